From an optimization exercise on the open Yosys and OpenROAD flow, aimed at small area; shortcuts taken in it are not production practice. Where RTL was checked, it was by simulation tests only, not by an equivalence proof against the original. The runs stand in the order in which they began. Some may have run side by side, so a run need not build on the results above it, and the first need not be the original design. Not every run is shown, and edits may drop behaviour that the tests do not exercise. No functional check of the RTL was part of runs 2, 3 and 20. In runs 7 to 21 the design's own scripts or RTL, not TritonCTS, make the clock network. The clock port is modelled as an ideal driver, which makes a skipped or thinned clock tree look cheaper than it is; a real chip needs a root buffer or a tree.

[design.v]
`timescale 1ns / 1ps
module full_adder( input logic a ,  b ,  cin ,  output logic  sum ,  cout );
    assign sum = a ^ b ^ cin;
    assign cout = (a & cin)|(b & cin)|(a & b) ;
endmodule
`timescale 1ns / 1ps
module mux_2_to_1(  input logic select, input logic [3:0] input1, input0,  output logic  [3:0]  result );
    assign  result  =  select  ?  input1  :  input0;
endmodule
`timescale 1ns / 1ps
module ALU( input logic [3:0] in1,  in2,  input logic [1:0]  select,  output logic [3:0]  Rel );
    logic [3:0] sum;
    logic [3:0]  sum2;
    logic [3:0]  cout;
    logic [3:0]  cout2;
    full_adder addbit0( in1[0],  in2[0],  1'b0, sum[0],  cout[0] );
    full_adder addbit1( in1[1],  in2[1],  cout[0],  sum[1],  cout[1] );
    full_adder addbit2( in1[2],  in2[2],  cout[1],  sum[2],  cout[2] );
    full_adder addbit3( in1[3],  in2[3],  cout[2],  sum[3],  cout[3] );
    full_adder subtractbit0( in1[0],  ~in2[0],  1'b1,  sum2[0],  cout2[0] );
    full_adder subtractbit1( in1[1],  ~in2[1],  cout2[0],  sum2[1],  cout2[1] );
    full_adder subtractbit2( in1[2],  ~in2[2],  cout2[1],  sum2[2],  cout2[2] );
    full_adder subtractbit3( in1[3],  ~in2[3],  cout2[2],  sum2[3],  cout2[3] );
    always_comb
        begin
            case( select )
            0: Rel = 0;
            1: Rel = sum;
            2: Rel = sum2;
            3: Rel = 0;
            endcase
        end
endmodule
`timescale 1ns / 1ps
module PC(input logic clk , ld , reset , output logic [2:0] result);
    always_ff @( posedge clk , posedge reset )
    if ( reset )
    begin
        result  <= 0;
    end      
    else if ( ld )
    begin
        result  <=  result + 1;
    end
endmodule
`timescale 1ns / 1ps
module IR(input logic clk, ld, reset, switch_en, input logic [11:0] in1, in0,  output logic [11:0] result);
    always_ff @(posedge clk or posedge reset)
      if (reset)
        begin
        result <= 0;
        end
      else
         begin
         if (ld)
         begin
         case (switch_en)
         0: result <= in0;
         1: result <=  in1;
         endcase
         end
      end
endmodule
`timescale 1ns / 1ps
module Instruction_Memory( input logic [2:0] rda, output logic [11:0] rdd);
        always_comb
        case ( rda )
        0: rdd = 12'b000_00_001_0011;  
        1: rdd = 12'b000_00_000_0111;  
        2: rdd = 12'b101_011_000_001;  
        3: rdd = 12'b101_111_001_011;  
        4: rdd = 12'b110_100_000_011;  
        5: rdd = 12'b001_00_100_0101;  
        6: rdd = 12'b000_00_000_0101;  
        7: rdd = 12'b101_111_001_000;  
        endcase
endmodule 
`timescale 1ns / 1ps
module Controller_sp(input logic switch_Enable , clk , reset , debouncer_left_btn , debouncer_right_btn , input logic [11:0] instructions, 
output logic D_rd , D_wr , isExternal,
output logic [1:0] ALUSel , 
output logic wr_en , 
output logic [3:0] D_addr , 
output logic [2:0] RF_addr1 , RF_addr2 , RF_waddr );
    logic cntr_load;
    always_ff @( posedge clk, posedge reset )
    if ( reset )
    begin
        ALUSel <= 0;
        D_rd <= 0;
        D_wr <= 0;
        isExternal <= 0; 
        wr_en <= 0; 
        D_addr <= 0;
        RF_addr1 <= 0;
        RF_addr2 <= 0;
        RF_waddr <= 0;
        cntr_load <= 0;   
    end
    else 
    begin
        if((debouncer_right_btn & switch_Enable) | (debouncer_left_btn & ~switch_Enable))
        begin           
            case( instructions[11:9] )
            3'b000:
            begin    
                isExternal <= 1;
                D_rd <=  1;
                D_wr <=  0;
                wr_en <=  1;
                ALUSel <= 0;
                RF_waddr <= instructions[6:4];
                D_addr <=  instructions[3:0];
                case ( cntr_load )
                0:
                begin
                cntr_load <= 1;
                RF_addr1  <= instructions[6:4];
                end
                1:
                begin
                cntr_load <= 0;
                RF_addr2  <= instructions[6:4];
                end
                endcase                 
            end
            3'b001:
            begin       
                cntr_load <= 1;      
                isExternal <= 0;   
                D_rd <= 0;
                D_wr <= 1;
                ALUSel <= 0;
                wr_en <= 0; 
                D_addr <= instructions[3:0];
                RF_addr1 <= instructions[6:4];
                case ( cntr_load )
                0:
                begin
                cntr_load <= 1;
                RF_addr1 <= instructions[6:4];
                end
                1:
                begin
                cntr_load <= 0;
                RF_addr2 <= instructions[6:4];
                end
                endcase 
            end
            3'b101:
            begin
                isExternal <= 0;
                D_rd <= 0;
                D_wr <= 0;
                ALUSel <= 2'b01;
                wr_en <= 1;
                RF_waddr <= instructions[8:6];
                RF_addr1 <= instructions[2:0];
                RF_addr2 <= instructions[5:3];
            end    
            3'b110:
            begin
                isExternal <= 0; 
                D_rd <= 0;
                D_wr <= 0;
                ALUSel <= 2'b10;
                wr_en <= 1;
                RF_waddr <= instructions[8:6];
                RF_addr1 <= instructions[2:0];
                RF_addr2 <= instructions[5:3];     
            end
            endcase 
         end   
    end
endmodule 
`timescale 1ns / 1ps
module Control_Unit( input logic clk, reset, leftBtnDebounce, rightBtnDebounce, switch_Enable, input logic[11:0] switch,
output logic [3:0] D_addr, 
output logic D_rd , D_wr, 
output logic [2:0] RF_addr1 , RF_addr2 , RF_waddr, 
output logic [1:0] ALUSel,
 output logic isExternal , wr_en);
    logic cntr_load, IR_ld;
    logic [2:0] PC_out;
    logic [2:0] PC_index;
    logic [11:0] instructions;
    logic [11:0] IM_ins;
    logic [11:0] IR_ins;
    assign IR_ld = 1;
    PC pc_counter( clk, leftBtnDebounce, reset, PC_index );        
    Instruction_Memory rom( PC_index , IM_ins );
    IR insforim( clk, IR_ld , reset, switch_Enable , switch, IM_ins, instructions );
    Controller_sp  controller( switch_Enable , clk , reset , leftBtnDebounce , rightBtnDebounce , instructions ,
    D_rd , D_wr , isExternal , ALUSel , wr_en , D_addr , RF_addr1 , RF_addr2 , RF_waddr );
endmodule
`timescale 1ns / 1ps
module Data_Memory(input logic  D_rd , D_wr , clk , reset , input logic [3:0] D_addr , W_data , output logic [3:0] R_data); 
    logic [3:0] data_mem [15:0];
    always_ff @(posedge clk or posedge reset)
    begin
        if (reset)
        begin
          R_data <= 0;
          data_mem[0]  <=  4'h0;
          data_mem[1]  <=  4'h1;
          data_mem[2]  <=  4'h2;
          data_mem[3]  <=  4'h3;
          data_mem[4]  <=  4'h4;
          data_mem[5]  <=  4'h5;
          data_mem[6]  <=  4'h6;
          data_mem[7]  <=  4'h7;
          data_mem[8]  <=  4'h8;
          data_mem[9]  <=  4'h9;
          data_mem[10] <=  4'hA;
          data_mem[11] <=  4'hB;
          data_mem[12] <=  4'hC;
          data_mem[13] <=  4'hD;
          data_mem[14] <=  4'hE;
          data_mem[15] <=  4'hF;
        end
        else
        begin
           if (D_rd)
                R_data  <=  data_mem[D_addr];
           else if (D_wr)
                data_mem [D_addr]  <=  W_data;
        end
    end
endmodule
`timescale 1ns / 1ps
module Register_File(input logic  clk ,  wr_en , reset , input logic [2:0] rda1 , rda2 , wra , input logic  [3:0] wrd , output logic [3:0] rdd1 , rdd2);
    logic cntr_load;
    logic [3:0] data [7:0];
    always_ff @( posedge clk or posedge reset )
    begin
        if ( reset )
        begin
          data[0]  <= 0;
          data[1]  <= 0;
          data[2]  <= 0;
          data[3]  <= 0;
          data[4]  <= 0;
          data[5]  <= 0;
          data[6]  <= 0;
          data[7]  <= 0;
          cntr_load <= 0;
          rdd1 <= 0;
          rdd2 <= 0;
        end
        else
        begin
            if (wr_en)
                data[wra]  <=  wrd;
            rdd1  <=  data[rda1];
            rdd2  <=  data[rda2]; 
        end
    end
endmodule
`timescale 1ns / 1ps
module SevenSegmentDisplay(
    input logic clk, reset,
    input logic [3:0] in3, in2, in1, in0,
    output logic [6:0]seg, output logic dp,
    output logic [3:0] an
    );
    localparam N = 18;
    logic [N-1:0] count;
    always@ (posedge clk or posedge reset)
        if (reset)
            count <= {N{1'b0}};
        else
            count <= count + 1;
    logic [4:0]digit_val;
    logic [3:0]digit_en;
    always@ (*)
     begin
     digit_en = 4'b1111;
     digit_val = in0;
      case(count[N-1:N-2])
       2'b00 :   
        begin
         digit_val = {1'b0, in0};
         digit_en = 4'b1110;
        end
       2'b01:   
        begin
         digit_val = {1'b0, in1};
         digit_en = 4'b1101;
        end
       2'b10:   
        begin
         digit_val = {1'b0, in2};
         digit_en = 4'b1011;
        end
       2'b11:   
        begin
         digit_val = {1'b0, in3};
         digit_en = 4'b0111;
        end
      endcase
     end
    logic [6:0] sseg_LEDs; 
    always @(*)
     begin 
      sseg_LEDs = 7'b1111111;  
      case( digit_val)
       5'd0 : sseg_LEDs = 7'b1000000;  
       5'd1 : sseg_LEDs = 7'b1111001;  
       5'd2 : sseg_LEDs = 7'b0100100;  
       5'd3 : sseg_LEDs = 7'b0110000;  
       5'd4 : sseg_LEDs = 7'b0011001;  
       5'd5 : sseg_LEDs = 7'b0010010;  
       5'd6 : sseg_LEDs = 7'b0000010;  
       5'd7 : sseg_LEDs = 7'b1111000;  
       5'd8 : sseg_LEDs = 7'b0000000;  
       5'd9 : sseg_LEDs = 7'b0010000;  
       5'd10: sseg_LEDs = 7'b0001000;  
       5'd11: sseg_LEDs = 7'b0000011;  
       5'd12: sseg_LEDs = 7'b1000110;  
       5'd13: sseg_LEDs = 7'b0100001;  
       5'd14: sseg_LEDs = 7'b0000110;  
       5'd15: sseg_LEDs = 7'b0001110;  
       5'd16: sseg_LEDs = 7'b0110111;  
       default : sseg_LEDs = 7'b0111111;  
      endcase
    end
    assign an = digit_en;
    assign seg = sseg_LEDs; 
    assign dp = 1'b1;  
endmodule
`timescale 1ns / 1ps
module debouncer(input logic clk, input logic reset, input logic btnL,output logic pulse);
    localparam logic [7:0] DEBOUNCE_CYCLES = 8'd200;
    logic [7:0] timer;
    typedef enum logic [1:0]{S0,S1,S2,S3} states;
    states state, nextState;
    logic gotInput;
    always_ff@(posedge clk or posedge reset)
        if (reset)
        begin
            state <= S0;
            timer <= 0;
        end
        else
        begin    
            state <= nextState;
            if(gotInput)
                timer <= DEBOUNCE_CYCLES;
            else
                timer <= timer - 1;
        end
    always_comb
        case(state)
            S0: if(btnL) 
                begin  
                    nextState = S1;    
                    gotInput = 1;
                end
                else begin nextState = S0; gotInput = 0; end
            S1: begin nextState = S2; gotInput = 0; end
            S2: begin nextState = S3; gotInput = 0; end
            S3: begin if(timer == 0) nextState = S0; else nextState = S3; gotInput = 0; end
            default: begin nextState = S0; gotInput = 0; end
            endcase
    assign pulse = ( state == S1 );
endmodule
module Datapath ( input logic [3:0] Ext_Data, input logic [2:0]  Addr_Src1,  Addr_Src2,  Addr_Dest, input logic  isExternal,  clk,  push_Button,  reset , input logic [1:0] ALUSel, output logic [6:0]seg, 
  output logic dp ,  output logic [3:0] an ,   output logic  [3:0] rdd1);
    logic pulse_for_btn;
    logic [3:0] data;
    logic [3:0] Rel;
    logic [3:0] rdd2;
    mux_2_to_1 select_for_data( isExternal, Ext_Data, Rel, data );
    debouncer debounce( clk, reset, push_Button, pulse_for_btn );
    Register_File register_file ( clk,  pulse_for_btn,  reset ,  Addr_Src1 ,  Addr_Src2 , Addr_Dest , data , rdd1 , rdd2 );
    ALU alu_operation ( rdd1 , rdd2 , ALUSel , Rel ); 
    SevenSegmentDisplay sevenSegment( clk , reset , rdd1 , rdd2 , 4'b0000 , Rel , seg , dp , an );    
endmodule
`timescale 1ns / 1ps
module Simple_Processor(input logic clk, reset,  leftBtn , rightBtn , switchEn, input logic [11:0] switch,
                          output logic [6:0] seg, output logic dp , output logic [3:0] an);
    logic D_wr;
    logic D_rd;
    logic isExternal;
    logic wr_en;
    logic debouncer_left_btn;
    logic debouncer_right_btn;
    logic [1:0] ALUSel;
    logic [3:0] D_addr;
    logic [3:0] Data_mem_read;
    logic [3:0] rdd1;
    logic [2:0] RF_waddr;
    logic [2:0] RF_addr1;
    logic [2:0] RF_addr2;
    debouncer debbouncer_rom( clk , reset , leftBtn , debouncer_left_btn );
    debouncer debouncer_switch( clk , reset , rightBtn , debouncer_right_btn );
    Control_Unit control_unit_sp( clk , reset , debouncer_left_btn , debouncer_right_btn , switchEn , switch , D_addr , D_rd , D_wr , RF_addr1 , RF_addr2 , RF_waddr , ALUSel , isExternal , wr_en );    
    Data_Memory data_memory_sp( D_rd , D_wr , clk , reset , D_addr , rdd1 , Data_mem_read );                                                                                            
    Datapath datapath_sp( Data_mem_read , RF_addr1 , RF_addr2 , RF_waddr , isExternal , clk ,  wr_en , reset , ALUSel , seg , dp , an , rdd1);
endmodule
[run.sh]
#!/bin/bash
# synth_recipe.tcl (not shown) runs the flow's synth.tcl, then flattens the netlist and writes it again
# the make line also repeats each setting of config.mk as NAME=value (left out here)
make -C /OpenROAD-flow-scripts/flow DESIGN_CONFIG=/design/flow/config.mk WORK_HOME=/design/flow/orfs CLKGATE_MAP_FILE= SYNTH_SCRIPT=/design/flow/synth_recipe.tcl finish
[config.mk]
export PLATFORM = sky130hd
export DESIGN_NAME = Simple_Processor
export DESIGN_NICKNAME = Simple_Processor
export VERILOG_FILES = /design/flow/design.v
export SDC_FILE = /design/flow/constraint.sdc
export NUM_CORES = 4
export LEC_CHECK = 0
export CAP_MARGIN = 20
export CORE_MARGIN = 2
export CORE_UTILIZATION = 40
export SLEW_MARGIN = 20
[constraint.sdc]
create_clock -name core_clock -period 10.0 [get_ports {clk}]
set_input_delay 2.0000 -clock core_clock [delete_from_list [all_inputs] [get_ports {clk}]]
set_output_delay 2.0000 -clock core_clock [all_outputs]
set_load 0.01 [all_outputs]
==> summary.txt, run 1 <==
Status
  • Status: no timing/DRC/antenna violations

Place
  • Buffers on Ports: 27
  • Final Wtd Congestion: around 0.81
  • DP Wirelength: 13800 um

STA
  • Min Tclk post-route: about 6400 ps
  • Worst-Margin Slew: 974 ps
  • Slew headroom: between 30% and 40%
  • RSZ-0062 raised after global routing: no
  • Max Slew Vio Count: 0
  • Final Skew: 14.0 ps
  • Final setup violation count: 0
  • Final hold viol count: 0
  • Tcrit/Tclk final: between 60% and 70%
  • Max Fclk: approximately 160 MHz
  • TNS Setup: 0 ps

Clock tree
  • Reg clk slew, reported paths: around 80 ps
  • Root Driver: clkbuf_16
  • Clk buf depth: 2
  • CTS H-Tree Depth: 4
  • Clock insertion delay at the later pin of the skew report: 440 ps
  • CTS buffer count: 17
  • CTS tree: yes
  • Post-CTS Hold Buffers: 0
  • TritonCTS Sinks: 190
  • Post-CTS setup buffer count: 0
  • CTS resizes: 0

Cells and area
  • Antenna fix cells: 0
  • Share of post-route cells with drive strength above 1: between 15 and 20%
  • Nets: 952
  • Area Growth Syn to Fin: 11.9%
  • Commonest cells after routing, fill and taps aside: dfrtp_1 (158), nand2_1 (104), mux2_2 (72)
  • Commonest non-fill, non-tap cell in the layout: dfrtp_1

Logic synthesis
  • Top post-synthesis cells by area: dfrtp_1 (42%), dfstp_2 (8.8%), mux2_2 (8.5%)
  • Primary FF master, synth: dfrtp_1
  • Yosys reg bits: 190
  • Syn avg cell area: 10.5 um^2
  • Top cell type's share of synthesized area: 41.6%
  • Cell area after synthesis: 9500 um^2
  • Seq/Total Area, Yosys: 50.4%
  • Syn Nets: 943
  • Area leader, netlist: dfrtp_1
  • Ys async rst share: 100%
  • Count of cell types in the netlist: 65
  • Post-synth EDFFs: 0
  • Post-Syn Instances: around 900
  • Synth warn: 11

Route
  • Via/cell ratio: 5.21
  • DRT Pass-1 Iters: 5
  • Routed via count: around 6500
  • Drt drc: 0
  • Routed wire length per instance: between 15 and 20 um
  • Detail Route Antenna Nets: 0
  • Post-Route WL: between 15000 and 20000 um
  • Drt initial violations: about 360

Hold path
  • WHS Path Cells: 1
  • Worst Hold Path EP: debbouncer_rom.timer[0]
  • Min-Delay Startpoint: debbouncer_rom.timer[0]
  • Tightest Hold Check Type: reg2reg

Worst setup path
  • Reg-to-reg startpoint: datapath_sp.register_file.rdd1[0]
  • Critical Path RT: about 8000 ps
  • Element type at the critical path end: output port
  • Reg-to-Reg End: datapath_sp.register_file.data[5][3]
  • Reg2Reg Setup Slack: around 6700 ps
  • Worst path arrival time: between 4000 and 5000 ps
  • Worst Setup Path Type: reg2out
  • Maximum fanout along the worst path: 14
  • Crit path launch type: flip-flop
  • Path depth of the worst reg2reg path: 10

Global route
  • All-layer global routing usage: 17.1%
  • Total grt overflow: 0
  • Vias in the first global route: between 6000 and 7000
  • First-pass GRT wire length: between 30000 and 40000 um
  • Largest net degree at the start of global routing: 131
  • Initial antenna violation count: 0

Die
  • Row count: 56
  • Placeable Area: between 20000 and 25000 um^2
  • # IOs: 29
  • Die width: 158 um
  • Chip height: 158 um
  • Die ar.: 25000 um^2
  • Starting density of the core: between 40% and 50%

Job
  • Max-cap violations: 0
-- layer usage --
metal	vias to the layer above	part of all wire [%]	track usage [%]	routed length, um
li1	3185	-	-	-
met1	3180	48	23.3	9510
met2	104	48	28.0	9530
met3	13	3.6	3.97	715
met4	0	0.91	3.78	182
met5	-	0	0	0
-- flip-flops by register name, indices dropped and copies added (netlist names), 8 cells and up --
register,count
data_memory_sp.data_mem,64
datapath_sp.register_file.data,32
datapath_sp.sevenSegment.count,18
control_unit_sp.insforim.result,12
datapath_sp.debounce.timer,8
debbouncer_rom.timer,8
debouncer_switch.timer,8
-- Yosys cell counts (all sizes together), types with 12 or more instances --
cell      n
mux2     72
o21ai    70
xor2     12
xnor2    22
nand3    16
clkbuf   30
nand2   104
nor3b    12
o22ai    16
dfrtp   158
ha       20
dfstp    32
mux2i    24
nor2     65
a21oi    49
inv      38
nand2b   17
-- critical path, cell delays in order (launching register included) --
cell,delay (ps)
dfrtp_1,460
inv_1,380
ha_1,270
fa_1,180
inv_1,60
fa_1,410
xor3_1,370
o22ai_1,100
a21oi_2,590
nor3b_1,120
or4_1,550
clkdlybuf4s50_1,490
-- worst max-delay path by stage --
stage	startpoint	end	slack [ps]	cells after the start
final	datapath_sp.register_file.rdd1[0]	seg[0]	3580	11
after detailed placement	datapath_sp.register_file.rdd1[0]	seg[0]	3710	11
after global placement	datapath_sp.register_file.rdd1[0]	seg[0]	3850	11
after floorplan	reset	control_unit_sp.controller.ALUSel[0]	2880	1
after CTS	datapath_sp.register_file.rdd1[0]	seg[0]	3210	11
after global routing	datapath_sp.register_file.rdd1[0]	seg[0]	3350	11
-- stage by stage --
| step | setup slack [ps] | std cells | utilization, % | cell area (um^2) | hold WS, ps |
|---|---|---|---|---|---|
| 5_1_grt | 3350 | 1243 | 45.4 | 10600 | 476 |
| 6_report | 3580 | 1243 | 45.4 | 10600 | 447 |
| 3_5_place_dp | 3710 | 1211 | 42.9 | 10000 | 437 |
| 2_1_floorplan | 2880 | 902 | - | 9500 | 419 |
| 3_3_place_gp | 3850 | 1211 | 42.9 | 10000 | 442 |
| 4_1_cts | 3210 | 1243 | 45.4 | 10600 | 449 |
-- cells by family (layout without fill, tap and decap cells) --
family | after synthesis | count (layout) | synth area share (%)
XOR/XNOR | 36 | 36 | 3.63
flip-flops | 190 | 190 | 50.4
AND/OR/NAND/NOR | 286 | 286 | 14.5
other | 1 | 1 | 0.0395
AO/OA/AOI/OAI | 180 | 180 | 11.3
buffers and inverters | 80 | 102 | 3.34
adder cells (fa/ha/maj) | 24 | 24 | 3.48
multiplexers | 105 | 105 | 13.2
-- area by class of cell --
class                   count  area, um^2
well taps                 319         399
multi-input cells         632        4400
flip-flops and latches    190        4790
repair buffers             31         300
clock inverters            14         163
fillers                  2250       12800
clock buffers              18         429
inverters                  39         154
Power of run 1 is not shown: the default activity estimate is doubtful for this run.
==> run 2: changes to the inputs <==
==> design.v (replaced) <==
`timescale 1ns / 1ps
module debouncer(input logic clk, reset, btn, output logic pulse);
    logic [7:0] c;
    logic idle;
    assign idle  = ~(c[7] | c[6] | c[5]);
    assign pulse = ~c[7] & ~c[6] & c[5] & ~c[3];
    always_ff @(posedge clk or posedge reset)
        if (reset)     c <= 8'd0;
        else if (idle) c <= btn ? 8'd55 : 8'd0;
        else           c <= c + 8'd1;
endmodule
module Simple_Processor(input logic clk, reset, leftBtn, rightBtn, switchEn, input logic [11:0] switch,
                        output logic [6:0] seg, output logic dp, output logic [3:0] an);
    logic lp, rp, wp;
    logic l, e, s;           
    debouncer deb_left (clk, reset, leftBtn,  lp);
    debouncer deb_right(clk, reset, rightBtn, rp);
    debouncer deb_wr   (clk, reset, l | e,    wp);    
    logic [2:0] pc;
    always_ff @(posedge clk or posedge reset)
        if (reset)   pc <= 3'd0;
        else if (lp) pc <= pc + 3'd1;
    logic [11:0] rom;
    always_comb
        case (pc)
            3'd0: rom = 12'b000_00_001_0011;
            3'd1: rom = 12'b000_00_000_0111;
            3'd2: rom = 12'b101_011_000_001;
            3'd3: rom = 12'b101_111_001_011;
            3'd4: rom = 12'b110_100_000_011;
            3'd5: rom = 12'b001_00_100_0101;
            3'd6: rom = 12'b000_00_000_0101;
            default: rom = 12'b101_111_001_000;
        endcase
    logic [11:0] ir;
    always_ff @(posedge clk)
        ir <= switchEn ? switch : rom;
    logic exec;
    assign exec = switchEn ? rp : lp;
    logic [2:0] op;
    assign op = ir[11:9];
    logic op_ld, op_st, op_mem, op_alu;
    assign op_ld  = (op == 3'b000);
    assign op_st  = (op == 3'b001);
    assign op_mem = op_ld | op_st;
    assign op_alu = (op == 3'b101) | (op == 3'b110);
    logic cnt;
    logic [2:0] a1, a2, wa;
    logic [3:0] daddr;
    always_ff @(posedge clk or posedge reset)
        if (reset) begin
            l <= 1'b0; e <= 1'b0; s <= 1'b0; cnt <= 1'b0; a1 <= 3'd0; a2 <= 3'd0;
        end else if (exec & (op_mem | op_alu)) begin
            l <= op_ld;
            e <= op[2];
            s <= op[2] ^ op[0];
            if (op_mem) begin
                cnt <= ~cnt;
                if (op_st | ~cnt) a1 <= ir[6:4];
                if (cnt)          a2 <= ir[6:4];
            end else begin
                a1 <= ir[2:0];
                a2 <= ir[5:3];
            end
        end
    always_ff @(posedge clk)
        if (exec) begin
            if (op_mem)         daddr <= ir[3:0];
            if (op_ld | op_alu) wa <= op_ld ? ir[6:4] : ir[8:6];
        end
    logic pend;
    always_ff @(posedge clk or posedge reset)
        if (reset) pend <= 1'b1;
        else       pend <= 1'b0;
    logic [3:0] rdd1, rdd2, alu;
    always_comb
        if (!e)     alu = 4'd0;
        else if (s) alu = rdd1 - rdd2;
        else        alu = rdd1 + rdd2;
    logic [3:0] dm [16];
    logic [3:0] rdata;
    always_ff @(posedge clk)
        for (int i = 0; i < 16; i++)
            if (pend)                            dm[i] <= 4'(i);
            else if (s & ~e & (daddr == 4'(i)))  dm[i] <= rdd1;
    always_ff @(posedge clk or posedge reset)
        if (reset)  rdata <= 4'd0;
        else if (l) rdata <= dm[daddr];
    logic [3:0] wd;
    assign wd = l ? rdata : alu;
    logic [3:0] rf0;
    logic [3:0] rfh [1:7];
    logic [3:0] rf [8];
    always_ff @(posedge clk or posedge reset)
        if (reset)                   rf0 <= 4'd0;
        else if (wp & (wa == 3'd0))  rf0 <= wd;
    always_ff @(posedge clk)
        for (int i = 1; i < 8; i++)
            if (pend)                      rfh[i] <= 4'd0;
            else if (wp & (wa == 3'(i)))   rfh[i] <= wd;
    always_comb begin
        rf[0] = rf0;
        for (int i = 1; i < 8; i++) rf[i] = rfh[i];
    end
    always_ff @(posedge clk or posedge reset)
        if (reset) begin
            rdd1 <= 4'd0; rdd2 <= 4'd0;
        end else begin
            rdd1 <= rf[a1];
            rdd2 <= rf[a2];
        end
    logic [15:0] lf;
    logic [1:0] ph;
    logic z;
    assign z = ~|lf[14:0];
    always_ff @(posedge clk or posedge reset)
        if (reset) begin
            lf <= 16'd0; ph <= 2'd0;
        end else begin
            lf <= {lf[14:0], lf[15] ^ lf[13] ^ lf[12] ^ lf[10] ^ z};
            if (lf[15] & z) ph <= ph + 2'd1;
        end
    logic [3:0] dv;
    always_comb
        case (ph)
            2'd0: dv = alu;
            2'd1: dv = 4'd0;
            2'd2: dv = rdd2;
            default: dv = rdd1;
        endcase
    always_comb
        case (dv)
            4'h0: seg = 7'b1000000;
            4'h1: seg = 7'b1111001;
            4'h2: seg = 7'b0100100;
            4'h3: seg = 7'b0110000;
            4'h4: seg = 7'b0011001;
            4'h5: seg = 7'b0010010;
            4'h6: seg = 7'b0000010;
            4'h7: seg = 7'b1111000;
            4'h8: seg = 7'b0000000;
            4'h9: seg = 7'b0010000;
            4'hA: seg = 7'b0001000;
            4'hB: seg = 7'b0000011;
            4'hC: seg = 7'b1000110;
            4'hD: seg = 7'b0100001;
            4'hE: seg = 7'b0000110;
            default: seg = 7'b0001110;
        endcase
    assign an = ~(4'b0001 << ph);
    assign dp = 1'b1;
endmodule
--- a/config.mk
+++ b/config.mk
@@ -6,4 +6,5 @@
 export NUM_CORES = 4
 export LEC_CHECK = 0
+export ABC_AREA = 1
 export CAP_MARGIN = 20
 export CORE_MARGIN = 2
==> run 2 against run 1 <==
Non-clock buffer count shrank 2. Global-route usage is 1.7 points higher. Via count is 11% higher. Fmax is 13% higher. Critical path type unchanged. Critical endpoint is now seg[6].
==> summary.txt, run 2 <==
Route
  • Drt drc: 0 (unchanged)
  • Via/cell ratio: 5.03 (-3.5%)
  • Drt initial violations: 513 (+43%)
  • DRT Pass-1 Iters: 5 (unchanged)
  • Post-Route WL: 20300 um (+2.1%)
  • Routed via count: 7164 (+11%)
  • Routed wire length per instance: 14.3 um (-11%)
  • Detail Route Antenna Nets: 0 (unchanged)

STA
  • Tcrit/Tclk final: 56.7% (-7.5 points)
  • Slew headroom: 38.8% (+3.7 points)
  • Final Skew: 16.1 ps (+2.02 ps)
  • Min Tclk post-route: 5670 ps (-749 ps)
  • Worst-Margin Slew: 919 ps (-55.5 ps)
  • Max Fclk: 176 MHz (+13%)
  • Max Slew Vio Count: 0 (unchanged)
  • RSZ-0062 raised after global routing: no
  • TNS Setup: 0 ps (unchanged)
  • Final hold viol count: 0 (unchanged)
  • Final setup violation count: 0 (unchanged)

Place
  • DP Wirelength: 14600 um (+6.2%)
  • Final Wtd Congestion: 0.881 (+8.8%)
  • Buffers on Ports: 27 (unchanged)

Logic synthesis
  • Syn avg cell area: 7.82 um^2 (-26%)
  • Ys async rst share: 39.3% (-61 points)
  • Synth warn: 5 (-6)
  • Top cell type's share of synthesized area: 24.0% (-18 points)
  • Count leader, synth: nand2_1
  • Syn Nets: 1150 (+22%)
  • Seq/Total Area, Yosys: 47.2% (-3.2 points)
  • Area leader, netlist: dfxtp_1
  • Synth cell count leaders: nand2_1 (241), inv_1 (165), o21ai_0 (113), dfxtp_1 (104), nor2_1 (81)
  • Count of cell types in the netlist: 45 (-31%)
  • Yosys reg bits: 183 (-3.7%)
  • Cell area after synthesis: 8670 um^2 (-8.8%)
  • Post-Syn Instances: 1109 (+23%)
  • Post-synth EDFFs: 7 (+7)
  • Top post-synthesis cells by area: dfxtp_1 (24%), dfrtp_1 (20%), nand2_1 (10%)
  • Primary FF master, synth: dfxtp_1

Die
  • # IOs: 29 (unchanged)
  • Die width: 151 um (-4.4%)
  • Row count: 53 (-5.4%)
  • Chip height: 151 um (-4.4%)
  • Placeable Area: 21200 um^2 (-9.6%)
  • Starting density of the core: 41.0% (+0.38 points)
  • Die ar.: 22900 um^2 (-8.6%)

Cells and area
  • Commonest non-fill, non-tap cell in the layout: nand2_1
  • Top reg by flops: dm
  • Area of the multi-input gates: 3820 um^2 (-13%)
  • Share of post-route cells with drive strength above 1: 5.74% (-11 points)
  • Nets: 1177 (+24%)
  • Antenna fix cells: 0 (unchanged)
  • Max reg flops: 64 (unchanged)
  • FF+latch area: 4100 um^2 (-15%)
  • Fillers: 2127 (-5.5%)
  • Regs by FF count: dm: 64 flops, rfh: 28 flops, lf: 16 flops
  • Area Growth Syn to Fin: 13.1%
  • Commonest cells after routing, fill and taps aside: nand2_1 (241), inv_1 (163), o21ai_0 (113)

Clock tree
  • CTS tree: yes
  • CTS buffer count: 17 (unchanged)
  • Clk buf depth: 2 (unchanged)
  • CTS H-Tree Depth: 4 (unchanged)
  • Clock insertion delay at the later pin of the skew report: 440 ps (about the same)
  • Post-CTS setup buffer count: 0 (unchanged)
  • TritonCTS Sinks: 183 (-3.7%)
  • Post-CTS Hold Buffers: 0 (unchanged)
  • Reg clk slew, reported paths: 70 ps (about the same)
  • Root Driver: clkbuf_16
  • CTS resizes: 0 (unchanged)

Job
  • Max-cap violations: 0 (unchanged)

Worst setup path
  • Worst Setup Path Type: reg2out
  • Maximum fanout along the worst path: 14 (unchanged)
  • CP max-delay cell: clkdlybuf4s50_1
  • Sum of buffers and inverters on the critical path: 3 (unchanged)
  • Element type at the critical path end: output port
  • CP cell instances: inv_1 > ha_1 > fa_1 > nor2_1 > nand2_1 > o211ai_1 > o21ai_1 > inv_1 > ha_1 > nand2_1 > o21ai_0 > nand2_1 > nand2_1 > clkdlybuf4s50_1
  • CP delay by family, top: buffers and inverters
  • Critical Path Stages: 14 (+3)
  • Most used cell, CP: nand2_1
  • Worst path arrival time: 3670 ps (-750 ps)
  • Critical path's largest stage delay: 530 ps (-60 ps)
  • Crit path launch type: flip-flop
  • Path depth of the worst reg2reg path: 8 (-2)
  • Critical Path RT: 8000 ps (about the same)

Global route
  • Vias in the first global route: 6744 (+6.4%)
  • Largest net degree at the start of global routing: 73 (-44%)
  • Total grt overflow: 0 (unchanged)
  • Initial antenna violation count: 0 (unchanged)
  • All-layer global routing usage: 18.8% (+1.7 points)
  • First-pass GRT wire length: 33600 um (+0.81%)

Hold path
  • Tightest Hold Check Type: reg2reg
  • WHS Path Cells: 0 (-1)

Status
  • Status: no timing/DRC/antenna violations
run 2: cell types whose count changed after synthesis, sizes merged, moves of 33 or more:
cell,before,now
dfrtp,158,71
dfxtp,0,104
nand2,104,244
mux2,72,0
inv,38,172
nand3,16,49
o21ai,70,123
run 2: final timing paths:
path / start / slack, ps / end
setup / recovery: rdd1[0] / 4330 / seg[6]
hold / removal: lf[6] / 380 / lf[7]
setup reg to reg: rdd1[0] / 7340 / rfh[1][2]
hold reg to reg: lf[6] / 380 / lf[7]
max in group asynchronous: reset / 7230 / rdd1[1]
min in group asynchronous: reset / 2150 / deb_right.c[5]
run 2: through the flow:
step	instance area, um^2	cells	hold WS (ps)	setup slack [ps]	utilization [%]
floorplan	8670	1109	354	5580	-
global placement	9200	1392	359	4840	43.5
detailed placement	9200	1392	364	4790	43.5
CTS	9810	1424	382	4310	46.4
global route	9810	1424	392	4030	46.4
finish	9810	1424	379	4330	46.4
run 2: worst reg2reg max path, stage by stage (launching register included):
cell and delay (ps):
dfrtp_1 430, inv_1 310, ha_1 350, fa_1 410
nand2_1 90, nand3_1 90, o21ai_1 600, o21ai_0 150
a21oi_1 150
run 2: layer usage:
layer / vias up / wire length (um) / global-route usage [%] / share of wire (%)
li1: 3697 / - / - / -
met1: 3302 / 10000 / 25.9 / 49
met2: 146 / 9150 / 30.5 / 45
met3: 19 / 972 / 4.07 / 4.8
met4: 0 / 192 / 3.74 / 0.94
met5: - / 0 / 0 / 0
run 2: cells by family after synthesis:
kind of cell	count (synthesis)	synth area share, %
AND/OR/NAND/NOR	431	22.2
flip-flops	183	47.2
other	2	0.0866
AO/OA/AOI/OAI	259	16.7
buffers and inverters	194	8.67
adder cells (fa/ha/maj)	24	3.55
XOR/XNOR	16	1.62
run 2: layout make-up:
type,instances,area share [%]
sequential,183,41.8
multi-input combinational,732,39.0
inverter,173,6.62
clock buffer,18,4.38
tap,275,3.51
timing repair buffer,29,2.91
clock inverter,14,1.82
Power of run 2 is not shown: the default activity estimate is doubtful for this run.
==> run 3: changes to the inputs <==
--- a/design.v
+++ b/design.v
@@ -1,2 +1,3 @@
+`default_nettype none
 `timescale 1ns / 1ps
 module debouncer(input logic clk, reset, btn, output logic pulse);
@@ -78,10 +79,19 @@
         else if (s) alu = rdd1 - rdd2;
         else        alu = rdd1 + rdd2;
+    logic st;
+    assign st = s & ~e;
+    logic [3:0] w1, w0;            
+    assign w1 = rdd1 | {4{pend}};
+    assign w0 = rdd1 & ~{4{pend}};
     logic [3:0] dm [16];
     logic [3:0] rdata;
-    always_ff @(posedge clk)
-        for (int i = 0; i < 16; i++)
-            if (pend)                            dm[i] <= 4'(i);
-            else if (s & ~e & (daddr == 4'(i)))  dm[i] <= rdd1;
+    for (genvar i = 0; i < 16; i++) begin : g_dm
+        logic [3:0] wi;
+        for (genvar b = 0; b < 4; b++) begin : g_b
+            assign wi[b] = ((i >> b) & 1) ? w1[b] : w0[b];
+        end
+        always_ff @(posedge clk)
+            if (pend | (st & (daddr == 4'(i)))) dm[i] <= wi;
+    end
     always_ff @(posedge clk or posedge reset)
         if (reset)  rdata <= 4'd0;
@@ -97,6 +107,5 @@
     always_ff @(posedge clk)
         for (int i = 1; i < 8; i++)
-            if (pend)                      rfh[i] <= 4'd0;
-            else if (wp & (wa == 3'(i)))   rfh[i] <= wd;
+            if (pend | (wp & (wa == 3'(i)))) rfh[i] <= wd & ~{4{pend}};
     always_comb begin
         rf[0] = rf0;
@@ -151,2 +160,3 @@
     assign dp = 1'b1;
 endmodule
+`default_nettype wire
==> flow/run.sh (new file) <==
#!/bin/bash
# Layout flow: the standard synthesis, then the combinational logic is
# re-mapped with a stronger ABC area script (registers untouched), then the
# rest of the standard flow (floorplan .. finish) on that netlist.
set -euo pipefail
HERE=$(pwd)
RES=$HERE/orfs/results/$FLOW_PLATFORM/Simple_Processor/base

bash standard.sh synth > std_synth.log 2>&1

cp $RES/1_2_yosys.v $RES/1_2_yosys_std.v
export REMAP_LIB=$FLOW_HOME/platforms/$FLOW_PLATFORM/lib/sky130_fd_sc_hd__tt_025C_1v80.lib
export REMAP_RESULTS=$RES
export REMAP_SCRIPT=$HERE/flow/abc.script
export REMAP_DONT_USE="$(sed -n '/DONT_USE_CELLS/,/^$/p' $FLOW_HOME/platforms/$FLOW_PLATFORM/config.mk | grep -o 'sky130_fd_sc_hd__[A-Za-z0-9_]*' | tr '\n' ' ')"
yosys -c flow/remap.tcl > remap.log 2>&1
touch $RES/1_2_yosys.v

bash standard.sh finish > std_finish.log 2>&1
==> flow/abc.script (new file) <==
strash
&get -n
&fraig -x
&put
scorr
dc2
strash
&get -n
&dch -f
&nf -R 1000 -p
&put
==> flow/remap.tcl (new file) <==
# Re-map the combinational logic of the standard synthesis netlist with a
# stronger ABC area script; registers (and tie cells) are kept as they are.
set lib $::env(REMAP_LIB)
set res $::env(REMAP_RESULTS)
yosys read_liberty -ignore_miss_func $lib
yosys read_verilog $res/1_2_yosys_std.v
yosys hierarchy -top $::env(FLOW_TOP)
yosys blackbox sky130_fd_sc_hd__df* sky130_fd_sc_hd__edf* sky130_fd_sc_hd__conb_1
yosys flatten
yosys delete t:\$scopeinfo
yosys opt_clean -purge
yosys opt
set du {}
foreach c $::env(REMAP_DONT_USE) { lappend du -dont_use $c }
yosys abc -script $::env(REMAP_SCRIPT) -liberty $lib {*}$du
yosys opt_clean -purge
yosys splitnets
yosys opt_clean -purge
yosys hilomap -singleton -hicell sky130_fd_sc_hd__conb_1 HI -locell sky130_fd_sc_hd__conb_1 LO
yosys insbuf -buf sky130_fd_sc_hd__buf_4 A X
# left out here: clean up, hide names made inside functions
yosys tee -o $res/remap_stat.txt stat -liberty $lib
yosys write_verilog -noattr -nohex -nodec $res/1_2_yosys.v
==> standard.sh (new file) <==
#!/bin/bash
# synth_recipe.tcl (not shown) runs the flow's synth.tcl, then flattens the netlist and writes it again
# the make line also repeats each setting of config.mk as NAME=value (left out here)
make -C /OpenROAD-flow-scripts/flow DESIGN_CONFIG=/design/flow/config.mk WORK_HOME=/design/flow/orfs CLKGATE_MAP_FILE= SYNTH_SCRIPT=/design/flow/synth_recipe.tcl "${@:-finish}"
removed: run.sh
==> run 3 against run 2 <==
Largest cell class unchanged. Utilization rose by 0.57 points. Register-to-register slack lost 100 ps. Hold slack is essentially flat. Sequential share of layout area grew 16 points. Still clean on timing, DRC and antenna. Critical endpoint is now seg[3]. Synthesized cell count decreased by 46%.
==> summary.txt, run 3 <==
Worst setup path
  • Critical Path RT: 8000 ps (about the same)
  • Worst Setup Path Type: reg2out
  • Maximum fanout along the worst path: 8 (-6)
  • Worst path arrival time: 3590 ps (-80 ps)
  • Element type at the critical path end: output port
  • Crit path launch type: flip-flop

Clock tree
  • CTS buffer count: 17 (unchanged)
  • CTS resizes: 0 (unchanged)
  • Clk buf depth: 2 (unchanged)
  • Reg clk slew, reported paths: 70 ps (about the same)
  • Post-CTS Hold Buffers: 0 (unchanged)
  • Post-CTS setup buffer count: 0 (unchanged)
  • TritonCTS Sinks: 183 (unchanged)
  • CTS tree: yes
  • CTS H-Tree Depth: 4 (unchanged)
  • Root Driver: clkbuf_16
  • Clock insertion delay at the later pin of the skew report: 430 ps (about the same)

Route
  • Drt initial violations: 680 (+33%)
  • Via/cell ratio: 5.79 (+15%)
  • DRT Pass-1 Iters: 6 (+1)
  • Detail Route Antenna Nets: 0 (unchanged)
  • Routed wire length per instance: 19.4 um (+35%)
  • Routed via count: 5191 (-28%)
  • Post-Route WL: 17300 um (-15%)
  • Drt drc: 0 (unchanged)

Cells and area
  • Commonest non-fill, non-tap cell in the layout: edfxtp_1
  • Regs by FF count: dm: 64 flops, rfh: 28 flops, lf: 16 flops
  • Top reg by flops: dm
  • Area Growth Syn to Fin: 16.0%
  • Fillers: 1614 (-24%)
  • Commonest cells after routing, fill and taps aside: edfxtp_1 (99), dfrtp_1 (71), nor2_1 (51)
  • Nets: 666 (-43%)
  • Share of post-route cells with drive strength above 1: 5.14% (-0.61 points)
  • Max reg flops: 64 (unchanged)
  • Antenna fix cells: 0 (unchanged)
  • Fin cells: 896 (-37%)

STA
  • Max Fclk: 179 MHz (+1.6%)
  • TNS Setup: 0 ps (unchanged)
  • Max Slew Vio Count: 0 (unchanged)
  • Worst-Margin Slew: 923 ps (+4.61 ps)
  • RSZ-0062 raised after global routing: no
  • Final Skew: 7.30 ps (-8.77 ps)
  • Tcrit/Tclk final: 55.9% (-0.88 points)
  • Min Tclk post-route: 5590 ps (-87.6 ps)
  • Final setup violation count: 0 (unchanged)
  • Post-route worst setup slack: 4410 ps (+87.6 ps)
  • Slew headroom: 38.5% (-0.31 points)
  • Final hold viol count: 0 (unchanged)

Logic synthesis
  • Cell area after synthesis: 7510 um^2 (-13%)
  • Syn avg cell area: 12.5 um^2 (+60%)
  • Synth warn: 5 (unchanged)
  • Syn Nets: 618 (-46%)
  • Post-Syn Instances: 601 (-46%)

Hold path
  • Tightest Hold Check Type: reg2reg

Die
  • Starting density of the core: 40.4% (-0.55 points)
  • Die width: 141 um (-6.7%)
  • Row count: 50 (-5.7%)
  • # IOs: 29 (unchanged)
  • Chip height: 141 um (-6.7%)
  • Die ar.: 19900 um^2 (-13%)
  • Placeable Area: 18600 um^2 (-12%)

Place
  • DP Wirelength: 12100 um (-17%)
  • Place WS: 4910 ps (+121 ps)
  • Buffers on Ports: 27 (unchanged)
  • Placed insts: 864 (-38%)
  • Final Wtd Congestion: 0.962 (+9.1%)

Global route
  • Total grt overflow: 0 (unchanged)
  • Largest net degree at the start of global routing: 73 (unchanged)
  • First-pass GRT wire length: 27800 um (-17%)
  • Vias in the first global route: 5149 (-24%)
  • All-layer global routing usage: 18.2% (-0.58 points)
  • Initial antenna violation count: 0 (unchanged)

Job
  • Max-cap violations: 0 (unchanged)

Status
  • Status: no timing/DRC/antenna violations
-- run 3: cell count changes in the layout (fill, tap and decap cells not counted), moves of 27 or more --
cell / change
nand2_1: -197
inv_1: -163
dfxtp_1: -92
edfxtp_1: +92
o21ai_0: -80
nand3_1: -32
nor2_1: -30
a22oi_1: +29
a21oi_1: -27
-- run 3: metal layers --
layer | up-vias | routed length, um | GRT usage [%]
met2 | 199 | 8060 | 28.3
met1 | 2546 | 7860 | 25.3
li1 | 2416 | - | -
met4 | 0 | 342 | 5.68
met5 | - | 0 | 0
met3 | 30 | 1070 | 4.59
-- run 3: critical path, stage by stage (launching register included) --
cell and delay, ps:
dfrtp_1 430, nor2_1 80, nor2_1 170, nand2_1 90
nand3_1 100, nor2b_1 160, xnor2_1 120, nand2_1 80
o21ai_0 600, nor2_1 160, nor2_1 220, o21ai_0 160
nand2_1 150, a21o_1 120, clkdlybuf4s50_1 530
-- run 3: per-stage QoR --
step	util (%)	hold WS [ps]	area, um^2
2_1_floorplan	-	354	7510
3_3_place_gp	43.5	356	8090
3_5_place_dp	43.5	361	8090
4_1_cts	46.9	382	8720
5_1_grt	46.9	389	8720
6_report	46.9	379	8720
-- run 3: worst paths after layout --
path	from	to	slack [ps]	cells past startpoint
worst min-delay path	lf[14]	lf[15]	380	0
worst max register to register	deb_left.c[3]	a1[0]	7240	8
worst min register to register	lf[14]	lf[15]	380	0
min in group asynchronous	reset	deb_wr.c[0]	2150	3
worst max-delay path	rdd2[0]	seg[3]	4410	14
max in group asynchronous	reset	lf[3]	7230	3
-- run 3: area by class of cell --
type | count | area, um^2 | area share [%]
Clock inverter | 13 | 194 | 2.22
Inverter | 7 | 26.3 | 0.301
Multi-Input combinational cell | 411 | 2470 | 28.3
Timing Repair Buffer | 29 | 285 | 3.27
Tap cell | 234 | 293 | 3.36
Clock buffer | 19 | 433 | 4.97
Sequential cell | 183 | 5020 | 57.5
Power of run 3 is not shown: the default activity estimate is doubtful for this run.
==> run 4: changes to the inputs <==
--- a/design.v
+++ b/design.v
@@ -2,12 +2,13 @@
 `timescale 1ns / 1ps
 module debouncer(input logic clk, reset, btn, output logic pulse);
-    logic [7:0] c;
-    logic idle;
-    assign idle  = ~(c[7] | c[6] | c[5]);
-    assign pulse = ~c[7] & ~c[6] & c[5] & ~c[3];
+    logic [7:0] s;
+    logic idle, last, start;
+    assign idle  = ~(s[0] | s[1] | s[2] | s[3] | s[5] | s[6]);
+    assign last  = s[0] & ~s[1] & ~s[2] & ~s[4] & ~s[6] & ~s[7];
+    assign pulse = ~s[0] & s[1] & ~s[2] & ~s[3] & ~s[5] & ~s[7];
+    assign start = idle & btn;
     always_ff @(posedge clk or posedge reset)
-        if (reset)     c <= 8'd0;
-        else if (idle) c <= btn ? 8'd55 : 8'd0;
-        else           c <= c + 8'd1;
+        if (reset) s <= 8'd0;
+        else       s <= ({s[6:0], s[7] ^ s[2]} & {8{~last}}) | ({8{start}} & 8'd18);
 endmodule
 module Simple_Processor(input logic clk, reset, leftBtn, rightBtn, switchEn, input logic [11:0] switch,
--- a/flow/run.sh
+++ b/flow/run.sh
@@ -17,3 +17,6 @@
 touch $RES/1_2_yosys.v
 
+# smallest buffer on the ports; no dummy loads and clkbuf_8 buffers in the clock tree
+export BUFFER_PORTS_ARGS="-buffer_cell sky130_fd_sc_hd__buf_1"
+export CTS_ARGS="-sink_clustering_enable -repair_clock_nets -dont_use_dummy_load -buf_list sky130_fd_sc_hd__clkbuf_8 -root_buf sky130_fd_sc_hd__clkbuf_8"
 bash standard.sh finish > std_finish.log 2>&1
==> run 4 against run 3 <==
Via count down 4.6%. Cell area down 7.9%. Count of clock-buffer cells in the layout down 2. Hold slack better by 6.1 ps. Sequential share of layout area up 4.9 points. Routed wire length down 4.1%. Largest cell class unchanged. Clock skew up 29 ps. Highest routed layer unchanged. Sequential cell count unchanged.
==> summary.txt, run 4 <==
Status
  • Status: no timing/DRC/antenna violations

Place
  • Final Wtd Congestion: 0.943 (-2.0%)
  • Buffers on Ports: 27 (unchanged)
  • DP Wirelength: 12100 um (-0.10%)

Cells and area
  • Area Growth Syn to Fin: 8.62%
  • Commonest cells after routing, fill and taps aside: edfxtp_1 (99), dfrtp_1 (71), nor2_1 (54)
  • Nets: 644 (-3.3%)
  • Top reg by flops: dm
  • Share of post-route cells with drive strength above 1: 3.36% (-1.8 points)
  • Commonest non-fill, non-tap cell in the layout: edfxtp_1
  • Antenna fix cells: 0 (unchanged)
  • Max reg flops: 64 (unchanged)
  • Fillers: 1655 (+2.5%)
  • Regs by FF count: dm: 64 flops, rfh: 28 flops, lf: 16 flops

STA
  • TNS Setup: 0 ps (unchanged)
  • Tcrit/Tclk final: 52.9% (-3.0 points)
  • Final hold viol count: 0 (unchanged)
  • Slew headroom: 37.2% (-1.3 points)
  • Worst hold margin: 385 ps (+6.10 ps)
  • Min Tclk post-route: 5290 ps (-300 ps)
  • Worst-Margin Slew: 933 ps (+9.66 ps)
  • Max Slew Vio Count: 0 (unchanged)
  • RSZ-0062 raised after global routing: no
  • Max Fclk: 189 MHz (+5.7%)
  • Final setup violation count: 0 (unchanged)
  • Final Skew: 36.1 ps (+28.8 ps)

Route
  • DRT Pass-1 Iters: 6 (unchanged)
  • Detail Route Antenna Nets: 0 (unchanged)
  • Via/cell ratio: 5.80 (about the same)
  • Routed via count: 4951 (-4.6%)
  • Drt drc: 0 (unchanged)
  • Routed wire length per instance: 19.5 um (+0.66%)
  • Drt initial violations: 609 (-10%)
  • Post-Route WL: 16600 um (-4.1%)

Worst setup path
  • Reg-to-reg startpoint: rdd2[1]
  • Worst Setup Path Type: reg2out
  • Maximum fanout along the worst path: 6 (-2)
  • Path depth of the worst reg2reg path: 11 (+3)
  • Worst path arrival time: 3290 ps (-300 ps)
  • Element type at the critical path end: output port
  • CP delay by family, top: compound AO/OA/AOI/OAI gates
  • Critical Path RT: 8000 ps (about the same)
  • CP max-delay cell: o31ai_1
  • Crit path to: seg[3]
  • Launch point of the worst path: rdd2[1]
  • Sum of buffers and inverters on the critical path: 1 (unchanged)
  • Crit path launch type: flip-flop
  • Critical path's largest stage delay: 470 ps (-130 ps)
  • Reg2Reg Setup Slack: 7480 ps (+240 ps)
  • CP cell instances: nor2_1 > nor2_1 > nand2_1 > a21o_1 > a21boi_0 > o21a_1 > nand2_1 > o21ai_0 > o21ai_0 > o31ai_1 > o22ai_1 > buf_1
  • Critical Path Stages: 12 (-2)
  • Reg-to-Reg End: rfh[5][3]

Clock tree
  • CTS resizes: 0 (unchanged)
  • CTS buffer count: 17 (unchanged)
  • Reg clk slew, reported paths: 90 ps (+20 ps)
  • CTS tree: yes
  • Clock insertion delay at the later pin of the skew report: 460 ps (+30 ps)
  • Post-CTS Hold Buffers: 0 (unchanged)
  • Post-CTS setup buffer count: 0 (unchanged)
  • TritonCTS Sinks: 183 (unchanged)
  • Root Driver: clkbuf_8
  • Clk buf depth: 2 (unchanged)
  • CTS H-Tree Depth: 4 (unchanged)

Die
  • # IOs: 29 (unchanged)
  • Die ar.: 19600 um^2 (-1.6%)
  • Starting density of the core: 41.0% (+0.57 points)
  • Row count: 49 (-2.0%)
  • Chip height: 140 um (-0.79%)
  • Die width: 140 um (-0.79%)
  • Placeable Area: 18000 um^2 (-3.0%)

Logic synthesis
  • Syn Nets: 596 (-3.6%)
  • Post-Syn Instances: 579 (-3.7%)
  • Cell area after synthesis: 7390 um^2 (-1.6%)
  • Syn avg cell area: 12.8 um^2 (+2.1%)
  • Synth warn: 5 (unchanged)

Global route
  • Largest net degree at the start of global routing: 73 (unchanged)
  • Total grt overflow: 0 (unchanged)
  • Initial antenna violation count: 0 (unchanged)
  • Vias in the first global route: 4998 (-2.9%)
  • First-pass GRT wire length: 27300 um (-2.1%)
  • All-layer global routing usage: 17.8% (-0.37 points)

Job
  • Max-cap violations: 0 (unchanged)

Hold path
  • Tightest Hold Check Type: reg2reg
[run 4: metal layers]
metal / GRT usage, % / wire, um
met1: 23.3 / 7180
met2: 30.0 / 8270
met3: 3.76 / 782
met4: 5.68 / 406
met5: 0 / 0
[run 4: stage by stage]
stage                     instance area, um^2  setup slack, ps  utilization, %  instances
after floorplan                          7390             5780               -        579
after global placement                   7790             5640            43.2        837
after detailed placement                 7790             5310            43.2        837
after CTS                                8030             4820            44.5        854
after global routing                     8030             4350            44.5        854
final                                    8030             4710            44.5        854
[run 4: final cells by class]
type,count,area (um^2),share of cell area (%)
clock buffers,17,234,2.91
inverters,12,45.0,0.561
multi-input cells,384,2330,29.0
flip-flops and latches,183,5020,62.5
well taps,229,287,3.57
repair buffers,29,116,1.45
[run 4: worst min-delay path by stage]
stage / slack [ps] / cells past startpoint / to / from
floorplan: 350 / 0 / deb_left.s[5] / deb_left.s[4]
global placement: 360 / 0 / deb_left.s[7] / deb_left.s[6]
global route: 390 / 0 / deb_left.s[5] / deb_left.s[4]
detailed placement: 360 / 0 / lf[3] / lf[2]
finish: 390 / 0 / lf[4] / lf[3]
CTS: 390 / 0 / lf[4] / lf[3]
Power of run 4 is not shown: the default activity estimate is doubtful for this run.
==> run 5: changes to the inputs <==
--- a/design.v
+++ b/design.v
@@ -1,22 +1,26 @@
 `default_nettype none
 `timescale 1ns / 1ps
-module debouncer(input logic clk, reset, btn, output logic pulse);
+module debouncer(input logic clk, reset, pend, btn, output logic pulse);
     logic [7:0] s;
-    logic idle, last, start;
+    logic idle, last, start, kill;
     assign idle  = ~(s[0] | s[1] | s[2] | s[3] | s[5] | s[6]);
     assign last  = s[0] & ~s[1] & ~s[2] & ~s[4] & ~s[6] & ~s[7];
-    assign pulse = ~s[0] & s[1] & ~s[2] & ~s[3] & ~s[5] & ~s[7];
-    assign start = idle & btn;
-    always_ff @(posedge clk or posedge reset)
-        if (reset) s <= 8'd0;
-        else       s <= ({s[6:0], s[7] ^ s[2]} & {8{~last}}) | ({8{start}} & 8'd18);
+    assign pulse = ~s[0] & s[1] & ~s[2] & ~s[3] & ~s[5] & ~s[7] & ~pend;
+    assign start = (idle | pend) & btn & ~reset;
+    assign kill  = last | pend;
+    always_ff @(posedge clk)
+        s <= ({s[6:0], s[7] ^ s[2]} & {8{~kill}}) | ({8{start}} & 8'd18);
 endmodule
 module Simple_Processor(input logic clk, reset, leftBtn, rightBtn, switchEn, input logic [11:0] switch,
                         output logic [6:0] seg, output logic dp, output logic [3:0] an);
+    logic pend;
+    always_ff @(posedge clk or posedge reset)
+        if (reset) pend <= 1'b1;
+        else       pend <= 1'b0;
     logic lp, rp, wp;
     logic l, e, s;           
-    debouncer deb_left (clk, reset, leftBtn,  lp);
-    debouncer deb_right(clk, reset, rightBtn, rp);
-    debouncer deb_wr   (clk, reset, l | e,    wp);    
+    debouncer deb_left (clk, reset, pend, leftBtn,  lp);
+    debouncer deb_right(clk, reset, pend, rightBtn, rp);
+    debouncer deb_wr   (clk, reset, pend, l | e,    wp);    
     logic [2:0] pc;
     always_ff @(posedge clk or posedge reset)
@@ -71,8 +75,4 @@
             if (op_ld | op_alu) wa <= op_ld ? ir[6:4] : ir[8:6];
         end
-    logic pend;
-    always_ff @(posedge clk or posedge reset)
-        if (reset) pend <= 1'b1;
-        else       pend <= 1'b0;
     logic [3:0] rdd1, rdd2, alu;
     always_comb
@@ -113,11 +113,8 @@
         for (int i = 1; i < 8; i++) rf[i] = rfh[i];
     end
-    always_ff @(posedge clk or posedge reset)
-        if (reset) begin
-            rdd1 <= 4'd0; rdd2 <= 4'd0;
-        end else begin
-            rdd1 <= rf[a1];
-            rdd2 <= rf[a2];
-        end
+    always_ff @(posedge clk) begin
+        rdd1 <= rf[a1];
+        rdd2 <= rf[a2];
+    end
     logic [15:0] lf;
     logic [1:0] ph;
==> run 5 against run 4 <==
Via count up 0.57%. Routed wire length down 4.4%. Die area down 1.1%. Critical path depth unchanged. Non-clock buffer count up 1. Synthesized cell count up 1.7%.
==> summary.txt, run 5 <==
Worst setup path
  • Reg-to-reg startpoint: deb_left.s[2]
  • Crit path launch type: flip-flop
  • Reg-to-Reg End: wa[1]
  • Reg2Reg Setup Slack: 6920 ps (-560 ps)
  • Worst Setup Path Type: reg2out
  • Path depth of the worst reg2reg path: 6 (-5)
  • Element type at the critical path end: output port
  • Worst path arrival time: 3210 ps (-80 ps)
  • Critical Path RT: 8000 ps (about the same)
  • Maximum fanout along the worst path: 9 (+3)

Logic synthesis
  • Post-Syn Instances: 589 (+1.7%)
  • Cell area after synthesis: 7310 um^2 (-1.1%)
  • Synth warn: 5 (unchanged)
  • Syn Nets: 606 (+1.7%)
  • Syn avg cell area: 12.4 um^2 (-2.8%)

Cells and area
  • Antenna fix cells: 0 (unchanged)
  • Nets: 655 (+1.7%)
  • Regs by FF count: dm: 64 flops, rfh: 28 flops, lf: 16 flops
  • Commonest non-fill, non-tap cell in the layout: edfxtp_1
  • Max reg flops: 64 (unchanged)
  • Top reg by flops: dm
  • Share of post-route cells with drive strength above 1: 3.30% (-0.058 points)
  • Area Growth Syn to Fin: 8.82%
  • Commonest cells after routing, fill and taps aside: edfxtp_1 (99), nor2_1 (62), dfxtp_1 (44)

Die
  • Starting density of the core: 40.7% (-0.32 points)
  • Placeable Area: 18000 um^2 (-0.34%)
  • Chip height: 139 um (-0.54%)
  • Die width: 139 um (-0.54%)
  • Die ar.: 19400 um^2 (-1.1%)
  • Row count: 49 (unchanged)
  • # IOs: 29 (unchanged)

Route
  • Routed wire length per instance: 18.4 um (-5.6%)
  • Detail Route Antenna Nets: 0 (unchanged)
  • Drt initial violations: 512 (-16%)
  • Post-Route WL: 15900 um (-4.4%)
  • Drt drc: 0 (unchanged)
  • DRT Pass-1 Iters: 5 (-1)
  • Routed via count: 4979 (+0.57%)
  • Via/cell ratio: 5.76 (-0.71%)

Global route
  • Initial antenna violation count: 0 (unchanged)
  • Total grt overflow: 0 (unchanged)
  • First-pass GRT wire length: 25200 um (-7.5%)
  • All-layer global routing usage: 16.7% (-1.1 points)
  • Vias in the first global route: 4818 (-3.6%)
  • Largest net degree at the start of global routing: 56 (-23%)

Clock tree
  • Clk buf depth: 2 (unchanged)
  • TritonCTS Sinks: 183 (unchanged)
  • Reg clk slew, reported paths: 80 ps (about the same)
  • Root Driver: clkbuf_8
  • CTS resizes: 0 (unchanged)
  • CTS buffer count: 17 (unchanged)
  • Post-CTS Hold Buffers: 0 (unchanged)
  • Post-CTS setup buffer count: 0 (unchanged)
  • Clock insertion delay at the later pin of the skew report: 470 ps (about the same)
  • CTS H-Tree Depth: 4 (unchanged)
  • CTS tree: yes

STA
  • Tcrit/Tclk final: 52.1% (-0.76 points)
  • Final hold viol count: 0 (unchanged)
  • Slew headroom: 28.5% (-8.6 points)
  • Worst-Margin Slew: 1060 ps (+128 ps)
  • RSZ-0062 raised after global routing: no
  • Max Slew Vio Count: 0 (unchanged)
  • TNS Setup: 0 ps (unchanged)
  • Final setup violation count: 0 (unchanged)
  • Final Skew: 25.6 ps (-10.5 ps)
  • Min Tclk post-route: 5210 ps (-76.3 ps)
  • Max Fclk: 192 MHz (+1.5%)

Hold path
  • Tightest Hold Check Type: reg2reg
  • WHS Path Cells: 0 (unchanged)
  • Min-Delay Startpoint: lf[5]
  • Worst Hold Path EP: lf[6]

Place
  • DP Wirelength: 11200 um (-6.7%)
  • Buffers on Ports: 27 (unchanged)
  • Final Wtd Congestion: 0.879 (-6.7%)

Status
  • Status: no timing/DRC/antenna violations

Job
  • Max-cap violations: 0 (unchanged)
## run 5: layer usage
metal,track usage (%),up-vias,wire length (um)
met5,0,-,0
met4,6.91,0,393
met3,4.11,40,894
met2,26.9,200,7660
met1,21.7,2405,6960
li1,-,2334,-
## run 5: critical path: stages (launching register included)
cell and delay, ps:
dfrtp_1 430, nor2_1 180, nand2_1 110, a21o_1 180, a21boi_0 140, nand2_1 140, nand2_1 80, o21ai_0 170
o21ai_0 350, or3_1 500, a21boi_0 140, a21oi_1 180, buf_1 160
## run 5: metrics by stage
step / worst slack [ps] / util (%) / hold slack [ps] / cells / area, um^2
floorplan: 5680 / - / 354 / 589 / 7310
global placement: 5460 / 43.0 / 362 / 848 / 7720
detailed placement: 5340 / 43.0 / 360 / 848 / 7720
CTS: 4840 / 44.3 / 378 / 865 / 7950
global route: 4520 / 44.3 / 382 / 865 / 7950
finish: 4790 / 44.3 / 368 / 865 / 7950
## run 5: how the worst max path moves through the flow
stage | cells past startpoint | endpoint | from
after global placement | 13 | seg[0] | rdd2[0]
after floorplan | 11 | seg[0] | rdd2[0]
after global routing | 12 | seg[0] | s
final | 12 | seg[0] | s
after detailed placement | 13 | seg[0] | rdd2[0]
after CTS | 12 | seg[0] | s
## run 5: cell type report
cell class              instances  area [um^2]
flip-flops and latches        183         4860
fillers                      1631        10000
well taps                     229          287
inverters                       8         30.0
repair buffers                 30          124
clock buffers                  17          234
multi-input cells             398         2420
Power of run 5 is not shown: the default activity estimate is doubtful for this run.
==> run 6: changes to the inputs <==
--- a/design.v
+++ b/design.v
@@ -1,26 +1,22 @@
 `default_nettype none
 `timescale 1ns / 1ps
-module debouncer(input logic clk, reset, pend, btn, output logic pulse);
+module debouncer(input logic clk, reset, btn, output logic pulse);
     logic [7:0] s;
-    logic idle, last, start, kill;
+    logic idle, last, start;
     assign idle  = ~(s[0] | s[1] | s[2] | s[3] | s[5] | s[6]);
     assign last  = s[0] & ~s[1] & ~s[2] & ~s[4] & ~s[6] & ~s[7];
-    assign pulse = ~s[0] & s[1] & ~s[2] & ~s[3] & ~s[5] & ~s[7] & ~pend;
-    assign start = (idle | pend) & btn & ~reset;
-    assign kill  = last | pend;
-    always_ff @(posedge clk)
-        s <= ({s[6:0], s[7] ^ s[2]} & {8{~kill}}) | ({8{start}} & 8'd18);
+    assign pulse = ~s[0] & s[1] & ~s[2] & ~s[3] & ~s[5] & ~s[7];
+    assign start = idle & btn;
+    always_ff @(posedge clk or posedge reset)
+        if (reset) s <= 8'd0;
+        else       s <= ({s[6:0], s[7] ^ s[2]} & {8{~last}}) | ({8{start}} & 8'd18);
 endmodule
 module Simple_Processor(input logic clk, reset, leftBtn, rightBtn, switchEn, input logic [11:0] switch,
                         output logic [6:0] seg, output logic dp, output logic [3:0] an);
-    logic pend;
-    always_ff @(posedge clk or posedge reset)
-        if (reset) pend <= 1'b1;
-        else       pend <= 1'b0;
     logic lp, rp, wp;
     logic l, e, s;           
-    debouncer deb_left (clk, reset, pend, leftBtn,  lp);
-    debouncer deb_right(clk, reset, pend, rightBtn, rp);
-    debouncer deb_wr   (clk, reset, pend, l | e,    wp);    
+    debouncer deb_left (clk, reset, leftBtn,  lp);
+    debouncer deb_right(clk, reset, rightBtn, rp);
+    debouncer deb_wr   (clk, reset, l | e,    wp);    
     logic [2:0] pc;
     always_ff @(posedge clk or posedge reset)
@@ -75,4 +71,8 @@
             if (op_ld | op_alu) wa <= op_ld ? ir[6:4] : ir[8:6];
         end
+    logic pend;
+    always_ff @(posedge clk or posedge reset)
+        if (reset) pend <= 1'b1;
+        else       pend <= 1'b0;
     logic [3:0] rdd1, rdd2, alu;
     always_comb
@@ -113,8 +113,11 @@
         for (int i = 1; i < 8; i++) rf[i] = rfh[i];
     end
-    always_ff @(posedge clk) begin
-        rdd1 <= rf[a1];
-        rdd2 <= rf[a2];
-    end
+    always_ff @(posedge clk or posedge reset)
+        if (reset) begin
+            rdd1 <= 4'd0; rdd2 <= 4'd0;
+        end else begin
+            rdd1 <= rf[a1];
+            rdd2 <= rf[a2];
+        end
     logic [15:0] lf;
     logic [1:0] ph;
--- a/config.mk
+++ b/config.mk
@@ -9,4 +9,4 @@
 export CAP_MARGIN = 20
 export CORE_MARGIN = 2
-export CORE_UTILIZATION = 40
+export CORE_UTILIZATION = 65
 export SLEW_MARGIN = 20
==> run 6 against run 5 <==
Still clean. Clock skew shrank 1.5 ps. Utilization grew 28 points. Register-to-register slack gained 670 ps. Setup slack gained 120 ps. Hold slack gained 16 ps. Synthesized area grew 1.1%. Cell area shrank 0.46%. Fmax grew 2.4%. Die area shrank 37%. Critical path type unchanged.
==> summary.txt, run 6 <==
STA
  • Final Skew: 24.1 ps (-1.53 ps)
  • RSZ-0062 raised after global routing: no
  • Max Fclk: 197 MHz (+2.4%)
  • Worst-Margin Slew: 902 ps (-159 ps)
  • Tcrit/Tclk final: 50.9% (-1.2 points)
  • Final setup violation count: 0 (unchanged)
  • Post-route worst setup slack: 4910 ps (+123 ps)
  • Slew headroom: 39.2% (+11 points)
  • Max Slew Vio Count: 0 (unchanged)
  • Min Tclk post-route: 5090 ps (-123 ps)
  • TNS Setup: 0 ps (unchanged)
  • Final hold viol count: 0 (unchanged)

Die
  • Chip height: 111 um (-21%)
  • Placeable Area: 11000 um^2 (-39%)
  • Starting density of the core: 67.3% (+27 points)
  • # IOs: 29 (unchanged)
  • Die ar.: 12200 um^2 (-37%)
  • Die width: 111 um (-21%)
  • Row count: 38 (-22%)

Cells and area
  • Max reg flops: 64 (unchanged)
  • Share of post-route cells with drive strength above 1: 3.36% (+0.058 points)
  • Antenna fix cells: 0 (unchanged)
  • Commonest non-fill, non-tap cell in the layout: edfxtp_1
  • Fillers: 750 (-54%)
  • Cell area after layout: 7920 um^2 (-0.46%)
  • Area Growth Syn to Fin: 7.11%
  • Top reg by flops: dm
  • Regs by FF count: dm: 64 flops, rfh: 28 flops, lf: 16 flops
  • Commonest cells after routing, fill and taps aside: edfxtp_1 (99), dfrtp_1 (71), nor2_1 (54)
  • Nets: 644 (-1.7%)
  • Post-layout util: 72.1% (+28 points)

Global route
  • Vias in the first global route: 4892 (+1.5%)
  • Initial antenna violation count: 0 (unchanged)
  • Total grt overflow: 0 (unchanged)
  • First-pass GRT wire length: 25300 um (+0.33%)
  • All-layer global routing usage: 26.9% (+10 points)
  • Largest net degree at the start of global routing: 73 (+30%)

Place
  • Buffers on Ports: 27 (unchanged)
  • Cell Area, Placed: 7680 um^2 (-0.47%)
  • DP Wirelength: 11500 um (+2.1%)
  • Place WS: 5450 ps (+106 ps)
  • Final Wtd Congestion: 0.974 (+11%)

Logic synthesis
  • Syn avg cell area: 12.8 um^2 (+2.9%)
  • Cell area after synthesis: 7390 um^2 (+1.1%)
  • Syn Nets: 596 (-1.7%)
  • Post-Syn Instances: 579 (-1.7%)
  • Synth warn: 5 (unchanged)

Clock tree
  • Clk buf depth: 2 (unchanged)
  • CTS buffer count: 17 (unchanged)
  • Reg clk slew, reported paths: 80 ps (about the same)
  • CTS tree: yes
  • Root Driver: clkbuf_8
  • Post-CTS Hold Buffers: 0 (unchanged)
  • CTS H-Tree Depth: 4 (unchanged)
  • CTS resizes: 0 (unchanged)
  • TritonCTS Sinks: 183 (unchanged)
  • Clock insertion delay at the later pin of the skew report: 460 ps (about the same)
  • Post-CTS setup buffer count: 0 (unchanged)

Worst setup path
  • Maximum fanout along the worst path: 7 (-2)
  • Crit path launch type: flip-flop
  • Reg-to-reg startpoint: rdd2[0]
  • Element type at the critical path end: output port
  • Worst path arrival time: 3090 ps (-120 ps)
  • Critical Path RT: 8000 ps (about the same)
  • Worst Setup Path Type: reg2out
  • Launch point of the worst path: rdd2[0]

Hold path
  • Min-Delay Startpoint: deb_wr.s[4]
  • Tightest Hold Check Type: reg2reg

Route
  • Via/cell ratio: 6.48 (+13%)
  • Drt initial violations: 535 (+4.5%)
  • Drt drc: 0 (unchanged)
  • Post-Route WL: 15800 um (-0.55%)
  • DRT Pass-1 Iters: 8 (+3)
  • Routed wire length per instance: 20.7 um (+12%)
  • Detail Route Antenna Nets: 0 (unchanged)
  • Routed via count: 4954 (-0.50%)

Job
  • Max-cap violations: 0 (unchanged)

Status
  • Status: no timing/DRC/antenna violations
==> run 6: worst max-delay path, cell delays in order (launching register included) <==
cell and delay (ps):
dfrtp_1 420, nor2_1 60, nor2_1 160, nand2_1 110, a21o_1 180, nand2_1 80, xor2_1 140, nand2_1 80
o21ai_0 140, o21ai_0 260, nor2b_1 380, and2_0 210, a21oi_1 60, a21oi_1 180, buf_1 160
==> run 6: final cells by class <==
class	instances	area, um^2	share of cell area [%]
clock buffers	17	234	2.96
inverters	12	45.0	0.569
multi-input cells	384	2330	29.4
flip-flops and latches	183	5020	63.4
well taps	140	175	2.21
repair buffers	29	116	1.47
==> run 6: path summary, 6_finish.rpt <==
path | cells after the start | end | slack, ps
max | 14 | seg[6] | 4910
min in group asynchronous | 3 | lf[13] | 1760
min reg2reg | 0 | deb_wr.s[5] | 380
min | 0 | deb_wr.s[5] | 380
max in group asynchronous | 3 | deb_wr.s[0] | 7630
max reg2reg | 11 | rfh[1][3] | 7590
==> run 6: per-layer routing <==
metal | GRT usage (%) | share of wire, % | vias up
met5 | 0 | 0 | -
met3 | 6.31 | 6.3 | 43
met2 | 44.1 | 49 | 209
met4 | 11.5 | 3.0 | 0
met1 | 34.8 | 41 | 2415
li1 | - | - | 2287
==> run 6: stage by stage <==
stage,hold slack [ps],cells
after floorplan,345,579
after global placement,359,748
after detailed placement,365,748
after CTS,378,765
after global routing,394,765
final,384,765
Power of run 6 is not shown: the default activity estimate is doubtful for this run.
==> run 7: changes to the inputs <==
--- a/design.v
+++ b/design.v
@@ -1,22 +1,26 @@
 `default_nettype none
 `timescale 1ns / 1ps
-module debouncer(input logic clk, reset, btn, output logic pulse);
+module debouncer(input logic clk, reset, pend, btn, output logic pulse);
     logic [7:0] s;
-    logic idle, last, start;
+    logic idle, last, start, kill;
     assign idle  = ~(s[0] | s[1] | s[2] | s[3] | s[5] | s[6]);
     assign last  = s[0] & ~s[1] & ~s[2] & ~s[4] & ~s[6] & ~s[7];
-    assign pulse = ~s[0] & s[1] & ~s[2] & ~s[3] & ~s[5] & ~s[7];
-    assign start = idle & btn;
-    always_ff @(posedge clk or posedge reset)
-        if (reset) s <= 8'd0;
-        else       s <= ({s[6:0], s[7] ^ s[2]} & {8{~last}}) | ({8{start}} & 8'd18);
+    assign pulse = ~s[0] & s[1] & ~s[2] & ~s[3] & ~s[5] & ~s[7] & ~pend;
+    assign start = (idle | pend) & btn & ~reset;
+    assign kill  = last | pend;
+    always_ff @(posedge clk)
+        s <= ({s[6:0], s[7] ^ s[2]} & {8{~kill}}) | ({8{start}} & 8'd18);
 endmodule
 module Simple_Processor(input logic clk, reset, leftBtn, rightBtn, switchEn, input logic [11:0] switch,
                         output logic [6:0] seg, output logic dp, output logic [3:0] an);
+    logic pend;
+    always_ff @(posedge clk or posedge reset)
+        if (reset) pend <= 1'b1;
+        else       pend <= 1'b0;
     logic lp, rp, wp;
     logic l, e, s;           
-    debouncer deb_left (clk, reset, leftBtn,  lp);
-    debouncer deb_right(clk, reset, rightBtn, rp);
-    debouncer deb_wr   (clk, reset, l | e,    wp);    
+    debouncer deb_left (clk, reset, pend, leftBtn,  lp);
+    debouncer deb_right(clk, reset, pend, rightBtn, rp);
+    debouncer deb_wr   (clk, reset, pend, l | e,    wp);    
     logic [2:0] pc;
     always_ff @(posedge clk or posedge reset)
@@ -71,8 +75,4 @@
             if (op_ld | op_alu) wa <= op_ld ? ir[6:4] : ir[8:6];
         end
-    logic pend;
-    always_ff @(posedge clk or posedge reset)
-        if (reset) pend <= 1'b1;
-        else       pend <= 1'b0;
     logic [3:0] rdd1, rdd2, alu;
     always_comb
@@ -113,11 +113,8 @@
         for (int i = 1; i < 8; i++) rf[i] = rfh[i];
     end
-    always_ff @(posedge clk or posedge reset)
-        if (reset) begin
-            rdd1 <= 4'd0; rdd2 <= 4'd0;
-        end else begin
-            rdd1 <= rf[a1];
-            rdd2 <= rf[a2];
-        end
+    always_ff @(posedge clk) begin
+        rdd1 <= rf[a1];
+        rdd2 <= rf[a2];
+    end
     logic [15:0] lf;
     logic [1:0] ph;
--- a/flow/run.sh
+++ b/flow/run.sh
@@ -17,6 +17,7 @@
 touch $RES/1_2_yosys.v
 
-# smallest buffer on the ports; no dummy loads and clkbuf_8 buffers in the clock tree
+# smallest buffer on the ports; clock tree built by flow/pre_cts.tcl
 export BUFFER_PORTS_ARGS="-buffer_cell sky130_fd_sc_hd__buf_1"
-export CTS_ARGS="-sink_clustering_enable -repair_clock_nets -dont_use_dummy_load -buf_list sky130_fd_sc_hd__clkbuf_8 -root_buf sky130_fd_sc_hd__clkbuf_8"
+export PRE_CTS_TCL=$HERE/flow/pre_cts.tcl
+export MY_CTS_LEAVES=10
 bash standard.sh finish > std_finish.log 2>&1
==> flow/mktree.tcl (new file) <==
# Manual clock tree: the clock port drives one root buffer, which drives
# NLEAF leaf buffers; each leaf drives one cluster of registers (k-means on
# register positions). Buffers are placed at their cluster's centre of mass;
# detailed placement legalizes them afterwards.
proc mk_clock_tree { nleaf rootm leafm } {
  set block [ord::get_db_block]
  set db [ord::get_db]
  set clk [$block findNet clk]
  set sinks {}
  foreach it [$clk getITerms] {
    set inst [$it getInst]
    set loc [$inst getLocation]
    lappend sinks [list $it [lindex $loc 0] [lindex $loc 1]]
  }
  set n [llength $sinks]
  puts "mk_clock_tree: $n sinks, $nleaf leaves"
  # k-means: init centres spread along sorted x then y
  set srt [lsort -real -index 1 $sinks]
  set cx {}; set cy {}
  for {set k 0} {$k < $nleaf} {incr k} {
    set s [lindex $srt [expr {int(($k + 0.5) * $n / $nleaf)}]]
    lappend cx [lindex $s 1]; lappend cy [lindex $s 2]
  }
  set cap [expr {int(ceil(double($n) / $nleaf)) + 2}]
  for {set iter 0} {$iter < 30} {incr iter} {
    # balanced assignment: greedy by distance with a capacity per cluster
    set pairs {}
    set i 0
    foreach s $sinks {
      for {set k 0} {$k < $nleaf} {incr k} {
        set d [expr {abs([lindex $s 1] - [lindex $cx $k]) + abs([lindex $s 2] - [lindex $cy $k])}]
        lappend pairs [list $d $i $k]
      }
      incr i
    }
    set pairs [lsort -real -index 0 $pairs]
    set asg [lrepeat $n -1]
    set cnt [lrepeat $nleaf 0]
    foreach p $pairs {
      lassign $p d i k
      if {[lindex $asg $i] >= 0} continue
      if {[lindex $cnt $k] >= $cap} continue
      lset asg $i $k
      lset cnt $k [expr {[lindex $cnt $k] + 1}]
    }
    set sx [lrepeat $nleaf 0.0]; set sy [lrepeat $nleaf 0.0]
    set i 0
    foreach s $sinks {
      set k [lindex $asg $i]
      lset sx $k [expr {[lindex $sx $k] + [lindex $s 1]}]
      lset sy $k [expr {[lindex $sy $k] + [lindex $s 2]}]
      incr i
    }
    for {set k 0} {$k < $nleaf} {incr k} {
      set c [lindex $cnt $k]
      if {$c > 0} {
        lset cx $k [expr {[lindex $sx $k] / $c}]
        lset cy $k [expr {[lindex $sy $k] / $c}]
      }
    }
  }
  puts "mk_clock_tree: cluster sizes $cnt"
  set lib_root [$db findMaster $rootm]
  set lib_leaf [$db findMaster $leafm]
  # root buffer at the centre of the leaves
  set rx 0.0; set ry 0.0
  for {set k 0} {$k < $nleaf} {incr k} { set rx [expr {$rx + [lindex $cx $k]}]; set ry [expr {$ry + [lindex $cy $k]}] }
  set rx [expr {int($rx / $nleaf)}]; set ry [expr {int($ry / $nleaf)}]
  set root [odb::dbInst_create $block $lib_root clkbuf_root]
  $root setLocation $rx $ry
  $root setPlacementStatus PLACED
  set rootnet [odb::dbNet_create $block clknet_root]
  $rootnet setSigType CLOCK
  [$root findITerm A] connect $clk
  [$root findITerm X] connect $rootnet
  for {set k 0} {$k < $nleaf} {incr k} {
    set b [odb::dbInst_create $block $lib_leaf clkbuf_leaf_$k]
    $b setLocation [expr {int([lindex $cx $k])}] [expr {int([lindex $cy $k])}]
    $b setPlacementStatus PLACED
    set net [odb::dbNet_create $block clknet_leaf_$k]
    $net setSigType CLOCK
    [$b findITerm A] connect $rootnet
    [$b findITerm X] connect $net
    set nets($k) $net
  }
  set i 0
  foreach s $sinks {
    set it [lindex $s 0]
    $it disconnect
    $it connect $nets([lindex $asg $i])
    incr i
  }
}
==> flow/pre_cts.tcl (new file) <==
# Runs before ORFS's CTS step: builds the clock tree by hand (one root
# buffer, leaf buffers on k-means clusters of the registers) and then stands
# in for TritonCTS, so the rest of ORFS's cts.tcl (timing repair, detailed
# placement, checks) runs on this tree.
source [file join [file dirname [info script]] mktree.tcl]
mk_clock_tree $::env(MY_CTS_LEAVES) sky130_fd_sc_hd__clkbuf_8 sky130_fd_sc_hd__clkbuf_8
set_propagated_clock [all_clocks]
rename clock_tree_synthesis __tritoncts
proc clock_tree_synthesis {args} { puts "clock tree built by flow/pre_cts.tcl; TritonCTS not run" }
==> run 7 against run 6 <==
Routed wire length grew 0.27%. Utilization shrank 0.82 points. Global-route usage shrank 0.73 points. Sequential share of layout area shrank 0.78 points. Clock skew grew 8.9 ps. Hold slack lost 21 ps. Cell area shrank 2.0%. Largest cell class unchanged.
==> summary.txt, run 7 <==
Clock tree
  • Reg clk slew, reported paths: 120 ps (+40 ps)
  • Post-CTS Hold Buffers: 0 (unchanged)
  • CTS resizes: 0 (unchanged)
  • Clock insertion delay at the later pin of the skew report: 440 ps (-20 ps)
  • Post-CTS setup buffer count: 0 (unchanged)

Route
  • Drt initial violations: 541 (+1.1%)
  • Routed via count: 5013 (+1.2%)
  • DRT Pass-1 Iters: 5 (-3)
  • Via/cell ratio: 6.51 (+0.53%)
  • Detail Route Antenna Nets: 0 (unchanged)
  • Post-Route WL: 15900 um (+0.27%)
  • Routed wire length per instance: 20.6 um (-0.39%)
  • Drt drc: 0 (unchanged)

Global route
  • All-layer global routing usage: 26.2% (-0.73 points)
  • Busiest grt layer: met2
  • Largest net degree at the start of global routing: 57 (-22%)
  • First-pass GRT wire length: 24400 um (-3.5%)
  • Initial antenna violation count: 0 (unchanged)
  • Total grt overflow: 0 (unchanged)
  • Met3 Usage GRT: 2.76% (-3.5 points)
  • GRT met1 Usage: 36.0% (+1.2 points)
  • Met2 global-route usage: 43.6% (-0.48 points)
  • Vias in the first global route: 4755 (-2.8%)

Logic synthesis
  • Syn Nets: 606 (+1.7%)
  • Syn avg cell area: 12.4 um^2 (-2.8%)
  • Cell area after synthesis: 7310 um^2 (-1.1%)
  • Synth warn: 5 (unchanged)
  • Post-Syn Instances: 589 (+1.7%)

Worst setup path
  • CP max-delay cell: o21ai_0
  • Crit path launch type: flip-flop
  • Maximum fanout along the worst path: 11 (+4)
  • Worst path arrival time: 3230 ps (+140 ps)
  • Critical Path RT: 8000 ps (about the same)
  • Critical path's largest stage delay: 420 ps (about the same)
  • Worst Setup Path Type: reg2out
  • Most used cell, CP: o21ai_0
  • CP cell instances: nor2_1 > nor2_1 > nand2_1 > a21o_1 > a21boi_0 > nand2_1 > a21o_1 > nand3_1 > o21ai_0 > o21ai_0 > o21ai_0 > o32ai_1 > buf_1
  • Element type at the critical path end: output port

STA
  • Tcrit/Tclk final: 52.3% (+1.4 points)
  • Min Tclk post-route: 5230 ps (+144 ps)
  • Max Slew Vio Count: 0 (unchanged)
  • Worst-Margin Slew: 1100 ps (+199 ps)
  • Final Skew: 33.0 ps (+8.89 ps)
  • Max Fclk: 191 MHz (-2.8%)
  • Final hold viol count: 0 (unchanged)
  • TNS Setup: 0 ps (unchanged)
  • RSZ-0062 raised after global routing: no
  • Slew headroom: 25.8% (-13 points)
  • Final setup violation count: 0 (unchanged)

Die
  • Die ar.: 12100 um^2 (-1.1%)
  • Starting density of the core: 67.1% (-0.17 points)
  • Placeable Area: 10900 um^2 (-0.87%)
  • Row count: 38 (unchanged)
  • Die width: 110 um (-0.54%)
  • # IOs: 29 (unchanged)
  • Chip height: 110 um (-0.54%)

Cells and area
  • Nets: 649 (+0.78%)
  • Commonest cells after routing, fill and taps aside: edfxtp_1 (99), nor2_1 (62), dfxtp_1 (44)
  • Antenna fix cells: 0 (unchanged)
  • Top reg by flops: dm
  • Regs by FF count: dm: 64 flops, rfh: 28 flops, lf: 16 flops
  • Share of post-route cells with drive strength above 1: 2.38% (-0.98 points)
  • Area Growth Syn to Fin: 6.16%
  • Commonest non-fill, non-tap cell in the layout: edfxtp_1
  • Max reg flops: 64 (unchanged)

Place
  • Buffers on Ports: 27 (unchanged)
  • DP Wirelength: 11300 um (-2.0%)
  • Final Wtd Congestion: 0.923 (-5.2%)

Hold path
  • Tightest Hold Check Type: reg2reg

Job
  • Max-cap violations: 0 (unchanged)

Status
  • Status: no timing/DRC/antenna violations
## run 7: final timing paths
check	slack (ps)	to	cells past startpoint	start
hold reg to reg	360	lf[1]	0	lf[0]
min in group asynchronous	1690	rf0[3]	3	reset
setup / recovery	4770	seg[1]	13	rdd2[0]
hold / removal	360	lf[1]	0	lf[0]
max in group asynchronous	7890	lf[0]	3	reset
setup reg to reg	6920	wa[2]	7	pend
## run 7: routing by layer
metal  up-vias  part of all wire, %  wire [um]
met4         0                  3.1        490
met2       215                   49       7750
met3        33                  6.2        983
li1       2330                    -          -
met1      2435                   42       6640
met5         -                    0          0
## run 7: layout make-up
type	instances	area, um^2
multi-input combinational	398	2420
fill	762	3130
timing repair buffer	30	124
tap	140	175
buffer	11	151
sequential	183	4860
inverter	8	30.0
## run 7: per-stage QoR
step	hold slack (ps)	std cells	worst slack (ps)	cell area, um^2	utilization [%]
after floorplan	354	589	5680	7310	-
after global placement	357	759	5480	7610	69.9
after detailed placement	360	759	5330	7610	69.9
after CTS	376	770	4830	7760	71.3
after global routing	372	770	4540	7760	71.3
final	363	770	4770	7760	71.3
## run 7: worst max-delay path, delay by kind of cell (launching register included)
kind            cells  cell delay, ps
compound gates      7            1730
simple gates        5             510
flops               1             370
buf+inv             1             180
Power of run 7 is not shown: the default activity estimate is doubtful for this run.
==> run 8: changes to the inputs <==
--- a/flow/run.sh
+++ b/flow/run.sh
@@ -20,4 +20,4 @@
 export BUFFER_PORTS_ARGS="-buffer_cell sky130_fd_sc_hd__buf_1"
 export PRE_CTS_TCL=$HERE/flow/pre_cts.tcl
-export MY_CTS_LEAVES=10
+export MY_CTS_LEAVES=13
 bash standard.sh finish > std_finish.log 2>&1
--- a/config.mk
+++ b/config.mk
@@ -9,4 +9,4 @@
 export CAP_MARGIN = 20
 export CORE_MARGIN = 2
-export CORE_UTILIZATION = 65
+export CORE_UTILIZATION = 80
 export SLEW_MARGIN = 20
==> run 8 against run 7 <==
Die area decreased by 18%. Sequential share of layout area hardly changed. Cell area barely moved. Synthesized cell count stayed put. Hold slack better by 15 ps. First-iteration DRC count rose by 26%. Fmax fell by 0.12%. Utilization is 17 points higher. Synthesized area unchanged. Critical path type unchanged.
==> summary.txt, run 8 <==
Worst setup path
  • Critical Path RT: 8000 ps (about the same)
  • Element type at the critical path end: output port
  • Crit path launch type: flip-flop
  • Maximum fanout along the worst path: 9 (-2)
  • Worst path arrival time: 3240 ps (about the same)
  • Worst Setup Path Type: reg2out

Cells and area
  • Area Growth Syn to Fin: 6.18% (about the same)
  • Antenna fix cells: 0 (unchanged)
  • Commonest cells after routing, fill and taps aside: edfxtp_1 (99), nor2_1 (62), dfxtp_1 (44)
  • Share of post-route cells with drive strength above 1: 2.84% (+0.46 points)
  • Top reg by flops: dm
  • Post-layout util: 88.1% (+17 points)
  • Nets: 652 (+0.46%)
  • Regs by FF count: dm: 64 flops, rfh: 28 flops, lf: 16 flops
  • Max reg flops: 64 (unchanged)
  • Commonest non-fill, non-tap cell in the layout: edfxtp_1

Die
  • Die ar.: 9920 um^2 (-18%)
  • Placeable Area: 8810 um^2 (-19%)
  • # IOs: 29 (unchanged)
  • Chip height: 99.6 um (-9.5%)
  • Die width: 99.6 um (-9.5%)
  • Row count: 34 (-11%)
  • Starting density of the core: 83.0% (+16 points)

Clock tree
  • Reg clk slew, reported paths: 80 ps (-40 ps)
  • Post-CTS Hold Buffers: 0 (unchanged)
  • Post-CTS setup buffer count: 0 (unchanged)
  • Clock insertion delay at the later pin of the skew report: 440 ps (about the same)
  • CTS resizes: 0 (unchanged)

STA
  • Min Tclk post-route: 5240 ps (+6.37 ps)
  • Final setup violation count: 0 (unchanged)
  • Max Slew Vio Count: 0 (unchanged)
  • TNS Setup: 0 ps (unchanged)
  • Worst-Margin Slew: 968 ps (-133 ps)
  • Max Fclk: 191 MHz (-0.12%)
  • RSZ-0062 raised after global routing: no
  • Final hold viol count: 0 (unchanged)
  • Slew headroom: 34.8% (+9.0 points)
  • Final Skew: 31.4 ps (-1.61 ps)
  • Tcrit/Tclk final: 52.4% (+0.064 points)

Job
  • Max-cap violations: 0 (unchanged)

Route
  • DRT Pass-1 Iters: 6 (+1)
  • Routed via count: 5261 (+4.9%)
  • Post-Route WL: 16900 um (+6.7%)
  • Detail Route Antenna Nets: 0 (unchanged)
  • Routed wire length per instance: 22.8 um (+11%)
  • Drt initial violations: 681 (+26%)
  • Via/cell ratio: 7.10 (+9.1%)
  • Drt drc: 0 (unchanged)

Logic synthesis
  • Syn Nets: 606 (unchanged)
  • Cell area after synthesis: 7310 um^2 (unchanged)
  • Post-Syn Instances: 589 (unchanged)
  • Syn avg cell area: 12.4 um^2 (unchanged)
  • Synth warn: 5 (unchanged)

Hold path
  • Tightest Hold Check Type: reg2reg

Global route
  • Total grt overflow: 0 (unchanged)
  • Initial antenna violation count: 0 (unchanged)
  • Largest net degree at the start of global routing: 56 (-1.8%)
  • All-layer global routing usage: 34.6% (+8.5 points)
  • Vias in the first global route: 5039 (+6.0%)
  • First-pass GRT wire length: 26700 um (+9.3%)

Place
  • Final Wtd Congestion: 1.01 (+9.9%)
  • Buffers on Ports: 27 (unchanged)
  • DP Wirelength: 12300 um (+9.6%)

Status
  • Status: no timing/DRC/antenna violations
run 8: final timing paths:
check | start | end | slack, ps | cells past startpoint
worst max register to register | deb_left.s[2] | wa[2] | 6760 | 6
worst min-delay path | lf[11] | lf[12] | 380 | 0
min in group asynchronous | reset | rf0[3] | 1690 | 3
max in group asynchronous | reset | lf[0] | 7900 | 3
worst min register to register | lf[11] | lf[12] | 380 | 0
worst max-delay path | rdd2[0] | seg[0] | 4760 | 12
run 8: cell type report:
cell class / instances / area, um^2
sequential: 183 / 4860
multi-input combinational: 398 / 2420
timing repair buffer: 30 / 124
buffer: 14 / 193
tap: 108 / 135
fill: 409 / 1040
inverter: 8 / 30.0
run 8: per-stage QoR:
| step | setup slack (ps) | hold slack, ps | cell area [um^2] | cells |
|---|---|---|---|---|
| after floorplan | 5680 | 354 | 7310 | 589 |
| after global placement | 5490 | 356 | 7570 | 727 |
| after detailed placement | 5280 | 370 | 7570 | 727 |
| after CTS | 4810 | 374 | 7760 | 741 |
| after global routing | 4490 | 391 | 7760 | 741 |
| final | 4760 | 378 | 7760 | 741 |
run 8: layer usage:
metal	global-route usage [%]	up-vias	part of all wire (%)
met1	46.4	2515	37
met4	9.80	0	3.3
met3	3.44	62	9.3
met5	0	-	0
li1	-	2330	-
met2	61.3	354	51
run 8: critical path: stages, from the launching register on:
cell,delay (ps)
dfxtp_1,410
nor2_1,70
nor2_1,190
xnor2_1,200
xor2_1,240
o21a_1,160
nand2_1,70
o21ai_0,140
o21ai_0,340
or3_1,510
a21boi_0,140
a21oi_1,180
buf_1,160
Power of run 8 is not shown: the default activity estimate is doubtful for this run.
==> run 9: changes to the inputs <==
--- a/config.mk
+++ b/config.mk
@@ -9,4 +9,4 @@
 export CAP_MARGIN = 20
 export CORE_MARGIN = 2
-export CORE_UTILIZATION = 80
+export CORE_UTILIZATION = 70
 export SLEW_MARGIN = 20
==> run 9 against run 8 <==
Still clean. Synthesized cell count stayed put. Critical path depth up 1. Fmax up 0.50%. Synthesized area stayed put. First-iteration DRC count decreased by 11%. Sequential share of layout area shrank 0.28 points. Highest routed layer unchanged. Die area is 14% higher. Routed wire length is 8.4% lower. Critical endpoint unchanged. Via count fell by 4.6%. Utilization down 12 points.
==> summary.txt, run 9 <==
Status
  • Status: no timing/DRC/antenna violations

Logic synthesis
  • Cell area after synthesis: 7310 um^2 (unchanged)
  • Synth warn: 5 (unchanged)
  • Post-Syn Instances: 589 (unchanged)
  • Syn Nets: 606 (unchanged)
  • Syn avg cell area: 12.4 um^2 (unchanged)

Global route
  • All-layer global routing usage: 27.8% (-6.8 points)
  • Total grt overflow: 0 (unchanged)
  • Vias in the first global route: 4803 (-4.7%)
  • Initial antenna violation count: 0 (unchanged)
  • Largest net degree at the start of global routing: 57 (+1.8%)
  • First-pass GRT wire length: 24700 um (-7.5%)

Die
  • # IOs: 29 (unchanged)
  • Chip height: 106 um (+6.6%)
  • Starting density of the core: 71.4% (-12 points)
  • Die ar.: 11300 um^2 (+14%)
  • Die width: 106 um (+6.6%)
  • Row count: 37 (+8.8%)
  • Placeable Area: 10200 um^2 (+16%)

Worst setup path
  • Most used cell, CP: nand2_1
  • CP cell instances: nor2_1 > nor2_1 > nand2_1 > a21o_1 > a21boi_0 > nand2_1 > nand2_1 > o21ai_0 > o21ai_0 > or3_1 > a21boi_0 > a21oi_1 > buf_1
  • CP delay by family, top: compound AO/OA/AOI/OAI gates
  • Worst path arrival time: 3210 ps (-30 ps)
  • Critical path's largest stage delay: 490 ps (-20 ps)
  • Worst Setup Path Type: reg2out
  • Launch point of the worst path: rdd2[0]
  • Critical Path RT: 8000 ps (about the same)
  • Path depth of the worst reg2reg path: 6 (unchanged)
  • Crit path to: seg[0]
  • Maximum fanout along the worst path: 9 (unchanged)
  • Reg-to-Reg End: wa[0]
  • Sum of buffers and inverters on the critical path: 1 (unchanged)
  • CP max-delay cell: or3_1
  • Critical Path Stages: 13 (+1)
  • Reg2Reg Setup Slack: 6740 ps (-20 ps)
  • Element type at the critical path end: output port
  • Reg-to-reg startpoint: deb_left.s[2]
  • Crit path launch type: flip-flop

Hold path
  • Tightest Hold Check Type: reg2reg

STA
  • TNS Setup: 0 ps (unchanged)
  • Max Fclk: 192 MHz (+0.50%)
  • Worst-Margin Slew: 962 ps (-6.76 ps)
  • Max Slew Vio Count: 0 (unchanged)
  • Min Tclk post-route: 5210 ps (-26.0 ps)
  • Worst hold margin: 388 ps (+10.0 ps)
  • Slew headroom: 35.2% (+0.46 points)
  • Final hold viol count: 0 (unchanged)
  • Final setup violation count: 0 (unchanged)
  • Final Skew: 21.5 ps (-9.83 ps)
  • Tcrit/Tclk final: 52.1% (-0.26 points)
  • RSZ-0062 raised after global routing: no

Clock tree
  • CTS resizes: 0 (unchanged)
  • Reg clk slew, reported paths: 90 ps (about the same)
  • Clock insertion delay at the later pin of the skew report: 450 ps (about the same)
  • Post-CTS Hold Buffers: 0 (unchanged)
  • Post-CTS setup buffer count: 0 (unchanged)

Place
  • Buffers on Ports: 27 (unchanged)
  • Final Wtd Congestion: 0.987 (-2.7%)
  • DP Wirelength: 11200 um (-9.4%)

Job
  • Max-cap violations: 0 (unchanged)

Cells and area
  • Max reg flops: 64 (unchanged)
  • Commonest non-fill, non-tap cell in the layout: edfxtp_1
  • Top reg by flops: dm
  • Antenna fix cells: 0 (unchanged)
  • Nets: 652 (unchanged)
  • Share of post-route cells with drive strength above 1: 2.84% (unchanged)
  • Regs by FF count: dm: 64 flops, rfh: 28 flops, lf: 16 flops
  • Area Growth Syn to Fin: 6.66%
  • Commonest cells after routing, fill and taps aside: edfxtp_1 (99), nor2_1 (62), dfxtp_1 (44)
  • Fillers: 698 (+71%)

Route
  • Routed via count: 5017 (-4.6%)
  • DRT Pass-1 Iters: 5 (-1)
  • Drt drc: 0 (unchanged)
  • Routed wire length per instance: 20.2 um (-12%)
  • Post-Route WL: 15500 um (-8.4%)
  • Drt initial violations: 603 (-11%)
  • Detail Route Antenna Nets: 0 (unchanged)
  • Via/cell ratio: 6.52 (-8.1%)
==> run 9: worst min-delay path by stage <==
stage | start | endpoint | slack (ps) | cells after the start
2_1_floorplan | lf[1] | lf[2] | 350 | 0
3_3_place_gp | lf[1] | lf[2] | 360 | 0
3_5_place_dp | lf[8] | lf[9] | 360 | 0
4_1_cts | lf[1] | lf[2] | 390 | 0
5_1_grt | lf[0] | lf[1] | 400 | 0
6_report | lf[1] | lf[2] | 390 | 0
==> run 9: final cells by class <==
class / count / area [um^2] / area share (%)
Sequential cell: 183 / 4860 / 62.3
Multi-Input combinational cell: 398 / 2420 / 31.1
Buffer: 14 / 193 / 2.47
Tap cell: 136 / 170 / 2.18
Timing Repair Buffer: 30 / 124 / 1.59
Inverter: 8 / 30.0 / 0.385
==> run 9: layer usage <==
| metal | track usage, % | routed length, um | vias up |
|---|---|---|---|
| met4 | 7.42 | 503 | 0 |
| li1 | - | - | 2325 |
| met2 | 47.5 | 7620 | 236 |
| met3 | 1.78 | 1080 | 38 |
| met5 | 0 | 0 | - |
| met1 | 39.5 | 6300 | 2418 |
==> run 9: worst register-to-register path: stages, from the launching register on <==
cell and delay [ps]:
dfxtp_1 350, or4_1 570, nor3b_1 760, nor2_1 120, a21oi_1 210, and3_1 280, a21boi_0 600
==> run 9: metrics by stage <==
step | util (%) | std cells | area, um^2 | setup WS (ps)
after detailed placement | 74.3 | 755 | 7600 | 5280
after CTS | 76.2 | 769 | 7800 | 4800
after global placement | 74.3 | 755 | 7600 | 5460
final | 76.2 | 769 | 7800 | 4790
after global routing | 76.2 | 769 | 7800 | 4430
after floorplan | - | 589 | 7310 | 5680
Power of run 9 is not shown: the default activity estimate is doubtful for this run.
==> run 10: changes to the inputs <==
--- a/config.mk
+++ b/config.mk
@@ -7,6 +7,6 @@
 export LEC_CHECK = 0
 export ABC_AREA = 1
-export CAP_MARGIN = 20
+export CAP_MARGIN = 0
 export CORE_MARGIN = 2
 export CORE_UTILIZATION = 70
-export SLEW_MARGIN = 20
+export SLEW_MARGIN = 0
==> run 10 against run 9 <==
Via count stayed put. Register-to-register slack about the same. Synthesized cell count stayed put. Final cell count stayed put. Largest cell class unchanged. Die area unchanged. Utilization unchanged. Critical path depth stayed put. First-iteration DRC count unchanged. Cell area unchanged.
==> summary.txt, run 10 <==
Cells and area
  • Nets: 652 (unchanged)
  • Share of post-route cells with drive strength above 1: 2.84% (unchanged)
  • Max reg flops: 64 (unchanged)
  • Antenna fix cells: 0 (unchanged)
  • Fillers: 698 (unchanged)
  • Fin cells: 769 (unchanged)
  • Top reg by flops: dm
  • Commonest cells after routing, fill and taps aside: edfxtp_1 (99), nor2_1 (62), dfxtp_1 (44)
  • Commonest non-fill, non-tap cell in the layout: edfxtp_1
  • Area Growth Syn to Fin: 6.66% (unchanged)
  • Regs by FF count: dm: 64 flops, rfh: 28 flops, lf: 16 flops

Die
  • Row count: 37 (unchanged)
  • Chip height: 106 um (unchanged)
  • Die ar.: 11300 um^2 (unchanged)
  • Starting density of the core: 71.4% (unchanged)
  • Placeable Area: 10200 um^2 (unchanged)
  • # IOs: 29 (unchanged)
  • Die width: 106 um (unchanged)

Global route
  • Vias in the first global route: 4803 (unchanged)
  • GRT met1 Usage: 39.5% (unchanged)
  • Met3 Usage GRT: 1.78% (unchanged)
  • Met2 global-route usage: 47.5% (unchanged)
  • Largest net degree at the start of global routing: 57 (unchanged)
  • Total grt overflow: 0 (unchanged)
  • Busiest grt layer: met2
  • All-layer global routing usage: 27.8% (unchanged)
  • First-pass GRT wire length: 24700 um (unchanged)
  • Initial antenna violation count: 0 (unchanged)

STA
  • Min Tclk post-route: 5210 ps (unchanged)
  • Final hold viol count: 0 (unchanged)
  • RSZ-0062 raised after global routing: no
  • Max Fclk: 192 MHz (unchanged)
  • Worst hold margin: 388 ps (unchanged)
  • Slew headroom: 35.2% (unchanged)
  • TNS Setup: 0 ps (unchanged)
  • Tcrit/Tclk final: 52.1% (unchanged)
  • Final setup violation count: 0 (unchanged)
  • Max Slew Vio Count: 0 (unchanged)
  • Post-route worst setup slack: 4790 ps (unchanged)
  • Final Skew: 21.5 ps (unchanged)
  • Worst-Margin Slew: 962 ps (unchanged)

Place
  • Final Wtd Congestion: 0.987 (unchanged)
  • Buffers on Ports: 27 (unchanged)
  • DP Wirelength: 11200 um (unchanged)
  • Placed insts: 755 (unchanged)
  • Place WS: 5280 ps (unchanged)

Clock tree
  • Clock insertion delay at the later pin of the skew report: 450 ps (about the same)
  • Reg clk slew, reported paths: 90 ps (about the same)
  • Post-CTS Hold Buffers: 0 (unchanged)
  • CTS resizes: 0 (unchanged)
  • Post-CTS setup buffer count: 0 (unchanged)

Worst setup path
  • Worst Setup Path Type: reg2out
  • Element type at the critical path end: output port
  • Reg2Reg Setup Slack: 6740 ps (about the same)
  • Critical Path RT: 8000 ps (about the same)
  • Reg-to-reg startpoint: deb_left.s[2]
  • Reg-to-Reg End: wa[0]
  • Crit path launch type: flip-flop
  • Path depth of the worst reg2reg path: 6 (unchanged)
  • Worst path arrival time: 3210 ps (about the same)
  • Maximum fanout along the worst path: 9 (unchanged)

Route
  • Post-Route WL: 15500 um (unchanged)
  • Detail Route Antenna Nets: 0 (unchanged)
  • Drt drc: 0 (unchanged)
  • Via/cell ratio: 6.52 (unchanged)
  • DRT Pass-1 Iters: 5 (unchanged)
  • Routed wire length per instance: 20.2 um (unchanged)
  • Drt initial violations: 603 (unchanged)
  • Routed via count: 5017 (unchanged)

Hold path
  • Min-Delay Startpoint: lf[1]
  • Worst Hold Path EP: lf[2]
  • Tightest Hold Check Type: reg2reg
  • WHS Path Cells: 0 (unchanged)

Logic synthesis
  • Syn avg cell area: 12.4 um^2 (unchanged)
  • Cell area after synthesis: 7310 um^2 (unchanged)
  • Post-Syn Instances: 589 (unchanged)
  • Syn Nets: 606 (unchanged)
  • Synth warn: 5 (unchanged)

Status
  • Status: no timing/DRC/antenna violations

Job
  • Max-cap violations: 0 (unchanged)
## run 10: routing by layer
metal  vias to the layer above  share of wire (%)
met3                        38                7.0
li1                       2325                  -
met4                         0                3.2
met1                      2418                 41
met5                         -                  0
met2                       236                 49
## run 10: worst max-delay path, stage by stage, from the launching register on
cell and delay (ps):
dfxtp_1 430, nor2_1 90, nor2_1 170, nand2_1 110, a21o_1 180, a21boi_0 130, nand2_1 130, nand2_1 70
o21ai_0 150, o21ai_0 330, or3_1 490, a21boi_0 140, a21oi_1 200, buf_1 170
## run 10: stage by stage
stage | util [%] | area, um^2
after CTS | 76.2 | 7800
after global routing | 76.2 | 7800
final | 76.2 | 7800
after floorplan | - | 7310
after global placement | 74.3 | 7600
after detailed placement | 74.3 | 7600
## run 10: final cells by class
class | count | area, um^2 | share of cell area (%)
timing repair buffer | 30 | 124 | 1.59
multi-input combinational | 398 | 2420 | 31.1
inverter | 8 | 30.0 | 0.385
tap | 136 | 170 | 2.18
buffer | 14 | 193 | 2.47
sequential | 183 | 4860 | 62.3
## run 10: worst max-delay path by stage
| stage | end | from | slack [ps] | depth (start not counted) |
|---|---|---|---|---|
| floorplan | seg[0] | rdd2[0] | 5680 | 11 |
| global placement | seg[0] | rdd2[0] | 5460 | 13 |
| detailed placement | seg[0] | rdd2[0] | 5280 | 13 |
| CTS | seg[0] | rdd2[0] | 4800 | 13 |
| global route | seg[0] | rdd2[0] | 4430 | 13 |
| finish | seg[0] | rdd2[0] | 4790 | 13 |
Power of run 10 is not shown: the default activity estimate is doubtful for this run.
==> run 11: changes to the inputs <==
==> flow/run.sh (replaced) <==
#!/bin/bash
# Layout flow: the standard synthesis; then the combinational logic is
# re-mapped with stronger ABC area scripts (registers untouched, the smaller
# of two recipes is kept); then the rest of the standard flow (floorplan
# .. finish) on that netlist, with buf_1 port buffers and a hand-built clock
# tree (flow/pre_cts.tcl).
set -euo pipefail
HERE=$(pwd)
RES=$HERE/orfs/results/$FLOW_PLATFORM/Simple_Processor/base

bash standard.sh synth > std_synth.log 2>&1

cp $RES/1_2_yosys.v $RES/1_2_yosys_std.v
export REMAP_LIB=$FLOW_HOME/platforms/$FLOW_PLATFORM/lib/sky130_fd_sc_hd__tt_025C_1v80.lib
export REMAP_DONT_USE="$(sed -n '/DONT_USE_CELLS/,/^$/p' $FLOW_HOME/platforms/$FLOW_PLATFORM/config.mk | grep -o 'sky130_fd_sc_hd__[A-Za-z0-9_]*' | tr '\n' ' ')"
remap() {  # in out script log
  REMAP_IN=$1 REMAP_OUT=$2 REMAP_STAT=$2.stat REMAP_SCRIPT=$HERE/flow/$3 yosys -c flow/remap.tcl > $4 2>&1
  grep "Chip area" $2.stat | awk '{print $NF}'
}
A=$(remap $RES/1_2_yosys_std.v $RES/remap_a.v abc_d4.script remap_a.log)
remap $RES/1_2_yosys_std.v $RES/remap_b1.v abc_c1.script remap_b1.log > /dev/null
B=$(remap $RES/remap_b1.v $RES/remap_b.v abc_d4.script remap_b.log)
echo "remap areas: a=$A b=$B" > remap_choice.log
if awk "BEGIN{exit !($A <= $B)}"; then cp $RES/remap_a.v $RES/1_2_yosys.v; else cp $RES/remap_b.v $RES/1_2_yosys.v; fi
touch $RES/1_2_yosys.v

# smallest buffer on the ports; clock tree built by flow/pre_cts.tcl
export BUFFER_PORTS_ARGS="-buffer_cell sky130_fd_sc_hd__buf_1"
export PRE_CTS_TCL=$HERE/flow/pre_cts.tcl
export MY_CTS_LEAVES=13
bash standard.sh finish > std_finish.log 2>&1
==> flow/abc_c1.script (new file) <==
strash
&get -n
&fraig -x
&put
scorr
dc2
strash
&get -n
&dch -f
&nf -R 1000 -p
&put
==> flow/abc_d4.script (new file) <==
strash
&get -n
&fraig -x
&put
scorr
dc2
strash
&get -n
&dch -f
&nf -R 1000 -p -E 2
&put
==> flow/remap.tcl (replaced) <==
# Re-map the combinational logic of a synthesized netlist with an ABC area
# script; registers (and tie cells) are kept as they are, with their names.
# env: REMAP_LIB, REMAP_IN, REMAP_OUT, REMAP_STAT, REMAP_SCRIPT, REMAP_DONT_USE, FLOW_TOP
set lib $::env(REMAP_LIB)
yosys read_liberty -ignore_miss_func $lib
yosys read_verilog $::env(REMAP_IN)
yosys hierarchy -top $::env(FLOW_TOP)
yosys blackbox sky130_fd_sc_hd__df* sky130_fd_sc_hd__edf* sky130_fd_sc_hd__conb_1
yosys flatten
yosys delete t:\$scopeinfo
yosys opt_clean -purge
yosys opt
set du {}
foreach c $::env(REMAP_DONT_USE) { lappend du -dont_use $c }
yosys abc -script $::env(REMAP_SCRIPT) -liberty $lib {*}$du
yosys opt_clean -purge
yosys splitnets
yosys opt_clean -purge
yosys hilomap -singleton -hicell sky130_fd_sc_hd__conb_1 HI -locell sky130_fd_sc_hd__conb_1 LO
yosys insbuf -buf sky130_fd_sc_hd__buf_4 A X
# left out here: clean up, hide names made inside functions
yosys tee -o $::env(REMAP_STAT) stat -liberty $lib
yosys write_verilog -noattr -nohex -nodec $::env(REMAP_OUT)
--- a/config.mk
+++ b/config.mk
@@ -7,6 +7,7 @@
 export LEC_CHECK = 0
 export ABC_AREA = 1
-export CAP_MARGIN = 0
+export CAP_MARGIN = 20
 export CORE_MARGIN = 2
 export CORE_UTILIZATION = 70
-export SLEW_MARGIN = 0
+export GPL_TIMING_DRIVEN = 0
+export SLEW_MARGIN = 20
removed: flow/abc.script
==> run 11 against run 10 <==
Clock skew grew 16 ps. Sequential cell count is the same. Global-route usage grew 1.3 points. Highest routed layer unchanged.
==> summary.txt, run 11 <==
Route
  • Via/cell ratio: 6.67 (+2.3%)
  • Metal-1 WL: 6490 um (+3.1%)
  • Routed via count: 5064 (+0.94%)
  • Top sig layer: met4
  • DRT Pass-1 Iters: 5 (unchanged)
  • Met2 Wirelength: 7600 um (-0.24%)
  • Drt initial violations: 512 (-15%)
  • Drt drc: 0 (unchanged)
  • Routed length on met3: 1540 um (+42%)
  • Routed wire length per instance: 21.2 um (+5.3%)
  • Detail Route Antenna Nets: 0 (unchanged)
  • Post-Route WL: 16100 um (+3.9%)

Clock tree
  • CTS resizes: 0 (unchanged)
  • Post-CTS setup buffer count: 0 (unchanged)
  • Clock insertion delay at the later pin of the skew report: 460 ps (about the same)
  • Post-CTS Hold Buffers: 0 (unchanged)
  • Reg clk slew, reported paths: 100 ps (about the same)

Worst setup path
  • Element type at the critical path end: output port
  • Worst Setup Path Type: reg2out
  • Reg2Reg Setup Slack: 7240 ps (+500 ps)
  • Path depth of the worst reg2reg path: 8 (+2)
  • Critical Path RT: 8000 ps (about the same)
  • Reg-to-Reg End: a2[1]
  • Reg-to-reg startpoint: pend
  • Maximum fanout along the worst path: 8 (-1)
  • Worst path arrival time: 3300 ps (+90 ps)
  • Crit path launch type: flip-flop

Hold path
  • WHS Path Cells: 0 (unchanged)
  • Worst Hold Path EP: lf[7]
  • Tightest Hold Check Type: reg2reg
  • Min-Delay Startpoint: lf[6]

Cells and area
  • Fillers: 611 (-12%)
  • Area of the multi-input gates: 2390 um^2 (-1.4%)
  • Area Growth Syn to Fin: 6.42%
  • Max reg flops: 64 (unchanged)
  • Fin cells: 759 (-1.3%)
  • FF+latch area: 4860 um^2 (unchanged)
  • Regs by FF count: dm: 64 flops, rfh: 28 flops, lf: 16 flops
  • Top reg by flops: dm
  • Commonest cells after routing, fill and taps aside: edfxtp_1 (99), nor2_1 (57), dfxtp_1 (44)
  • Antenna fix cells: 0 (unchanged)
  • Commonest non-fill, non-tap cell in the layout: edfxtp_1
  • Nets: 642 (-1.5%)
  • Share of post-route cells with drive strength above 1: 2.73% (-0.11 points)

STA
  • Tcrit/Tclk final: 53.0% (+0.85 points)
  • RSZ-0062 raised after global routing: no
  • Min Tclk post-route: 5300 ps (+85.4 ps)
  • TNS Setup: 0 ps (unchanged)
  • Worst-Margin Slew: 1070 ps (+108 ps)
  • Max Fclk: 189 MHz (-1.6%)
  • Slew headroom: 27.9% (-7.3 points)
  • Final hold viol count: 0 (unchanged)
  • Final Skew: 38.0 ps (+16.5 ps)
  • Max Slew Vio Count: 0 (unchanged)
  • Final setup violation count: 0 (unchanged)

Logic synthesis
  • Cell area after synthesis: 7290 um^2 (-0.26%)
  • Post-Syn Instances: 582 (-1.2%)
  • Synth warn: 5 (unchanged)
  • Syn Nets: 599 (-1.2%)
  • Syn avg cell area: 12.5 um^2 (+0.94%)

Die
  • # IOs: 29 (unchanged)
  • Die width: 106 um (-0.12%)
  • Row count: 37 (unchanged)
  • Starting density of the core: 71.3% (-0.18 points)
  • Die ar.: 11200 um^2 (-0.24%)
  • Chip height: 106 um (-0.12%)
  • Placeable Area: 10200 um^2 (unchanged)

Global route
  • All-layer global routing usage: 29.1% (+1.3 points)
  • First-pass GRT wire length: 25800 um (+4.3%)
  • Largest net degree at the start of global routing: 57 (unchanged)
  • Initial antenna violation count: 0 (unchanged)
  • Total grt overflow: 0 (unchanged)
  • Vias in the first global route: 4885 (+1.7%)

Place
  • DP Wirelength: 11700 um (+4.7%)
  • Placed insts: 745 (-1.3%)
  • Final Wtd Congestion: 0.915 (-7.3%)
  • Buffers on Ports: 27 (unchanged)

Status
  • Status: no timing/DRC/antenna violations

Job
  • Max-cap violations: 0 (unchanged)
## run 11: critical path, stage by stage, from the launching register on
cell and delay [ps]:
dfrtp_1 470, o21bai_1 200, a21oi_1 70, a21oi_1 230
nand2_1 90, a21oi_1 220, o21ai_0 100, a21oi_1 180
nand2_1 70, nand2_1 100, o21ai_0 380, nand2_1 220
clkinv_1 100, a21oi_1 140, a21oi_1 80, buf_1 170
## run 11: how the worst max path moves through the flow
stage	startpoint	end	slack, ps	cells after the start
after floorplan	rdd2[0]	seg[1]	5740	13
after global placement	s	seg[2]	5290	15
after detailed placement	s	seg[2]	5110	15
after CTS	s	seg[2]	4590	15
after global routing	s	seg[1]	4380	14
final	s	seg[0]	4700	15
## run 11: cell type report
class                      instances  area share, %
buffer                            14           2.48
inverter                          13          0.645
multi-input combinational        386           30.8
sequential                       183           62.6
tap                              136           2.19
timing repair buffer              27           1.31
## run 11: stage by stage
| step | utilization [%] | hold slack (ps) | instance area (um^2) | setup WS [ps] |
|---|---|---|---|---|
| finish | 75.8 | 383 | 7760 | 4700 |
| floorplan | - | 354 | 7290 | 5740 |
| detailed placement | 74.0 | 366 | 7570 | 5110 |
| CTS | 75.8 | 385 | 7760 | 4590 |
| global route | 75.8 | 394 | 7760 | 4380 |
| global placement | 73.9 | 358 | 7560 | 5290 |
## run 11: layer usage
metal  up-vias  global-route usage [%]
li1       2308                       -
met1      2421                    41.9
met2       295                    47.5
met3        40                    3.74
met4         0                    8.46
met5         -                       0
Power of run 11 is not shown: the default activity estimate is doubtful for this run.
==> run 12: changes to the inputs <==
==> flow/run.sh (replaced) <==
#!/bin/bash
# Layout flow: the standard synthesis; then the combinational logic is
# re-mapped with stronger ABC area scripts (registers untouched, the smallest
# of a few recipes is kept); then the rest of the standard flow (floorplan
# .. finish) on that netlist, with buf_1 port buffers and a hand-built clock
# tree (flow/pre_cts.tcl).
set -euo pipefail
HERE=$(pwd)
RES=$HERE/orfs/results/$FLOW_PLATFORM/Simple_Processor/base

bash standard.sh synth > std_synth.log 2>&1

cp $RES/1_2_yosys.v $RES/1_2_yosys_std.v
export REMAP_LIB=$FLOW_HOME/platforms/$FLOW_PLATFORM/lib/sky130_fd_sc_hd__tt_025C_1v80.lib
export REMAP_DONT_USE="$(sed -n '/DONT_USE_CELLS/,/^$/p' $FLOW_HOME/platforms/$FLOW_PLATFORM/config.mk | grep -o 'sky130_fd_sc_hd__[A-Za-z0-9_]*' | tr '\n' ' ')"
remap() {  # in out script log -> prints the area
  REMAP_IN=$1 REMAP_OUT=$2 REMAP_STAT=$2.stat REMAP_SCRIPT=$HERE/flow/$3 yosys -c flow/remap.tcl > $4 2>&1
  grep "Chip area" $2.stat | awk '{print $NF}'
}
# recipes: each a chain of ABC scripts applied in turn; the smallest result is kept
RECIPES=("d4" "c1 d4" "c1" "a2" "b1" "a2 d4" "d4 c1" "b1 d4")
BEST=""; BESTA=1e99; n=0
for r in "${RECIPES[@]}"; do
  n=$((n+1)); IN=$RES/1_2_yosys_std.v; k=0
  for s in $r; do
    k=$((k+1)); OUT=$RES/remap_${n}_$k.v
    A=$(remap $IN $OUT abc_$s.script remap_${n}_$k.log)
    IN=$OUT
  done
  echo "recipe $n ($r): $A" >> remap_choice.log
  if awk "BEGIN{exit !($A < $BESTA)}"; then BESTA=$A; BEST=$IN; fi
done
echo "kept $BEST ($BESTA)" >> remap_choice.log
cp $BEST $RES/1_2_yosys.v
touch $RES/1_2_yosys.v

# smallest buffer on the ports; clock tree built by flow/pre_cts.tcl
export BUFFER_PORTS_ARGS="-buffer_cell sky130_fd_sc_hd__buf_1"
export PRE_CTS_TCL=$HERE/flow/pre_cts.tcl
export MY_CTS_LEAVES=13
export MY_CTS_SLACK=0
bash standard.sh finish > std_finish.log 2>&1
==> flow/abc_a2.script (new file) <==
strash
&get -n
&fraig -x
&put
scorr
dc2
dretime
strash
&get -n
&dch -f
&nf -R 1000
&put
==> flow/abc_b1.script (new file) <==
strash
&get -n
&st
&dch -f
&nf -R 1000
&put
mfs2
strash
&get -n
&st
&dch -f
&nf -R 1000
&put
--- a/flow/mktree.tcl
+++ b/flow/mktree.tcl
@@ -22,5 +22,5 @@
     lappend cx [lindex $s 1]; lappend cy [lindex $s 2]
   }
-  set cap [expr {int(ceil(double($n) / $nleaf)) + 2}]
+  set cap [expr {int(ceil(double($n) / $nleaf)) + $::env(MY_CTS_SLACK)}]
   for {set iter 0} {$iter < 30} {incr iter} {
     # balanced assignment: greedy by distance with a capacity per cluster
==> run 12 against run 11 <==
Sequential cell count unchanged. Critical path depth unchanged. Global-route usage decreased by 0.18 points. First-iteration DRC count increased by 15%. Largest cell class unchanged. Routed wire length decreased by 0.52%. Die area unchanged. Utilization unchanged. Clock skew decreased by 13 ps. Cell area unchanged. Hold slack improved by 2.4 ps.
==> summary.txt, run 12 <==
Cells and area
  • Regs by FF count: dm: 64 flops, rfh: 28 flops, lf: 16 flops
  • Commonest non-fill, non-tap cell in the layout: edfxtp_1
  • Post-layout util: 75.8% (unchanged)
  • Top reg by flops: dm
  • Max reg flops: 64 (unchanged)
  • Area Growth Syn to Fin: 6.42% (unchanged)
  • Fillers: 618 (+1.1%)
  • Cell area after layout: 7760 um^2 (unchanged)
  • Nets: 642 (unchanged)
  • Area of the multi-input gates: 2390 um^2 (unchanged)
  • FF+latch area: 4860 um^2 (unchanged)
  • Commonest cells after routing, fill and taps aside: edfxtp_1 (99), nor2_1 (57), dfxtp_1 (44)
  • Share of post-route cells with drive strength above 1: 2.73% (unchanged)
  • Antenna fix cells: 0 (unchanged)

Worst setup path
  • Element type at the critical path end: output port
  • Worst Setup Path Type: reg2out
  • Crit path launch type: flip-flop
  • Maximum fanout along the worst path: 8 (unchanged)
  • CP max-delay cell: dfrtp_1
  • Most used cell, CP: a21oi_1
  • Reg-to-reg startpoint: pend
  • Critical Path RT: 8000 ps (about the same)
  • Critical path's largest stage delay: 460 ps (about the same)
  • Worst path arrival time: 3270 ps (-30 ps)
  • CP cell instances: o21bai_1 > a21oi_1 > a21oi_1 > nand2_1 > a21oi_1 > o21ai_0 > a21oi_1 > nand2_1 > nand2_1 > o21ai_0 > nand2_1 > clkinv_1 > a21oi_1 > a21oi_1 > buf_1
  • Launch point of the worst path: s

Route
  • Metal-1 WL: 6570 um (+1.2%)
  • Routed via count: 5074 (+0.20%)
  • Post-Route WL: 16000 um (-0.52%)
  • Drt initial violations: 587 (+15%)
  • Drt drc: 0 (unchanged)
  • Via/cell ratio: 6.69 (+0.20%)
  • Routed length on met3: 1370 um (-11%)
  • DRT Pass-1 Iters: 5 (unchanged)
  • Top sig layer: met4
  • Detail Route Antenna Nets: 0 (unchanged)
  • Met2 Wirelength: 7560 um (-0.64%)
  • Routed wire length per instance: 21.1 um (-0.52%)

Place
  • Final Wtd Congestion: 0.915 (unchanged)
  • Cell Area, Placed: 7570 um^2 (unchanged)
  • DP Wirelength: 11700 um (unchanged)
  • Buffers on Ports: 27 (unchanged)

STA
  • Final setup violation count: 0 (unchanged)
  • Tcrit/Tclk final: 52.7% (-0.31 points)
  • Max Fclk: 190 MHz (+0.59%)
  • TNS Setup: 0 ps (unchanged)
  • RSZ-0062 raised after global routing: no
  • Worst hold margin: 386 ps (+2.38 ps)
  • Final Skew: 24.6 ps (-13.4 ps)
  • Worst-Margin Slew: 1060 ps (-12.0 ps)
  • Final hold viol count: 0 (unchanged)
  • Min Tclk post-route: 5270 ps (-30.9 ps)
  • Slew headroom: 28.7% (+0.81 points)
  • Max Slew Vio Count: 0 (unchanged)

Global route
  • Vias in the first global route: 4882 (-0.061%)
  • Largest net degree at the start of global routing: 57 (unchanged)
  • Initial antenna violation count: 0 (unchanged)
  • First-pass GRT wire length: 25600 um (-0.75%)
  • Total grt overflow: 0 (unchanged)
  • All-layer global routing usage: 29.0% (-0.18 points)

Die
  • Die width: 106 um (unchanged)
  • Die ar.: 11200 um^2 (unchanged)
  • # IOs: 29 (unchanged)
  • Starting density of the core: 71.3% (unchanged)
  • Row count: 37 (unchanged)
  • Placeable Area: 10200 um^2 (unchanged)
  • Chip height: 106 um (unchanged)

Status
  • Status: no timing/DRC/antenna violations

Logic synthesis
  • Cell area after synthesis: 7290 um^2 (unchanged)
  • Syn Nets: 599 (unchanged)
  • Synth warn: 5 (unchanged)
  • Post-Syn Instances: 582 (unchanged)
  • Syn avg cell area: 12.5 um^2 (unchanged)

Clock tree
  • CTS resizes: 0 (unchanged)
  • Reg clk slew, reported paths: 90 ps (about the same)
  • Clock insertion delay at the later pin of the skew report: 440 ps (-20 ps)
  • Post-CTS setup buffer count: 0 (unchanged)
  • Post-CTS Hold Buffers: 0 (unchanged)

Hold path
  • Min-Delay Startpoint: lf[6]
  • Tightest Hold Check Type: reg2reg

Job
  • Max-cap violations: 0 (unchanged)
run 12: per-layer routing:
metal	track usage [%]	vias to the layer above
li1	-	2307
met1	41.5	2464
met2	46.9	260
met3	3.74	43
met4	9.40	0
met5	0	-
run 12: final timing paths:
check	end	slack (ps)	depth (start not counted)
setup / recovery	seg[0]	4730	15
hold / removal	lf[7]	390	0
setup reg to reg	a2[0]	7240	8
hold reg to reg	lf[7]	390	0
max in group asynchronous	lf[8]	7890	2
min in group asynchronous	l	1670	2
run 12: cell type report:
type                    instances  share of cell area (%)
plain buffers                  14                    2.48
inverters                      13                   0.645
multi-input cells             386                    30.8
flip-flops and latches        183                    62.6
well taps                     136                    2.19
repair buffers                 27                    1.31
run 12: stage by stage:
step | cells | worst slack, ps
after floorplan | 582 | 5740
after global routing | 759 | 4380
after global placement | 745 | 5290
after detailed placement | 745 | 5110
after CTS | 759 | 4620
final | 759 | 4730
run 12: worst max-delay path, delay by kind of cell, from the launching register on:
kind	cells	cell delay, ps
buffers and inverters	2	270
AND/OR/NAND/NOR	4	480
flip-flops	1	460
AO/OA/AOI/OAI	9	1620
Power of run 12 is not shown: the default activity estimate is doubtful for this run.
==> run 13: changes to the inputs <==
--- a/flow/run.sh
+++ b/flow/run.sh
@@ -38,5 +38,5 @@
 export BUFFER_PORTS_ARGS="-buffer_cell sky130_fd_sc_hd__buf_1"
 export PRE_CTS_TCL=$HERE/flow/pre_cts.tcl
-export MY_CTS_LEAVES=13
+export MY_CTS_LEAVES=12
 export MY_CTS_SLACK=0
 bash standard.sh finish > std_finish.log 2>&1
==> run 13 against run 12 <==
Synthesized area did not move. Synthesized cell count did not move. Still clean. Global-route usage barely moved. Sequential cell count did not move. Sequential share of layout area rose by 0.11 points. Clock skew fell by 5.2 ps. Setup slack got worse by 0.80 ps. First-iteration DRC count fell by 8.9%. Hold slack improved by 4.4 ps. Via count fell by 0.67%. Critical path depth fell by 1. Cell area fell by 0.18%.
==> summary.txt, run 13 <==
Clock tree
  • Post-CTS Hold Buffers: 0 (unchanged)
  • Clock insertion delay at the later pin of the skew report: 440 ps (about the same)
  • Post-CTS setup buffer count: 0 (unchanged)
  • CTS resizes: 0 (unchanged)
  • Reg clk slew, reported paths: 100 ps (about the same)

Job
  • Max-cap violations: 0 (unchanged)

Worst setup path
  • Critical Path RT: 8000 ps (about the same)
  • Worst Setup Path Type: reg2out
  • Maximum fanout along the worst path: 11 (+3)
  • Crit path launch type: flip-flop
  • Worst path arrival time: 3270 ps (about the same)
  • Element type at the critical path end: output port

STA
  • Min Tclk post-route: 5270 ps (+0.800 ps)
  • Final hold viol count: 0 (unchanged)
  • Tcrit/Tclk final: 52.7% (about the same)
  • Worst-Margin Slew: 1040 ps (-16.8 ps)
  • Max Fclk: 190 MHz (about the same)
  • Final setup violation count: 0 (unchanged)
  • Slew headroom: 29.9% (+1.1 points)
  • Max Slew Vio Count: 0 (unchanged)
  • Final Skew: 19.4 ps (-5.18 ps)
  • TNS Setup: 0 ps (unchanged)
  • RSZ-0062 raised after global routing: no

Cells and area
  • Antenna fix cells: 0 (unchanged)
  • Share of post-route cells with drive strength above 1: 2.57% (-0.16 points)
  • Max reg flops: 64 (unchanged)
  • Area of the multi-input gates: 2390 um^2 (unchanged)
  • Regs by FF count: dm: 64 flops, rfh: 28 flops, lf: 16 flops
  • Top reg by flops: dm
  • Nets: 641 (-0.16%)
  • Cell area after layout: 7740 um^2 (-0.18%)
  • Area Growth Syn to Fin: 6.23%
  • FF+latch area: 4860 um^2 (unchanged)
  • Commonest non-fill, non-tap cell in the layout: edfxtp_1
  • Fillers: 616 (-0.32%)
  • Commonest cells after routing, fill and taps aside: edfxtp_1 (99), nor2_1 (57), dfxtp_1 (44)

Global route
  • Vias in the first global route: 4912 (+0.61%)
  • Total grt overflow: 0 (unchanged)
  • Initial antenna violation count: 0 (unchanged)
  • First-pass GRT wire length: 25600 um (about the same)
  • Largest net degree at the start of global routing: 57 (unchanged)
  • All-layer global routing usage: 29.0% (about the same)

Logic synthesis
  • Post-Syn Instances: 582 (unchanged)
  • Syn avg cell area: 12.5 um^2 (unchanged)
  • Synth warn: 5 (unchanged)
  • Syn Nets: 599 (unchanged)
  • Cell area after synthesis: 7290 um^2 (unchanged)

Status
  • Status: no timing/DRC/antenna violations

Place
  • DP Wirelength: 11700 um (unchanged)
  • Buffers on Ports: 27 (unchanged)
  • Cell Area, Placed: 7570 um^2 (unchanged)
  • Final Wtd Congestion: 0.915 (unchanged)

Route
  • Routed via count: 5040 (-0.67%)
  • Metal-1 WL: 6650 um (+1.2%)
  • Top sig layer: met4
  • Routed wire length per instance: 21.3 um (+0.64%)
  • Detail Route Antenna Nets: 0 (unchanged)
  • DRT Pass-1 Iters: 7 (+2)
  • Via/cell ratio: 6.65 (-0.54%)
  • Post-Route WL: 16100 um (+0.51%)
  • Met2 Wirelength: 7520 um (-0.53%)
  • Drt initial violations: 535 (-8.9%)
  • Drt drc: 0 (unchanged)
  • Routed length on met3: 1430 um (+4.0%)

Die
  • Chip height: 106 um (unchanged)
  • # IOs: 29 (unchanged)
  • Placeable Area: 10200 um^2 (unchanged)
  • Die width: 106 um (unchanged)
  • Die ar.: 11200 um^2 (unchanged)
  • Starting density of the core: 71.3% (unchanged)
  • Row count: 37 (unchanged)

Hold path
  • Tightest Hold Check Type: reg2reg
run 13: cell count changes in the layout (fill, tap and decap cells not counted):
cell,previous run,this run
clkbuf_8,14,13
run 13: area by class of cell:
cell class	instances	area share, %
repair buffers	27	1.31
plain buffers	13	2.31
multi-input cells	386	30.8
flip-flops and latches	183	62.7
well taps	136	2.20
inverters	13	0.646
run 13: final timing paths:
check,slack (ps),to,cells after the start,startpoint
worst max register to register,7290,a2[0],8,pend
max in group asynchronous,7880,rdata[2],2,reset
min in group asynchronous,1680,pc[2],2,reset
worst max-delay path,4730,seg[3],14,s
worst min-delay path,390,lf[7],0,lf[6]
worst min register to register,390,lf[7],0,lf[6]
run 13: metrics by stage:
step	instances	worst slack [ps]	hold WS [ps]	utilization, %
final	758	4730	390	75.7
after global routing	758	4410	401	75.7
after CTS	758	4620	392	75.7
after detailed placement	745	5110	366	74.0
after global placement	745	5290	358	73.9
after floorplan	582	5740	354	-
run 13: critical path, cell delays in order (launching register included):
cell and delay [ps]:
dfrtp_1 460, o21bai_1 200, a21oi_1 70, a21oi_1 230, nand2_1 90, a21oi_1 220
nand2_1 110, a21oi_1 160, nor2_1 80, nand2_1 60, nand2_1 60, o21ai_1 450
o21ai_0 260, o22ai_1 190, buf_1 170
run 13: metal layers:
| layer | up-vias | track usage [%] |
|---|---|---|
| met2 | 260 | 46.9 |
| met3 | 44 | 4.66 |
| met4 | 0 | 8.83 |
| li1 | 2307 | - |
| met5 | - | 0 |
| met1 | 2429 | 41.1 |
Power of run 13 is not shown: the default activity estimate is doubtful for this run.
==> run 14: changes to the inputs <==
--- a/flow/run.sh
+++ b/flow/run.sh
@@ -40,3 +40,5 @@
 export MY_CTS_LEAVES=12
 export MY_CTS_SLACK=0
+export MY_CTS_ROOT=sky130_fd_sc_hd__clkbuf_8
+export MY_CTS_LEAF=sky130_fd_sc_hd__buf_6
 bash standard.sh finish > std_finish.log 2>&1
--- a/flow/pre_cts.tcl
+++ b/flow/pre_cts.tcl
@@ -4,5 +4,5 @@
 # placement, checks) runs on this tree.
 source [file join [file dirname [info script]] mktree.tcl]
-mk_clock_tree $::env(MY_CTS_LEAVES) sky130_fd_sc_hd__clkbuf_8 sky130_fd_sc_hd__clkbuf_8
+mk_clock_tree $::env(MY_CTS_LEAVES) $::env(MY_CTS_ROOT) $::env(MY_CTS_LEAF)
 set_propagated_clock [all_clocks]
 rename clock_tree_synthesis __tritoncts
==> run 14 against run 13 <==
Synthesized cell count unchanged. Register-to-register slack got worse by 80 ps. Synthesized area stayed put. Clock skew rose by 4.0 ps. Fmax rose by 0.70%. Hold slack got worse by 2.1 ps. Setup slack gained 37 ps. Routed wire length fell by 0.31%. Utilization is 0.29 points lower. Cell area is 0.39% lower. Global-route usage about the same. First-iteration DRC count is 18% higher.
==> summary.txt, run 14 <==
Die
  • Die width: 106 um (unchanged)
  • Die ar.: 11200 um^2 (unchanged)
  • Placeable Area: 10200 um^2 (unchanged)
  • # IOs: 29 (unchanged)
  • Chip height: 106 um (unchanged)
  • Starting density of the core: 71.3% (unchanged)
  • Row count: 37 (unchanged)

Worst setup path
  • CP max-delay cell: dfrtp_1
  • Launch point of the worst path: s
  • Maximum fanout along the worst path: 11 (unchanged)
  • Crit path launch type: flip-flop
  • Element type at the critical path end: output port
  • Critical path's largest stage delay: 460 ps (about the same)
  • Sum of buffers and inverters on the critical path: 1 (unchanged)
  • Worst Setup Path Type: reg2out
  • Critical Path RT: 8000 ps (about the same)
  • CP delay by family, top: compound AO/OA/AOI/OAI gates
  • Reg-to-reg startpoint: pend
  • Worst path arrival time: 3230 ps (-40 ps)
  • CP cell instances: o21bai_1 > a21oi_1 > a21oi_1 > nand2_1 > a21oi_1 > nand2_1 > a21oi_1 > nor2_1 > nand2_1 > nand2_1 > o21ai_1 > o21ai_0 > o32ai_1 > buf_1

Place
  • DP Wirelength: 11700 um (unchanged)
  • Buffers on Ports: 27 (unchanged)
  • Final Wtd Congestion: 0.915 (unchanged)

Logic synthesis
  • Syn avg cell area: 12.5 um^2 (unchanged)
  • Synth warn: 5 (unchanged)
  • Syn Nets: 599 (unchanged)
  • Post-Syn Instances: 582 (unchanged)
  • Cell area after synthesis: 7290 um^2 (unchanged)

Cells and area
  • Nets: 641 (unchanged)
  • FF+latch area: 4860 um^2 (unchanged)
  • Antenna fix cells: 0 (unchanged)
  • Fillers: 621 (+0.81%)
  • Commonest non-fill, non-tap cell in the layout: edfxtp_1
  • Share of post-route cells with drive strength above 1: 2.57% (unchanged)
  • Max reg flops: 64 (unchanged)
  • Area Growth Syn to Fin: 5.82%
  • Commonest cells after routing, fill and taps aside: edfxtp_1 (99), nor2_1 (57), dfxtp_1 (44)
  • Area of the multi-input gates: 2390 um^2 (unchanged)
  • Top reg by flops: dm
  • Regs by FF count: dm: 64 flops, rfh: 28 flops, lf: 16 flops

STA
  • Max Slew Vio Count: 0 (unchanged)
  • Final hold viol count: 0 (unchanged)
  • Tcrit/Tclk final: 52.3% (-0.37 points)
  • RSZ-0062 raised after global routing: no
  • Worst-Margin Slew: 1040 ps (+0.0469 ps)
  • Final Skew: 23.4 ps (+3.99 ps)
  • TNS Setup: 0 ps (unchanged)
  • Slew headroom: 29.9% (about the same)
  • Min Tclk post-route: 5230 ps (-36.7 ps)
  • Max Fclk: 191 MHz (+0.70%)
  • Final setup violation count: 0 (unchanged)

Global route
  • Vias in the first global route: 4884 (-0.57%)
  • First-pass GRT wire length: 25500 um (-0.27%)
  • Largest net degree at the start of global routing: 57 (unchanged)
  • Total grt overflow: 0 (unchanged)
  • Initial antenna violation count: 0 (unchanged)
  • GRT met1 Usage: 41.2% (+0.16 points)
  • All-layer global routing usage: 28.9% (-0.033 points)
  • Busiest grt layer: met2
  • Met3 Usage GRT: 4.17% (-0.49 points)
  • Met2 global-route usage: 47.0% (+0.092 points)

Job
  • Max-cap violations: 0 (unchanged)

Clock tree
  • Post-CTS setup buffer count: 0 (unchanged)
  • Clock insertion delay at the later pin of the skew report: 420 ps (-20 ps)
  • CTS resizes: 0 (unchanged)
  • Post-CTS Hold Buffers: 0 (unchanged)
  • Reg clk slew, reported paths: 100 ps (about the same)

Route
  • Via/cell ratio: 6.65 (unchanged)
  • Routed via count: 5040 (unchanged)
  • Routed wire length per instance: 21.2 um (-0.31%)
  • Drt drc: 0 (unchanged)
  • Post-Route WL: 16100 um (-0.31%)
  • Detail Route Antenna Nets: 0 (unchanged)
  • DRT Pass-1 Iters: 6 (-1)
  • Drt initial violations: 630 (+18%)

Hold path
  • Tightest Hold Check Type: reg2reg
  • Min-Delay Startpoint: lf[6]

Status
  • Status: no timing/DRC/antenna violations
-- run 14: worst paths after layout --
| check | to | slack (ps) | cells past startpoint |
|---|---|---|---|
| hold / removal | lf[7] | 390 | 0 |
| setup reg to reg | a2[0] | 7210 | 8 |
| hold reg to reg | lf[7] | 390 | 0 |
| max in group asynchronous | rdata[2] | 7860 | 2 |
| setup / recovery | seg[6] | 4770 | 14 |
| min in group asynchronous | e | 1700 | 2 |
-- run 14: through the flow --
step / util [%] / worst slack [ps] / instance area, um^2 / hold WS (ps) / instances
2_1_floorplan: - / 5740 / 7290 / 354 / 582
3_3_place_gp: 73.9 / 5290 / 7560 / 358 / 745
3_5_place_dp: 74.0 / 5110 / 7570 / 366 / 745
4_1_cts: 75.4 / 4640 / 7710 / 389 / 758
5_1_grt: 75.4 / 4430 / 7710 / 400 / 758
6_report: 75.4 / 4770 / 7710 / 388 / 758
-- run 14: cell type report --
class	instances	share of cell area (%)
timing repair buffer	27	1.31
sequential	183	62.9
tap	136	2.21
inverter	13	0.649
buffer	13	1.93
multi-input combinational	386	31.0
-- run 14: worst register-to-register path, stage by stage (launching register included) --
cell     delay (ps)
dfstp_2        1240
nor2b_1         180
nand2_1         140
nor2_1          100
a22oi_1         360
nor2_1          170
o21ai_0         290
nand2_1         120
o31ai_1          90
-- run 14: routing by layer --
metal,part of all wire [%],routed length (um),up-vias
li1,-,-,2310
met1,41,6570,2415
met5,0,0,-
met3,8.7,1400,47
met2,47,7510,268
met4,3.7,588,0
Power of run 14 is not shown: the default activity estimate is doubtful for this run.
==> run 15: changes to the inputs <==
--- a/flow/run.sh
+++ b/flow/run.sh
@@ -38,5 +38,5 @@
 export BUFFER_PORTS_ARGS="-buffer_cell sky130_fd_sc_hd__buf_1"
 export PRE_CTS_TCL=$HERE/flow/pre_cts.tcl
-export MY_CTS_LEAVES=12
+export MY_CTS_LEAVES=13
 export MY_CTS_SLACK=0
 export MY_CTS_ROOT=sky130_fd_sc_hd__clkbuf_8
==> run 15 against run 14 <==
Synthesized area unchanged. Synthesized cell count unchanged. Utilization increased by 0.11 points. Via count increased by 0.30%. Clock skew increased by 3.8 ps. Global-route usage decreased by 0.054 points.
==> summary.txt, run 15 <==
Status
  • Status: no timing/DRC/antenna violations

Die
  • Chip height: 106 um (unchanged)
  • # IOs: 29 (unchanged)
  • Starting density of the core: 71.3% (unchanged)
  • Die width: 106 um (unchanged)
  • Die ar.: 11200 um^2 (unchanged)
  • Row count: 37 (unchanged)
  • Placeable Area: 10200 um^2 (unchanged)

Logic synthesis
  • Cell area after synthesis: 7290 um^2 (unchanged)
  • Syn avg cell area: 12.5 um^2 (unchanged)
  • Post-Syn Instances: 582 (unchanged)
  • Synth warn: 5 (unchanged)
  • Syn Nets: 599 (unchanged)

Job
  • Max-cap violations: 0 (unchanged)

Worst setup path
  • Reg-to-Reg End: a2[0]
  • Reg2Reg Setup Slack: 7230 ps (+20 ps)
  • Maximum fanout along the worst path: 8 (-3)
  • Worst Setup Path Type: reg2out
  • Crit path launch type: flip-flop
  • Critical Path RT: 8000 ps (about the same)
  • Reg-to-reg startpoint: pend
  • Element type at the critical path end: output port
  • Path depth of the worst reg2reg path: 8 (unchanged)
  • Worst path arrival time: 3220 ps (about the same)

Global route
  • Initial antenna violation count: 0 (unchanged)
  • Total grt overflow: 0 (unchanged)
  • Vias in the first global route: 4881 (-0.061%)
  • All-layer global routing usage: 28.9% (-0.054 points)
  • First-pass GRT wire length: 25500 um (-0.19%)
  • Largest net degree at the start of global routing: 57 (unchanged)

STA
  • Tcrit/Tclk final: 52.2% (-0.082 points)
  • Final Skew: 27.1 ps (+3.75 ps)
  • TNS Setup: 0 ps (unchanged)
  • Final hold viol count: 0 (unchanged)
  • Min Tclk post-route: 5220 ps (-8.15 ps)
  • Max Fclk: 191 MHz (+0.16%)
  • Max Slew Vio Count: 0 (unchanged)
  • RSZ-0062 raised after global routing: no
  • Final setup violation count: 0 (unchanged)
  • Worst-Margin Slew: 1050 ps (+4.86 ps)
  • Slew headroom: 30.3% (+0.41 points)

Route
  • Drt drc: 0 (unchanged)
  • Post-Route WL: 16000 um (-0.44%)
  • Routed via count: 5055 (+0.30%)
  • Routed wire length per instance: 21.1 um (-0.57%)
  • Via/cell ratio: 6.66 (+0.17%)
  • Drt initial violations: 603 (-4.3%)
  • DRT Pass-1 Iters: 5 (-1)
  • Detail Route Antenna Nets: 0 (unchanged)

Cells and area
  • Top reg by flops: dm
  • Share of post-route cells with drive strength above 1: 2.73% (+0.16 points)
  • Area of the multi-input gates: 2390 um^2 (unchanged)
  • Area Growth Syn to Fin: 5.97%
  • Nets: 642 (+0.16%)
  • Regs by FF count: dm: 64 flops, rfh: 28 flops, lf: 16 flops
  • Fillers: 622 (+0.16%)
  • FF+latch area: 4860 um^2 (unchanged)
  • Max reg flops: 64 (unchanged)
  • Commonest non-fill, non-tap cell in the layout: edfxtp_1
  • Antenna fix cells: 0 (unchanged)
  • Commonest cells after routing, fill and taps aside: edfxtp_1 (99), nor2_1 (57), dfxtp_1 (44)

Hold path
  • Min-Delay Startpoint: lf[6]
  • Worst Hold Path EP: lf[7]
  • WHS Path Cells: 0 (unchanged)
  • Tightest Hold Check Type: reg2reg

Clock tree
  • CTS resizes: 0 (unchanged)
  • Reg clk slew, reported paths: 90 ps (about the same)
  • Post-CTS setup buffer count: 0 (unchanged)
  • Clock insertion delay at the later pin of the skew report: 430 ps (about the same)
  • Post-CTS Hold Buffers: 0 (unchanged)

Place
  • DP Wirelength: 11700 um (unchanged)
  • Final Wtd Congestion: 0.915 (unchanged)
  • Buffers on Ports: 27 (unchanged)
==> run 15: stage by stage <==
stage               instance area [um^2]  instances  worst slack, ps  util, %  hold WS, ps
CTS                                 7730        759             4620     75.5          387
floorplan                           7290        582             5740        -          354
detailed placement                  7570        745             5110     74.0          366
finish                              7730        759             4780     75.5          387
global placement                    7560        745             5290     73.9          358
global route                        7730        759             4380     75.5          399
==> run 15: worst max-delay path by stage <==
stage	from	end	slack, ps	cells after the start
after CTS	s	seg[2]	4620	15
final	s	seg[0]	4780	15
after global routing	s	seg[1]	4380	14
after global placement	s	seg[2]	5290	15
after floorplan	rdd2[0]	seg[1]	5740	13
after detailed placement	s	seg[2]	5110	15
==> run 15: cell type report <==
class | count | share of cell area [%]
multi-input combinational | 386 | 30.9
inverter | 13 | 0.648
tap | 136 | 2.20
sequential | 183 | 62.9
timing repair buffer | 27 | 1.31
buffer | 14 | 2.07
==> run 15: per-layer routing <==
layer	track usage, %	part of all wire, %	up-vias	wire, um
met1	41.2	40	2395	6470
met3	4.23	9.6	51	1530
met2	46.6	46	297	7430
met4	9.30	3.5	0	563
met5	0	0	-	0
li1	-	-	2312	-
==> run 15: worst max-delay path: stages, from the launching register on <==
cell      delay [ps]
dfrtp_1          460
o21bai_1         200
a21oi_1           70
a21oi_1          230
nand2_1           90
a21oi_1          220
o21ai_0          100
a21oi_1          180
nand2_1           70
nand2_1          100
o21ai_0          370
nand2_1          220
clkinv_1         100
a21oi_1          150
a21oi_1           80
buf_1            170
Power of run 15 is not shown: the default activity estimate is doubtful for this run.
==> run 16: changes to the inputs <==
--- a/design.v
+++ b/design.v
@@ -1,11 +1,17 @@
 `default_nettype none
 `timescale 1ns / 1ps
-module debouncer(input logic clk, reset, pend, btn, output logic pulse);
+module debouncer #(parameter bit QUIET = 0)
+                 (input logic clk, reset, pend, btn, output logic pulse);
     logic [7:0] s;
     logic idle, last, start, kill;
     assign idle  = ~(s[0] | s[1] | s[2] | s[3] | s[5] | s[6]);
     assign last  = s[0] & ~s[1] & ~s[2] & ~s[4] & ~s[6] & ~s[7];
-    assign pulse = ~s[0] & s[1] & ~s[2] & ~s[3] & ~s[5] & ~s[7] & ~pend;
-    assign start = (idle | pend) & btn & ~reset;
+    if (QUIET) begin : g_quiet
+        assign pulse = ~s[0] & s[1] & ~s[2] & ~s[3] & ~s[5] & ~s[7];
+        assign start = idle & btn;
+    end else begin : g_noisy
+        assign pulse = ~s[0] & s[1] & ~s[2] & ~s[3] & ~s[5] & ~s[7] & ~pend;
+        assign start = (idle | pend) & btn & ~reset;
+    end
     assign kill  = last | pend;
     always_ff @(posedge clk)
@@ -22,5 +28,5 @@
     debouncer deb_left (clk, reset, pend, leftBtn,  lp);
     debouncer deb_right(clk, reset, pend, rightBtn, rp);
-    debouncer deb_wr   (clk, reset, pend, l | e,    wp);    
+    debouncer #(.QUIET(1)) deb_wr(clk, reset, pend, l | e, wp);
     logic [2:0] pc;
     always_ff @(posedge clk or posedge reset)
@@ -108,5 +114,5 @@
     always_ff @(posedge clk)
         for (int i = 1; i < 8; i++)
-            if (pend | (wp & (wa == 3'(i)))) rfh[i] <= wd & ~{4{pend}};
+            if (pend | (wp & (wa == 3'(i)))) rfh[i] <= wd;    
     always_comb begin
         rf[0] = rf0;
==> run 16 against run 15 <==
Still clean on timing, DRC and antenna. Via count fell by 1.6%. Utilization rose by 0.22 points. Clock skew fell by 7.0 ps. Die area barely moved. Final cell count rose by 0.79%. Fmax fell by 2.8%. Routed wire length fell by 5.3%. Critical path type unchanged.
==> summary.txt, run 16 <==
STA
  • Final Skew: 20.1 ps (-7.04 ps)
  • Max Slew Vio Count: 0 (unchanged)
  • Tcrit/Tclk final: 53.7% (+1.5 points)
  • Worst-Margin Slew: 1000 ps (-45.6 ps)
  • RSZ-0062 raised after global routing: no
  • Final setup violation count: 0 (unchanged)
  • Max Fclk: 186 MHz (-2.8%)
  • Slew headroom: 32.6% (+2.3 points)
  • TNS Setup: 0 ps (unchanged)
  • Final hold viol count: 0 (unchanged)
  • Min Tclk post-route: 5370 ps (+152 ps)

Place
  • Final Wtd Congestion: 0.921 (+0.59%)
  • Buffers on Ports: 27 (unchanged)
  • DP Wirelength: 10800 um (-7.7%)

Die
  • Die ar.: 11200 um^2 (about the same)
  • Chip height: 106 um (about the same)
  • Starting density of the core: 71.2% (about the same)
  • # IOs: 29 (unchanged)
  • Placeable Area: 10200 um^2 (unchanged)
  • Row count: 37 (unchanged)
  • Die width: 106 um (about the same)

Cells and area
  • Max reg flops: 64 (unchanged)
  • Area of the multi-input gates: 2380 um^2 (-0.37%)
  • Nets: 648 (+0.93%)
  • Commonest non-fill, non-tap cell in the layout: edfxtp_1
  • Regs by FF count: dm: 64 flops, rfh: 28 flops, lf: 16 flops
  • Antenna fix cells: 0 (unchanged)
  • Area Growth Syn to Fin: 6.34%
  • FF+latch area: 4860 um^2 (unchanged)
  • Commonest cells after routing, fill and taps aside: edfxtp_1 (99), nand2_1 (49), nor2_1 (47)
  • Top reg by flops: dm
  • Fillers: 689 (+11%)
  • Share of post-route cells with drive strength above 1: 3.02% (+0.29 points)

Logic synthesis
  • Syn Nets: 604 (+0.83%)
  • Post-Syn Instances: 587 (+0.86%)
  • Cell area after synthesis: 7290 um^2 (about the same)
  • Syn avg cell area: 12.4 um^2 (-0.90%)
  • Synth warn: 6 (+1)

Global route
  • Met3 Usage GRT: 2.94% (-1.3 points)
  • Vias in the first global route: 4708 (-3.5%)
  • Busiest grt layer: met2
  • Total grt overflow: 0 (unchanged)
  • Initial antenna violation count: 0 (unchanged)
  • GRT met1 Usage: 40.0% (-1.2 points)
  • All-layer global routing usage: 26.8% (-2.0 points)
  • Met2 global-route usage: 43.5% (-3.0 points)
  • Largest net degree at the start of global routing: 51 (-11%)
  • First-pass GRT wire length: 23900 um (-6.3%)

Worst setup path
  • Worst path arrival time: 3370 ps (+150 ps)
  • Maximum fanout along the worst path: 10 (+2)
  • Crit path launch type: flip-flop
  • Worst Setup Path Type: reg2out
  • Element type at the critical path end: output port
  • Critical Path RT: 8000 ps (about the same)

Job
  • Max-cap violations: 0 (unchanged)

Route
  • Via/cell ratio: 6.50 (-2.4%)
  • Detail Route Antenna Nets: 0 (unchanged)
  • DRT Pass-1 Iters: 8 (+3)
  • Routed wire length per instance: 19.8 um (-6.1%)
  • Drt initial violations: 694 (+15%)
  • Post-Route WL: 15100 um (-5.3%)
  • Routed via count: 4973 (-1.6%)
  • Drt drc: 0 (unchanged)

Clock tree
  • Reg clk slew, reported paths: 100 ps (about the same)
  • Post-CTS setup buffer count: 0 (unchanged)
  • Post-CTS Hold Buffers: 0 (unchanged)
  • CTS resizes: 0 (unchanged)
  • Clock insertion delay at the later pin of the skew report: 420 ps (about the same)

Hold path
  • Tightest Hold Check Type: reg2reg

Status
  • Status: no timing/DRC/antenna violations
[run 16: cell type report]
class	instances	area share [%]
sequential	183	62.7
inverter	16	0.791
buffer	14	2.07
timing repair buffer	28	1.57
multi-input combinational	388	30.7
tap	136	2.20
[run 16: metal layers]
layer	up-vias	wire, um
met5	-	0
met4	0	343
met3	28	1150
met2	241	7210
met1	2365	6430
li1	2339	-
[run 16: stage by stage]
stage | hold slack (ps) | setup WS, ps | std cells | utilization [%] | cell area, um^2
after detailed placement | 363 | 5130 | 751 | 74.1 | 7590
after CTS | 376 | 4640 | 765 | 75.7 | 7750
after global placement | 363 | 5260 | 750 | 73.9 | 7560
after floorplan | 354 | 5490 | 587 | - | 7290
final | 376 | 4630 | 765 | 75.7 | 7750
after global routing | 392 | 4190 | 765 | 75.7 | 7750
[run 16: critical path, stage by stage (launching register included)]
cell	delay, ps
dfxtp_1	420
clkinv_1	110
nor2_1	120
xnor2_1	160
xor2_1	100
o21ai_0	110
nand2_1	130
maj3_1	380
o21ai_0	160
a21o_1	120
o21ai_0	70
o21ai_0	370
o21ai_0	280
a21boi_0	230
buf_1	170
[run 16: path summary, 6_finish.rpt]
path                       startpoint  endpoint  slack, ps  cells after the start
setup / recovery              rdd2[0]    seg[5]       4630                     14
hold / removal                  lf[6]     lf[7]        380                      0
max in group asynchronous       reset      pend       8120                      3
hold reg to reg                 lf[6]     lf[7]        380                      0
min in group asynchronous       reset     a1[1]       1610                      3
setup reg to reg                 pend     a1[1]       7170                      9
Power of run 16 is not shown: the default activity estimate is doubtful for this run.
==> run 17: changes to the inputs <==
--- a/design.v
+++ b/design.v
@@ -1,17 +1,11 @@
 `default_nettype none
 `timescale 1ns / 1ps
-module debouncer #(parameter bit QUIET = 0)
-                 (input logic clk, reset, pend, btn, output logic pulse);
+module debouncer(input logic clk, reset, pend, btn, output logic pulse);
     logic [7:0] s;
     logic idle, last, start, kill;
     assign idle  = ~(s[0] | s[1] | s[2] | s[3] | s[5] | s[6]);
     assign last  = s[0] & ~s[1] & ~s[2] & ~s[4] & ~s[6] & ~s[7];
-    if (QUIET) begin : g_quiet
-        assign pulse = ~s[0] & s[1] & ~s[2] & ~s[3] & ~s[5] & ~s[7];
-        assign start = idle & btn;
-    end else begin : g_noisy
-        assign pulse = ~s[0] & s[1] & ~s[2] & ~s[3] & ~s[5] & ~s[7] & ~pend;
-        assign start = (idle | pend) & btn & ~reset;
-    end
+    assign pulse = ~s[0] & s[1] & ~s[2] & ~s[3] & ~s[5] & ~s[7] & ~pend;
+    assign start = (idle | pend) & btn & ~reset;
     assign kill  = last | pend;
     always_ff @(posedge clk)
@@ -28,5 +22,5 @@
     debouncer deb_left (clk, reset, pend, leftBtn,  lp);
     debouncer deb_right(clk, reset, pend, rightBtn, rp);
-    debouncer #(.QUIET(1)) deb_wr(clk, reset, pend, l | e, wp);
+    debouncer deb_wr   (clk, reset, pend, l | e,    wp);    
     logic [2:0] pc;
     always_ff @(posedge clk or posedge reset)
@@ -114,5 +108,5 @@
     always_ff @(posedge clk)
         for (int i = 1; i < 8; i++)
-            if (pend | (wp & (wa == 3'(i)))) rfh[i] <= wd;    
+            if (pend | (wp & (wa == 3'(i)))) rfh[i] <= wd & ~{4{pend}};
     always_comb begin
         rf[0] = rf0;
--- a/config.mk
+++ b/config.mk
@@ -7,7 +7,7 @@
 export LEC_CHECK = 0
 export ABC_AREA = 1
-export CAP_MARGIN = 20
+export CAP_MARGIN = 0
 export CORE_MARGIN = 2
 export CORE_UTILIZATION = 70
 export GPL_TIMING_DRIVEN = 0
-export SLEW_MARGIN = 20
+export SLEW_MARGIN = 0
==> run 17 against run 16 <==
Synthesized area about the same. Sequential cell count is the same. Clock skew fell by 1.3 ps. Synthesized cell count down 0.85%. Routed wire length up 6.0%. Critical path type unchanged.
==> summary.txt, run 17 <==
Logic synthesis
  • Synth warn: 5 (-1)
  • Cell area after synthesis: 7290 um^2 (about the same)
  • Post-Syn Instances: 582 (-0.85%)
  • Syn Nets: 599 (-0.83%)
  • Syn avg cell area: 12.5 um^2 (+0.91%)

Worst setup path
  • Crit path launch type: flip-flop
  • Element type at the critical path end: output port
  • Critical Path RT: 8000 ps (about the same)
  • Worst Setup Path Type: reg2out
  • Reg2Reg Setup Slack: 7260 ps (+90 ps)
  • Worst path arrival time: 3400 ps (+30 ps)
  • Reg-to-reg startpoint: pend
  • Path depth of the worst reg2reg path: 8 (-1)
  • Maximum fanout along the worst path: 11 (+1)
  • Reg-to-Reg End: a2[0]

Die
  • Die ar.: 11200 um^2 (about the same)
  • Starting density of the core: 71.3% (about the same)
  • # IOs: 29 (unchanged)
  • Chip height: 106 um (about the same)
  • Placeable Area: 10200 um^2 (unchanged)
  • Die width: 106 um (about the same)
  • Row count: 37 (unchanged)

Cells and area
  • FF+latch area: 4860 um^2 (unchanged)
  • Area Growth Syn to Fin: 6.20%
  • Top reg by flops: dm
  • Share of post-route cells with drive strength above 1: 2.56% (-0.46 points)
  • Regs by FF count: dm: 64 flops, rfh: 28 flops, lf: 16 flops
  • Commonest non-fill, non-tap cell in the layout: edfxtp_1
  • Fillers: 645 (-6.4%)
  • Max reg flops: 64 (unchanged)
  • Antenna fix cells: 0 (unchanged)
  • Area of the multi-input gates: 2390 um^2 (+0.26%)
  • Nets: 643 (-0.77%)
  • Commonest cells after routing, fill and taps aside: edfxtp_1 (99), nor2_1 (57), dfxtp_1 (44)
  • Cell area after layout: 7740 um^2 (about the same)

Route
  • Routed wire length per instance: 21.1 um (+6.7%)
  • Detail Route Antenna Nets: 0 (unchanged)
  • Drt drc: 0 (unchanged)
  • Routed via count: 5127 (+3.1%)
  • Post-Route WL: 16000 um (+6.0%)
  • Via/cell ratio: 6.75 (+3.8%)
  • DRT Pass-1 Iters: 8 (unchanged)
  • Drt initial violations: 579 (-17%)

Place
  • Buffers on Ports: 27 (unchanged)
  • Final Wtd Congestion: 0.915 (-0.59%)
  • Place WS: 5120 ps (-3.79 ps)
  • DP Wirelength: 11600 um (+7.6%)
  • Cell Area, Placed: 7580 um^2 (about the same)

STA
  • Slew headroom: 12.2% (-20 points)
  • Tcrit/Tclk final: 54.0% (+0.23 points)
  • Worst-Margin Slew: 1310 ps (+314 ps)
  • Max Fclk: 185 MHz (-0.42%)
  • Post-route worst setup slack: 4600 ps (-22.7 ps)
  • Max Slew Vio Count: 0 (unchanged)
  • Final setup violation count: 0 (unchanged)
  • TNS Setup: 0 ps (unchanged)
  • Worst hold margin: 384 ps (+8.02 ps)
  • Final Skew: 18.8 ps (-1.28 ps)
  • Min Tclk post-route: 5400 ps (+22.7 ps)
  • RSZ-0062 raised after global routing: no
  • Final hold viol count: 0 (unchanged)

Clock tree
  • Post-CTS setup buffer count: 0 (unchanged)
  • CTS resizes: 0 (unchanged)
  • Reg clk slew, reported paths: 100 ps (about the same)
  • Post-CTS Hold Buffers: 0 (unchanged)
  • Clock insertion delay at the later pin of the skew report: 440 ps (+20 ps)

Hold path
  • Tightest Hold Check Type: reg2reg
  • WHS Path Cells: 0 (unchanged)
  • Worst Hold Path EP: lf[7]
  • Min-Delay Startpoint: lf[6]

Global route
  • First-pass GRT wire length: 25600 um (+7.1%)
  • All-layer global routing usage: 28.9% (+2.0 points)
  • Vias in the first global route: 4903 (+4.1%)
  • Largest net degree at the start of global routing: 57 (+12%)
  • Initial antenna violation count: 0 (unchanged)
  • Total grt overflow: 0 (unchanged)

Status
  • Status: no timing/DRC/antenna violations

Job
  • Max-cap violations: 0 (unchanged)
==> run 17: worst max-delay path by stage <==
stage / from / to / depth (start not counted)
after detailed placement: s / seg[2] / 15
after CTS: s / seg[2] / 15
final: s / seg[2] / 15
after floorplan: rdd2[0] / seg[1] / 13
after global routing: s / seg[2] / 15
after global placement: s / seg[2] / 15
==> run 17: metal layers <==
layer	part of all wire (%)	track usage, %	up-vias
li1	-	-	2308
met1	39	39.8	2465
met2	48	46.8	300
met3	9.4	4.60	54
met4	3.6	11.1	0
met5	0	0	-
==> run 17: final cells by class <==
cell class / instances / share of cell area [%]
plain buffers: 14 / 2.07
inverters: 13 / 0.630
well taps: 136 / 2.20
multi-input cells: 386 / 30.8
repair buffers: 28 / 1.57
flip-flops and latches: 183 / 62.7
==> run 17: stage by stage <==
step           instances  util (%)
5_1_grt              760      75.7
2_1_floorplan        582         -
6_report             760      75.7
3_5_place_dp         746      74.1
3_3_place_gp         745      73.9
4_1_cts              760      75.7
==> run 17: critical path: stages, from the launching register on <==
cell and delay [ps]:
dfrtp_1 460, o21bai_1 200, a21oi_1 70, a21oi_1 230, nand2_1 90, a21oi_1 220, nand2_1 110, nand3_1 90
nand2_1 50, nor2_1 120, nand2_1 70, nand2_1 70, o21ai_0 440, a211oi_1 450, a21o_1 130, buf_1 160
Power of run 17 is not shown: the default activity estimate is doubtful for this run.
==> run 18: changes to the inputs <==
--- a/design.v
+++ b/design.v
@@ -1,11 +1,17 @@
 `default_nettype none
 `timescale 1ns / 1ps
-module debouncer(input logic clk, reset, pend, btn, output logic pulse);
+module debouncer #(parameter bit QUIET = 0)
+                 (input logic clk, reset, pend, btn, output logic pulse);
     logic [7:0] s;
     logic idle, last, start, kill;
     assign idle  = ~(s[0] | s[1] | s[2] | s[3] | s[5] | s[6]);
     assign last  = s[0] & ~s[1] & ~s[2] & ~s[4] & ~s[6] & ~s[7];
-    assign pulse = ~s[0] & s[1] & ~s[2] & ~s[3] & ~s[5] & ~s[7] & ~pend;
-    assign start = (idle | pend) & btn & ~reset;
+    if (QUIET) begin : g_quiet
+        assign pulse = ~s[0] & s[1] & ~s[2] & ~s[3] & ~s[5] & ~s[7];
+        assign start = idle & btn;
+    end else begin : g_noisy
+        assign pulse = ~s[0] & s[1] & ~s[2] & ~s[3] & ~s[5] & ~s[7] & ~pend;
+        assign start = (idle | pend) & btn & ~reset;
+    end
     assign kill  = last | pend;
     always_ff @(posedge clk)
@@ -22,5 +28,5 @@
     debouncer deb_left (clk, reset, pend, leftBtn,  lp);
     debouncer deb_right(clk, reset, pend, rightBtn, rp);
-    debouncer deb_wr   (clk, reset, pend, l | e,    wp);    
+    debouncer #(.QUIET(1)) deb_wr(clk, reset, pend, l | e, wp);
     logic [2:0] pc;
     always_ff @(posedge clk or posedge reset)
@@ -108,5 +114,5 @@
     always_ff @(posedge clk)
         for (int i = 1; i < 8; i++)
-            if (pend | (wp & (wa == 3'(i)))) rfh[i] <= wd & ~{4{pend}};
+            if (pend | (wp & (wa == 3'(i)))) rfh[i] <= wd;    
     always_comb begin
         rf[0] = rf0;
==> run 18 against run 17 <==
Utilization shrank 0.22 points. Via count fell by 2.9%. Setup slack improved by 9.4 ps. Sequential share of layout area rose by 0.18 points. Final cell count rose by 0.53%.
==> summary.txt, run 18 <==
Status
  • Status: no timing/DRC/antenna violations

STA
  • Slew headroom: 10.4% (-1.8 points)
  • Final setup violation count: 0 (unchanged)
  • Max Fclk: 186 MHz (+0.17%)
  • Worst hold margin: 382 ps (-1.42 ps)
  • Min Tclk post-route: 5390 ps (-9.40 ps)
  • Worst-Margin Slew: 1340 ps (+27.4 ps)
  • Tcrit/Tclk final: 53.9% (-0.094 points)
  • Final Skew: 21.4 ps (+2.65 ps)
  • TNS Setup: 0 ps (unchanged)
  • Final hold viol count: 0 (unchanged)
  • Max Slew Vio Count: 0 (unchanged)
  • RSZ-0062 raised after global routing: no

Hold path
  • Tightest Hold Check Type: reg2reg

Place
  • Buffers on Ports: 27 (unchanged)
  • Final Wtd Congestion: 0.921 (+0.59%)
  • DP Wirelength: 10700 um (-7.6%)

Die
  • Chip height: 106 um (about the same)
  • Placeable Area: 10200 um^2 (unchanged)
  • Die ar.: 11200 um^2 (about the same)
  • Die width: 106 um (about the same)
  • # IOs: 29 (unchanged)
  • Starting density of the core: 71.2% (about the same)
  • Row count: 37 (unchanged)

Logic synthesis
  • Cell area after synthesis: 7290 um^2 (about the same)
  • Post-Syn Instances: 587 (+0.86%)
  • Syn avg cell area: 12.4 um^2 (-0.90%)
  • Syn Nets: 604 (+0.83%)
  • Synth warn: 6 (+1)

Cells and area
  • Nets: 647 (+0.62%)
  • Commonest cells after routing, fill and taps aside: edfxtp_1 (99), nand2_1 (49), nor2_1 (47)
  • Antenna fix cells: 0 (unchanged)
  • Share of post-route cells with drive strength above 1: 2.55% (-0.016 points)
  • Area Growth Syn to Fin: 5.94%
  • Regs by FF count: dm: 64 flops, rfh: 28 flops, lf: 16 flops
  • Top reg by flops: dm
  • Fillers: 679 (+5.3%)
  • Commonest non-fill, non-tap cell in the layout: edfxtp_1
  • Max reg flops: 64 (unchanged)

Worst setup path
  • CP delay by family, top: compound AO/OA/AOI/OAI gates
  • Critical path's largest stage delay: 410 ps (-50 ps)
  • Most used cell, CP: o21ai_0
  • Worst path arrival time: 3390 ps (about the same)
  • CP max-delay cell: dfxtp_1
  • Worst Setup Path Type: reg2out
  • Element type at the critical path end: output port
  • Maximum fanout along the worst path: 10 (-1)
  • CP cell instances: clkinv_1 > nor2_1 > xnor2_1 > xor2_1 > o21ai_0 > nand2_1 > maj3_1 > o21ai_0 > a21o_1 > o21ai_0 > o21ai_0 > o21ai_0 > a21boi_0 > buf_1
  • Crit path launch type: flip-flop
  • Sum of buffers and inverters on the critical path: 2 (+1)
  • Critical Path RT: 8000 ps (about the same)

Clock tree
  • Clock insertion delay at the later pin of the skew report: 420 ps (-20 ps)
  • Post-CTS Hold Buffers: 0 (unchanged)
  • CTS resizes: 0 (unchanged)
  • Reg clk slew, reported paths: 100 ps (about the same)
  • Post-CTS setup buffer count: 0 (unchanged)

Global route
  • Largest net degree at the start of global routing: 51 (-11%)
  • Total grt overflow: 0 (unchanged)
  • First-pass GRT wire length: 24000 um (-6.3%)
  • All-layer global routing usage: 26.8% (-2.1 points)
  • Vias in the first global route: 4656 (-5.0%)
  • Initial antenna violation count: 0 (unchanged)

Route
  • Routed wire length per instance: 19.8 um (-6.1%)
  • Via/cell ratio: 6.51 (-3.4%)
  • Post-Route WL: 15200 um (-5.6%)
  • Detail Route Antenna Nets: 0 (unchanged)
  • Drt drc: 0 (unchanged)
  • Drt initial violations: 642 (+11%)
  • DRT Pass-1 Iters: 7 (-1)
  • Routed via count: 4977 (-2.9%)

Job
  • Max-cap violations: 0 (unchanged)
## run 18: final cells by class
type                            count  area [um^2]  area share [%]
Multi-Input combinational cell    388         2370            30.7
Tap cell                          136          170            2.20
Inverter                           16         61.3           0.794
Sequential cell                   183         4860            62.9
Buffer                             14          160            2.07
Timing Repair Buffer               27          101            1.31
## run 18: worst paths after layout
check	from	to	slack, ps	cells past startpoint
setup / recovery	rdd2[0]	seg[5]	4610	14
hold reg to reg	lf[14]	lf[15]	380	0
hold / removal	lf[14]	lf[15]	380	0
max in group asynchronous	reset	rf0[0]	7860	2
min in group asynchronous	reset	pc[1]	1680	2
setup reg to reg	pend	a1[1]	7130	9
## run 18: through the flow
stage	cells	setup WS, ps	utilization, %	area, um^2
final	764	4610	75.5	7720
after global routing	764	4160	75.5	7720
after CTS	764	4630	75.5	7720
after detailed placement	750	5110	73.9	7560
after global placement	750	5260	73.9	7560
after floorplan	587	5490	-	7290
## run 18: per-layer routing
metal	global-route usage, %	wire length, um
met3	2.70	1180
met4	5.64	260
met1	40.5	6610
met5	0	0
met2	43.3	7100
Power of run 18 is not shown: the default activity estimate is doubtful for this run.
==> run 19: changes to the inputs <==
--- a/flow/run.sh
+++ b/flow/run.sh
@@ -14,4 +14,8 @@
 export REMAP_LIB=$FLOW_HOME/platforms/$FLOW_PLATFORM/lib/sky130_fd_sc_hd__tt_025C_1v80.lib
 export REMAP_DONT_USE="$(sed -n '/DONT_USE_CELLS/,/^$/p' $FLOW_HOME/platforms/$FLOW_PLATFORM/config.mk | grep -o 'sky130_fd_sc_hd__[A-Za-z0-9_]*' | tr '\n' ' ')"
+# where a stronger size of a cell has the same area, leave out the weaker one
+for c in inv_1 clkinv_1 a21bo_1 a21boi_0 a31o_1 and2_0 and4bb_1 mux2_1 o211a_1 o21ai_0 o21ba_1 o221a_1 o311ai_0 or2_0 or2_1 or3b_1 or4b_1; do
+  REMAP_DONT_USE="$REMAP_DONT_USE sky130_fd_sc_hd__$c"
+done
 remap() {  # in out script log -> prints the area
   REMAP_IN=$1 REMAP_OUT=$2 REMAP_STAT=$2.stat REMAP_SCRIPT=$HERE/flow/$3 yosys -c flow/remap.tcl > $4 2>&1
==> run 19 against run 18 <==
Still clean on timing, DRC and antenna. Register-to-register slack improved by 250 ps. Fmax increased by 5.3%. Cell area is essentially flat. Synthesized area unchanged. Utilization is essentially flat. Critical path type unchanged.
==> summary.txt, run 19 <==
Status
  • Status: no timing/DRC/antenna violations

STA
  • RSZ-0062 raised after global routing: no
  • Final hold viol count: 0 (unchanged)
  • Final Skew: 25.8 ps (+4.33 ps)
  • Max Slew Vio Count: 0 (unchanged)
  • Slew headroom: 9.16% (-1.2 points)
  • Max Fclk: 195 MHz (+5.3%)
  • Final setup violation count: 0 (unchanged)
  • Min Tclk post-route: 5120 ps (-273 ps)
  • Worst-Margin Slew: 1360 ps (+18.0 ps)
  • TNS Setup: 0 ps (unchanged)
  • Tcrit/Tclk final: 51.2% (-2.7 points)

Hold path
  • WHS Path Cells: 0 (unchanged)
  • Tightest Hold Check Type: reg2reg
  • Min-Delay Startpoint: lf[0]
  • Worst Hold Path EP: lf[1]

Die
  • Chip height: 106 um (unchanged)
  • Die width: 106 um (unchanged)
  • Placeable Area: 10200 um^2 (unchanged)
  • # IOs: 29 (unchanged)
  • Row count: 37 (unchanged)
  • Die ar.: 11200 um^2 (unchanged)
  • Starting density of the core: 71.2% (unchanged)

Worst setup path
  • Critical Path RT: 8000 ps (about the same)
  • Element type at the critical path end: output port
  • Worst path arrival time: 3120 ps (-270 ps)
  • Maximum fanout along the worst path: 10 (unchanged)
  • Worst Setup Path Type: reg2out
  • Reg2Reg Setup Slack: 7380 ps (+250 ps)
  • Crit path launch type: flip-flop
  • Reg-to-reg startpoint: pend
  • Reg-to-Reg End: a1[1]
  • Path depth of the worst reg2reg path: 9 (unchanged)

Cells and area
  • Regs by FF count: dm: 64 flops, rfh: 28 flops, lf: 16 flops
  • Commonest non-fill, non-tap cell in the layout: edfxtp_1
  • Share of post-route cells with drive strength above 1: 7.64% (+5.1 points)
  • Fin cells: 764 (unchanged)
  • Max reg flops: 64 (unchanged)
  • Commonest cells after routing, fill and taps aside: edfxtp_1 (99), nand2_1 (49), nor2_1 (47)
  • Nets: 647 (unchanged)
  • Antenna fix cells: 0 (unchanged)
  • Top reg by flops: dm
  • Area Growth Syn to Fin: 5.92% (about the same)

Clock tree
  • Clock insertion delay at the later pin of the skew report: 420 ps (about the same)
  • CTS resizes: 0 (unchanged)
  • Reg clk slew, reported paths: 90 ps (about the same)
  • Post-CTS Hold Buffers: 0 (unchanged)
  • Post-CTS setup buffer count: 0 (unchanged)

Route
  • Routed wire length per instance: 20.4 um (+2.9%)
  • Detail Route Antenna Nets: 0 (unchanged)
  • Routed via count: 5120 (+2.9%)
  • Post-Route WL: 15600 um (+2.9%)
  • DRT Pass-1 Iters: 7 (unchanged)
  • Via/cell ratio: 6.70 (+2.9%)
  • Drt initial violations: 547 (-15%)
  • Drt drc: 0 (unchanged)

Logic synthesis
  • Cell area after synthesis: 7290 um^2 (unchanged)
  • Syn avg cell area: 12.4 um^2 (unchanged)
  • Post-Syn Instances: 587 (unchanged)
  • Syn Nets: 604 (unchanged)
  • Synth warn: 6 (unchanged)

Global route
  • Largest net degree at the start of global routing: 51 (unchanged)
  • Total grt overflow: 0 (unchanged)
  • First-pass GRT wire length: 24900 um (+4.1%)
  • Vias in the first global route: 4758 (+2.2%)
  • Initial antenna violation count: 0 (unchanged)
  • All-layer global routing usage: 28.2% (+1.4 points)

Place
  • Final Wtd Congestion: 1.01 (+9.4%)
  • Placed insts: 750 (unchanged)
  • Buffers on Ports: 27 (unchanged)
  • DP Wirelength: 11400 um (+6.2%)

Job
  • Max-cap violations: 0 (unchanged)
-- run 19: cell type report --
| class | instances | area, um^2 |
|---|---|---|
| Multi-Input combinational cell | 388 | 2370 |
| Sequential cell | 183 | 4860 |
| Timing Repair Buffer | 27 | 101 |
| Buffer | 14 | 160 |
| Fill cell | 676 | 2510 |
| Tap cell | 136 | 170 |
| Inverter | 16 | 60.1 |
-- run 19: worst max-delay path by stage --
stage              to  cells past startpoint    start  slack, ps
2_1_floorplan  seg[4]                     13  rdd2[0]       5710
3_3_place_gp   seg[3]                     13        s       5440
3_5_place_dp   seg[4]                     13        s       5360
4_1_cts        seg[4]                     13        s       4870
5_1_grt        seg[4]                     13        s       4620
6_report       seg[4]                     13        s       4880
-- run 19: per-layer routing --
| layer | routed length (um) | track usage [%] |
|---|---|---|
| met1 | 6320 | 39.9 |
| met2 | 7630 | 48.2 |
| met3 | 1220 | 2.70 |
| met4 | 420 | 6.30 |
| met5 | 0 | 0 |
-- run 19: metrics by stage --
stage	hold slack (ps)	setup WS (ps)	utilization, %	instance area (um^2)
2_1_floorplan	354	5710	-	7290
3_3_place_gp	364	5440	73.9	7560
3_5_place_dp	360	5360	73.9	7560
4_1_cts	388	4870	75.4	7720
5_1_grt	401	4620	75.4	7720
6_report	386	4880	75.4	7720
-- run 19: critical path, stage by stage, from the launching register on --
cell and delay, ps:
dfrtp_1 450, nor2_1 160, xnor2_1 170, xor2_1 110, o21ai_1 110, nand2_1 120, maj3_1 380, o21ai_1 130
a21o_1 120, o21ai_1 60, o21ai_1 320, a21oi_1 90, nor3b_1 310, buf_1 190
Power of run 19 is not shown: the default activity estimate is doubtful for this run.
==> run 20: changes to the inputs <==
--- a/design.v
+++ b/design.v
@@ -101,25 +101,23 @@
             if (pend | (st & (daddr == 4'(i)))) dm[i] <= wi;
     end
-    always_ff @(posedge clk or posedge reset)
-        if (reset)  rdata <= 4'd0;
-        else if (l) rdata <= dm[daddr];
+    logic [3:0] dmrd;
+    always_comb begin
+        dmrd = 4'd0;
+        for (int i = 0; i < 16; i++)
+            dmrd = dmrd | (dm[i] & {4{(daddr == 4'(i)) & ~pend}});
+    end
+    always_ff @(posedge clk)
+        if (l | pend) rdata <= dmrd;
     logic [3:0] wd;
     assign wd = l ? rdata : alu;
-    logic [3:0] rf0;
-    logic [3:0] rfh [1:7];
     logic [3:0] rf [8];
-    always_ff @(posedge clk or posedge reset)
-        if (reset)                   rf0 <= 4'd0;
-        else if (wp & (wa == 3'd0))  rf0 <= wd;
     always_ff @(posedge clk)
-        for (int i = 1; i < 8; i++)
-            if (pend | (wp & (wa == 3'(i)))) rfh[i] <= wd;    
-    always_comb begin
-        rf[0] = rf0;
-        for (int i = 1; i < 8; i++) rf[i] = rfh[i];
-    end
+        for (int i = 0; i < 8; i++)
+            if (pend | (wp & (wa == 3'(i)))) rf[i] <= wd;    
+    logic [3:0] rf0m;
+    assign rf0m = rf[0] & ~{4{pend}};
     always_ff @(posedge clk) begin
-        rdd1 <= rf[a1];
-        rdd2 <= rf[a2];
+        rdd1 <= (a1 == 3'd0) ? rf0m : rf[a1];
+        rdd2 <= (a2 == 3'd0) ? rf0m : rf[a2];
     end
     logic [15:0] lf;
==> run 20 against run 19 <==
Synthesized area increased by 0.58%. Clock skew increased by 0.78 ps. Hold slack about the same. Synthesized cell count increased by 3.1%. Critical path type unchanged. Critical endpoint is now seg[0].
==> summary.txt, run 20 <==
Logic synthesis
  • Syn avg cell area: 12.1 um^2 (-2.4%)
  • Cell area after synthesis: 7330 um^2 (+0.58%)
  • Synth warn: 5 (-1)
  • Post-Syn Instances: 605 (+3.1%)
  • Syn Nets: 622 (+3.0%)

Die
  • Placeable Area: 10200 um^2 (unchanged)
  • Row count: 37 (unchanged)
  • Die ar.: 11300 um^2 (+0.56%)
  • # IOs: 29 (unchanged)
  • Starting density of the core: 71.6% (+0.42 points)
  • Die width: 106 um (+0.28%)
  • Chip height: 106 um (+0.28%)

Place
  • Final Wtd Congestion: 0.976 (-3.1%)
  • Cell Area, Placed: 7600 um^2 (+0.56%)
  • DP Wirelength: 11800 um (+3.5%)
  • Buffers on Ports: 27 (unchanged)

Hold path
  • Tightest Hold Check Type: reg2reg
  • Min-Delay Startpoint: lf[11]
  • WHS Path Cells: 0 (unchanged)

Cells and area
  • FF+latch area: 4900 um^2 (+0.82%)
  • Commonest non-fill, non-tap cell in the layout: edfxtp_1
  • Top reg by flops: dm
  • Commonest cells after routing, fill and taps aside: edfxtp_1 (107), nand2_1 (62), o21ai_1 (45)
  • Fillers: 677 (+0.15%)
  • Area Growth Syn to Fin: 5.89% (about the same)
  • Area of the multi-input gates: 2370 um^2 (-0.21%)
  • Cell area after layout: 7760 um^2 (+0.55%)
  • Max reg flops: 64 (unchanged)
  • Nets: 665 (+2.8%)
  • Antenna fix cells: 0 (unchanged)
  • Share of post-route cells with drive strength above 1: 6.97% (-0.68 points)
  • Regs by FF count: dm: 64 flops, rf: 32 flops, lf: 16 flops

STA
  • RSZ-0062 raised after global routing: no
  • Tcrit/Tclk final: 54.1% (+3.0 points)
  • Slew headroom: 38.5% (+29 points)
  • Final hold viol count: 0 (unchanged)
  • Worst-Margin Slew: 916 ps (-444 ps)
  • Final Skew: 26.6 ps (+0.779 ps)
  • Max Slew Vio Count: 0 (unchanged)
  • Max Fclk: 185 MHz (-5.5%)
  • TNS Setup: 0 ps (unchanged)
  • Min Tclk post-route: 5410 ps (+297 ps)
  • Final setup violation count: 0 (unchanged)

Route
  • Routed wire length per instance: 20.7 um (+1.2%)
  • Routed via count: 5180 (+1.2%)
  • DRT Pass-1 Iters: 5 (-2)
  • Post-Route WL: 16200 um (+3.6%)
  • Detail Route Antenna Nets: 0 (unchanged)
  • Via/cell ratio: 6.62 (-1.2%)
  • Drt drc: 0 (unchanged)
  • Drt initial violations: 860 (+57%)

Global route
  • Total grt overflow: 0 (unchanged)
  • Vias in the first global route: 4892 (+2.8%)
  • First-pass GRT wire length: 25500 um (+2.3%)
  • Initial antenna violation count: 0 (unchanged)
  • All-layer global routing usage: 29.3% (+1.1 points)
  • Largest net degree at the start of global routing: 39 (-24%)

Worst setup path
  • Crit path to: seg[0]
  • Path depth of the worst reg2reg path: 6 (-3)
  • CP max-delay cell: dfrtp_1
  • CP cell instances: nor2b_1 > xnor2_1 > and2_1 > nor2b_1 > or3_1 > nand2_1 > o21ai_1 > a21o_1 > o21ai_1 > o21ai_1 > or2_2 > nor2b_1 > a32o_1 > buf_1
  • CP delay by family, top: simple AND/OR/NAND/NOR gates
  • Critical Path Stages: 14 (+1)
  • Crit path launch type: flip-flop
  • Launch point of the worst path: s
  • Maximum fanout along the worst path: 9 (-1)
  • Critical Path RT: 8000 ps (about the same)
  • Reg-to-Reg End: rdata[0]
  • Worst Setup Path Type: reg2out
  • Sum of buffers and inverters on the critical path: 1 (unchanged)
  • Critical path's largest stage delay: 440 ps (about the same)
  • Reg2Reg Setup Slack: 6830 ps (-550 ps)
  • Element type at the critical path end: output port
  • Worst path arrival time: 3410 ps (+290 ps)
  • Reg-to-reg startpoint: pend

Job
  • Max-cap violations: 0 (unchanged)

Status
  • Status: no timing/DRC/antenna violations

Clock tree
  • Post-CTS setup buffer count: 0 (unchanged)
  • CTS resizes: 0 (unchanged)
  • Reg clk slew, reported paths: 90 ps (about the same)
  • Clock insertion delay at the later pin of the skew report: 440 ps (+20 ps)
  • Post-CTS Hold Buffers: 0 (unchanged)
-- run 20: cell type report --
| type | instances | share of cell area [%] |
|---|---|---|
| tap | 136 | 2.19 |
| timing repair buffer | 27 | 1.31 |
| inverter | 18 | 0.871 |
| multi-input combinational | 404 | 30.5 |
| buffer | 14 | 2.06 |
| sequential | 183 | 63.1 |
-- run 20: through the flow --
step           cells  utilization [%]  hold WS, ps  setup slack, ps
6_report         782             75.9          387             4590
5_1_grt          782             75.9          396             4350
4_1_cts          782             75.9          391             4600
3_5_place_dp     768             74.3          361             5100
3_3_place_gp     768             74.3          360             5230
2_1_floorplan    605                -          354             5500
-- run 20: worst min path at each step --
stage              to
5_1_grt        lf[12]
3_5_place_dp    lf[9]
2_1_floorplan  lf[10]
6_report       lf[12]
4_1_cts        lf[12]
3_3_place_gp    lf[9]
-- run 20: per-layer routing --
metal	part of all wire [%]	track usage, %
met1	42	44.5
met2	45	45.7
met3	10	4.11
met4	2.7	6.95
met5	0	0
Power of run 20 is not shown: the default activity estimate is doubtful for this run.
==> run 21: changes to the inputs <==
--- a/design.v
+++ b/design.v
@@ -77,8 +77,10 @@
         end
     always_ff @(posedge clk)
-        if (exec) begin
-            if (op_mem)         daddr <= ir[3:0];
-            if (op_ld | op_alu) wa <= op_ld ? ir[6:4] : ir[8:6];
-        end
+        if (exec & op_mem) daddr <= ir[3:0];
+    logic wa_ld, wa_alu;
+    assign wa_ld  = exec & op_ld;
+    assign wa_alu = exec & op_alu;
+    always_ff @(posedge clk)     
+        wa <= ({3{wa_ld}} & ir[6:4]) | ({3{wa_alu}} & ir[8:6]) | ({3{~(wa_ld | wa_alu)}} & wa);
     logic [3:0] rdd1, rdd2, alu;
     always_comb
@@ -101,35 +103,37 @@
             if (pend | (st & (daddr == 4'(i)))) dm[i] <= wi;
     end
-    logic [3:0] dmrd;
-    always_comb begin
-        dmrd = 4'd0;
-        for (int i = 0; i < 16; i++)
-            dmrd = dmrd | (dm[i] & {4{(daddr == 4'(i)) & ~pend}});
-    end
-    always_ff @(posedge clk)
-        if (l | pend) rdata <= dmrd;
+    always_ff @(posedge clk or posedge reset)
+        if (reset)  rdata <= 4'd0;
+        else if (l) rdata <= dm[daddr];
     logic [3:0] wd;
     assign wd = l ? rdata : alu;
+    logic [3:0] rf0;
+    logic [3:0] rfh [1:7];
     logic [3:0] rf [8];
+    always_ff @(posedge clk or posedge reset)
+        if (reset)                   rf0 <= 4'd0;
+        else if (wp & (wa == 3'd0))  rf0 <= wd;
     always_ff @(posedge clk)
-        for (int i = 0; i < 8; i++)
-            if (pend | (wp & (wa == 3'(i)))) rf[i] <= wd;    
-    logic [3:0] rf0m;
-    assign rf0m = rf[0] & ~{4{pend}};
+        for (int i = 1; i < 8; i++)
+            if (pend | (wp & (wa == 3'(i)))) rfh[i] <= wd;    
+    always_comb begin
+        rf[0] = rf0;
+        for (int i = 1; i < 8; i++) rf[i] = rfh[i];
+    end
     always_ff @(posedge clk) begin
-        rdd1 <= (a1 == 3'd0) ? rf0m : rf[a1];
-        rdd2 <= (a2 == 3'd0) ? rf0m : rf[a2];
+        rdd1 <= rf[a1];
+        rdd2 <= rf[a2];
     end
-    logic [15:0] lf;
+    logic [15:0] lfq, lf, lf_next;
     logic [1:0] ph;
     logic z;
+    assign lf = lfq ^ 16'hAAAA;
     assign z = ~|lf[14:0];
+    assign lf_next = {lf[14:0] & ~{15{pend}}, ~reset & (pend | (lf[15] ^ lf[13] ^ lf[12] ^ lf[10] ^ z))};
+    always_ff @(posedge clk)
+        lfq <= lf_next ^ 16'hAAAA;
     always_ff @(posedge clk or posedge reset)
-        if (reset) begin
-            lf <= 16'd0; ph <= 2'd0;
-        end else begin
-            lf <= {lf[14:0], lf[15] ^ lf[13] ^ lf[12] ^ lf[10] ^ z};
-            if (lf[15] & z) ph <= ph + 2'd1;
-        end
+        if (reset)                   ph <= 2'd0;
+        else if (lf[15] & z & ~pend) ph <= ph + 2'd1;
     logic [3:0] dv;
     always_comb
==> run 21 against run 20 <==
Still clean on timing, DRC and antenna. Sequential cell count stayed put. Utilization is 0.39 points lower. Critical path depth is 2 lower. Register-to-register slack better by 250 ps. Via count is 0.50% lower. Final cell count is 1.5% higher. Sequential share of layout area is 1.3 points lower. Die area is 0.99% lower. Critical endpoint is now seg[3].
==> summary.txt, run 21 <==
Status
  • Status: no timing/DRC/antenna violations

Hold path
  • Tightest Hold Check Type: reg2reg
  • Min-Delay Startpoint: lfq[2]

Worst setup path
  • Crit path launch type: flip-flop
  • Worst Setup Path Type: reg2out
  • Element type at the critical path end: output port
  • Maximum fanout along the worst path: 8 (-1)
  • Launch point of the worst path: s
  • Critical Path RT: 8000 ps (about the same)
  • Reg-to-reg startpoint: deb_left.s[5]
  • Worst path arrival time: 3150 ps (-260 ps)

Logic synthesis
  • Post-Syn Instances: 617 (+2.0%)
  • Syn avg cell area: 11.8 um^2 (-2.9%)
  • Cell area after synthesis: 7250 um^2 (-1.0%)
  • Synth warn: 6 (+1)
  • Syn Nets: 634 (+1.9%)

STA
  • Final setup violation count: 0 (unchanged)
  • RSZ-0062 raised after global routing: no
  • Min Tclk post-route: 5150 ps (-265 ps)
  • Final hold viol count: 0 (unchanged)
  • Final Skew: 24.4 ps (-2.18 ps)
  • TNS Setup: 0 ps (unchanged)
  • Slew headroom: 30.5% (-8.0 points)
  • Tcrit/Tclk final: 51.5% (-2.6 points)
  • Max Fclk: 194 MHz (+5.1%)
  • Worst-Margin Slew: 1040 ps (+123 ps)
  • Max Slew Vio Count: 0 (unchanged)

Job
  • Max-cap violations: 0 (unchanged)

Global route
  • Largest net degree at the start of global routing: 37 (-5.1%)
  • Vias in the first global route: 4882 (-0.20%)
  • Total grt overflow: 0 (unchanged)
  • First-pass GRT wire length: 25100 um (-1.5%)
  • Initial antenna violation count: 0 (unchanged)
  • All-layer global routing usage: 28.4% (-0.86 points)

Die
  • Die width: 106 um (-0.49%)
  • Chip height: 106 um (-0.49%)
  • Placeable Area: 10200 um^2 (-0.45%)
  • Die ar.: 11200 um^2 (-0.99%)
  • # IOs: 29 (unchanged)
  • Starting density of the core: 71.2% (-0.41 points)
  • Row count: 37 (unchanged)

Clock tree
  • CTS resizes: 0 (unchanged)
  • Clock insertion delay at the later pin of the skew report: 430 ps (about the same)
  • Reg clk slew, reported paths: 100 ps (about the same)
  • Post-CTS setup buffer count: 0 (unchanged)
  • Post-CTS Hold Buffers: 0 (unchanged)

Route
  • Routed wire length per instance: 20.0 um (-3.1%)
  • Routed via count: 5154 (-0.50%)
  • Drt drc: 0 (unchanged)
  • Drt initial violations: 580 (-33%)
  • Post-Route WL: 15900 um (-1.6%)
  • Via/cell ratio: 6.49 (-2.0%)
  • DRT Pass-1 Iters: 5 (unchanged)
  • Detail Route Antenna Nets: 0 (unchanged)

Cells and area
  • Commonest cells after routing, fill and taps aside: edfxtp_1 (96), nand2_1 (90), dfxtp_1 (63)
  • Fillers: 679 (+0.30%)
  • Regs by FF count: dm: 64 flops, rfh: 28 flops, lfq: 16 flops
  • Share of post-route cells with drive strength above 1: 7.29% (+0.33 points)
  • Commonest non-fill, non-tap cell in the layout: edfxtp_1
  • Top reg by flops: dm
  • Max reg flops: 64 (unchanged)
  • Area Growth Syn to Fin: 5.95% (about the same)
  • Nets: 677 (+1.8%)
  • Antenna fix cells: 0 (unchanged)

Place
  • Final Wtd Congestion: 1.00 (+2.5%)
  • Buffers on Ports: 27 (unchanged)
  • DP Wirelength: 11400 um (-3.3%)
-- run 21: path summary, 6_finish.rpt --
path	endpoint	slack, ps	cells after the start
worst min-delay path	lfq[3]	400	1
max in group asynchronous	pc[2]	7950	2
worst max register to register	wa[1]	7080	8
worst max-delay path	seg[3]	4850	12
worst min register to register	lfq[3]	400	1
min in group asynchronous	pc[0]	1650	2
-- run 21: layout make-up --
cell class	instances	area, um^2	area share (%)
buffer	14	160	2.08
inverter	21	78.8	1.03
multi-input combinational	413	2430	31.6
sequential	183	4750	61.7
tap	136	170	2.21
timing repair buffer	27	101	1.32
-- run 21: per-layer routing --
layer	vias up	track usage, %	wire (um)
met5	-	0	0
met4	0	7.33	459
met3	39	2.10	1100
met2	262	47.8	7670
met1	2451	40.9	6660
li1	2402	-	-
-- run 21: per-stage QoR --
stage | hold slack, ps | cell area (um^2) | std cells | worst slack, ps | utilization (%)
after floorplan | 358 | 7250 | 617 | 5800 | -
after global placement | 367 | 7530 | 780 | 5490 | 73.9
after detailed placement | 380 | 7530 | 780 | 5370 | 73.9
after CTS | 403 | 7690 | 794 | 4890 | 75.5
after global routing | 422 | 7690 | 794 | 4610 | 75.5
final | 398 | 7690 | 794 | 4850 | 75.5
-- run 21: worst max-delay path, cell delays in order (launching register included) --
cell and delay, ps:
dfrtp_1 480, nor2b_1 170, xnor2_1 110, maj3_1 350
nor2_1 140, o21ai_1 100, o21ai_1 150, a21boi_1 530
nand3_1 180, o21ai_1 120, nand2_1 90, o221ai_1 110
buf_1 170
Power of run 21 is not shown: the default activity estimate is doubtful for this run.

afterwards: timing with drivers on the ports:
How much do the figures lean on ideal ports? The routed layouts below were timed once more, with nothing changed but the port constraints.
Step 1 assumes that a clkbuf_16 drives the clock port and a buf_2 every other input.
Step 2, shift: input delay + t, output delay - t, t = (earliest + latest rising clock arrival at the registers) / 2. This alone moves slack from input paths to output paths.
a / b / c = ideal ports / drivers / drivers and shift; a / b = the first two.
run | t (ns) | setup slack, ns | worst data-port slew with drivers (ns) | cell pins on the clock port's net
run 1 | 0.478 | 3.576 / 3.531 / 4.009 | 0.03 | 1
run 2 | 0.469 | 4.325 / 4.283 / 4.752 | 0.03 | 1
run 3 | 0.471 | 4.413 / 4.369 / 4.839 | 0.03 | 1
run 4 | 0.483 | 4.713 / 4.674 / 5.156 | 0.03 | 1
run 5 | 0.486 | 4.789 / 4.754 / 5.240 | 0.03 | 1
run 6 | 0.486 | 4.912 / 4.875 / 5.361 | 0.04 | 1
run 7 | 0.456 | 4.767 / 4.732 / 5.187 | 0.03 | 1
run 8 | 0.465 | 4.761 / 4.728 / 5.192 | 0.03 | 1
run 9 | 0.476 | 4.787 / 4.751 / 5.227 | 0.04 | 1
run 10 | 0.476 | 4.787 / 4.751 / 5.227 | 0.04 | 1
run 11 | 0.471 | 4.702 / 4.668 / 5.138 | 0.03 | 1
run 12 | 0.465 | 4.732 / 4.700 / 5.164 | 0.03 | 1
run 13 | 0.467 | 4.732 / 4.700 / 5.167 | 0.03 | 1
run 14 | 0.443 | 4.768 / 4.737 / 5.180 | 0.03 | 1
run 15 | 0.449 | 4.777 / 4.744 / 5.193 | 0.03 | 1
run 16 | 0.441 | 4.625 / 4.594 / 5.035 | 0.03 | 1
run 17 | 0.459 | 4.602 / 4.570 / 5.029 | 0.03 | 1
run 18 | 0.443 | 4.612 / 4.580 / 5.023 | 0.03 | 1
run 19 | 0.442 | 4.885 / 4.852 / 5.294 | 0.03 | 1
run 20 | 0.460 | 4.588 / 4.554 / 5.014 | 0.03 | 1
run 21 | 0.452 | 4.853 / 4.819 / 5.271 | 0.03 | 1
After both steps every run listed still meets setup and hold.
